Context: an optimization exercise on an open-source flow, tuned for small area, a short achievable clock period and few clock cycles per item. The choices shown serve that exercise and are no tape-out recipe.
Where RTL was checked, it was by simulation tests only, not by an equivalence proof against the original.
Order is by start time. A run may have started before the one above it ended, and the first run may already hold edits.
Some runs may be left out. An edit can pass the tests and still lose a function that they never use.
No functional check of the RTL was part of runs 2 to 4.

==> flow/design.v <==
module network_4_8_12_16_20_16(clk, reset, s_valid, m_ready, data_in, m_valid, s_ready, data_out);
   input clk, reset,s_valid, m_ready;
   input signed [15:0] data_in;
   output logic signed [15:0] data_out;
   output logic m_valid, s_ready;
   logic  signed [15:0] data_in_1;
   logic  signed [15:0] data_out_1;
    logic m_valid_1, m_ready_1;
    logic m_valid_2, m_ready_2;
    logic s_ready_2,s_ready_3;
   logic  signed [15:0] data_out_2;
layer1_8_4_4_16 mod1(.clk(clk),.reset(reset),.data_in(data_in),.s_valid(s_valid),.s_ready(s_ready),
             .data_out(data_out_1),.m_valid(m_valid_1),.m_ready(m_ready_1));
layer2_12_8_6_16 mod2(.clk(clk),.reset(reset),.data_in(data_out_1),.s_valid(m_valid_1),.s_ready(m_ready_1),
             .data_out(data_out_2),.m_valid(m_valid_2),.m_ready(m_ready_2));
layer3_16_12_8_16 mod3(.clk(clk),.reset(reset),.data_in(data_out_2),.s_valid(m_valid_2),.s_ready(m_ready_2),
             .data_out(data_out),.m_valid(m_valid),.m_ready(m_ready));
endmodule
module ff(clk,clear_acc,in,out,enable);
   input clk,clear_acc;
   input signed [15:0] in;
   output logic signed [15:0] out;
   input enable;
   always_ff @(posedge clk) begin
      if(clear_acc)
        out <= 0;
      else if(enable)
        out <= in;
   end
endmodule
module adder(out,in1,in2);
   input signed [15:0] in1;
   input signed [15:0] in2;
   output logic signed [15:0] out;
   always_comb begin
        out = in1 + in2;
   end
endmodule
module memory(clk, data_in, data_out, addr, wr_en);
   parameter WIDTH=16, SIZE=4, LOGSIZE=2;
   input signed [WIDTH-1:0] data_in;
   output logic signed [WIDTH-1:0] data_out;
   input [LOGSIZE-1:0] addr;
   input clk, wr_en;
   logic [SIZE-1:0][WIDTH-1:0] mem;
   always_ff @(posedge clk) begin
        data_out <= mem[addr];
        if(wr_en)
          mem[addr] <= data_in;
   end
endmodule
module mult(out,in1,in2);
   input signed [15:0] in1, in2;
   output logic signed [15:0] out;
   always_comb begin
        out = in1 * in2;
   end
endmodule
module mux (out,in1,in2,sel);
   input signed [15:0] in1;
   input signed [15:0] in2;
   output logic signed [15:0] out;
   input sel;
   logic [15:0] fill_zero;
   assign fill_zero = 8'd0;
   always_comb begin
      if(sel)
        out = {fill_zero,in1};
      else
        out = in2;
   end
endmodule
module mac(clk,reset,out_rom_W,out_rom_B,x_data_out,en,data_out,accum_src);
     input signed [15:0] out_rom_W;
     input signed [15:0] out_rom_B;
     input signed [15:0] x_data_out;
     input en;
     input accum_src;
     input clk,reset; 
     output logic  signed [15:0] data_out;
     logic  signed [15:0] mult_out;
     logic  signed [15:0]adder_out;
     logic  signed [15:0]mux_out;
     logic  signed [15:0]pipe_out;
     logic  signed [15:0]data_out_r;
       logic clear_acc_pipe, enable_pipe;
   mult multiplier(.out(mult_out),
        .in1(out_rom_W),
        .in2(x_data_out));
   ff pipe(.clk(clk),
      .clear_acc(clear_acc_pipe),
      .in(mult_out),
      .out(pipe_out),
      .enable(enable_pipe));
   adder a1(.out(adder_out),
         .in1(data_out_r),
         .in2(pipe_out));
   mux mux1(.out(mux_out),
        .in2(adder_out),
        .in1(out_rom_B),
        .sel(accum_src));
   always @* begin
      if(data_out_r[15]==1)
        data_out <= 0;
      else
        data_out <= data_out_r;
   end
   ff f1(.clk(clk),
      .clear_acc(reset),
      .in(mux_out),
      .out(data_out_r),
      .enable(en));
   assign clear_acc_pipe = 0;
   assign enable_pipe = 1;
endmodule
module layer1_8_4_4_16(clk,reset,s_valid,m_ready,data_in,m_valid,s_ready,data_out);
   input clk, reset,s_valid, m_ready;
   input signed [15:0] data_in;
   output logic signed [15:0] data_out;
   output logic m_valid, s_ready;
   logic wr_en_a;
   logic wr_en_m;
   logic wr_en_x;
   logic accum_src;
   logic en;
     logic [1:0] sel_out;
   logic [3:0] addr_W;
   logic [0:0] addr_B;
   logic [2:0] addr_X;
   mvm_controlpath_layer1_8_4_4_16  cp(clk, s_valid, reset, m_ready, addr_W,addr_X, wr_en_x, m_valid,s_ready,accum_src,en,addr_B,sel_out);
   mvm_datapath_layer1_8_4_4_16 datapath(wr_en_x,addr_X,data_in,data_out,clk,reset,en,addr_W,addr_B,accum_src,sel_out);
endmodule
module layer1_8_4_4_16_W_rom0(clk, addr, z);
   input clk;
   input [2:0] addr;
   output logic signed [15:0] z;
   always_ff @(posedge clk) begin
      case(addr)
        0: z <= -16'd92;
        1: z <= -16'd38;
        2: z <= 16'd53;
        3: z <= 16'd3;
        4: z <= -16'd21;
        5: z <= 16'd40;
        6: z <= -16'd9;
        7: z <= 16'd22;
      endcase
   end
endmodule
module layer1_8_4_4_16_W_rom1(clk, addr, z);
   input clk;
   input [2:0] addr;
   output logic signed [15:0] z;
   always_ff @(posedge clk) begin
      case(addr)
        0: z <= 16'd109;
        1: z <= -16'd25;
        2: z <= 16'd0;
        3: z <= -16'd100;
        4: z <= 16'd59;
        5: z <= -16'd76;
        6: z <= -16'd80;
        7: z <= -16'd100;
      endcase
   end
endmodule
module layer1_8_4_4_16_W_rom2(clk, addr, z);
   input clk;
   input [2:0] addr;
   output logic signed [15:0] z;
   always_ff @(posedge clk) begin
      case(addr)
        0: z <= 16'd117;
        1: z <= 16'd56;
        2: z <= 16'd53;
        3: z <= -16'd77;
        4: z <= -16'd48;
        5: z <= -16'd89;
        6: z <= 16'd23;
        7: z <= -16'd6;
      endcase
   end
endmodule
module layer1_8_4_4_16_W_rom3(clk, addr, z);
   input clk;
   input [2:0] addr;
   output logic signed [15:0] z;
   always_ff @(posedge clk) begin
      case(addr)
        0: z <= 16'd67;
        1: z <= 16'd30;
        2: z <= 16'd116;
        3: z <= -16'd112;
        4: z <= 16'd111;
        5: z <= 16'd68;
        6: z <= -16'd10;
        7: z <= -16'd109;
      endcase
   end
endmodule
module layer1_8_4_4_16_B_rom0(clk, addr, z);
   input clk;
   input [0:0] addr;
   output logic signed [15:0] z;
   always_ff @(posedge clk) begin
      case(addr)
        0: z <= -16'd98;
        1: z <= 16'd19;
      endcase
   end
endmodule
module layer1_8_4_4_16_B_rom1(clk, addr, z);
   input clk;
   input [0:0] addr;
   output logic signed [15:0] z;
   always_ff @(posedge clk) begin
      case(addr)
        0: z <= -16'd85;
        1: z <= -16'd106;
      endcase
   end
endmodule
module layer1_8_4_4_16_B_rom2(clk, addr, z);
   input clk;
   input [0:0] addr;
   output logic signed [15:0] z;
   always_ff @(posedge clk) begin
      case(addr)
        0: z <= 16'd22;
        1: z <= -16'd88;
      endcase
   end
endmodule
module layer1_8_4_4_16_B_rom3(clk, addr, z);
   input clk;
   input [0:0] addr;
   output logic signed [15:0] z;
   always_ff @(posedge clk) begin
      case(addr)
        0: z <= -16'd116;
        1: z <= 16'd8;
      endcase
   end
endmodule
module mvm_datapath_layer1_8_4_4_16(wr_en_x,addr_X,data_in,data_out,clk,reset,en,addr_W,addr_B,accum_src,sel_out);
   input wr_en_x,clk,reset,en;
   input [3:0] addr_W;
   input [0:0] addr_B;
   input [2:0] addr_X;
   input accum_src;
   input signed [15:0] data_in;
   logic signed [15:0] x_data_out;
   output logic signed [15:0] data_out;
   input [1:0] sel_out;
   logic signed [15:0] out_rom_W_0;
   logic signed [15:0] data_out0;
   layer1_8_4_4_16_W_rom0 rom_W0(.clk(clk),.addr(addr_W[2:0]),.z(out_rom_W_0));
   logic signed [15:0] out_rom_B_0;
   layer1_8_4_4_16_B_rom0 rom_B0(.clk(clk),.addr(addr_B[0:0]),.z(out_rom_B_0));
      mac mac0(clk,reset,out_rom_W_0,out_rom_B_0,x_data_out,en,data_out0,accum_src);
   logic signed [15:0] out_rom_W_1;
   logic signed [15:0] data_out1;
   layer1_8_4_4_16_W_rom1 rom_W1(.clk(clk),.addr(addr_W[2:0]),.z(out_rom_W_1));
   logic signed [15:0] out_rom_B_1;
   layer1_8_4_4_16_B_rom1 rom_B1(.clk(clk),.addr(addr_B[0:0]),.z(out_rom_B_1));
      mac mac1(clk,reset,out_rom_W_1,out_rom_B_1,x_data_out,en,data_out1,accum_src);
   logic signed [15:0] out_rom_W_2;
   logic signed [15:0] data_out2;
   layer1_8_4_4_16_W_rom2 rom_W2(.clk(clk),.addr(addr_W[2:0]),.z(out_rom_W_2));
   logic signed [15:0] out_rom_B_2;
   layer1_8_4_4_16_B_rom2 rom_B2(.clk(clk),.addr(addr_B[0:0]),.z(out_rom_B_2));
      mac mac2(clk,reset,out_rom_W_2,out_rom_B_2,x_data_out,en,data_out2,accum_src);
   logic signed [15:0] out_rom_W_3;
   logic signed [15:0] data_out3;
   layer1_8_4_4_16_W_rom3 rom_W3(.clk(clk),.addr(addr_W[2:0]),.z(out_rom_W_3));
   logic signed [15:0] out_rom_B_3;
   layer1_8_4_4_16_B_rom3 rom_B3(.clk(clk),.addr(addr_B[0:0]),.z(out_rom_B_3));
      mac mac3(clk,reset,out_rom_W_3,out_rom_B_3,x_data_out,en,data_out3,accum_src);
  mux1layer1_8_4_4_16 Mux(.sel_line(sel_out),.data_out0(data_out0),.data_out1(data_out1),.data_out2(data_out2),.data_out3(data_out3),.data_out(data_out));
   memory #(16,4,2 )myMemInstX(.clk(clk),
            .data_in(data_in),
            .data_out(x_data_out),
            .addr(addr_X[1:0]),
            .wr_en(wr_en_x));
 endmodule
module mux1layer1_8_4_4_16(sel_line,data_out0,data_out1,data_out2,data_out3,data_out);
input[1:0] sel_line;
input signed [15:0]data_out0;
input signed [15:0]data_out1;
input signed [15:0]data_out2;
input signed [15:0]data_out3;
output logic signed [15:0]data_out;
always_comb
begin
	if(sel_line==0)
  		data_out = data_out0;
	else if (sel_line==1)
 			data_out = data_out1;
	else if (sel_line==2)
 			data_out = data_out2;
	else if (sel_line==3)
 			data_out = data_out3;
	else data_out=0;
end
endmodule
module mvm_controlpath_layer1_8_4_4_16(clk, s_valid, reset, m_ready, addr_W,addr_X, wr_en_x, m_valid,s_ready,accum_src,en,addr_B,sel_out);
   input clk, s_valid, reset, m_ready;
   output logic s_ready, m_valid;
   output logic wr_en_x;
   output logic[3:0] addr_W;
   output logic[0:0] addr_B;
   output logic [2:0] addr_X;
   output logic en;
   logic [3:0] next_state;
	output logic [1:0] sel_out;
   parameter [2:0] Initial=3'b000, Load_Vector=3'b001, Multiply=3'b010, Data_output=3'b101, Idle=3'b110, Idle_pipe2=3'b111;
 logic en_r;
   output logic accum_src;
   parameter M=8;
   parameter N=4;
   parameter P=4;
   logic [3:0] cntr_x;
   logic [3:0] cntr;
   always_ff @(posedge clk) begin
      if(reset == 1) begin
        s_ready <= 0;
        addr_W <= 0;
        addr_B <= 0;
        wr_en_x <= 0;
        en_r <= 1;
        addr_X <= 0;
        accum_src <= 0;  
        m_valid <= 0;
        cntr_x <= 0;
        cntr <= 0;
           sel_out<=0;
        next_state <= Initial;
      end
      else begin
        case(next_state)
        Initial: begin
                   addr_W <= 0;
                   addr_B <= 0;
                   s_ready <= 0;
                   wr_en_x <= 1;
                   addr_X <= 0;
                   accum_src <= 1;  
                   m_valid <= 0;
                   cntr_x <= 0;
                   addr_X <= 0;
                   next_state <= Load_Vector;
                   cntr <= 0;
                 end
        Load_Vector: begin
                       if(s_valid == 1) begin
                         s_ready <= 1;
                          wr_en_x <= 1;
                          accum_src <= 1;  
                         if(addr_X == N-1) begin
                           wr_en_x <= 0;
                           addr_X <= 0;
                           cntr_x <= 0;
                           next_state <= Multiply;
                         s_ready<=0;
                         end
                         else begin
                           cntr_x <= cntr_x + 1;
                            addr_X <= cntr_x;     
                         end
                       end
                       else begin
                          next_state <= Load_Vector;
                       end
                     end
        Multiply: begin
                    if(addr_X == 1) begin
                      accum_src <= 0;
                      addr_B <= addr_B + 1;
                    end
                    if(addr_X >= N) begin
                      next_state <= Idle_pipe2;
                      addr_X <= 0;
                      addr_W <= addr_W;
                    end
                    else begin
                      addr_X <= addr_X +1;
                       addr_W <= addr_W + 1;
                       m_valid<=0;
                    end
                  end
        Idle_pipe2: begin
                     m_valid<= 1;
                      next_state <= Data_output;
                    end
        Data_output: begin
            if(m_ready) begin
                     if(sel_out==P-1) begin 
		          accum_src <= 1;
                  	   m_valid<= 0;
			  sel_out<=0;
			end
			else begin
 				sel_out<=sel_out+1;
			end
                    if(addr_W >= (M*N)/P && sel_out==P-1) begin
                           accum_src <= 0;
                           addr_W <= 0;
                           addr_X <= 0;
                           s_ready <= 0;
                           next_state <= Initial;
                         end
                         else begin
				if(m_ready && sel_out==P-1)   
                            next_state <= Multiply;
                         end
                       end
                       else begin
                         next_state <= Data_output;
                       end
                     end
        endcase
      end 
   end 
always_comb begin 
en=en_r; 
     case(next_state) 
           Data_output:begin 
             if(m_ready) 
			if(sel_out==P-1)begin
                		en=1; 
			end else
				en=0;
               else
           en=0;
    end
       endcase 
      end
endmodule
module layer2_12_8_6_16(clk,reset,s_valid,m_ready,data_in,m_valid,s_ready,data_out);
   input clk, reset,s_valid, m_ready;
   input signed [15:0] data_in;
   output logic signed [15:0] data_out;
   output logic m_valid, s_ready;
   logic wr_en_a;
   logic wr_en_m;
   logic wr_en_x;
   logic accum_src;
   logic en;
     logic [2:0] sel_out;
   logic [4:0] addr_W;
   logic [0:0] addr_B;
   logic [3:0] addr_X;
   mvm_controlpath_layer2_12_8_6_16  cp(clk, s_valid, reset, m_ready, addr_W,addr_X, wr_en_x, m_valid,s_ready,accum_src,en,addr_B,sel_out);
   mvm_datapath_layer2_12_8_6_16 datapath(wr_en_x,addr_X,data_in,data_out,clk,reset,en,addr_W,addr_B,accum_src,sel_out);
endmodule
module layer2_12_8_6_16_W_rom0(clk, addr, z);
   input clk;
   input [3:0] addr;
   output logic signed [15:0] z;
   always_ff @(posedge clk) begin
      case(addr)
        0: z <= 16'd78;
        1: z <= 16'd94;
        2: z <= 16'd60;
        3: z <= 16'd18;
        4: z <= -16'd4;
        5: z <= 16'd48;
        6: z <= 16'd34;
        7: z <= 16'd103;
        8: z <= 16'd35;
        9: z <= 16'd36;
        10: z <= 16'd100;
        11: z <= -16'd82;
        12: z <= -16'd78;
        13: z <= 16'd59;
        14: z <= 16'd88;
        15: z <= 16'd108;
      endcase
   end
endmodule
module layer2_12_8_6_16_W_rom1(clk, addr, z);
   input clk;
   input [3:0] addr;
   output logic signed [15:0] z;
   always_ff @(posedge clk) begin
      case(addr)
        0: z <= -16'd40;
        1: z <= -16'd103;
        2: z <= -16'd3;
        3: z <= -16'd109;
        4: z <= -16'd51;
        5: z <= 16'd46;
        6: z <= -16'd81;
        7: z <= 16'd30;
        8: z <= -16'd88;
        9: z <= 16'd13;
        10: z <= -16'd71;
        11: z <= 16'd44;
        12: z <= -16'd21;
        13: z <= -16'd113;
        14: z <= 16'd126;
        15: z <= -16'd89;
      endcase
   end
endmodule
module layer2_12_8_6_16_W_rom2(clk, addr, z);
   input clk;
   input [3:0] addr;
   output logic signed [15:0] z;
   always_ff @(posedge clk) begin
      case(addr)
        0: z <= 16'd85;
        1: z <= 16'd70;
        2: z <= -16'd104;
        3: z <= 16'd68;
        4: z <= 16'd11;
        5: z <= 16'd14;
        6: z <= 16'd87;
        7: z <= 16'd41;
        8: z <= 16'd32;
        9: z <= 16'd98;
        10: z <= -16'd32;
        11: z <= 16'd98;
        12: z <= -16'd24;
        13: z <= 16'd0;
        14: z <= -16'd4;
        15: z <= -16'd120;
      endcase
   end
endmodule
module layer2_12_8_6_16_W_rom3(clk, addr, z);
   input clk;
   input [3:0] addr;
   output logic signed [15:0] z;
   always_ff @(posedge clk) begin
      case(addr)
        0: z <= 16'd58;
        1: z <= -16'd19;
        2: z <= 16'd53;
        3: z <= -16'd51;
        4: z <= 16'd3;
        5: z <= 16'd94;
        6: z <= 16'd85;
        7: z <= -16'd46;
        8: z <= -16'd99;
        9: z <= -16'd87;
        10: z <= 16'd118;
        11: z <= -16'd23;
        12: z <= -16'd122;
        13: z <= 16'd1;
        14: z <= 16'd9;
        15: z <= 16'd42;
      endcase
   end
endmodule
module layer2_12_8_6_16_W_rom4(clk, addr, z);
   input clk;
   input [3:0] addr;
   output logic signed [15:0] z;
   always_ff @(posedge clk) begin
      case(addr)
        0: z <= 16'd60;
        1: z <= 16'd17;
        2: z <= 16'd100;
        3: z <= -16'd72;
        4: z <= -16'd63;
        5: z <= 16'd6;
        6: z <= -16'd96;
        7: z <= 16'd26;
        8: z <= -16'd91;
        9: z <= -16'd18;
        10: z <= 16'd88;
        11: z <= -16'd40;
        12: z <= -16'd87;
        13: z <= 16'd48;
        14: z <= -16'd60;
        15: z <= -16'd46;
      endcase
   end
endmodule
module layer2_12_8_6_16_W_rom5(clk, addr, z);
   input clk;
   input [3:0] addr;
   output logic signed [15:0] z;
   always_ff @(posedge clk) begin
      case(addr)
        0: z <= 16'd32;
        1: z <= 16'd29;
        2: z <= 16'd45;
        3: z <= 16'd109;
        4: z <= -16'd53;
        5: z <= 16'd93;
        6: z <= 16'd11;
        7: z <= -16'd96;
        8: z <= -16'd66;
        9: z <= -16'd2;
        10: z <= 16'd126;
        11: z <= 16'd41;
        12: z <= 16'd13;
        13: z <= 16'd124;
        14: z <= 16'd81;
        15: z <= -16'd83;
      endcase
   end
endmodule
module layer2_12_8_6_16_B_rom0(clk, addr, z);
   input clk;
   input [0:0] addr;
   output logic signed [15:0] z;
   always_ff @(posedge clk) begin
      case(addr)
        0: z <= 16'd94;
        1: z <= -16'd49;
      endcase
   end
endmodule
module layer2_12_8_6_16_B_rom1(clk, addr, z);
   input clk;
   input [0:0] addr;
   output logic signed [15:0] z;
   always_ff @(posedge clk) begin
      case(addr)
        0: z <= -16'd79;
        1: z <= 16'd78;
      endcase
   end
endmodule
module layer2_12_8_6_16_B_rom2(clk, addr, z);
   input clk;
   input [0:0] addr;
   output logic signed [15:0] z;
   always_ff @(posedge clk) begin
      case(addr)
        0: z <= -16'd113;
        1: z <= 16'd53;
      endcase
   end
endmodule
module layer2_12_8_6_16_B_rom3(clk, addr, z);
   input clk;
   input [0:0] addr;
   output logic signed [15:0] z;
   always_ff @(posedge clk) begin
      case(addr)
        0: z <= -16'd58;
        1: z <= -16'd59;
      endcase
   end
endmodule
module layer2_12_8_6_16_B_rom4(clk, addr, z);
   input clk;
   input [0:0] addr;
   output logic signed [15:0] z;
   always_ff @(posedge clk) begin
      case(addr)
        0: z <= 16'd49;
        1: z <= -16'd73;
      endcase
   end
endmodule
module layer2_12_8_6_16_B_rom5(clk, addr, z);
   input clk;
   input [0:0] addr;
   output logic signed [15:0] z;
   always_ff @(posedge clk) begin
      case(addr)
        0: z <= 16'd11;
        1: z <= 16'd59;
      endcase
   end
endmodule
module mvm_datapath_layer2_12_8_6_16(wr_en_x,addr_X,data_in,data_out,clk,reset,en,addr_W,addr_B,accum_src,sel_out);
   input wr_en_x,clk,reset,en;
   input [4:0] addr_W;
   input [0:0] addr_B;
   input [3:0] addr_X;
   input accum_src;
   input signed [15:0] data_in;
   logic signed [15:0] x_data_out;
   output logic signed [15:0] data_out;
   input [2:0] sel_out;
   logic signed [15:0] out_rom_W_0;
   logic signed [15:0] data_out0;
   layer2_12_8_6_16_W_rom0 rom_W0(.clk(clk),.addr(addr_W[3:0]),.z(out_rom_W_0));
   logic signed [15:0] out_rom_B_0;
   layer2_12_8_6_16_B_rom0 rom_B0(.clk(clk),.addr(addr_B[0:0]),.z(out_rom_B_0));
      mac mac0(clk,reset,out_rom_W_0,out_rom_B_0,x_data_out,en,data_out0,accum_src);
   logic signed [15:0] out_rom_W_1;
   logic signed [15:0] data_out1;
   layer2_12_8_6_16_W_rom1 rom_W1(.clk(clk),.addr(addr_W[3:0]),.z(out_rom_W_1));
   logic signed [15:0] out_rom_B_1;
   layer2_12_8_6_16_B_rom1 rom_B1(.clk(clk),.addr(addr_B[0:0]),.z(out_rom_B_1));
      mac mac1(clk,reset,out_rom_W_1,out_rom_B_1,x_data_out,en,data_out1,accum_src);
   logic signed [15:0] out_rom_W_2;
   logic signed [15:0] data_out2;
   layer2_12_8_6_16_W_rom2 rom_W2(.clk(clk),.addr(addr_W[3:0]),.z(out_rom_W_2));
   logic signed [15:0] out_rom_B_2;
   layer2_12_8_6_16_B_rom2 rom_B2(.clk(clk),.addr(addr_B[0:0]),.z(out_rom_B_2));
      mac mac2(clk,reset,out_rom_W_2,out_rom_B_2,x_data_out,en,data_out2,accum_src);
   logic signed [15:0] out_rom_W_3;
   logic signed [15:0] data_out3;
   layer2_12_8_6_16_W_rom3 rom_W3(.clk(clk),.addr(addr_W[3:0]),.z(out_rom_W_3));
   logic signed [15:0] out_rom_B_3;
   layer2_12_8_6_16_B_rom3 rom_B3(.clk(clk),.addr(addr_B[0:0]),.z(out_rom_B_3));
      mac mac3(clk,reset,out_rom_W_3,out_rom_B_3,x_data_out,en,data_out3,accum_src);
   logic signed [15:0] out_rom_W_4;
   logic signed [15:0] data_out4;
   layer2_12_8_6_16_W_rom4 rom_W4(.clk(clk),.addr(addr_W[3:0]),.z(out_rom_W_4));
   logic signed [15:0] out_rom_B_4;
   layer2_12_8_6_16_B_rom4 rom_B4(.clk(clk),.addr(addr_B[0:0]),.z(out_rom_B_4));
      mac mac4(clk,reset,out_rom_W_4,out_rom_B_4,x_data_out,en,data_out4,accum_src);
   logic signed [15:0] out_rom_W_5;
   logic signed [15:0] data_out5;
   layer2_12_8_6_16_W_rom5 rom_W5(.clk(clk),.addr(addr_W[3:0]),.z(out_rom_W_5));
   logic signed [15:0] out_rom_B_5;
   layer2_12_8_6_16_B_rom5 rom_B5(.clk(clk),.addr(addr_B[0:0]),.z(out_rom_B_5));
      mac mac5(clk,reset,out_rom_W_5,out_rom_B_5,x_data_out,en,data_out5,accum_src);
  mux1layer2_12_8_6_16 Mux(.sel_line(sel_out),.data_out0(data_out0),.data_out1(data_out1),.data_out2(data_out2),.data_out3(data_out3),.data_out4(data_out4),.data_out5(data_out5),.data_out(data_out));
   memory #(16,8,3 )myMemInstX(.clk(clk),
            .data_in(data_in),
            .data_out(x_data_out),
            .addr(addr_X[2:0]),
            .wr_en(wr_en_x));
 endmodule
module mux1layer2_12_8_6_16(sel_line,data_out0,data_out1,data_out2,data_out3,data_out4,data_out5,data_out);
input[2:0] sel_line;
input signed [15:0]data_out0;
input signed [15:0]data_out1;
input signed [15:0]data_out2;
input signed [15:0]data_out3;
input signed [15:0]data_out4;
input signed [15:0]data_out5;
output logic signed [15:0]data_out;
always_comb
begin
	if(sel_line==0)
  		data_out = data_out0;
	else if (sel_line==1)
 			data_out = data_out1;
	else if (sel_line==2)
 			data_out = data_out2;
	else if (sel_line==3)
 			data_out = data_out3;
	else if (sel_line==4)
 			data_out = data_out4;
	else if (sel_line==5)
 			data_out = data_out5;
	else data_out=0;
end
endmodule
module mvm_controlpath_layer2_12_8_6_16(clk, s_valid, reset, m_ready, addr_W,addr_X, wr_en_x, m_valid,s_ready,accum_src,en,addr_B,sel_out);
   input clk, s_valid, reset, m_ready;
   output logic s_ready, m_valid;
   output logic wr_en_x;
   output logic[4:0] addr_W;
   output logic[0:0] addr_B;
   output logic [3:0] addr_X;
   output logic en;
   logic [3:0] next_state;
	output logic [2:0] sel_out;
   parameter [2:0] Initial=3'b000, Load_Vector=3'b001, Multiply=3'b010, Data_output=3'b101, Idle=3'b110, Idle_pipe2=3'b111;
 logic en_r;
   output logic accum_src;
   parameter M=12;
   parameter N=8;
   parameter P=6;
   logic [4:0] cntr_x;
   logic [3:0] cntr;
   always_ff @(posedge clk) begin
      if(reset == 1) begin
        s_ready <= 0;
        addr_W <= 0;
        addr_B <= 0;
        wr_en_x <= 0;
        en_r <= 1;
        addr_X <= 0;
        accum_src <= 0;  
        m_valid <= 0;
        cntr_x <= 0;
        cntr <= 0;
           sel_out<=0;
        next_state <= Initial;
      end
      else begin
        case(next_state)
        Initial: begin
                   addr_W <= 0;
                   addr_B <= 0;
                   s_ready <= 0;
                   wr_en_x <= 1;
                   addr_X <= 0;
                   accum_src <= 1;  
                   m_valid <= 0;
                   cntr_x <= 0;
                   addr_X <= 0;
                   next_state <= Load_Vector;
                   cntr <= 0;
                 end
        Load_Vector: begin
                       if(s_valid == 1) begin
                         s_ready <= 1;
                          wr_en_x <= 1;
                          accum_src <= 1;  
                         if(addr_X == N-1) begin
                           wr_en_x <= 0;
                           addr_X <= 0;
                           cntr_x <= 0;
                           next_state <= Multiply;
                         s_ready<=0;
                         end
                         else begin
                           cntr_x <= cntr_x + 1;
                            addr_X <= cntr_x;     
                         end
                       end
                       else begin
                          next_state <= Load_Vector;
                       end
                     end
        Multiply: begin
                    if(addr_X == 1) begin
                      accum_src <= 0;
                      addr_B <= addr_B + 1;
                    end
                    if(addr_X >= N) begin
                      next_state <= Idle_pipe2;
                      addr_X <= 0;
                      addr_W <= addr_W;
                    end
                    else begin
                      addr_X <= addr_X +1;
                       addr_W <= addr_W + 1;
                       m_valid<=0;
                    end
                  end
        Idle_pipe2: begin
                     m_valid<= 1;
                      next_state <= Data_output;
                    end
        Data_output: begin
            if(m_ready) begin
                     if(sel_out==P-1) begin 
		          accum_src <= 1;
                  	   m_valid<= 0;
			  sel_out<=0;
			end
			else begin
 				sel_out<=sel_out+1;
			end
                    if(addr_W >= (M*N)/P && sel_out==P-1) begin
                           accum_src <= 0;
                           addr_W <= 0;
                           addr_X <= 0;
                           s_ready <= 0;
                           next_state <= Initial;
                         end
                         else begin
				if(m_ready && sel_out==P-1)   
                            next_state <= Multiply;
                         end
                       end
                       else begin
                         next_state <= Data_output;
                       end
                     end
        endcase
      end 
   end 
always_comb begin 
en=en_r; 
     case(next_state) 
           Data_output:begin 
             if(m_ready) 
			if(sel_out==P-1)begin
                		en=1; 
			end else
				en=0;
               else
           en=0;
    end
       endcase 
      end
endmodule
module layer3_16_12_8_16(clk,reset,s_valid,m_ready,data_in,m_valid,s_ready,data_out);
   input clk, reset,s_valid, m_ready;
   input signed [15:0] data_in;
   output logic signed [15:0] data_out;
   output logic m_valid, s_ready;
   logic wr_en_a;
   logic wr_en_m;
   logic wr_en_x;
   logic accum_src;
   logic en;
     logic [2:0] sel_out;
   logic [5:0] addr_W;
   logic [0:0] addr_B;
   logic [4:0] addr_X;
   mvm_controlpath_layer3_16_12_8_16  cp(clk, s_valid, reset, m_ready, addr_W,addr_X, wr_en_x, m_valid,s_ready,accum_src,en,addr_B,sel_out);
   mvm_datapath_layer3_16_12_8_16 datapath(wr_en_x,addr_X,data_in,data_out,clk,reset,en,addr_W,addr_B,accum_src,sel_out);
endmodule
module layer3_16_12_8_16_W_rom0(clk, addr, z);
   input clk;
   input [4:0] addr;
   output logic signed [15:0] z;
   always_ff @(posedge clk) begin
      case(addr)
        0: z <= 16'd70;
        1: z <= 16'd65;
        2: z <= -16'd27;
        3: z <= 16'd108;
        4: z <= -16'd81;
        5: z <= -16'd66;
        6: z <= -16'd60;
        7: z <= -16'd40;
        8: z <= 16'd110;
        9: z <= 16'd8;
        10: z <= 16'd42;
        11: z <= -16'd84;
        12: z <= -16'd107;
        13: z <= -16'd52;
        14: z <= 16'd120;
        15: z <= -16'd85;
        16: z <= -16'd62;
        17: z <= -16'd71;
        18: z <= -16'd99;
        19: z <= 16'd58;
        20: z <= -16'd122;
        21: z <= 16'd113;
        22: z <= -16'd35;
        23: z <= -16'd77;
      endcase
   end
endmodule
module layer3_16_12_8_16_W_rom1(clk, addr, z);
   input clk;
   input [4:0] addr;
   output logic signed [15:0] z;
   always_ff @(posedge clk) begin
      case(addr)
        0: z <= -16'd122;
        1: z <= 16'd40;
        2: z <= 16'd86;
        3: z <= 16'd19;
        4: z <= 16'd36;
        5: z <= 16'd39;
        6: z <= 16'd65;
        7: z <= 16'd2;
        8: z <= 16'd88;
        9: z <= 16'd80;
        10: z <= 16'd73;
        11: z <= 16'd9;
        12: z <= -16'd68;
        13: z <= 16'd78;
        14: z <= -16'd23;
        15: z <= 16'd61;
        16: z <= 16'd17;
        17: z <= -16'd2;
        18: z <= -16'd58;
        19: z <= -16'd17;
        20: z <= 16'd125;
        21: z <= -16'd77;
        22: z <= -16'd1;
        23: z <= -16'd68;
      endcase
   end
endmodule
module layer3_16_12_8_16_W_rom2(clk, addr, z);
   input clk;
   input [4:0] addr;
   output logic signed [15:0] z;
   always_ff @(posedge clk) begin
      case(addr)
        0: z <= -16'd36;
        1: z <= -16'd104;
        2: z <= -16'd41;
        3: z <= -16'd111;
        4: z <= -16'd35;
        5: z <= 16'd15;
        6: z <= 16'd76;
        7: z <= -16'd93;
        8: z <= -16'd48;
        9: z <= -16'd78;
        10: z <= -16'd113;
        11: z <= -16'd1;
        12: z <= 16'd20;
        13: z <= -16'd98;
        14: z <= 16'd74;
        15: z <= -16'd74;
        16: z <= -16'd15;
        17: z <= 16'd120;
        18: z <= -16'd53;
        19: z <= 16'd6;
        20: z <= -16'd59;
        21: z <= -16'd61;
        22: z <= 16'd49;
        23: z <= 16'd7;
      endcase
   end
endmodule
module layer3_16_12_8_16_W_rom3(clk, addr, z);
   input clk;
   input [4:0] addr;
   output logic signed [15:0] z;
   always_ff @(posedge clk) begin
      case(addr)
        0: z <= -16'd16;
        1: z <= -16'd45;
        2: z <= 16'd87;
        3: z <= -16'd34;
        4: z <= 16'd92;
        5: z <= 16'd2;
        6: z <= 16'd11;
        7: z <= 16'd98;
        8: z <= -16'd86;
        9: z <= -16'd31;
        10: z <= -16'd10;
        11: z <= 16'd79;
        12: z <= -16'd4;
        13: z <= 16'd78;
        14: z <= -16'd62;
        15: z <= 16'd2;
        16: z <= 16'd63;
        17: z <= 16'd31;
        18: z <= 16'd54;
        19: z <= 16'd123;
        20: z <= -16'd19;
        21: z <= -16'd97;
        22: z <= 16'd57;
        23: z <= 16'd127;
      endcase
   end
endmodule
module layer3_16_12_8_16_W_rom4(clk, addr, z);
   input clk;
   input [4:0] addr;
   output logic signed [15:0] z;
   always_ff @(posedge clk) begin
      case(addr)
        0: z <= -16'd120;
        1: z <= -16'd73;
        2: z <= -16'd47;
        3: z <= 16'd96;
        4: z <= -16'd121;
        5: z <= -16'd102;
        6: z <= -16'd23;
        7: z <= -16'd29;
        8: z <= -16'd78;
        9: z <= 16'd64;
        10: z <= -16'd12;
        11: z <= 16'd15;
        12: z <= 16'd29;
        13: z <= 16'd127;
        14: z <= -16'd18;
        15: z <= 16'd26;
        16: z <= -16'd78;
        17: z <= 16'd109;
        18: z <= 16'd86;
        19: z <= 16'd70;
        20: z <= -16'd117;
        21: z <= 16'd33;
        22: z <= 16'd124;
        23: z <= -16'd4;
      endcase
   end
endmodule
module layer3_16_12_8_16_W_rom5(clk, addr, z);
   input clk;
   input [4:0] addr;
   output logic signed [15:0] z;
   always_ff @(posedge clk) begin
      case(addr)
        0: z <= -16'd49;
        1: z <= -16'd63;
        2: z <= 16'd51;
        3: z <= 16'd31;
        4: z <= -16'd13;
        5: z <= 16'd66;
        6: z <= -16'd98;
        7: z <= 16'd99;
        8: z <= -16'd106;
        9: z <= 16'd118;
        10: z <= -16'd63;
        11: z <= 16'd114;
        12: z <= 16'd25;
        13: z <= -16'd57;
        14: z <= -16'd126;
        15: z <= 16'd94;
        16: z <= 16'd10;
        17: z <= 16'd51;
        18: z <= -16'd26;
        19: z <= -16'd121;
        20: z <= 16'd1;
        21: z <= 16'd40;
        22: z <= 16'd9;
        23: z <= -16'd63;
      endcase
   end
endmodule
module layer3_16_12_8_16_W_rom6(clk, addr, z);
   input clk;
   input [4:0] addr;
   output logic signed [15:0] z;
   always_ff @(posedge clk) begin
      case(addr)
        0: z <= -16'd8;
        1: z <= 16'd76;
        2: z <= 16'd84;
        3: z <= 16'd34;
        4: z <= -16'd83;
        5: z <= -16'd54;
        6: z <= -16'd15;
        7: z <= -16'd75;
        8: z <= 16'd1;
        9: z <= 16'd67;
        10: z <= -16'd107;
        11: z <= 16'd9;
        12: z <= -16'd57;
        13: z <= -16'd65;
        14: z <= -16'd68;
        15: z <= 16'd52;
        16: z <= -16'd34;
        17: z <= 16'd117;
        18: z <= 16'd51;
        19: z <= 16'd124;
        20: z <= 16'd117;
        21: z <= -16'd95;
        22: z <= 16'd22;
        23: z <= -16'd89;
      endcase
   end
endmodule
module layer3_16_12_8_16_W_rom7(clk, addr, z);
   input clk;
   input [4:0] addr;
   output logic signed [15:0] z;
   always_ff @(posedge clk) begin
      case(addr)
        0: z <= 16'd93;
        1: z <= -16'd2;
        2: z <= 16'd108;
        3: z <= -16'd112;
        4: z <= -16'd65;
        5: z <= -16'd31;
        6: z <= 16'd31;
        7: z <= 16'd14;
        8: z <= 16'd34;
        9: z <= -16'd46;
        10: z <= -16'd82;
        11: z <= -16'd107;
        12: z <= -16'd114;
        13: z <= -16'd19;
        14: z <= 16'd110;
        15: z <= -16'd102;
        16: z <= -16'd114;
        17: z <= 16'd106;
        18: z <= 16'd22;
        19: z <= 16'd39;
        20: z <= -16'd78;
        21: z <= 16'd25;
        22: z <= 16'd6;
        23: z <= 16'd60;
      endcase
   end
endmodule
module layer3_16_12_8_16_B_rom0(clk, addr, z);
   input clk;
   input [0:0] addr;
   output logic signed [15:0] z;
   always_ff @(posedge clk) begin
      case(addr)
        0: z <= -16'd52;
        1: z <= 16'd12;
      endcase
   end
endmodule
module layer3_16_12_8_16_B_rom1(clk, addr, z);
   input clk;
   input [0:0] addr;
   output logic signed [15:0] z;
   always_ff @(posedge clk) begin
      case(addr)
        0: z <= 16'd108;
        1: z <= -16'd53;
      endcase
   end
endmodule
module layer3_16_12_8_16_B_rom2(clk, addr, z);
   input clk;
   input [0:0] addr;
   output logic signed [15:0] z;
   always_ff @(posedge clk) begin
      case(addr)
        0: z <= 16'd67;
        1: z <= 16'd15;
      endcase
   end
endmodule
module layer3_16_12_8_16_B_rom3(clk, addr, z);
   input clk;
   input [0:0] addr;
   output logic signed [15:0] z;
   always_ff @(posedge clk) begin
      case(addr)
        0: z <= 16'd78;
        1: z <= 16'd107;
      endcase
   end
endmodule
module layer3_16_12_8_16_B_rom4(clk, addr, z);
   input clk;
   input [0:0] addr;
   output logic signed [15:0] z;
   always_ff @(posedge clk) begin
      case(addr)
        0: z <= 16'd20;
        1: z <= -16'd63;
      endcase
   end
endmodule
module layer3_16_12_8_16_B_rom5(clk, addr, z);
   input clk;
   input [0:0] addr;
   output logic signed [15:0] z;
   always_ff @(posedge clk) begin
      case(addr)
        0: z <= -16'd51;
        1: z <= -16'd61;
      endcase
   end
endmodule
module layer3_16_12_8_16_B_rom6(clk, addr, z);
   input clk;
   input [0:0] addr;
   output logic signed [15:0] z;
   always_ff @(posedge clk) begin
      case(addr)
        0: z <= -16'd113;
        1: z <= 16'd103;
      endcase
   end
endmodule
module layer3_16_12_8_16_B_rom7(clk, addr, z);
   input clk;
   input [0:0] addr;
   output logic signed [15:0] z;
   always_ff @(posedge clk) begin
      case(addr)
        0: z <= 16'd91;
        1: z <= -16'd74;
      endcase
   end
endmodule
module mvm_datapath_layer3_16_12_8_16(wr_en_x,addr_X,data_in,data_out,clk,reset,en,addr_W,addr_B,accum_src,sel_out);
   input wr_en_x,clk,reset,en;
   input [5:0] addr_W;
   input [0:0] addr_B;
   input [4:0] addr_X;
   input accum_src;
   input signed [15:0] data_in;
   logic signed [15:0] x_data_out;
   output logic signed [15:0] data_out;
   input [2:0] sel_out;
   logic signed [15:0] out_rom_W_0;
   logic signed [15:0] data_out0;
   layer3_16_12_8_16_W_rom0 rom_W0(.clk(clk),.addr(addr_W[4:0]),.z(out_rom_W_0));
   logic signed [15:0] out_rom_B_0;
   layer3_16_12_8_16_B_rom0 rom_B0(.clk(clk),.addr(addr_B[0:0]),.z(out_rom_B_0));
      mac mac0(clk,reset,out_rom_W_0,out_rom_B_0,x_data_out,en,data_out0,accum_src);
   logic signed [15:0] out_rom_W_1;
   logic signed [15:0] data_out1;
   layer3_16_12_8_16_W_rom1 rom_W1(.clk(clk),.addr(addr_W[4:0]),.z(out_rom_W_1));
   logic signed [15:0] out_rom_B_1;
   layer3_16_12_8_16_B_rom1 rom_B1(.clk(clk),.addr(addr_B[0:0]),.z(out_rom_B_1));
      mac mac1(clk,reset,out_rom_W_1,out_rom_B_1,x_data_out,en,data_out1,accum_src);
   logic signed [15:0] out_rom_W_2;
   logic signed [15:0] data_out2;
   layer3_16_12_8_16_W_rom2 rom_W2(.clk(clk),.addr(addr_W[4:0]),.z(out_rom_W_2));
   logic signed [15:0] out_rom_B_2;
   layer3_16_12_8_16_B_rom2 rom_B2(.clk(clk),.addr(addr_B[0:0]),.z(out_rom_B_2));
      mac mac2(clk,reset,out_rom_W_2,out_rom_B_2,x_data_out,en,data_out2,accum_src);
   logic signed [15:0] out_rom_W_3;
   logic signed [15:0] data_out3;
   layer3_16_12_8_16_W_rom3 rom_W3(.clk(clk),.addr(addr_W[4:0]),.z(out_rom_W_3));
   logic signed [15:0] out_rom_B_3;
   layer3_16_12_8_16_B_rom3 rom_B3(.clk(clk),.addr(addr_B[0:0]),.z(out_rom_B_3));
      mac mac3(clk,reset,out_rom_W_3,out_rom_B_3,x_data_out,en,data_out3,accum_src);
   logic signed [15:0] out_rom_W_4;
   logic signed [15:0] data_out4;
   layer3_16_12_8_16_W_rom4 rom_W4(.clk(clk),.addr(addr_W[4:0]),.z(out_rom_W_4));
   logic signed [15:0] out_rom_B_4;
   layer3_16_12_8_16_B_rom4 rom_B4(.clk(clk),.addr(addr_B[0:0]),.z(out_rom_B_4));
      mac mac4(clk,reset,out_rom_W_4,out_rom_B_4,x_data_out,en,data_out4,accum_src);
   logic signed [15:0] out_rom_W_5;
   logic signed [15:0] data_out5;
   layer3_16_12_8_16_W_rom5 rom_W5(.clk(clk),.addr(addr_W[4:0]),.z(out_rom_W_5));
   logic signed [15:0] out_rom_B_5;
   layer3_16_12_8_16_B_rom5 rom_B5(.clk(clk),.addr(addr_B[0:0]),.z(out_rom_B_5));
      mac mac5(clk,reset,out_rom_W_5,out_rom_B_5,x_data_out,en,data_out5,accum_src);
   logic signed [15:0] out_rom_W_6;
   logic signed [15:0] data_out6;
   layer3_16_12_8_16_W_rom6 rom_W6(.clk(clk),.addr(addr_W[4:0]),.z(out_rom_W_6));
   logic signed [15:0] out_rom_B_6;
   layer3_16_12_8_16_B_rom6 rom_B6(.clk(clk),.addr(addr_B[0:0]),.z(out_rom_B_6));
      mac mac6(clk,reset,out_rom_W_6,out_rom_B_6,x_data_out,en,data_out6,accum_src);
   logic signed [15:0] out_rom_W_7;
   logic signed [15:0] data_out7;
   layer3_16_12_8_16_W_rom7 rom_W7(.clk(clk),.addr(addr_W[4:0]),.z(out_rom_W_7));
   logic signed [15:0] out_rom_B_7;
   layer3_16_12_8_16_B_rom7 rom_B7(.clk(clk),.addr(addr_B[0:0]),.z(out_rom_B_7));
      mac mac7(clk,reset,out_rom_W_7,out_rom_B_7,x_data_out,en,data_out7,accum_src);
  mux1layer3_16_12_8_16 Mux(.sel_line(sel_out),.data_out0(data_out0),.data_out1(data_out1),.data_out2(data_out2),.data_out3(data_out3),.data_out4(data_out4),.data_out5(data_out5),.data_out6(data_out6),.data_out7(data_out7),.data_out(data_out));
   memory #(16,12,4 )myMemInstX(.clk(clk),
            .data_in(data_in),
            .data_out(x_data_out),
            .addr(addr_X[3:0]),
            .wr_en(wr_en_x));
 endmodule
module mux1layer3_16_12_8_16(sel_line,data_out0,data_out1,data_out2,data_out3,data_out4,data_out5,data_out6,data_out7,data_out);
input[2:0] sel_line;
input signed [15:0]data_out0;
input signed [15:0]data_out1;
input signed [15:0]data_out2;
input signed [15:0]data_out3;
input signed [15:0]data_out4;
input signed [15:0]data_out5;
input signed [15:0]data_out6;
input signed [15:0]data_out7;
output logic signed [15:0]data_out;
always_comb
begin
	if(sel_line==0)
  		data_out = data_out0;
	else if (sel_line==1)
 			data_out = data_out1;
	else if (sel_line==2)
 			data_out = data_out2;
	else if (sel_line==3)
 			data_out = data_out3;
	else if (sel_line==4)
 			data_out = data_out4;
	else if (sel_line==5)
 			data_out = data_out5;
	else if (sel_line==6)
 			data_out = data_out6;
	else if (sel_line==7)
 			data_out = data_out7;
	else data_out=0;
end
endmodule
module mvm_controlpath_layer3_16_12_8_16(clk, s_valid, reset, m_ready, addr_W,addr_X, wr_en_x, m_valid,s_ready,accum_src,en,addr_B,sel_out);
   input clk, s_valid, reset, m_ready;
   output logic s_ready, m_valid;
   output logic wr_en_x;
   output logic[5:0] addr_W;
   output logic[0:0] addr_B;
   output logic [4:0] addr_X;
   output logic en;
   logic [3:0] next_state;
	output logic [2:0] sel_out;
   parameter [2:0] Initial=3'b000, Load_Vector=3'b001, Multiply=3'b010, Data_output=3'b101, Idle=3'b110, Idle_pipe2=3'b111;
 logic en_r;
   output logic accum_src;
   parameter M=16;
   parameter N=12;
   parameter P=8;
   logic [5:0] cntr_x;
   logic [3:0] cntr;
   always_ff @(posedge clk) begin
      if(reset == 1) begin
        s_ready <= 0;
        addr_W <= 0;
        addr_B <= 0;
        wr_en_x <= 0;
        en_r <= 1;
        addr_X <= 0;
        accum_src <= 0;  
        m_valid <= 0;
        cntr_x <= 0;
        cntr <= 0;
           sel_out<=0;
        next_state <= Initial;
      end
      else begin
        case(next_state)
        Initial: begin
                   addr_W <= 0;
                   addr_B <= 0;
                   s_ready <= 0;
                   wr_en_x <= 1;
                   addr_X <= 0;
                   accum_src <= 1;  
                   m_valid <= 0;
                   cntr_x <= 0;
                   addr_X <= 0;
                   next_state <= Load_Vector;
                   cntr <= 0;
                 end
        Load_Vector: begin
                       if(s_valid == 1) begin
                         s_ready <= 1;
                          wr_en_x <= 1;
                          accum_src <= 1;  
                         if(addr_X == N-1) begin
                           wr_en_x <= 0;
                           addr_X <= 0;
                           cntr_x <= 0;
                           next_state <= Multiply;
                         s_ready<=0;
                         end
                         else begin
                           cntr_x <= cntr_x + 1;
                            addr_X <= cntr_x;     
                         end
                       end
                       else begin
                          next_state <= Load_Vector;
                       end
                     end
        Multiply: begin
                    if(addr_X == 1) begin
                      accum_src <= 0;
                      addr_B <= addr_B + 1;
                    end
                    if(addr_X >= N) begin
                      next_state <= Idle_pipe2;
                      addr_X <= 0;
                      addr_W <= addr_W;
                    end
                    else begin
                      addr_X <= addr_X +1;
                       addr_W <= addr_W + 1;
                       m_valid<=0;
                    end
                  end
        Idle_pipe2: begin
                     m_valid<= 1;
                      next_state <= Data_output;
                    end
        Data_output: begin
            if(m_ready) begin
                     if(sel_out==P-1) begin 
		          accum_src <= 1;
                  	   m_valid<= 0;
			  sel_out<=0;
			end
			else begin
 				sel_out<=sel_out+1;
			end
                    if(addr_W >= (M*N)/P && sel_out==P-1) begin
                           accum_src <= 0;
                           addr_W <= 0;
                           addr_X <= 0;
                           s_ready <= 0;
                           next_state <= Initial;
                         end
                         else begin
				if(m_ready && sel_out==P-1)   
                            next_state <= Multiply;
                         end
                       end
                       else begin
                         next_state <= Data_output;
                       end
                     end
        endcase
      end 
   end 
always_comb begin 
en=en_r; 
     case(next_state) 
           Data_output:begin 
             if(m_ready) 
			if(sel_out==P-1)begin
                		en=1; 
			end else
				en=0;
               else
           en=0;
    end
       endcase 
      end
endmodule
==> flow/run.sh <==
#!/bin/bash
# synth_recipe.tcl (not shown) runs the flow's synth.tcl, then flattens the netlist and writes it again
# the make line also repeats each setting of config.mk as NAME=value (left out here)
make -C /OpenROAD-flow-scripts/flow DESIGN_CONFIG=/design/flow/config.mk WORK_HOME=/design/flow/orfs CLKGATE_MAP_FILE= SYNTH_SCRIPT=/design/flow/synth_recipe.tcl finish
==> flow/config.mk <==
export PLATFORM = sky130hd
export DESIGN_NAME = network_4_8_12_16_20_16
export DESIGN_NICKNAME = network_4_8_12_16_20_16
export VERILOG_FILES = /design/flow/design.v
export SDC_FILE = /design/flow/constraint.sdc
export NUM_CORES = 4
export LEC_CHECK = 0
export CAP_MARGIN = 20
export CORE_MARGIN = 2
export CORE_UTILIZATION = 40
export SLEW_MARGIN = 20
==> flow/constraint.sdc <==
create_clock -name core_clock -period 10.0 [get_ports {clk}]
set_input_delay 2.0000 -clock core_clock [delete_from_list [all_inputs] [get_ports {clk}]]
set_output_delay 2.0000 -clock core_clock [all_outputs]
set_load 0.01 [all_outputs]
==> results.txt, run 1 <==
number of buffers added for setup after CTS 0; fill cell instance count of the final layout 31,100; cell type with the highest aggregate area in the netlist fa_1; post-layout instance area approximately 140,000 µm²; hold depth 0; top-count cell post-synth inv_1; Post-Synthesis Cells ~14,000; pin count of the biggest net entering global routing between 90 and 100; CTS Buf Count 156; Synth warnings 50; Worst Reg-to-Reg Cells 18; Total Die Area between 300,000 and 400,000 µm²; via count of the first global-routing pass 95,600; Setup Crit Path Kind flip-flop to primary output; final hold violations 0; Clock Root Buffer clkbuf_16; clock-pin slew reported for the worst setup and hold paths after clock tree synthesis roughly 60 ps; CP Max Fanout 16; CP Capture Type primary output; cells taking the most area after synthesis fa_1 (21%), ha_1 (13%), dfxtp_1 (12%); most flop-heavy register mod3.datapath.myMemInstX.mem; Top Registers mod3.datapath.myMemInstX.mem: 192 flops, mod2.datapath.myMemInstX.mem: 128 flops, mod1.datapath.myMemInstX.mem: 64 flops; initial antenna violation count 9; row count roughly 210; Detail Route Antenna Nets 0; final period demand of the worst path roughly 7000 ps; global-route total usage across every layer a little over a fifth; overflow left after global routing 0; # setup viols final 0; top-area cell type share of the netlist area between 20% and 30%; CP Data Arrival Time between 4000 and 5000 ps; I/O pin count 38; total detailed-routing wirelength about 340,000 µm; global routing usage on met3 2.60%; prevailing post-synth register cell dfxtp_1; post-detailed-route DRC marker count 0; startpoint kind of the worst setup timing path flip-flop; weighted congestion at the end of routability-driven global placement about 0.93; share of the clock period used by the worst path 69.9%; syn_nets between 15,000 and 20,000; via density per instance about 5.3; max cap viols 0; number of register bits inferred by synthesis between 1,000 and 1,500; sum of net half-perimeters after detailed placement roughly 250,000 µm; RSZ-0062 raised after global routing no; maximum number of buffers from clock root to sink 4; number of instances resized during post-cts repair 0; Mapped Area between 100,000 and 150,000 µm²; transition time of the tightest slew-check pin between 1000 and 1500 ps; status timing/DRC/antenna clean; final layout net count about 16,000; H-Tree Depth 4; final worst slack between 3000 and 4000 ps; fraction of synthesis flops using an asynchronous set or reset pin 0%; final core utilization 43.1%; Slew headroom 24.7%; post-place setup slack around 4000 ps; first-pass GRT wire length around 550,000 µm; worst clock skew around 82 ps; Final Slew Violations 0; die extent in x roughly 570 µm; Syn-to-layout area delta 7.32%; type of the tightest min-delay check flip-flop to flip-flop; synthesized area per cell ~9.1 µm²; met1 Track Usage GR roughly 30%; CTS Hold Bufs 0; number of distinct library cells after synthesis 95; vias around 94,000; max reg flops between 150 and 200; first-pass detailed-route iteration total 6; Iter 0 DRT Violations 6,841; share of cells above drive strength 1 under 10%; count of port buffers added during placement 36; post-detailed-route wirelength per cell ~19 µm; number of enable flip-flop cells after synthesis 448; met2 track demand over resource 34.6%; placeable core area about 320,000 µm²; highest-utilization routing layer at the global route stage met2; highest clock rate between 0.1 and 0.15 GHz; required time at the endpoint of the critical path around 8000 ps; vertical die dimension around 570 µm; standard cell area after detailed placement 132,000 µm²; total negative slack 0 ps; clock latency on the worst-skew pair between 800 and 900 ps; synth cell count leaders inv_1 (2,393), nand2_1 (1,423), ha_1 (1,374); CTS tree yes; initial cell density of the core approximately 40%; Clock Sink Count 1,226; post-synthesis sequential area ratio a little under a quarter
-- metrics by stage --
stage | std cells | hold WS (ps)
3_5_place_dp | 17600 | 454
6_report | 17900 | 441
4_1_cts | 17900 | 447
3_3_place_gp | 17600 | 455
2_1_floorplan | 14000 | 364
5_1_grt | 17900 | 435
-- metal layers --
metal / up-vias / part of all wire, %
li1: 44600 / -
met1: 46700 / 46
met2: 2412 / 46
met3: 478 / 5.7
met4: 0 / 2.6
met5: - / 0
-- kinds of logic (layout without fill, tap and decap cells) --
logic type	Yosys count	after routing	synth area share, %
compound gates	2159	2159	11.3
mux	164	164	2.27
xor+xnor	822	822	5.63
buf+inv	3082	2847	9.09
fa+ha+maj	2724	2724	34.6
simple gates	3798	3798	14.4
flops	1226	1226	22.7
other cells	1	10	0.00293
-- worst paths after layout --
check | startpoint | end | slack, ps
max | mod3.cp.sel_out[0] | data_out[13] | 3010
min | mod1.cp.addr_B | mod1.datapath.rom_B0.z[0] | 440
max reg2reg | mod3.datapath.myMemInstX.data_out[1] | mod3.datapath.mac3.pipe.out[15] | 3840
min reg2reg | mod1.cp.addr_B | mod1.datapath.rom_B0.z[0] | 440
-- cell type report --
class | instances | area [µm²] | area share, %
multi-input combinational | 9668 | 87300 | 63.7
tap | 4180 | 5230 | 3.81
clock inverter | 82 | 930 | 0.678
timing repair buffer | 165 | 1360 | 0.990
clock buffer | 199 | 4230 | 3.08
inverter | 2401 | 9010 | 6.57
antenna | 9 | 22.5 | 0.0164
sequential | 1226 | 29100 | 21.2
-- placed cells by master, fill, tap and decap left out, drive strengths merged, types with 49 or more instances in the layout --
cell,n
inv,2406
edfxtp,448
nor2,673
nand2,1423
nor3,172
o21a,87
a211oi,77
a31oi,69
a22oi,80
a22o,215
o21bai,65
nand3,131
buf,130
mux4,97
dfxtp,778
clkinv,53
o22ai,57
fa,1350
a21o,100
xor2,189
nor3b,49
clkbuf,199
nand3b,87
o21ai,527
or3,51
nand2b,64
xnor2,633
nor2b,99
and2,943
a21oi,485
ha,1374
-- worst max-delay path, cell delays in order (launching register included) --
cell and delay (ps):
dfxtp_1 400, ha_1 220, and2_0 520, nor2b_1 760, nand2_1 130, o21ai_0 110, a21oi_1 110, o21a_1 220
o21ai_0 150, a21oi_1 90, o21ai_2 770, clkdlybuf4s50_1 690
Testbench counts, summed over its fixed seeds: cycles 13,344, vectors 192.
Power of run 1 is not shown: the default activity estimate is doubtful for this run.
==> run 2: too many edits to list; what changed since run 1 <==
flow/design.v: 1482 -> 4024 lines; modules unchanged: 0
  network_4_8_12_16_20_16: edited, 18 -> 4024 lines, shown in part
  removed: ff, adder, memory, mult, mux, mac, layer1_8_4_4_16, layer1_8_4_4_16_W_rom0, layer1_8_4_4_16_W_rom1, layer1_8_4_4_16_W_rom2, layer1_8_4_4_16_W_rom3, layer1_8_4_4_16_B_rom0, layer1_8_4_4_16_B_rom1, layer1_8_4_4_16_B_rom2, layer1_8_4_4_16_B_rom3, mvm_datapath_layer1_8_4_4_16, mux1layer1_8_4_4_16, mvm_controlpath_layer1_8_4_4_16, layer2_12_8_6_16, layer2_12_8_6_16_W_rom0, layer2_12_8_6_16_W_rom1, layer2_12_8_6_16_W_rom2, layer2_12_8_6_16_W_rom3, layer2_12_8_6_16_W_rom4, layer2_12_8_6_16_W_rom5, layer2_12_8_6_16_B_rom0, layer2_12_8_6_16_B_rom1, layer2_12_8_6_16_B_rom2, layer2_12_8_6_16_B_rom3, layer2_12_8_6_16_B_rom4 and 24 more
==> module network_4_8_12_16_20_16, changes in run 2, first 36 of 4041 lines <==
@@ -1,18 +1,4024 @@
 module network_4_8_12_16_20_16(clk, reset, s_valid, m_ready, data_in, m_valid, s_ready, data_out);
-   input clk, reset,s_valid, m_ready;
-   input signed [15:0] data_in;
-   output logic signed [15:0] data_out;
-   output logic m_valid, s_ready;
-   logic  signed [15:0] data_in_1;
-   logic  signed [15:0] data_out_1;
-    logic m_valid_1, m_ready_1;
-    logic m_valid_2, m_ready_2;
-    logic s_ready_2,s_ready_3;
-   logic  signed [15:0] data_out_2;
-layer1_8_4_4_16 mod1(.clk(clk),.reset(reset),.data_in(data_in),.s_valid(s_valid),.s_ready(s_ready),
-             .data_out(data_out_1),.m_valid(m_valid_1),.m_ready(m_ready_1));
-layer2_12_8_6_16 mod2(.clk(clk),.reset(reset),.data_in(data_out_1),.s_valid(m_valid_1),.s_ready(m_ready_1),
-             .data_out(data_out_2),.m_valid(m_valid_2),.m_ready(m_ready_2));
-layer3_16_12_8_16 mod3(.clk(clk),.reset(reset),.data_in(data_out_2),.s_valid(m_valid_2),.s_ready(m_ready_2),
-             .data_out(data_out),.m_valid(m_valid),.m_ready(m_ready));
+  input clk, reset, s_valid, m_ready;
+  input signed [15:0] data_in;
+  output logic signed [15:0] data_out;
+  output logic m_valid, s_ready;
+  localparam [15:0] MASK_l1a_o0 = 16'h6776;
+  localparam [15:0] MASK_l1a_t0 = 16'h8000;
+  localparam [15:0] MASK_l1a_n0 = 16'he740;
+  localparam [15:0] MASK_l1a_o1 = 16'h5f7;
+  localparam [15:0] MASK_l1a_t1 = 16'ha200;
+  localparam [15:0] MASK_l1a_n1 = 16'h504;
+  localparam [15:0] MASK_l1a_o2 = 16'hfbb6;
+  localparam [15:0] MASK_l1a_t2 = 16'h1;
+  localparam [15:0] MASK_l1a_n2 = 16'hcbb7;
+  localparam [15:0] MASK_l1a_o3 = 16'h1c63;
+  localparam [15:0] MASK_l1a_t3 = 16'h4094;
+  localparam [15:0] MASK_l1a_n3 = 16'h1801;
+  localparam [15:0] MASK_l1b_o0 = 16'h9026;
+  localparam [15:0] MASK_l1b_t0 = 16'h2241;
==> run 2 against run 1 <==
Still clean on timing, DRC and antenna. Die area shrank 40%. Register-to-register slack lost 1100 ps. Synthesized area shrank 40%. Final cell count shrank 45%. First-iteration DRC count shrank 14%. Hold slack lost 130 ps. Synthesized cell count shrank 47%. Non-clock buffer count grew 97. Sequential cell count shrank 431. Global-route usage grew 7.1 points. Sequential share of layout area grew 4.7 points. Via count shrank 41%. Largest cell class unchanged. Highest routed layer unchanged.
==> results.txt, run 2 <==
status timing/DRC/antenna clean; overflow left after global routing 0 (unchanged); max reg flops 192 (unchanged); post-detailed-route DRC marker count 0 (unchanged); max cap viols 0 (unchanged); number of enable flip-flop cells after synthesis 547 (+22%); final period demand of the worst path 7250 ps (+262 ps); row count 160 (-23%); clock latency on the worst-skew pair 770 ps (-100 ps); Clock Sink Count 795 (-35%); Final Slew Violations 0 (unchanged); delay of the slowest cell on the worst path 740 ps (-30 ps); Slowest-stage cell, CP a21oi_2; number of register bits inferred by synthesis 795 (-35%); initial cell density of the core 40.2% (about the same); final core utilization 43.5% (+0.40 points); Syn-to-layout area delta 8.36%; vertical die dimension 441 µm (-23%); top library cells by usage in the layout, fill and taps aside a22oi_1 (875), inv_1 (844), fa_1 (841), xnor2_1 (760), edfxtp_1 (547); synthesized area per cell 10.3 µm² (+13%); top-count cell post-synth a22oi_1; Mapped Area 76,300 µm² (-40%); standard cell area after detailed placement 79,300 µm² (-40%); top-area cell type share of the netlist area 22.1% (+0.94 points); CTS Buf Count 91 (-42%); first-pass detailed-route iteration total 6 (unchanged); I/O pin count 38 (unchanged); post-layout instance area 82,600 µm² (-40%); dominant delay contributor by cell family on the critical path adder cells; synth cell count leaders a22oi_1 (875), inv_1 (845), fa_1 (841); total detailed-routing wirelength 276,000 µm (-19%); weighted congestion at the end of routability-driven global placement 1.04 (+12%); placeable core area 190,000 µm² (-40%); via density per instance 5.69 (+8.4%); cells taking the most area after synthesis fa_1 (22%), edfxtp_1 (22%), xnor2_1 (8.7%); required time at the endpoint of the critical path 10,460 ps (+2460 ps); number of instances resized during post-cts repair 0 (unchanged); most common cell after layout, fill and taps aside a22oi_1; first-pass GRT wire length 399,000 µm (-27%); sum of net half-perimeters after detailed placement 218,000 µm (-14%); CTS Hold Bufs 0 (unchanged); Post-Synthesis Cells 7,396 (-47%); final layout net count 8,323 (-49%); Critical path buffers and inverters 2 (+1); maximum number of buffers from clock root to sink 3 (-1); Iter 0 DRT Violations 5,898 (-14%); global-route total usage across every layer 28.3% (+7.1 points); RSZ-0062 raised after global routing no; type of the tightest min-delay check flip-flop to flip-flop; fraction of synthesis flops using an asynchronous set or reset pin 0% (unchanged); worst clock skew 64.3 ps (-17.6 ps); die extent in x 441 µm (-23%); CP Max Fanout 24 (+8); vias 55,700 (-41%); syn_nets 8,528 (-49%); transition time of the tightest slew-check pin 1190 ps (+63.2 ps); Slew headroom 20.6% (-4.1 points); Top Registers acc: 192 flops, h2: 180 flops; prevailing post-synth register cell edfxtp_1; CTS tree yes; Synth warnings 3 (-94%); sequence of cells on the critical path inv_1 -> ha_1 -> nand2b_1 -> o21ai_0 -> a21oi_2 -> xnor2_1 -> fa_1 -> inv_1 -> fa_1 -> fa_1 -> fa_1 -> fa_1 -> ha_1 -> o21a_1 -> o211ai_1 -> o21ai_0 -> o21ai_0 -> o21ai_0 -> xor2_2 -> nor2b_1; final hold violations 0 (unchanged); share of the clock period used by the worst path 72.5% (+2.6 points); Setup Crit Path Kind flip-flop to flip-flop; cell type with the highest aggregate area in the netlist fa_1; CP Capture Type flip-flop; highest-utilization routing layer at the global route stage met2; highest clock rate 0.138 GHz (-3.6%); count of port buffers added during placement 37 (+2.8%); via count of the first global-routing pass 56,500 (-41%); # setup viols final 0 (unchanged); Total Die Area 194,000 µm² (-40%); Clock Root Buffer clkbuf_16; startpoint kind of the worst setup timing path flip-flop; post-detailed-route wirelength per cell 28.2 µm (+48%); fill cell instance count of the final layout 18,000 (-42%); met1 Track Usage GR 35.7% (+5.8 points); H-Tree Depth 3 (-1); clock-pin slew reported for the worst setup and hold paths after clock tree synthesis 70 ps (about the same); Detail Route Antenna Nets 0 (unchanged); most flop-heavy register acc; initial antenna violation count 1 (-8); CP Data Arrival Time 7710 ps (+2720 ps); number of buffers added for setup after CTS 0 (unchanged); Worst path most repeated cell fa_1; global routing usage on met3 3.95% (+1.4 points); post-synthesis sequential area ratio 28.1% (+5.3 points); met2 track demand over resource 45.8% (+11 points); total negative slack 0 ps (unchanged); number of distinct library cells after synthesis 88 (-7.4%); pin count of the biggest net entering global routing 83 (-14%); share of cells above drive strength 1 7.70% (+3.1 points)
-- run 2: per-stage QoR --
step / hold slack, ps / worst slack, ps / instances
floorplan: 310 / 2910 / 7396
global placement: 316 / 2430 / 9608
detailed placement: 315 / 2470 / 9609
CTS: 314 / 2380 / 9780
global route: 317 / 2230 / 9780
finish: 310 / 2750 / 9781
-- run 2: area by class of cell --
type | instances | area, µm² | area share [%]
Sequential cell | 795 | 21400 | 25.9
Clock buffer | 111 | 2480 | 3.00
Timing Repair Buffer | 262 | 2050 | 2.49
Tap cell | 2511 | 3140 | 3.80
Multi-Input combinational cell | 5190 | 49500 | 60.0
Antenna cell | 1 | 2.50 | 0.00303
Inverter | 851 | 3190 | 3.87
Clock inverter | 60 | 817 | 0.989
-- run 2: path summary, 6_finish.rpt --
path / startpoint / end / slack [ps] / cells after the start
setup / recovery: t[0] / h1[12] / 2750 / 20
hold / removal: l3_k[0] / l3_r0_6 / 310 / 0
setup reg to reg: t[0] / h1[12] / 2750 / 20
hold reg to reg: l3_k[0] / l3_r0_6 / 310 / 0
-- run 2: logic make-up after synthesis --
| kind of cell | count (synthesis) | share of synthesized area [%] |
|---|---|---|
| AO/OA/AOI/OAI | 1618 | 14.8 |
| buffers and inverters | 1411 | 7.33 |
| XOR/XNOR | 1273 | 14.7 |
| adder cells (fa/ha/maj) | 1112 | 26.5 |
| AND/OR/NAND/NOR | 1029 | 6.41 |
| flip-flops | 795 | 28.1 |
| multiplexers | 158 | 2.19 |
-- run 2: routing by layer --
| layer | vias to the layer above | wire (µm) |
|---|---|---|
| li1 | 24400 | - |
| met1 | 28000 | 108000 |
| met2 | 2678 | 128000 |
| met3 | 647 | 18500 |
| met4 | 0 | 21300 |
| met5 | - | 0 |
Power of run 2 is not shown: default switching activity piles up to over one toggle a cycle in this logic, so the estimate is an artifact.
## Run 3: large edit since run 2, in outline
flow/design.v: 4024 -> 4079 lines; modules unchanged: 0
  network_4_8_12_16_20_16: edited, 4024 -> 4079 lines, shown in part
==> module network_4_8_12_16_20_16, changes in run 3, first 41 of 4631 lines <==
@@ -27,6 +27,22 @@
   localparam [15:0] MASK_l1b_o3 = 16'h5531;
   localparam [15:0] MASK_l1b_t3 = 16'h8888;
   localparam [15:0] MASK_l1b_n3 = 16'h9ca9;
+  localparam [15:0] MASK_l1_k0 = 16'h5423;
+  localparam [15:0] MASK_l1_k1 = 16'ha651;
+  localparam [15:0] MASK_l1_k2 = 16'h2948;
+  localparam [15:0] MASK_l1_k3 = 16'h5550;
+  localparam [15:0] MASK_l1_k4 = 16'hdb87;
+  localparam [15:0] MASK_l1_k5 = 16'h1531;
+  localparam [15:0] MASK_l1_k6 = 16'h84ac;
+  localparam [15:0] MASK_l1_k7 = 16'hc44;
+  localparam [15:0] MASK_l1_k8 = 16'h444;
+  localparam [15:0] MASK_l1_k9 = 16'h444;
+  localparam [15:0] MASK_l1_k10 = 16'h444;
+  localparam [15:0] MASK_l1_k11 = 16'h444;
+  localparam [15:0] MASK_l1_k12 = 16'h444;
+  localparam [15:0] MASK_l1_k13 = 16'h444;
+  localparam [15:0] MASK_l1_k14 = 16'h444;
+  localparam [15:0] MASK_l1_k15 = 16'h444;
   localparam [15:0] MASK_l2u0_o0 = 16'h62a8;
   localparam [15:0] MASK_l2u0_t0 = 16'h9845;
   localparam [15:0] MASK_l2u0_n0 = 16'hf8c5;
@@ -39,6 +55,22 @@
   localparam [15:0] MASK_l2u0_o3 = 16'h3e17;
   localparam [15:0] MASK_l2u0_t3 = 16'h4088;
   localparam [15:0] MASK_l2u0_n3 = 16'h228a;
+  localparam [15:0] MASK_l2u0_k0 = 16'hf8c7;
+  localparam [15:0] MASK_l2u0_k1 = 16'h1;
+  localparam [15:0] MASK_l2u0_k2 = 16'h33b;
+  localparam [15:0] MASK_l2u0_k3 = 16'h1;
+  localparam [15:0] MASK_l2u0_k4 = 16'h7c03;
+  localparam [15:0] MASK_l2u0_k5 = 16'h2;
+  localparam [15:0] MASK_l2u0_k6 = 16'h228b;
+  localparam [15:0] MASK_l2u0_k7 = 16'h2;
+  localparam [15:0] MASK_l2u0_k8 = 16'h2;
+  localparam [15:0] MASK_l2u0_k9 = 16'h2;
+  localparam [15:0] MASK_l2u0_k10 = 16'h2;
+  localparam [15:0] MASK_l2u0_k11 = 16'h2;
+  localparam [15:0] MASK_l2u0_k12 = 16'h2;
+  localparam [15:0] MASK_l2u0_k13 = 16'h2;
--- a/flow/config.mk
+++ b/flow/config.mk
@@ -8,4 +8,5 @@
 export CAP_MARGIN = 20
 export CORE_MARGIN = 2
 export CORE_UTILIZATION = 40
+export SETUP_SLACK_MARGIN = 5
 export SLEW_MARGIN = 20
==> run 3 against run 2 <==
Design area rose by 9.7%. Critical path depth rose by 5. Synthesized area fell by 1.1%. Utilization rose by 4.8 points. Routed wire length rose by 9.6%. Non-clock buffer count rose by 414. Via count rose by 7.3%.
==> results.txt, run 3 <==
status timing/DRC/antenna clean; initial cell density of the core 40.2% (about the same); transition time of the tightest slew-check pin 1260 ps (+69.0 ps); number of distinct library cells after synthesis 102 (+16%); Final Slew Violations 0 (unchanged); fill cell instance count of the final layout 16,700 (-7.2%); row count 159 (-0.63%); synth cell count leaders fa_1 (853), a22oi_1 (836), inv_1 (748); top library cells by usage in the layout, fill and taps aside fa_1 (798), a22oi_1 (743), xnor2_1 (688), inv_1 (674), edfxtp_1 (563); via density per instance 5.94 (+4.3%); I/O pin count 38 (unchanged); global-route total usage across every layer 30.7% (+2.4 points); RSZ-0062 raised after global routing yes; worst clock skew 60.1 ps (-4.23 ps); pin count of the biggest net entering global routing 181 (+120%); prevailing post-synth register cell edfxtp_1; fraction of synthesis flops using an asynchronous set or reset pin 0% (unchanged); CTS tree yes; Clock Sink Count 763 (-4.0%); number of enable flip-flop cells after synthesis 563 (+2.9%); Setup Crit Path Kind flip-flop to flip-flop; vertical die dimension 438 µm (-0.53%); highest clock rate 0.186 GHz (+35%); cell type with the highest aggregate area in the netlist fa_1; maximum number of buffers from clock root to sink 3 (unchanged); most flop-heavy register acc; type of the tightest min-delay check flip-flop to flip-flop; Clock Root Buffer clkbuf_16; Synth warnings 3 (unchanged); syn_nets 8,399 (-1.5%); Worst R2R Setup Slack 4630 ps (+1880 ps); post-synthesis sequential area ratio 27.7% (-0.33 points); CP Capture Type flip-flop; clock latency on the worst-skew pair 740 ps (-30 ps); # setup viols final 0 (unchanged); die extent in x 438 µm (-0.53%); required time at the endpoint of the critical path 10,470 ps (about the same); post-place setup slack 3030 ps (+565 ps); via count of the first global-routing pass 59,600 (+5.5%); CP Data Arrival Time 5840 ps (-1870 ps); final period demand of the worst path 5370 ps (-1880 ps); max cap viols 0 (unchanged); synthesized area per cell 10.4 µm² (+0.47%); Worst path most repeated cell buf_4; share of the clock period used by the worst path 53.7% (-19 points); post-detailed-route wirelength per cell 30.1 µm (+6.5%); Iter 0 DRT Violations 7,128 (+21%); CTS Buf Count 87 (-4.4%); total detailed-routing wirelength 303,000 µm (+9.6%); first-pass GRT wire length 427,000 µm (+6.8%); highest-utilization routing layer at the global route stage met2; top-count cell post-synth fa_1; CTS Hold Bufs 0 (unchanged); Top Registers acc: 192 flops, h2: 180 flops; Syn-to-layout area delta 20.2%; sum of net half-perimeters after detailed placement 219,000 µm (+0.53%); global routing usage on met3 6.13% (+2.2 points); Slew headroom 15.7% (-4.9 points); post-detailed-route DRC marker count 0 (unchanged); startpoint kind of the worst setup timing path flip-flop; final layout net count 8,612 (+3.5%); weighted congestion at the end of routability-driven global placement 1.10 (+5.2%); CP Max Fanout 6 (-75%); Post-Synthesis Cells 7,283 (-1.5%); total negative slack 0 ps (unchanged); clock-pin slew reported for the worst setup and hold paths after clock tree synthesis 60 ps (about the same); placeable core area 188,000 µm² (-1.1%); met1 Track Usage GR 39.8% (+4.1 points); first-pass detailed-route iteration total 8 (+2); count of port buffers added during placement 37 (unchanged); final worst slack 4630 ps (+1880 ps); top-area cell type share of the netlist area 22.6% (+0.56 points); initial antenna violation count 1 (unchanged); max reg flops 192 (unchanged); Slowest-stage cell, CP fa_1; overflow left after global routing 0 (unchanged); cells taking the most area after synthesis fa_1 (23%), edfxtp_1 (22%), xnor2_1 (8.6%); share of cells above drive strength 1 21.7% (+14 points); H-Tree Depth 3 (unchanged); most common cell after layout, fill and taps aside fa_1; delay of the slowest cell on the worst path 530 ps (-210 ps); vias 59,700 (+7.3%); final hold violations 0 (unchanged); Detail Route Antenna Nets 0 (unchanged); number of register bits inferred by synthesis 763 (-4.0%); Mapped Area 75,400 µm² (-1.1%); met2 track demand over resource 46.0% (+0.18 points); Total Die Area 192,000 µm² (-1.1%)
run 3: cell count changes after synthesis, sizes merged, moves of 15 or more:
cell    delta
mux2      -15
ha        -28
o22ai     +36
xnor2     -15
inv       -98
a22oi     -38
edfxtp    +16
dfxtp     -48
run 3: cell families after synthesis:
group / count (synthesis) / synth area share, %
flip-flops: 763 / 27.7
buffers and inverters: 1315 / 6.92
adder cells (fa/ha/maj): 1096 / 26.7
multiplexers: 142 / 1.95
XOR/XNOR: 1261 / 14.7
AND/OR/NAND/NOR: 1053 / 6.72
AO/OA/AOI/OAI: 1653 / 15.3
run 3: area by class of cell:
class,count,area (µm²),share of cell area (%)
Multi-Input combinational cell,5210,54000,59.5
Sequential cell,763,20900,23.1
Timing Repair Buffer,676,6770,7.47
Tap cell,2495,3120,3.44
Inverter,758,2940,3.25
Clock buffer,114,2360,2.60
Clock inverter,45,538,0.593
Antenna cell,2,5.00,0.00552
run 3: metrics by stage:
step / cells / area [µm²] / util, % / hold slack [ps]
after CTS: 9928 / 87500 / 46.6 / 420
after global routing: 10100 / 90700 / 48.3 / 424
after floorplan: 7283 / 76500 / - / 400
after global placement: 9423 / 78700 / 42.0 / 400
final: 10100 / 90700 / 48.3 / 417
after detailed placement: 9423 / 78700 / 42.0 / 406
run 3: repair_timing:
item,in CTS,in global routing
buffers inserted,327,121
gates cloned,19,11
endpoints found under the setup margin,320,196
gates resized for setup,626,429
pin swaps,213,299
run 3: path summary, 6_finish.rpt:
| path | cells past startpoint | to | start |
|---|---|---|---|
| hold reg to reg | 0 | x0[14] | xs0[14] |
| setup reg to reg | 25 | acc[6][15] | u[1] |
| hold / removal | 0 | x0[14] | xs0[14] |
| setup / recovery | 25 | acc[6][15] | u[1] |
run 3: layer usage:
layer / wire length [µm] / vias to the layer above / share of wire (%)
met5: 14 / - / 0.0046
met4: 26500 / 2 / 8.8
met2: 131000 / 3579 / 43
li1: - / 25100 / -
met3: 27600 / 891 / 9.1
met1: 117000 / 30100 / 39
run 3: critical path, delay by kind of cell (launching register included):
| kind | cells | cell delay [ps] |
|---|---|---|
| adders and majority gates | 5 | 1940 |
| xor gates and xnor gates | 2 | 220 |
| buffers and inverters | 9 | 1170 |
| DFF | 1 | 400 |
| and+or+nand+nor | 2 | 220 |
| AOI/OAI and AO/OA | 7 | 1130 |
Power of run 3 is left out for the same reason.
==> run 4: changes to the inputs <==
--- a/flow/design.v
+++ b/flow/design.v
@@ -3549,451 +3549,355 @@
   wire l3_fs1791 = l3_fs1667 ^ l3_fs1669 ^ l3_fs1671;
   wire l3_fs1793 = l3_fs1673 ^ l3_fc1652 ^ l3_fc1654;
   wire l3_fs1795 = l3_fc1656 ^ l3_fc1658 ^ l3_fc1660;
+  wire l3_fs1797 = l3c6_p0_0 ^ l3c7_p0_0 ^ l3c8_p0_0;
+  wire l3_fc1798 = (l3c6_p0_0 & l3c7_p0_0) | (l3c6_p0_0 & l3c8_p0_0) | (l3c7_p0_0 & l3c8_p0_0);
+  wire l3_hs1799 = l3c9_p0_0 ^ l3c10_p0_0;
+  wire l3_hc1800 = l3c9_p0_0 & l3c10_p0_0;
+  wire l3_fs1801 = l3c9_p0_1 ^ l3c10_p0_1 ^ l3c11_p0_1;
+  wire l3_fc1802 = (l3c9_p0_1 & l3c10_p0_1) | (l3c9_p0_1 & l3c11_p0_1) | (l3c10_p0_1 & l3c11_p0_1);
+  wire l3_fs1803 = l3_k1 ^ l3_fs1679 ^ l3_fs1681;
+  wire l3_fc1804 = (l3_k1 & l3_fs1679) | (l3_k1 & l3_fs1681) | (l3_fs1679 & l3_fs1681);
+  wire l3_hs1805 = l3_fs1683 ^ l3_fc1676;
+  wire l3_hc1806 = l3_fs1683 & l3_fc1676;
+  wire l3_fs1807 = l3_fs1517 ^ l3_fs1519 ^ l3_fs1685;
+  wire l3_fc1808 = (l3_fs1517 & l3_fs1519) | (l3_fs1517 & l3_fs1685) | (l3_fs1519 & l3_fs1685);
+  wire l3_fs1809 = l3_fs1687 ^ l3_fs1689 ^ l3_hs1691;
+  wire l3_fc1810 = (l3_fs1687 & l3_fs1689) | (l3_fs1687 & l3_hs1691) | (l3_fs1689 & l3_hs1691);
+  wire l3_fs1811 = l3_fc1680 ^ l3_fc1682 ^ l3_fc1684;
+  wire l3_fc1812 = (l3_fc1680 & l3_fc1682) | (l3_fc1680 & l3_fc1684) | (l3_fc1682 & l3_fc1684);
+  wire l3_fs1813 = l3_fc1520 ^ l3_fs1693 ^ l3_fs1695;
+  wire l3_fc1814 = (l3_fc1520 & l3_fs1693) | (l3_fc1520 & l3_fs1695) | (l3_fs1693 & l3_fs1695);
+  wire l3_fs1815 = l3_fs1697 ^ l3_fs1699 ^ l3_fc1686;
+  wire l3_fc1816 = (l3_fs1697 & l3_fs1699) | (l3_fs1697 & l3_fc1686) | (l3_fs1699 & l3_fc1686);
+  wire l3_fs1817 = l3_fc1688 ^ l3_fc1690 ^ l3_hc1692;
+  wire l3_fc1818 = (l3_fc1688 & l3_fc1690) | (l3_fc1688 & l3_hc1692) | (l3_fc1690 & l3_hc1692);
+  wire l3_fs1819 = l3_hc1530 ^ l3_fs1701 ^ l3_fs1703;
+  wire l3_fc1820 = (l3_hc1530 & l3_fs1701) | (l3_hc1530 & l3_fs1703) | (l3_fs1701 & l3_fs1703);
+  wire l3_fs1821 = l3_fs1705 ^ l3_fs1707 ^ l3_fc1694;
+  wire l3_fc1822 = (l3_fs1705 & l3_fs1707) | (l3_fs1705 & l3_fc1694) | (l3_fs1707 & l3_fc1694);
+  wire l3_fs1823 = l3_fc1696 ^ l3_fc1698 ^ l3_fc1700;
+  wire l3_fc1824 = (l3_fc1696 & l3_fc1698) | (l3_fc1696 & l3_fc1700) | (l3_fc1698 & l3_fc1700);
+  wire l3_fs1825 = l3_hc1542 ^ l3_fs1709 ^ l3_fs1711;
+  wire l3_fc1826 = (l3_hc1542 & l3_fs1709) | (l3_hc1542 & l3_fs1711) | (l3_fs1709 & l3_fs1711);
+  wire l3_fs1827 = l3_fs1713 ^ l3_fs1715 ^ l3_fc1702;
+  wire l3_fc1828 = (l3_fs1713 & l3_fs1715) | (l3_fs1713 & l3_fc1702) | (l3_fs1715 & l3_fc1702);
+  wire l3_fs1829 = l3_fc1704 ^ l3_fc1706 ^ l3_fc1708;
+  wire l3_fc1830 = (l3_fc1704 & l3_fc1706) | (l3_fc1704 & l3_fc1708) | (l3_fc1706 & l3_fc1708);
+  wire l3_fs1831 = l3_fc1554 ^ l3_fs1717 ^ l3_fs1719;
+  wire l3_fc1832 = (l3_fc1554 & l3_fs1717) | (l3_fc1554 & l3_fs1719) | (l3_fs1717 & l3_fs1719);
+  wire l3_fs1833 = l3_fs1721 ^ l3_fs1723 ^ l3_fc1710;
+  wire l3_fc1834 = (l3_fs1721 & l3_fs1723) | (l3_fs1721 & l3_fc1710) | (l3_fs1723 & l3_fc1710);
+  wire l3_fs1835 = l3_fc1712 ^ l3_fc1714 ^ l3_fc1716;
+  wire l3_fc1836 = (l3_fc1712 & l3_fc1714) | (l3_fc1712 & l3_fc1716) | (l3_fc1714 & l3_fc1716);
+  wire l3_fs1837 = l3_fc1566 ^ l3_fs1725 ^ l3_fs1727;
+  wire l3_fc1838 = (l3_fc1566 & l3_fs1725) | (l3_fc1566 & l3_fs1727) | (l3_fs1725 & l3_fs1727);
+  wire l3_fs1839 = l3_fs1729 ^ l3_fs1731 ^ l3_fc1718;
+  wire l3_fc1840 = (l3_fs1729 & l3_fs1731) | (l3_fs1729 & l3_fc1718) | (l3_fs1731 & l3_fc1718);
+  wire l3_fs1841 = l3_fc1720 ^ l3_fc1722 ^ l3_fc1724;
+  wire l3_fc1842 = (l3_fc1720 & l3_fc1722) | (l3_fc1720 & l3_fc1724) | (l3_fc1722 & l3_fc1724);
+  wire l3_fs1843 = l3_fc1578 ^ l3_fs1733 ^ l3_fs1735;
+  wire l3_fc1844 = (l3_fc1578 & l3_fs1733) | (l3_fc1578 & l3_fs1735) | (l3_fs1733 & l3_fs1735);
+  wire l3_fs1845 = l3_fs1737 ^ l3_fs1739 ^ l3_fc1726;
+  wire l3_fc1846 = (l3_fs1737 & l3_fs1739) | (l3_fs1737 & l3_fc1726) | (l3_fs1739 & l3_fc1726);
+  wire l3_fs1847 = l3_fc1728 ^ l3_fc1730 ^ l3_fc1732;
+  wire l3_fc1848 = (l3_fc1728 & l3_fc1730) | (l3_fc1728 & l3_fc1732) | (l3_fc1730 & l3_fc1732);
+  wire l3_fs1849 = l3_fc1590 ^ l3_fs1741 ^ l3_fs1743;
+  wire l3_fc1850 = (l3_fc1590 & l3_fs1741) | (l3_fc1590 & l3_fs1743) | (l3_fs1741 & l3_fs1743);
+  wire l3_fs1851 = l3_fs1745 ^ l3_fs1747 ^ l3_fc1734;
+  wire l3_fc1852 = (l3_fs1745 & l3_fs1747) | (l3_fs1745 & l3_fc1734) | (l3_fs1747 & l3_fc1734);
+  wire l3_fs1853 = l3_fc1736 ^ l3_fc1738 ^ l3_fc1740;
+  wire l3_fc1854 = (l3_fc1736 & l3_fc1738) | (l3_fc1736 & l3_fc1740) | (l3_fc1738 & l3_fc1740);
+  wire l3_fs1855 = l3_fc1602 ^ l3_fs1749 ^ l3_fs1751;
+  wire l3_fc1856 = (l3_fc1602 & l3_fs1749) | (l3_fc1602 & l3_fs1751) | (l3_fs1749 & l3_fs1751);
+  wire l3_fs1857 = l3_fs1753 ^ l3_fs1755 ^ l3_fc1742;
+  wire l3_fc1858 = (l3_fs1753 & l3_fs1755) | (l3_fs1753 & l3_fc1742) | (l3_fs1755 & l3_fc1742);
+  wire l3_fs1859 = l3_fc1744 ^ l3_fc1746 ^ l3_fc1748;
+  wire l3_fc1860 = (l3_fc1744 & l3_fc1746) | (l3_fc1744 & l3_fc1748) | (l3_fc1746 & l3_fc1748);
+  wire l3_fs1861 = l3_fc1614 ^ l3_fs1757 ^ l3_fs1759;
+  wire l3_fc1862 = (l3_fc1614 & l3_fs1757) | (l3_fc1614 & l3_fs1759) | (l3_fs1757 & l3_fs1759);
+  wire l3_fs1863 = l3_fs1761 ^ l3_fs1763 ^ l3_fc1750;
+  wire l3_fc1864 = (l3_fs1761 & l3_fs1763) | (l3_fs1761 & l3_fc1750) | (l3_fs1763 & l3_fc1750);
+  wire l3_fs1865 = l3_fc1752 ^ l3_fc1754 ^ l3_fc1756;
+  wire l3_fc1866 = (l3_fc1752 & l3_fc1754) | (l3_fc1752 & l3_fc1756) | (l3_fc1754 & l3_fc1756);
+  wire l3_fs1867 = l3_fc1626 ^ l3_fs1765 ^ l3_fs1767;
+  wire l3_fc1868 = (l3_fc1626 & l3_fs1765) | (l3_fc1626 & l3_fs1767) | (l3_fs1765 & l3_fs1767);
+  wire l3_fs1869 = l3_fs1769 ^ l3_fs1771 ^ l3_fc1758;
+  wire l3_fc1870 = (l3_fs1769 & l3_fs1771) | (l3_fs1769 & l3_fc1758) | (l3_fs1771 & l3_fc1758);
+  wire l3_fs1871 = l3_fc1760 ^ l3_fc1762 ^ l3_fc1764;
+  wire l3_fc1872 = (l3_fc1760 & l3_fc1762) | (l3_fc1760 & l3_fc1764) | (l3_fc1762 & l3_fc1764);
+  wire l3_fs1873 = l3_fc1638 ^ l3_fs1773 ^ l3_fs1775;
+  wire l3_fc1874 = (l3_fc1638 & l3_fs1773) | (l3_fc1638 & l3_fs1775) | (l3_fs1773 & l3_fs1775);
+  wire l3_fs1875 = l3_fs1777 ^ l3_fs1779 ^ l3_fc1766;
+  wire l3_fc1876 = (l3_fs1777 & l3_fs1779) | (l3_fs1777 & l3_fc1766) | (l3_fs1779 & l3_fc1766);
+  wire l3_fs1877 = l3_fc1768 ^ l3_fc1770 ^ l3_fc1772;
+  wire l3_fc1878 = (l3_fc1768 & l3_fc1770) | (l3_fc1768 & l3_fc1772) | (l3_fc1770 & l3_fc1772);
+  wire l3_fs1879 = l3_fc1650 ^ l3_fs1781 ^ l3_fs1783;
+  wire l3_fc1880 = (l3_fc1650 & l3_fs1781) | (l3_fc1650 & l3_fs1783) | (l3_fs1781 & l3_fs1783);
+  wire l3_fs1881 = l3_fs1785 ^ l3_fs1787 ^ l3_fc1774;
+  wire l3_fc1882 = (l3_fs1785 & l3_fs1787) | (l3_fs1785 & l3_fc1774) | (l3_fs1787 & l3_fc1774);
+  wire l3_fs1883 = l3_fc1776 ^ l3_fc1778 ^ l3_fc1780;
+  wire l3_fc1884 = (l3_fc1776 & l3_fc1778) | (l3_fc1776 & l3_fc1780) | (l3_fc1778 & l3_fc1780);
+  wire l3_fs1885 = l3_fc1662 ^ l3_fs1789 ^ l3_fs1791;
+  wire l3_fs1887 = l3_fs1793 ^ l3_fs1795 ^ l3_fc1782;
+  wire l3_fs1889 = l3_fc1784 ^ l3_fc1786 ^ l3_fc1788;
   logic l3_r0_0;
   logic l3_r0_1;
   logic l3_r0_2;
   logic l3_r0_3;
   logic l3_r0_4;
   logic l3_r0_5;
-  logic l3_r0_6;
-  logic l3_r0_7;
-  logic l3_r0_8;
   logic l3_r1_0;
   logic l3_r1_1;
   logic l3_r1_2;
   logic l3_r1_3;
   logic l3_r1_4;
   logic l3_r1_5;
-  logic l3_r1_6;
-  logic l3_r1_7;
-  logic l3_r1_8;
   logic l3_r2_0;
   logic l3_r2_1;
   logic l3_r2_2;
   logic l3_r2_3;
   logic l3_r2_4;
   logic l3_r2_5;
-  logic l3_r2_6;
-  logic l3_r2_7;
-  logic l3_r2_8;
   logic l3_r3_0;
   logic l3_r3_1;
   logic l3_r3_2;
   logic l3_r3_3;
   logic l3_r3_4;
   logic l3_r3_5;
-  logic l3_r3_6;
-  logic l3_r3_7;
-  logic l3_r3_8;
   logic l3_r4_0;
   logic l3_r4_1;
   logic l3_r4_2;
   logic l3_r4_3;
   logic l3_r4_4;
   logic l3_r4_5;
-  logic l3_r4_6;
-  logic l3_r4_7;
-  logic l3_r4_8;
   logic l3_r5_0;
   logic l3_r5_1;
   logic l3_r5_2;
   logic l3_r5_3;
   logic l3_r5_4;
   logic l3_r5_5;
-  logic l3_r5_6;
-  logic l3_r5_7;
-  logic l3_r5_8;
   logic l3_r6_0;
   logic l3_r6_1;
   logic l3_r6_2;
   logic l3_r6_3;
   logic l3_r6_4;
   logic l3_r6_5;
-  logic l3_r6_6;
-  logic l3_r6_7;
-  logic l3_r6_8;
   logic l3_r7_0;
   logic l3_r7_1;
   logic l3_r7_2;
   logic l3_r7_3;
   logic l3_r7_4;
   logic l3_r7_5;
-  logic l3_r7_6;
-  logic l3_r7_7;
-  logic l3_r7_8;
   logic l3_r8_0;
   logic l3_r8_1;
   logic l3_r8_2;
   logic l3_r8_3;
   logic l3_r8_4;
   logic l3_r8_5;
-  logic l3_r8_6;
-  logic l3_r8_7;
-  logic l3_r8_8;
   logic l3_r9_0;
   logic l3_r9_1;
   logic l3_r9_2;
   logic l3_r9_3;
   logic l3_r9_4;
   logic l3_r9_5;
-  logic l3_r9_6;
-  logic l3_r9_7;
-  logic l3_r9_8;
   logic l3_r10_0;
   logic l3_r10_1;
   logic l3_r10_2;
   logic l3_r10_3;
   logic l3_r10_4;
   logic l3_r10_5;
-  logic l3_r10_6;
-  logic l3_r10_7;
-  logic l3_r10_8;
   logic l3_r11_0;
   logic l3_r11_1;
   logic l3_r11_2;
   logic l3_r11_3;
   logic l3_r11_4;
   logic l3_r11_5;
-  logic l3_r11_6;
-  logic l3_r11_7;
-  logic l3_r11_8;
   logic l3_r12_0;
   logic l3_r12_1;
   logic l3_r12_2;
   logic l3_r12_3;
   logic l3_r12_4;
   logic l3_r12_5;
-  logic l3_r12_6;
-  logic l3_r12_7;
-  logic l3_r12_8;
   logic l3_r13_0;
   logic l3_r13_1;
   logic l3_r13_2;
   logic l3_r13_3;
   logic l3_r13_4;
   logic l3_r13_5;
-  logic l3_r13_6;
-  logic l3_r13_7;
-  logic l3_r13_8;
   logic l3_r14_0;
   logic l3_r14_1;
   logic l3_r14_2;
   logic l3_r14_3;
   logic l3_r14_4;
   logic l3_r14_5;
-  logic l3_r14_6;
-  logic l3_r14_7;
-  logic l3_r14_8;
   logic l3_r15_0;
   logic l3_r15_1;
   logic l3_r15_2;
   logic l3_r15_3;
   logic l3_r15_4;
   logic l3_r15_5;
-  logic l3_r15_6;
-  logic l3_r15_7;
-  logic l3_r15_8;
   always_ff @(posedge clk) begin
-    l3_r0_0 <= l3c6_p0_0;
-    l3_r0_1 <= l3c7_p0_0;
-    l3_r0_2 <= l3c8_p0_0;
-    l3_r0_3 <= l3c9_p0_0;
-    l3_r0_4 <= l3c10_p0_0;
-    l3_r0_5 <= l3c11_p0_0;
-    l3_r0_6 <= l3_k0;
-    l3_r0_7 <= l3_fs1675;
-    l3_r0_8 <= l3_fs1677;
-    l3_r1_0 <= l3c9_p0_1;
-    l3_r1_1 <= l3c10_p0_1;
-    l3_r1_2 <= l3c11_p0_1;
-    l3_r1_3 <= l3_k1;
-    l3_r1_4 <= l3_fs1679;
-    l3_r1_5 <= l3_fs1681;
-    l3_r1_6 <= l3_fs1683;
-    l3_r1_7 <= l3_fc1676;
-    l3_r1_8 <= l3_fc1678;
-    l3_r2_0 <= l3_fs1517;
-    l3_r2_1 <= l3_fs1519;
-    l3_r2_2 <= l3_fs1685;
-    l3_r2_3 <= l3_fs1687;
-    l3_r2_4 <= l3_fs1689;
-    l3_r2_5 <= l3_hs1691;
-    l3_r2_6 <= l3_fc1680;
-    l3_r2_7 <= l3_fc1682;
-    l3_r2_8 <= l3_fc1684;
-    l3_r3_0 <= l3_fc1520;
-    l3_r3_1 <= l3_fs1693;
-    l3_r3_2 <= l3_fs1695;
-    l3_r3_3 <= l3_fs1697;
-    l3_r3_4 <= l3_fs1699;
-    l3_r3_5 <= l3_fc1686;
-    l3_r3_6 <= l3_fc1688;
-    l3_r3_7 <= l3_fc1690;
-    l3_r3_8 <= l3_hc1692;
-    l3_r4_0 <= l3_hc1530;
-    l3_r4_1 <= l3_fs1701;
-    l3_r4_2 <= l3_fs1703;
-    l3_r4_3 <= l3_fs1705;
-    l3_r4_4 <= l3_fs1707;
-    l3_r4_5 <= l3_fc1694;
-    l3_r4_6 <= l3_fc1696;
-    l3_r4_7 <= l3_fc1698;
-    l3_r4_8 <= l3_fc1700;
-    l3_r5_0 <= l3_hc1542;
-    l3_r5_1 <= l3_fs1709;
-    l3_r5_2 <= l3_fs1711;
-    l3_r5_3 <= l3_fs1713;
-    l3_r5_4 <= l3_fs1715;
-    l3_r5_5 <= l3_fc1702;
-    l3_r5_6 <= l3_fc1704;
-    l3_r5_7 <= l3_fc1706;
-    l3_r5_8 <= l3_fc1708;
-    l3_r6_0 <= l3_fc1554;
-    l3_r6_1 <= l3_fs1717;
-    l3_r6_2 <= l3_fs1719;
-    l3_r6_3 <= l3_fs1721;
-    l3_r6_4 <= l3_fs1723;
-    l3_r6_5 <= l3_fc1710;
-    l3_r6_6 <= l3_fc1712;
-    l3_r6_7 <= l3_fc1714;
-    l3_r6_8 <= l3_fc1716;
-    l3_r7_0 <= l3_fc1566;
-    l3_r7_1 <= l3_fs1725;
-    l3_r7_2 <= l3_fs1727;
-    l3_r7_3 <= l3_fs1729;
-    l3_r7_4 <= l3_fs1731;
-    l3_r7_5 <= l3_fc1718;
-    l3_r7_6 <= l3_fc1720;
-    l3_r7_7 <= l3_fc1722;
-    l3_r7_8 <= l3_fc1724;
-    l3_r8_0 <= l3_fc1578;
-    l3_r8_1 <= l3_fs1733;
-    l3_r8_2 <= l3_fs1735;
-    l3_r8_3 <= l3_fs1737;
-    l3_r8_4 <= l3_fs1739;
-    l3_r8_5 <= l3_fc1726;
-    l3_r8_6 <= l3_fc1728;
-    l3_r8_7 <= l3_fc1730;
-    l3_r8_8 <= l3_fc1732;
-    l3_r9_0 <= l3_fc1590;
-    l3_r9_1 <= l3_fs1741;
-    l3_r9_2 <= l3_fs1743;
-    l3_r9_3 <= l3_fs1745;
-    l3_r9_4 <= l3_fs1747;
-    l3_r9_5 <= l3_fc1734;
-    l3_r9_6 <= l3_fc1736;
-    l3_r9_7 <= l3_fc1738;
-    l3_r9_8 <= l3_fc1740;
-    l3_r10_0 <= l3_fc1602;
-    l3_r10_1 <= l3_fs1749;
-    l3_r10_2 <= l3_fs1751;
-    l3_r10_3 <= l3_fs1753;
-    l3_r10_4 <= l3_fs1755;
-    l3_r10_5 <= l3_fc1742;
-    l3_r10_6 <= l3_fc1744;
-    l3_r10_7 <= l3_fc1746;
-    l3_r10_8 <= l3_fc1748;
-    l3_r11_0 <= l3_fc1614;
-    l3_r11_1 <= l3_fs1757;
-    l3_r11_2 <= l3_fs1759;
-    l3_r11_3 <= l3_fs1761;
-    l3_r11_4 <= l3_fs1763;
-    l3_r11_5 <= l3_fc1750;
-    l3_r11_6 <= l3_fc1752;
-    l3_r11_7 <= l3_fc1754;
-    l3_r11_8 <= l3_fc1756;
-    l3_r12_0 <= l3_fc1626;
-    l3_r12_1 <= l3_fs1765;
-    l3_r12_2 <= l3_fs1767;
-    l3_r12_3 <= l3_fs1769;
-    l3_r12_4 <= l3_fs1771;
-    l3_r12_5 <= l3_fc1758;
-    l3_r12_6 <= l3_fc1760;
-    l3_r12_7 <= l3_fc1762;
-    l3_r12_8 <= l3_fc1764;
-    l3_r13_0 <= l3_fc1638;
-    l3_r13_1 <= l3_fs1773;
-    l3_r13_2 <= l3_fs1775;
-    l3_r13_3 <= l3_fs1777;
-    l3_r13_4 <= l3_fs1779;
-    l3_r13_5 <= l3_fc1766;
-    l3_r13_6 <= l3_fc1768;
-    l3_r13_7 <= l3_fc1770;
-    l3_r13_8 <= l3_fc1772;
-    l3_r14_0 <= l3_fc1650;
-    l3_r14_1 <= l3_fs1781;
-    l3_r14_2 <= l3_fs1783;
-    l3_r14_3 <= l3_fs1785;
-    l3_r14_4 <= l3_fs1787;
-    l3_r14_5 <= l3_fc1774;
-    l3_r14_6 <= l3_fc1776;
-    l3_r14_7 <= l3_fc1778;
-    l3_r14_8 <= l3_fc1780;
-    l3_r15_0 <= l3_fc1662;
-    l3_r15_1 <= l3_fs1789;
-    l3_r15_2 <= l3_fs1791;
-    l3_r15_3 <= l3_fs1793;
-    l3_r15_4 <= l3_fs1795;
-    l3_r15_5 <= l3_fc1782;
-    l3_r15_6 <= l3_fc1784;
-    l3_r15_7 <= l3_fc1786;
-    l3_r15_8 <= l3_fc1788;
+    l3_r0_0 <= l3c11_p0_0;
+    l3_r0_1 <= l3_k0;
+    l3_r0_2 <= l3_fs1675;
+    l3_r0_3 <= l3_fs1677;
+    l3_r0_4 <= l3_fs1797;
+    l3_r0_5 <= l3_hs1799;
+    l3_r1_0 <= l3_fc1678;
+    l3_r1_1 <= l3_fs1801;
+    l3_r1_2 <= l3_fs1803;
+    l3_r1_3 <= l3_hs1805;
+    l3_r1_4 <= l3_fc1798;
+    l3_r1_5 <= l3_hc1800;
+    l3_r2_0 <= l3_fs1807;
+    l3_r2_1 <= l3_fs1809;
+    l3_r2_2 <= l3_fs1811;
+    l3_r2_3 <= l3_fc1802;
+    l3_r2_4 <= l3_fc1804;
+    l3_r2_5 <= l3_hc1806;
+    l3_r3_0 <= l3_fs1813;
+    l3_r3_1 <= l3_fs1815;
+    l3_r3_2 <= l3_fs1817;
+    l3_r3_3 <= l3_fc1808;
+    l3_r3_4 <= l3_fc1810;
+    l3_r3_5 <= l3_fc1812;
+    l3_r4_0 <= l3_fs1819;
+    l3_r4_1 <= l3_fs1821;
+    l3_r4_2 <= l3_fs1823;
+    l3_r4_3 <= l3_fc1814;
+    l3_r4_4 <= l3_fc1816;
+    l3_r4_5 <= l3_fc1818;
+    l3_r5_0 <= l3_fs1825;
+    l3_r5_1 <= l3_fs1827;
+    l3_r5_2 <= l3_fs1829;
+    l3_r5_3 <= l3_fc1820;
+    l3_r5_4 <= l3_fc1822;
+    l3_r5_5 <= l3_fc1824;
+    l3_r6_0 <= l3_fs1831;
+    l3_r6_1 <= l3_fs1833;
+    l3_r6_2 <= l3_fs1835;
+    l3_r6_3 <= l3_fc1826;
+    l3_r6_4 <= l3_fc1828;
+    l3_r6_5 <= l3_fc1830;
+    l3_r7_0 <= l3_fs1837;
+    l3_r7_1 <= l3_fs1839;
+    l3_r7_2 <= l3_fs1841;
+    l3_r7_3 <= l3_fc1832;
+    l3_r7_4 <= l3_fc1834;
+    l3_r7_5 <= l3_fc1836;
+    l3_r8_0 <= l3_fs1843;
+    l3_r8_1 <= l3_fs1845;
+    l3_r8_2 <= l3_fs1847;
+    l3_r8_3 <= l3_fc1838;
+    l3_r8_4 <= l3_fc1840;
+    l3_r8_5 <= l3_fc1842;
+    l3_r9_0 <= l3_fs1849;
+    l3_r9_1 <= l3_fs1851;
+    l3_r9_2 <= l3_fs1853;
+    l3_r9_3 <= l3_fc1844;
+    l3_r9_4 <= l3_fc1846;
+    l3_r9_5 <= l3_fc1848;
+    l3_r10_0 <= l3_fs1855;
+    l3_r10_1 <= l3_fs1857;
+    l3_r10_2 <= l3_fs1859;
+    l3_r10_3 <= l3_fc1850;
+    l3_r10_4 <= l3_fc1852;
+    l3_r10_5 <= l3_fc1854;
+    l3_r11_0 <= l3_fs1861;
+    l3_r11_1 <= l3_fs1863;
+    l3_r11_2 <= l3_fs1865;
+    l3_r11_3 <= l3_fc1856;
+    l3_r11_4 <= l3_fc1858;
+    l3_r11_5 <= l3_fc1860;
+    l3_r12_0 <= l3_fs1867;
+    l3_r12_1 <= l3_fs1869;
+    l3_r12_2 <= l3_fs1871;
+    l3_r12_3 <= l3_fc1862;
+    l3_r12_4 <= l3_fc1864;
+    l3_r12_5 <= l3_fc1866;
+    l3_r13_0 <= l3_fs1873;
+    l3_r13_1 <= l3_fs1875;
+    l3_r13_2 <= l3_fs1877;
+    l3_r13_3 <= l3_fc1868;
+    l3_r13_4 <= l3_fc1870;
+    l3_r13_5 <= l3_fc1872;
+    l3_r14_0 <= l3_fs1879;
+    l3_r14_1 <= l3_fs1881;
+    l3_r14_2 <= l3_fs1883;
+    l3_r14_3 <= l3_fc1874;
+    l3_r14_4 <= l3_fc1876;
+    l3_r14_5 <= l3_fc1878;
+    l3_r15_0 <= l3_fs1885;
+    l3_r15_1 <= l3_fs1887;
+    l3_r15_2 <= l3_fs1889;
+    l3_r15_3 <= l3_fc1880;
+    l3_r15_4 <= l3_fc1882;
+    l3_r15_5 <= l3_fc1884;
   end
-  wire l3_fs1797 = l3_r0_0 ^ l3_r0_1 ^ l3_r0_2;
-  wire l3_fc1798 = (l3_r0_0 & l3_r0_1) | (l3_r0_0 & l3_r0_2) | (l3_r0_1 & l3_r0_2);
-  wire l3_hs1799 = l3_r0_3 ^ l3_r0_4;
-  wire l3_hc1800 = l3_r0_3 & l3_r0_4;
-  wire l3_fs1801 = l3_r1_0 ^ l3_r1_1 ^ l3_r1_2;
-  wire l3_fc1802 = (l3_r1_0 & l3_r1_1) | (l3_r1_0 & l3_r1_2) | (l3_r1_1 & l3_r1_2);
-  wire l3_fs1803 = l3_r1_3 ^ l3_r1_4 ^ l3_r1_5;
-  wire l3_fc1804 = (l3_r1_3 & l3_r1_4) | (l3_r1_3 & l3_r1_5) | (l3_r1_4 & l3_r1_5);
-  wire l3_hs1805 = l3_r1_6 ^ l3_r1_7;
-  wire l3_hc1806 = l3_r1_6 & l3_r1_7;
-  wire l3_fs1807 = l3_r2_0 ^ l3_r2_1 ^ l3_r2_2;
-  wire l3_fc1808 = (l3_r2_0 & l3_r2_1) | (l3_r2_0 & l3_r2_2) | (l3_r2_1 & l3_r2_2);
-  wire l3_fs1809 = l3_r2_3 ^ l3_r2_4 ^ l3_r2_5;
-  wire l3_fc1810 = (l3_r2_3 & l3_r2_4) | (l3_r2_3 & l3_r2_5) | (l3_r2_4 & l3_r2_5);
-  wire l3_fs1811 = l3_r2_6 ^ l3_r2_7 ^ l3_r2_8;
-  wire l3_fc1812 = (l3_r2_6 & l3_r2_7) | (l3_r2_6 & l3_r2_8) | (l3_r2_7 & l3_r2_8);
-  wire l3_fs1813 = l3_r3_0 ^ l3_r3_1 ^ l3_r3_2;
-  wire l3_fc1814 = (l3_r3_0 & l3_r3_1) | (l3_r3_0 & l3_r3_2) | (l3_r3_1 & l3_r3_2);
-  wire l3_fs1815 = l3_r3_3 ^ l3_r3_4 ^ l3_r3_5;
-  wire l3_fc1816 = (l3_r3_3 & l3_r3_4) | (l3_r3_3 & l3_r3_5) | (l3_r3_4 & l3_r3_5);
-  wire l3_fs1817 = l3_r3_6 ^ l3_r3_7 ^ l3_r3_8;
-  wire l3_fc1818 = (l3_r3_6 & l3_r3_7) | (l3_r3_6 & l3_r3_8) | (l3_r3_7 & l3_r3_8);
-  wire l3_fs1819 = l3_r4_0 ^ l3_r4_1 ^ l3_r4_2;
-  wire l3_fc1820 = (l3_r4_0 & l3_r4_1) | (l3_r4_0 & l3_r4_2) | (l3_r4_1 & l3_r4_2);
-  wire l3_fs1821 = l3_r4_3 ^ l3_r4_4 ^ l3_r4_5;
-  wire l3_fc1822 = (l3_r4_3 & l3_r4_4) | (l3_r4_3 & l3_r4_5) | (l3_r4_4 & l3_r4_5);
-  wire l3_fs1823 = l3_r4_6 ^ l3_r4_7 ^ l3_r4_8;
-  wire l3_fc1824 = (l3_r4_6 & l3_r4_7) | (l3_r4_6 & l3_r4_8) | (l3_r4_7 & l3_r4_8);
-  wire l3_fs1825 = l3_r5_0 ^ l3_r5_1 ^ l3_r5_2;
-  wire l3_fc1826 = (l3_r5_0 & l3_r5_1) | (l3_r5_0 & l3_r5_2) | (l3_r5_1 & l3_r5_2);
-  wire l3_fs1827 = l3_r5_3 ^ l3_r5_4 ^ l3_r5_5;
-  wire l3_fc1828 = (l3_r5_3 & l3_r5_4) | (l3_r5_3 & l3_r5_5) | (l3_r5_4 & l3_r5_5);
-  wire l3_fs1829 = l3_r5_6 ^ l3_r5_7 ^ l3_r5_8;
-  wire l3_fc1830 = (l3_r5_6 & l3_r5_7) | (l3_r5_6 & l3_r5_8) | (l3_r5_7 & l3_r5_8);
-  wire l3_fs1831 = l3_r6_0 ^ l3_r6_1 ^ l3_r6_2;
-  wire l3_fc1832 = (l3_r6_0 & l3_r6_1) | (l3_r6_0 & l3_r6_2) | (l3_r6_1 & l3_r6_2);
-  wire l3_fs1833 = l3_r6_3 ^ l3_r6_4 ^ l3_r6_5;
-  wire l3_fc1834 = (l3_r6_3 & l3_r6_4) | (l3_r6_3 & l3_r6_5) | (l3_r6_4 & l3_r6_5);
-  wire l3_fs1835 = l3_r6_6 ^ l3_r6_7 ^ l3_r6_8;
-  wire l3_fc1836 = (l3_r6_6 & l3_r6_7) | (l3_r6_6 & l3_r6_8) | (l3_r6_7 & l3_r6_8);
-  wire l3_fs1837 = l3_r7_0 ^ l3_r7_1 ^ l3_r7_2;
-  wire l3_fc1838 = (l3_r7_0 & l3_r7_1) | (l3_r7_0 & l3_r7_2) | (l3_r7_1 & l3_r7_2);
-  wire l3_fs1839 = l3_r7_3 ^ l3_r7_4 ^ l3_r7_5;
-  wire l3_fc1840 = (l3_r7_3 & l3_r7_4) | (l3_r7_3 & l3_r7_5) | (l3_r7_4 & l3_r7_5);
-  wire l3_fs1841 = l3_r7_6 ^ l3_r7_7 ^ l3_r7_8;
-  wire l3_fc1842 = (l3_r7_6 & l3_r7_7) | (l3_r7_6 & l3_r7_8) | (l3_r7_7 & l3_r7_8);
-  wire l3_fs1843 = l3_r8_0 ^ l3_r8_1 ^ l3_r8_2;
-  wire l3_fc1844 = (l3_r8_0 & l3_r8_1) | (l3_r8_0 & l3_r8_2) | (l3_r8_1 & l3_r8_2);
-  wire l3_fs1845 = l3_r8_3 ^ l3_r8_4 ^ l3_r8_5;
-  wire l3_fc1846 = (l3_r8_3 & l3_r8_4) | (l3_r8_3 & l3_r8_5) | (l3_r8_4 & l3_r8_5);
-  wire l3_fs1847 = l3_r8_6 ^ l3_r8_7 ^ l3_r8_8;
-  wire l3_fc1848 = (l3_r8_6 & l3_r8_7) | (l3_r8_6 & l3_r8_8) | (l3_r8_7 & l3_r8_8);
-  wire l3_fs1849 = l3_r9_0 ^ l3_r9_1 ^ l3_r9_2;
-  wire l3_fc1850 = (l3_r9_0 & l3_r9_1) | (l3_r9_0 & l3_r9_2) | (l3_r9_1 & l3_r9_2);
-  wire l3_fs1851 = l3_r9_3 ^ l3_r9_4 ^ l3_r9_5;
-  wire l3_fc1852 = (l3_r9_3 & l3_r9_4) | (l3_r9_3 & l3_r9_5) | (l3_r9_4 & l3_r9_5);
-  wire l3_fs1853 = l3_r9_6 ^ l3_r9_7 ^ l3_r9_8;
-  wire l3_fc1854 = (l3_r9_6 & l3_r9_7) | (l3_r9_6 & l3_r9_8) | (l3_r9_7 & l3_r9_8);
-  wire l3_fs1855 = l3_r10_0 ^ l3_r10_1 ^ l3_r10_2;
-  wire l3_fc1856 = (l3_r10_0 & l3_r10_1) | (l3_r10_0 & l3_r10_2) | (l3_r10_1 & l3_r10_2);
-  wire l3_fs1857 = l3_r10_3 ^ l3_r10_4 ^ l3_r10_5;
-  wire l3_fc1858 = (l3_r10_3 & l3_r10_4) | (l3_r10_3 & l3_r10_5) | (l3_r10_4 & l3_r10_5);
-  wire l3_fs1859 = l3_r10_6 ^ l3_r10_7 ^ l3_r10_8;
-  wire l3_fc1860 = (l3_r10_6 & l3_r10_7) | (l3_r10_6 & l3_r10_8) | (l3_r10_7 & l3_r10_8);
-  wire l3_fs1861 = l3_r11_0 ^ l3_r11_1 ^ l3_r11_2;
-  wire l3_fc1862 = (l3_r11_0 & l3_r11_1) | (l3_r11_0 & l3_r11_2) | (l3_r11_1 & l3_r11_2);
-  wire l3_fs1863 = l3_r11_3 ^ l3_r11_4 ^ l3_r11_5;
-  wire l3_fc1864 = (l3_r11_3 & l3_r11_4) | (l3_r11_3 & l3_r11_5) | (l3_r11_4 & l3_r11_5);
-  wire l3_fs1865 = l3_r11_6 ^ l3_r11_7 ^ l3_r11_8;
-  wire l3_fc1866 = (l3_r11_6 & l3_r11_7) | (l3_r11_6 & l3_r11_8) | (l3_r11_7 & l3_r11_8);
-  wire l3_fs1867 = l3_r12_0 ^ l3_r12_1 ^ l3_r12_2;
-  wire l3_fc1868 = (l3_r12_0 & l3_r12_1) | (l3_r12_0 & l3_r12_2) | (l3_r12_1 & l3_r12_2);
-  wire l3_fs1869 = l3_r12_3 ^ l3_r12_4 ^ l3_r12_5;
-  wire l3_fc1870 = (l3_r12_3 & l3_r12_4) | (l3_r12_3 & l3_r12_5) | (l3_r12_4 & l3_r12_5);
-  wire l3_fs1871 = l3_r12_6 ^ l3_r12_7 ^ l3_r12_8;
-  wire l3_fc1872 = (l3_r12_6 & l3_r12_7) | (l3_r12_6 & l3_r12_8) | (l3_r12_7 & l3_r12_8);
-  wire l3_fs1873 = l3_r13_0 ^ l3_r13_1 ^ l3_r13_2;
-  wire l3_fc1874 = (l3_r13_0 & l3_r13_1) | (l3_r13_0 & l3_r13_2) | (l3_r13_1 & l3_r13_2);
-  wire l3_fs1875 = l3_r13_3 ^ l3_r13_4 ^ l3_r13_5;
-  wire l3_fc1876 = (l3_r13_3 & l3_r13_4) | (l3_r13_3 & l3_r13_5) | (l3_r13_4 & l3_r13_5);
-  wire l3_fs1877 = l3_r13_6 ^ l3_r13_7 ^ l3_r13_8;
-  wire l3_fc1878 = (l3_r13_6 & l3_r13_7) | (l3_r13_6 & l3_r13_8) | (l3_r13_7 & l3_r13_8);
-  wire l3_fs1879 = l3_r14_0 ^ l3_r14_1 ^ l3_r14_2;
-  wire l3_fc1880 = (l3_r14_0 & l3_r14_1) | (l3_r14_0 & l3_r14_2) | (l3_r14_1 & l3_r14_2);
-  wire l3_fs1881 = l3_r14_3 ^ l3_r14_4 ^ l3_r14_5;
-  wire l3_fc1882 = (l3_r14_3 & l3_r14_4) | (l3_r14_3 & l3_r14_5) | (l3_r14_4 & l3_r14_5);
-  wire l3_fs1883 = l3_r14_6 ^ l3_r14_7 ^ l3_r14_8;
-  wire l3_fc1884 = (l3_r14_6 & l3_r14_7) | (l3_r14_6 & l3_r14_8) | (l3_r14_7 & l3_r14_8);
-  wire l3_fs1885 = l3_r15_0 ^ l3_r15_1 ^ l3_r15_2;
-  wire l3_fs1887 = l3_r15_3 ^ l3_r15_4 ^ l3_r15_5;
-  wire l3_fs1889 = l3_r15_6 ^ l3_r15_7 ^ l3_r15_8;
-  wire l3_fs1891 = l3_r0_5 ^ l3_r0_6 ^ l3_r0_7;
-  wire l3_fc1892 = (l3_r0_5 & l3_r0_6) | (l3_r0_5 & l3_r0_7) | (l3_r0_6 & l3_r0_7);
-  wire l3_fs1893 = l3_r1_8 ^ l3_fs1801 ^ l3_fs1803;
-  wire l3_fc1894 = (l3_r1_8 & l3_fs1801) | (l3_r1_8 & l3_fs1803) | (l3_fs1801 & l3_fs1803);
-  wire l3_hs1895 = l3_hs1805 ^ l3_fc1798;
-  wire l3_hc1896 = l3_hs1805 & l3_fc1798;
-  wire l3_fs1897 = l3_fs1807 ^ l3_fs1809 ^ l3_fs1811;
-  wire l3_fc1898 = (l3_fs1807 & l3_fs1809) | (l3_fs1807 & l3_fs1811) | (l3_fs1809 & l3_fs1811);
-  wire l3_fs1899 = l3_fc1802 ^ l3_fc1804 ^ l3_hc1806;
-  wire l3_fc1900 = (l3_fc1802 & l3_fc1804) | (l3_fc1802 & l3_hc1806) | (l3_fc1804 & l3_hc1806);
-  wire l3_fs1901 = l3_fs1813 ^ l3_fs1815 ^ l3_fs1817;
-  wire l3_fc1902 = (l3_fs1813 & l3_fs1815) | (l3_fs1813 & l3_fs1817) | (l3_fs1815 & l3_fs1817);
-  wire l3_fs1903 = l3_fc1808 ^ l3_fc1810 ^ l3_fc1812;
-  wire l3_fc1904 = (l3_fc1808 & l3_fc1810) | (l3_fc1808 & l3_fc1812) | (l3_fc1810 & l3_fc1812);
-  wire l3_fs1905 = l3_fs1819 ^ l3_fs1821 ^ l3_fs1823;
-  wire l3_fc1906 = (l3_fs1819 & l3_fs1821) | (l3_fs1819 & l3_fs1823) | (l3_fs1821 & l3_fs1823);
-  wire l3_fs1907 = l3_fc1814 ^ l3_fc1816 ^ l3_fc1818;
-  wire l3_fc1908 = (l3_fc1814 & l3_fc1816) | (l3_fc1814 & l3_fc1818) | (l3_fc1816 & l3_fc1818);
-  wire l3_fs1909 = l3_fs1825 ^ l3_fs1827 ^ l3_fs1829;
-  wire l3_fc1910 = (l3_fs1825 & l3_fs1827) | (l3_fs1825 & l3_fs1829) | (l3_fs1827 & l3_fs1829);
-  wire l3_fs1911 = l3_fc1820 ^ l3_fc1822 ^ l3_fc1824;
-  wire l3_fc1912 = (l3_fc1820 & l3_fc1822) | (l3_fc1820 & l3_fc1824) | (l3_fc1822 & l3_fc1824);
-  wire l3_fs1913 = l3_fs1831 ^ l3_fs1833 ^ l3_fs1835;
-  wire l3_fc1914 = (l3_fs1831 & l3_fs1833) | (l3_fs1831 & l3_fs1835) | (l3_fs1833 & l3_fs1835);
-  wire l3_fs1915 = l3_fc1826 ^ l3_fc1828 ^ l3_fc1830;
-  wire l3_fc1916 = (l3_fc1826 & l3_fc1828) | (l3_fc1826 & l3_fc1830) | (l3_fc1828 & l3_fc1830);
-  wire l3_fs1917 = l3_fs1837 ^ l3_fs1839 ^ l3_fs1841;
-  wire l3_fc1918 = (l3_fs1837 & l3_fs1839) | (l3_fs1837 & l3_fs1841) | (l3_fs1839 & l3_fs1841);
-  wire l3_fs1919 = l3_fc1832 ^ l3_fc1834 ^ l3_fc1836;
-  wire l3_fc1920 = (l3_fc1832 & l3_fc1834) | (l3_fc1832 & l3_fc1836) | (l3_fc1834 & l3_fc1836);
-  wire l3_fs1921 = l3_fs1843 ^ l3_fs1845 ^ l3_fs1847;
-  wire l3_fc1922 = (l3_fs1843 & l3_fs1845) | (l3_fs1843 & l3_fs1847) | (l3_fs1845 & l3_fs1847);
-  wire l3_fs1923 = l3_fc1838 ^ l3_fc1840 ^ l3_fc1842;
-  wire l3_fc1924 = (l3_fc1838 & l3_fc1840) | (l3_fc1838 & l3_fc1842) | (l3_fc1840 & l3_fc1842);
-  wire l3_fs1925 = l3_fs1849 ^ l3_fs1851 ^ l3_fs1853;
-  wire l3_fc1926 = (l3_fs1849 & l3_fs1851) | (l3_fs1849 & l3_fs1853) | (l3_fs1851 & l3_fs1853);
-  wire l3_fs1927 = l3_fc1844 ^ l3_fc1846 ^ l3_fc1848;
-  wire l3_fc1928 = (l3_fc1844 & l3_fc1846) | (l3_fc1844 & l3_fc1848) | (l3_fc1846 & l3_fc1848);
-  wire l3_fs1929 = l3_fs1855 ^ l3_fs1857 ^ l3_fs1859;
-  wire l3_fc1930 = (l3_fs1855 & l3_fs1857) | (l3_fs1855 & l3_fs1859) | (l3_fs1857 & l3_fs1859);
-  wire l3_fs1931 = l3_fc1850 ^ l3_fc1852 ^ l3_fc1854;
-  wire l3_fc1932 = (l3_fc1850 & l3_fc1852) | (l3_fc1850 & l3_fc1854) | (l3_fc1852 & l3_fc1854);
-  wire l3_fs1933 = l3_fs1861 ^ l3_fs1863 ^ l3_fs1865;
-  wire l3_fc1934 = (l3_fs1861 & l3_fs1863) | (l3_fs1861 & l3_fs1865) | (l3_fs1863 & l3_fs1865);
-  wire l3_fs1935 = l3_fc1856 ^ l3_fc1858 ^ l3_fc1860;
-  wire l3_fc1936 = (l3_fc1856 & l3_fc1858) | (l3_fc1856 & l3_fc1860) | (l3_fc1858 & l3_fc1860);
-  wire l3_fs1937 = l3_fs1867 ^ l3_fs1869 ^ l3_fs1871;
-  wire l3_fc1938 = (l3_fs1867 & l3_fs1869) | (l3_fs1867 & l3_fs1871) | (l3_fs1869 & l3_fs1871);
-  wire l3_fs1939 = l3_fc1862 ^ l3_fc1864 ^ l3_fc1866;
-  wire l3_fc1940 = (l3_fc1862 & l3_fc1864) | (l3_fc1862 & l3_fc1866) | (l3_fc1864 & l3_fc1866);
-  wire l3_fs1941 = l3_fs1873 ^ l3_fs1875 ^ l3_fs1877;
-  wire l3_fc1942 = (l3_fs1873 & l3_fs1875) | (l3_fs1873 & l3_fs1877) | (l3_fs1875 & l3_fs1877);
-  wire l3_fs1943 = l3_fc1868 ^ l3_fc1870 ^ l3_fc1872;
-  wire l3_fc1944 = (l3_fc1868 & l3_fc1870) | (l3_fc1868 & l3_fc1872) | (l3_fc1870 & l3_fc1872);
-  wire l3_fs1945 = l3_fs1879 ^ l3_fs1881 ^ l3_fs1883;
-  wire l3_fc1946 = (l3_fs1879 & l3_fs1881) | (l3_fs1879 & l3_fs1883) | (l3_fs1881 & l3_fs1883);
-  wire l3_fs1947 = l3_fc1874 ^ l3_fc1876 ^ l3_fc1878;
-  wire l3_fc1948 = (l3_fc1874 & l3_fc1876) | (l3_fc1874 & l3_fc1878) | (l3_fc1876 & l3_fc1878);
-  wire l3_fs1949 = l3_fs1885 ^ l3_fs1887 ^ l3_fs1889;
-  wire l3_fs1951 = l3_fc1880 ^ l3_fc1882 ^ l3_fc1884;
-  wire l3_hs1953 = l3_r0_8 ^ l3_fs1797;
-  wire l3_hc1954 = l3_r0_8 & l3_fs1797;
-  wire l3_fs1955 = l3_hc1800 ^ l3_fs1893 ^ l3_hs1895;
-  wire l3_fc1956 = (l3_hc1800 & l3_fs1893) | (l3_hc1800 & l3_hs1895) | (l3_fs1893 & l3_hs1895);
+  wire l3_fs1891 = l3_r0_0 ^ l3_r0_1 ^ l3_r0_2;
+  wire l3_fc1892 = (l3_r0_0 & l3_r0_1) | (l3_r0_0 & l3_r0_2) | (l3_r0_1 & l3_r0_2);
+  wire l3_fs1893 = l3_r1_0 ^ l3_r1_1 ^ l3_r1_2;
+  wire l3_fc1894 = (l3_r1_0 & l3_r1_1) | (l3_r1_0 & l3_r1_2) | (l3_r1_1 & l3_r1_2);
+  wire l3_hs1895 = l3_r1_3 ^ l3_r1_4;
+  wire l3_hc1896 = l3_r1_3 & l3_r1_4;
+  wire l3_fs1897 = l3_r2_0 ^ l3_r2_1 ^ l3_r2_2;
+  wire l3_fc1898 = (l3_r2_0 & l3_r2_1) | (l3_r2_0 & l3_r2_2) | (l3_r2_1 & l3_r2_2);
+  wire l3_fs1899 = l3_r2_3 ^ l3_r2_4 ^ l3_r2_5;
+  wire l3_fc1900 = (l3_r2_3 & l3_r2_4) | (l3_r2_3 & l3_r2_5) | (l3_r2_4 & l3_r2_5);
+  wire l3_fs1901 = l3_r3_0 ^ l3_r3_1 ^ l3_r3_2;
+  wire l3_fc1902 = (l3_r3_0 & l3_r3_1) | (l3_r3_0 & l3_r3_2) | (l3_r3_1 & l3_r3_2);
+  wire l3_fs1903 = l3_r3_3 ^ l3_r3_4 ^ l3_r3_5;
+  wire l3_fc1904 = (l3_r3_3 & l3_r3_4) | (l3_r3_3 & l3_r3_5) | (l3_r3_4 & l3_r3_5);
+  wire l3_fs1905 = l3_r4_0 ^ l3_r4_1 ^ l3_r4_2;
+  wire l3_fc1906 = (l3_r4_0 & l3_r4_1) | (l3_r4_0 & l3_r4_2) | (l3_r4_1 & l3_r4_2);
+  wire l3_fs1907 = l3_r4_3 ^ l3_r4_4 ^ l3_r4_5;
+  wire l3_fc1908 = (l3_r4_3 & l3_r4_4) | (l3_r4_3 & l3_r4_5) | (l3_r4_4 & l3_r4_5);
+  wire l3_fs1909 = l3_r5_0 ^ l3_r5_1 ^ l3_r5_2;
+  wire l3_fc1910 = (l3_r5_0 & l3_r5_1) | (l3_r5_0 & l3_r5_2) | (l3_r5_1 & l3_r5_2);
+  wire l3_fs1911 = l3_r5_3 ^ l3_r5_4 ^ l3_r5_5;
+  wire l3_fc1912 = (l3_r5_3 & l3_r5_4) | (l3_r5_3 & l3_r5_5) | (l3_r5_4 & l3_r5_5);
+  wire l3_fs1913 = l3_r6_0 ^ l3_r6_1 ^ l3_r6_2;
+  wire l3_fc1914 = (l3_r6_0 & l3_r6_1) | (l3_r6_0 & l3_r6_2) | (l3_r6_1 & l3_r6_2);
+  wire l3_fs1915 = l3_r6_3 ^ l3_r6_4 ^ l3_r6_5;
+  wire l3_fc1916 = (l3_r6_3 & l3_r6_4) | (l3_r6_3 & l3_r6_5) | (l3_r6_4 & l3_r6_5);
+  wire l3_fs1917 = l3_r7_0 ^ l3_r7_1 ^ l3_r7_2;
+  wire l3_fc1918 = (l3_r7_0 & l3_r7_1) | (l3_r7_0 & l3_r7_2) | (l3_r7_1 & l3_r7_2);
+  wire l3_fs1919 = l3_r7_3 ^ l3_r7_4 ^ l3_r7_5;
+  wire l3_fc1920 = (l3_r7_3 & l3_r7_4) | (l3_r7_3 & l3_r7_5) | (l3_r7_4 & l3_r7_5);
+  wire l3_fs1921 = l3_r8_0 ^ l3_r8_1 ^ l3_r8_2;
+  wire l3_fc1922 = (l3_r8_0 & l3_r8_1) | (l3_r8_0 & l3_r8_2) | (l3_r8_1 & l3_r8_2);
+  wire l3_fs1923 = l3_r8_3 ^ l3_r8_4 ^ l3_r8_5;
+  wire l3_fc1924 = (l3_r8_3 & l3_r8_4) | (l3_r8_3 & l3_r8_5) | (l3_r8_4 & l3_r8_5);
+  wire l3_fs1925 = l3_r9_0 ^ l3_r9_1 ^ l3_r9_2;
+  wire l3_fc1926 = (l3_r9_0 & l3_r9_1) | (l3_r9_0 & l3_r9_2) | (l3_r9_1 & l3_r9_2);
+  wire l3_fs1927 = l3_r9_3 ^ l3_r9_4 ^ l3_r9_5;
+  wire l3_fc1928 = (l3_r9_3 & l3_r9_4) | (l3_r9_3 & l3_r9_5) | (l3_r9_4 & l3_r9_5);
+  wire l3_fs1929 = l3_r10_0 ^ l3_r10_1 ^ l3_r10_2;
+  wire l3_fc1930 = (l3_r10_0 & l3_r10_1) | (l3_r10_0 & l3_r10_2) | (l3_r10_1 & l3_r10_2);
+  wire l3_fs1931 = l3_r10_3 ^ l3_r10_4 ^ l3_r10_5;
+  wire l3_fc1932 = (l3_r10_3 & l3_r10_4) | (l3_r10_3 & l3_r10_5) | (l3_r10_4 & l3_r10_5);
+  wire l3_fs1933 = l3_r11_0 ^ l3_r11_1 ^ l3_r11_2;
+  wire l3_fc1934 = (l3_r11_0 & l3_r11_1) | (l3_r11_0 & l3_r11_2) | (l3_r11_1 & l3_r11_2);
+  wire l3_fs1935 = l3_r11_3 ^ l3_r11_4 ^ l3_r11_5;
+  wire l3_fc1936 = (l3_r11_3 & l3_r11_4) | (l3_r11_3 & l3_r11_5) | (l3_r11_4 & l3_r11_5);
+  wire l3_fs1937 = l3_r12_0 ^ l3_r12_1 ^ l3_r12_2;
+  wire l3_fc1938 = (l3_r12_0 & l3_r12_1) | (l3_r12_0 & l3_r12_2) | (l3_r12_1 & l3_r12_2);
+  wire l3_fs1939 = l3_r12_3 ^ l3_r12_4 ^ l3_r12_5;
+  wire l3_fc1940 = (l3_r12_3 & l3_r12_4) | (l3_r12_3 & l3_r12_5) | (l3_r12_4 & l3_r12_5);
+  wire l3_fs1941 = l3_r13_0 ^ l3_r13_1 ^ l3_r13_2;
+  wire l3_fc1942 = (l3_r13_0 & l3_r13_1) | (l3_r13_0 & l3_r13_2) | (l3_r13_1 & l3_r13_2);
+  wire l3_fs1943 = l3_r13_3 ^ l3_r13_4 ^ l3_r13_5;
+  wire l3_fc1944 = (l3_r13_3 & l3_r13_4) | (l3_r13_3 & l3_r13_5) | (l3_r13_4 & l3_r13_5);
+  wire l3_fs1945 = l3_r14_0 ^ l3_r14_1 ^ l3_r14_2;
+  wire l3_fc1946 = (l3_r14_0 & l3_r14_1) | (l3_r14_0 & l3_r14_2) | (l3_r14_1 & l3_r14_2);
+  wire l3_fs1947 = l3_r14_3 ^ l3_r14_4 ^ l3_r14_5;
+  wire l3_fc1948 = (l3_r14_3 & l3_r14_4) | (l3_r14_3 & l3_r14_5) | (l3_r14_4 & l3_r14_5);
+  wire l3_fs1949 = l3_r15_0 ^ l3_r15_1 ^ l3_r15_2;
+  wire l3_fs1951 = l3_r15_3 ^ l3_r15_4 ^ l3_r15_5;
+  wire l3_hs1953 = l3_r0_3 ^ l3_r0_4;
+  wire l3_hc1954 = l3_r0_3 & l3_r0_4;
+  wire l3_fs1955 = l3_r1_5 ^ l3_fs1893 ^ l3_hs1895;
+  wire l3_fc1956 = (l3_r1_5 & l3_fs1893) | (l3_r1_5 & l3_hs1895) | (l3_fs1893 & l3_hs1895);
   wire l3_fs1957 = l3_fs1897 ^ l3_fs1899 ^ l3_fc1894;
   wire l3_fc1958 = (l3_fs1897 & l3_fs1899) | (l3_fs1897 & l3_fc1894) | (l3_fs1899 & l3_fc1894);
   wire l3_fs1959 = l3_fs1901 ^ l3_fs1903 ^ l3_fc1898;
@@ -4021,8 +3925,8 @@
   wire l3_fs1981 = l3_fs1945 ^ l3_fs1947 ^ l3_fc1942;
   wire l3_fc1982 = (l3_fs1945 & l3_fs1947) | (l3_fs1945 & l3_fc1942) | (l3_fs1947 & l3_fc1942);
   wire l3_fs1983 = l3_fs1949 ^ l3_fs1951 ^ l3_fc1946;
-  wire l3_hs1985 = l3_hs1799 ^ l3_fs1891;
-  wire l3_hc1986 = l3_hs1799 & l3_fs1891;
+  wire l3_hs1985 = l3_r0_5 ^ l3_fs1891;
+  wire l3_hc1986 = l3_r0_5 & l3_fs1891;
   wire l3_fs1987 = l3_fc1892 ^ l3_fs1955 ^ l3_hc1954;
   wire l3_fc1988 = (l3_fc1892 & l3_fs1955) | (l3_fc1892 & l3_hc1954) | (l3_fs1955 & l3_hc1954);
   wire l3_fs1989 = l3_hc1896 ^ l3_fs1957 ^ l3_fc1956;
==> run 4 against run 3 <==
Via count is 0.28% lower. Largest cell class unchanged. Final cell count about the same. Still clean on timing, DRC and antenna. Sequential cell count decreased by 48. Critical path type unchanged. Synthesized cell count fell by 1.5%. Die area fell by 1.3%.
==> results.txt, run 4 <==
top-area cell type share of the netlist area 22.9% (+0.31 points); fraction of synthesis flops using an asynchronous set or reset pin 0% (unchanged); CP Max Fanout 7 (+1); most flop-heavy register acc; I/O pin count 38 (unchanged); standard cell area after detailed placement 78,200 µm² (-0.63%); synthesized area per cell 10.4 µm² (+0.14%); Worst R2R Setup Slack 4390 ps (-240 ps); cell type with the highest aggregate area in the netlist fa_1; number of enable flip-flop cells after synthesis 563 (unchanged); Slew headroom 14.7% (-1.0 points); highest clock rate 0.178 GHz (-4.2%); post-layout instance area 91,100 µm² (+0.46%); Worst Reg-to-Reg Cells 18 (-28%); CTS Hold Bufs 0 (unchanged); final layout net count 8,623 (+0.13%); Total Die Area 190,000 µm² (-1.3%); post-synthesis sequential area ratio 26.8% (-0.91 points); initial cell density of the core 40.2% (about the same); sum of net half-perimeters after detailed placement 223,000 µm (+2.0%); global-route total usage across every layer 31.0% (+0.29 points); CP Capture Type flip-flop; dominant delay contributor by cell family on the critical path adder cells; initial antenna violation count 9 (+8); uppermost metal layer occupied by signal nets met5; hold depth 0 (unchanged); type of the tightest min-delay check flip-flop to flip-flop; cells taking the most area after synthesis fa_1 (23%), edfxtp_1 (23%), xnor2_1 (9.0%); pin count of the biggest net entering global routing 181 (unchanged); Clock Sink Count 715 (-6.3%); CP Data Arrival Time 6260 ps (+420 ps); number of register bits inferred by synthesis 715 (-6.3%); top library cells by usage in the layout, fill and taps aside a22oi_1 (764), fa_1 (722), inv_1 (682), xnor2_1 (681), edfxtp_1 (563); share of cells above drive strength 1 25.2% (+3.5 points); Setup Crit Path Kind flip-flop to flip-flop; status timing/DRC/antenna clean; cell count along the critical path 18 (-28%); Top Registers acc: 192 flops, h2: 180 flops; transition time of the tightest slew-check pin 1280 ps (+19.6 ps); sequence of cells on the critical path clkinvlp_4 -> ha_4 -> buf_6 -> and2_4 -> nor3_2 -> a31oi_1 -> buf_6 -> buf_6 -> buf_6 -> a22oi_2 -> xor2_1 -> fa_1 -> fa_2 -> fa_2 -> fa_2 -> fa_1 -> inv_2 -> fa_2; syn_nets 8,292 (-1.3%); via density per instance 5.92 (-0.22%); delay of the slowest cell on the worst path 620 ps (+90 ps); total detailed-routing wirelength 302,000 µm (-0.27%); Mapped Area 74,400 µm² (-1.3%); via count of the first global-routing pass 59,200 (-0.60%); WHS 417 ps (-0.132 ps); Final Slew Violations 0 (unchanged); number of distinct library cells after synthesis 97 (-4.9%); final hold violations 0 (unchanged); share of the clock period used by the worst path 56.1% (+2.4 points); H-Tree Depth 3 (unchanged); RSZ-0062 raised after global routing yes; overflow left after global routing 0 (unchanged); clock latency on the worst-skew pair 760 ps (+20 ps); prevailing post-synth register cell edfxtp_1; Clock Root Buffer clkbuf_16; required time at the endpoint of the critical path 10,660 ps (+190 ps); placeable core area 185,000 µm² (-1.3%); vias 59,600 (-0.28%); top-count cell post-synth a22oi_1; wl on met1 120,000 µm (+2.6%); CTS Buf Count 83 (-4.6%); vertical die dimension 435 µm (-0.67%); final core utilization 49.2% (+0.84 points); Detail Route Antenna Nets 0 (unchanged); footprint of the flip-flops and latches 20,000 µm² (-4.6%); WL met2 133,000 µm (+1.2%); Critical path buffers and inverters 6 (-3); first-pass detailed-route iteration total 8 (unchanged); worst clock skew 74.4 ps (+14.3 ps); weighted congestion at the end of routability-driven global placement 1.08 (-1.7%); total negative slack 0 ps (unchanged); row count 158 (-0.63%); max cap viols 0 (unchanged); maximum number of buffers from clock root to sink 3 (unchanged); max reg flops 192 (unchanged); first-pass GRT wire length 429,000 µm (+0.49%); die extent in x 435 µm (-0.67%); post-detailed-route DRC marker count 0 (unchanged); clock-pin slew reported for the worst setup and hold paths after clock tree synthesis 60 ps (about the same); # setup viols final 0 (unchanged); fill cell instance count of the final layout 16,600 (-0.59%); synth cell count leaders a22oi_1 (873), fa_1 (853), inv_1 (770); Post-Synthesis Cells 7,175 (-1.5%); startpoint kind of the worst setup timing path flip-flop; Iter 0 DRT Violations 7,016 (-1.6%); most common cell after layout, fill and taps aside a22oi_1; Synth warnings 3 (unchanged); count of port buffers added during placement 37 (unchanged); final period demand of the worst path 5610 ps (+237 ps); Slowest-stage cell, CP fa_2; post-detailed-route wirelength per cell 30.0 µm (-0.20%); met3 layer wire length in the routed design 28,400 µm (+2.7%); footprint of the multi-input gates 54,400 µm² (+0.74%); CTS tree yes; Syn-to-layout area delta 22.4%
-- run 4: cell types whose count changed in the layout (fill, tap and decap cells not counted), sizes merged, moves of 15 or more --
cell / before / now
dfxtp: 200 / 152
mux2: 25 / 53
a31oi: 38 / 69
o31ai: 15 / 30
inv: 752 / 772
a22oi: 838 / 874
o22ai: 96 / 40
xnor2: 745 / 763
nand3: 62 / 37
buf: 623 / 735
a21oi: 216 / 170
o21ai: 190 / 160
-- run 4: routing by layer --
metal | up-vias | track usage, %
met5 | - | 0
met4 | 8 | 17.3
met3 | 916 | 6.43
met2 | 3477 | 47.4
met1 | 30200 | 41.0
li1 | 24900 | -
-- run 4: cell families after synthesis --
kind of cell	Yosys count	share of synthesized area, %
fa+ha+maj	1097	27.0
flops	715	26.8
simple gates	1041	6.76
xor+xnor	1268	15.0
compound gates	1569	15.0
mux	163	2.30
buf+inv	1322	7.10
-- run 4: cell type report --
class	instances	area share, %
clock inverter	52	0.787
timing repair buffer	786	8.41
multi-input combinational	5144	59.7
inverter	776	3.26
sequential	715	21.9
clock buffer	102	2.48
tap	2480	3.41
antenna	1	0.00275
-- run 4: worst paths after layout --
kind,end,startpoint
max,l3_r12_0,v[0]
min,x0[10],xs0[10]
max reg2reg,l3_r12_0,v[0]
min reg2reg,x0[10],xs0[10]
-- run 4: what timing repair did --
item                                    in CTS  in global routing
endpoints found under the setup margin     245                182
buffers inserted                           405                136
resized for setup                          763                316
gates cloned                                16                  7
pin swaps                                  305                305
-- run 4: stage by stage --
step	cells	setup WS, ps
after global placement	9337	3150
final	10100	4390
after CTS	9912	4470
after detailed placement	9337	3350
after floorplan	7175	4480
after global routing	10100	4310
Power of run 4 is left out for the same reason.
==> run 5: too many edits to list; what changed since run 4 <==
flow/design.v: 3983 -> 4161 lines; modules unchanged: 0
  network_4_8_12_16_20_16: edited, 3983 -> 4161 lines, shown in part
==> module network_4_8_12_16_20_16, changes in run 5, first 48 of 4777 lines <==
@@ -3,6 +3,7 @@
   input signed [15:0] data_in;
   output logic signed [15:0] data_out;
   output logic m_valid, s_ready;
+  localparam [15:0] MASK_l1_sel = 16'haaaa;
   localparam [15:0] MASK_l1a_o0 = 16'h6776;
   localparam [15:0] MASK_l1a_t0 = 16'h8000;
   localparam [15:0] MASK_l1a_n0 = 16'he740;
@@ -43,6 +44,8 @@
   localparam [15:0] MASK_l1_k13 = 16'h444;
   localparam [15:0] MASK_l1_k14 = 16'h444;
   localparam [15:0] MASK_l1_k15 = 16'h444;
+  localparam [15:0] MASK_l2_odd = 16'haaaa;
+  localparam [15:0] MASK_l2_first = 16'h3;
   localparam [15:0] MASK_l2u0_o0 = 16'h62a8;
   localparam [15:0] MASK_l2u0_t0 = 16'h9845;
   localparam [15:0] MASK_l2u0_n0 = 16'hf8c5;
@@ -341,7 +344,7 @@
   logic V1, V2, V2d, V3;      
   logic [1:0] cnt;            
   logic [15:0] e1, e2;        
-  logic tokA;               
+  logic tokA;                 
   wire adv = ({1'b0, cnt} + {2'b0, tokA}) < 3'd3;
   wire full = ic[2];
   wire empty = ~V1 & ~V2 & ~V2d & ~V3;
@@ -350,14 +353,18 @@
   wire acc_in = s_valid & s_ready;
   wire issue = go & V3;       
   wire pop = m_valid & m_ready;
+  wire [3:0] t_n = go ? t + 4'd1 : t;
+  wire [3:0] u_n = go ? u + 4'd1 : u;
+  wire [3:0] v_n = go ? v + 4'd1 : v;
   always_ff @(posedge clk) begin
+    t <= reset ? 4'd15 : t_n;
+    u <= reset ? 4'd12 : u_n;
+    v <= reset ? 4'd11 : v_n;
     if (reset) begin
-      t <= 4'd15; u <= 4'd12; v <= 4'd11;
       ic <= 3'd0; s_ready <= 1'b0;
       V1 <= 1'b0; V2 <= 1'b0; V2d <= 1'b0; V3 <= 1'b0;
     end else begin
       if (go) begin
-        t <= t + 4'd1; u <= u + 4'd1; v <= v + 4'd1;
         if (t == 4'd15) V1 <= full;
         if (t == 4'd2) begin V2 <= V1; V2d <= V2; end
         if (t == 4'd3) begin V3 <= V2d; V2d <= 1'b0; end
@@ -377,8 +384,9 @@
==> run 5 against run 4 <==
Still clean. Synthesized area up 5.4%. Clock-buffer cell count up 16. Die area up 5.4%.
==> results.txt, run 5 <==
Worst path most repeated cell xnor2_1; row count 162 (+2.5%); footprint of the multi-input gates 51,200 µm² (-5.8%); first-pass GRT wire length 401,000 µm (-6.5%); total negative slack 0 ps (unchanged); most common cell after layout, fill and taps aside inv_1; weighted congestion at the end of routability-driven global placement 1.04 (-3.8%); CP Data Arrival Time 5950 ps (-310 ps); status timing/DRC/antenna clean; highest-utilization routing layer at the global route stage met2; standard cell area after detailed placement 81,200 µm² (+3.9%); CTS Hold Bufs 0 (unchanged); total detailed-routing wirelength 277,000 µm (-8.2%); overflow left after global routing 0 (unchanged); via count of the first global-routing pass 58,100 (-1.9%); max reg flops 192 (unchanged); required time at the endpoint of the critical path 10,680 ps (+20 ps); synth cell count leaders inv_1 (1,052), fa_1 (855), a22oi_1 (843); post-detailed-route DRC marker count 0 (unchanged); count of port buffers added during placement 37 (unchanged); final period demand of the worst path 5270 ps (-333 ps); CTS Buf Count 95 (+14%); Slew headroom 23.3% (+8.6 points); Post-Synthesis Cells 7,732 (+7.8%); Iter 0 DRT Violations 6,907 (-1.6%); fill cell instance count of the final layout 18,300 (+10%); share of cells above drive strength 1 11.3% (-14 points); vertical die dimension 447 µm (+2.7%); initial cell density of the core 40.2% (+0.062 points); sequence of cells on the critical path inv_8 -> ha_4 -> buf_6 -> nand2b_4 -> buf_4 -> a32oi_4 -> buf_6 -> a22oi_2 -> xor2_1 -> fa_1 -> fa_2 -> inv_2 -> fa_2 -> fa_2 -> xor2_2 -> xnor2_2 -> xnor2_1 -> xnor2_1 -> xnor2_1 -> xnor2_1 -> xnor2_1; type of the tightest min-delay check flip-flop to flip-flop; Top Registers acc: 192 flops, h2: 180 flops; transition time of the tightest slew-check pin 1140 ps (-141 ps); maximum number of buffers from clock root to sink 3 (unchanged); global-route total usage across every layer 27.4% (-3.6 points); final hold violations 0 (unchanged); cell type with the highest aggregate area in the netlist fa_1; worst clock skew 114 ps (+39.5 ps); clock latency on the worst-skew pair 810 ps (+50 ps); syn_nets 8,862 (+6.9%); top-area cell type share of the netlist area 21.8% (-1.1 points); initial antenna violation count 11 (+2); number of register bits inferred by synthesis 835 (+17%); top library cells by usage in the layout, fill and taps aside inv_1 (1,031), a22oi_1 (826), fa_1 (818), xnor2_1 (780), edfxtp_1 (563); pin count of the biggest net entering global routing 161 (-11%); CP Max Fanout 8 (+1); final layout net count 8,746 (+1.4%); vias 58,500 (-1.8%); Mapped Area 78,500 µm² (+5.4%); most flop-heavy register acc; Setup Crit Path Kind flip-flop to flip-flop; prevailing post-synth register cell edfxtp_1; dominant delay contributor by cell family on the critical path adder cells; top-count cell post-synth inv_1; met1 Track Usage GR 35.2% (-5.8 points); cells taking the most area after synthesis fa_1 (22%), edfxtp_1 (22%), xnor2_1 (8.8%); Final Slew Violations 0 (unchanged); share of the clock period used by the worst path 52.7% (-3.3 points); startpoint kind of the worst setup timing path flip-flop; sum of net half-perimeters after detailed placement 213,000 µm (-4.6%); CP Capture Type flip-flop; Clock Root Buffer clkbuf_16; Total Die Area 200,000 µm² (+5.4%); met2 track demand over resource 42.8% (-4.5 points); CTS tree yes; Synth warnings 3 (unchanged); post-detailed-route wirelength per cell 26.8 µm (-11%); RSZ-0062 raised after global routing yes; number of enable flip-flop cells after synthesis 563 (unchanged); placeable core area 195,000 µm² (+5.3%); first-pass detailed-route iteration total 7 (-1); die extent in x 447 µm (+2.7%); H-Tree Depth 3 (unchanged); clock-pin slew reported for the worst setup and hold paths after clock tree synthesis 90 ps (+30 ps); footprint of the flip-flops and latches 22,400 µm² (+12%); global routing usage on met3 5.12% (-1.3 points); via density per instance 5.66 (-4.4%); Slowest-stage cell, CP fa_2; Worst Reg-to-Reg Cells 21 (+3); highest clock rate 0.190 GHz (+6.3%); Critical path buffers and inverters 5 (-1); synthesized area per cell 10.1 µm² (-2.2%); max cap viols 0 (unchanged); post-layout instance area 87,700 µm² (-3.7%); delay of the slowest cell on the worst path 560 ps (-60 ps); fraction of synthesis flops using an asynchronous set or reset pin 0% (unchanged); hold depth 0 (unchanged); # setup viols final 0 (unchanged); I/O pin count 38 (unchanged); number of distinct library cells after synthesis 88 (-9.3%); Detail Route Antenna Nets 0 (unchanged); post-synthesis sequential area ratio 28.5% (+1.7 points); Clock Sink Count 835 (+17%); cell count along the critical path 21 (+3); Syn-to-layout area delta 11.8%
[run 5: through the flow]
stage	setup WS [ps]	util (%)	std cells	hold WS, ps
after floorplan	4990	-	7732	400
after global placement	3370	41.7	9986	401
after detailed placement	3490	41.7	9986	405
after CTS	4870	44.6	10300	416
after global routing	4520	45.0	10300	424
final	4730	45.0	10300	417
[run 5: kinds of logic (layout without fill, tap and decap cells)]
| logic type | count (synthesis) | in the layout | synth area share [%] |
|---|---|---|---|
| XOR/XNOR | 1262 | 1262 | 14.1 |
| multiplexers | 159 | 159 | 2.12 |
| adder cells (fa/ha/maj) | 1110 | 1110 | 25.9 |
| AND/OR/NAND/NOR | 1117 | 1117 | 6.88 |
| other | 0 | 4 | 0 |
| AO/OA/AOI/OAI | 1622 | 1622 | 14.4 |
| buffers and inverters | 1627 | 1591 | 8.10 |
| flip-flops | 835 | 835 | 28.5 |
[run 5: final timing paths]
path | to | slack [ps] | startpoint
setup / recovery | l3_r15_4 | 4730 | v[1]
hold / removal | x0[10] | 420 | xs0[10]
setup reg to reg | l3_r15_4 | 4730 | v[1]
hold reg to reg | x0[10] | 420 | xs0[10]
[run 5: final cells by class]
type / count / share of cell area [%]
clock buffer: 118 / 2.94
inverter: 1060 / 4.60
timing repair buffer: 352 / 3.94
clock inverter: 59 / 0.809
tap: 2624 / 3.74
antenna: 4 / 0.0114
sequential: 835 / 25.5
multi-input combinational: 5270 / 58.4
timing repair inverter: 2 / 0.0114
[run 5: per-layer routing]
layer	share of wire [%]	vias to the layer above	wire length [µm]
li1	-	25500	-
met1	39	29400	108000
met2	45	2974	125000
met3	8.3	650	23100
met4	7.2	0	20100
met5	0	-	0
[run 5: what timing repair did]
action | 4_1_cts | 5_1_grt
resized for setup | 298 | 147
buffers inserted | 119 | 28
endpoints found under the hold margin | 0 | 0
cloned | 5 | 5
endpoints found under the setup margin | 252 | 97
pin swaps | 65 | 53
Testbench counts for the RTL of run 5, summed over its fixed seeds: cycles 3,296, vectors 192.
Power of run 5 is left out for the same reason.
==> run 6: changes to the inputs <==
--- a/flow/config.mk
+++ b/flow/config.mk
@@ -7,6 +7,6 @@
 export LEC_CHECK = 0
 export CAP_MARGIN = 20
 export CORE_MARGIN = 2
-export CORE_UTILIZATION = 40
+export CORE_UTILIZATION = 60
 export SETUP_SLACK_MARGIN = 5
 export SLEW_MARGIN = 20
==> run 6 against run 5 <==
Still clean on timing, DRC and antenna. Clock-buffer cell count is 4 lower. Critical path depth is 1 lower. Routed wire length is 0.55% lower. Die area shrank 33%. Synthesized cell count unchanged. Synthesized area stayed put. First-iteration DRC count grew 18%. Register-to-register slack worse by 90 ps. Critical path type unchanged. Critical endpoint is now l3_r15_3. Largest cell class unchanged.
==> results.txt, run 6 <==
area fraction in compound gates after synthesis 14.4% (unchanged); total negative slack 0 ps (unchanged); CP Max Fanout 11 (+3); prevailing post-synth register cell edfxtp_1; max reg flops 192 (unchanged); share of synthesized cell area in and, or, nand and nor gates 6.88% (unchanged); synthesized area per cell 10.1 µm² (unchanged); Mapped Area 78,500 µm² (unchanged); Adder-Cell Fraction of Synth Area 25.9% (unchanged); Slowest-stage cell, CP fa_1; share of the clock period used by the worst path 53.6% (+0.87 points); area share of xor/xnor cells in the synthesized design 14.1% (unchanged); transition time of the tightest slew-check pin 1040 ps (-101 ps); highest clock rate 0.187 GHz (-1.6%); most common cell after layout, fill and taps aside inv_1; Total Die Area 134,000 µm² (-33%); Clock Sink Count 835 (unchanged); row count 132 (-19%); final hold violations 0 (unchanged); number of register bits inferred by synthesis 835 (unchanged); overflow left after global routing 0 (unchanged); Setup Crit Path Kind flip-flop to flip-flop; weighted congestion at the end of routability-driven global placement 1.09 (+4.6%); number of distinct library cells after synthesis 88 (unchanged); # setup viols final 0 (unchanged); cells taking the most area after synthesis fa_1 (22%), edfxtp_1 (22%), xnor2_1 (8.8%); initial cell density of the core 60.5% (+20 points); RSZ-0062 raised after global routing yes; vertical die dimension 366 µm (-18%); vias 59,800 (+2.2%); max cap viols 0 (unchanged); sequence of cells on the critical path inv_8 -> ha_2 -> and2_1 -> o21ai_0 -> o31a_2 -> a22oi_1 -> xor2_1 -> fa_1 -> fa_1 -> inv_2 -> fa_2 -> xor2_1 -> xnor2_1 -> xnor2_1 -> xnor2_1 -> xnor2_1 -> xnor2_1 -> xnor2_1 -> xnor2_1 -> xnor3_1; first-pass detailed-route iteration total 10 (+3); initial antenna violation count 14 (+3); Slew headroom 28.8% (+5.5 points); top-area cell type share of the netlist area 21.8% (unchanged); clock latency on the worst-skew pair 750 ps (-60 ps); syn_nets 8,862 (unchanged); fraction of synthesis flops using an asynchronous set or reset pin 0% (unchanged); Synth warnings 3 (unchanged); die extent in x 366 µm (-18%); count of port buffers added during placement 37 (unchanged); Final Slew Violations 0 (unchanged); top library cells by usage in the layout, fill and taps aside inv_1 (1,035), a22oi_1 (833), fa_1 (813), xnor2_1 (781), edfxtp_1 (563); first-pass GRT wire length 398,000 µm (-0.78%); final period demand of the worst path 5360 ps (+86.8 ps); CP Capture Type flip-flop; final layout net count 8,759 (+0.15%); post-synthesis sequential area ratio 28.5% (unchanged); placeable core area 130,000 µm² (-34%); pin count of the biggest net entering global routing 81 (-50%); Post-Synthesis Cells 7,732 (unchanged); top-count cell post-synth inv_1; post-detailed-route wirelength per cell 29.1 µm (+8.6%); delay of the slowest cell on the worst path 560 ps (about the same); I/O pin count 38 (unchanged); sum of net half-perimeters after detailed placement 209,000 µm (-1.8%); total detailed-routing wirelength 275,000 µm (-0.55%); number of enable flip-flop cells after synthesis 563 (unchanged); status timing/DRC/antenna clean; cell type with the highest aggregate area in the netlist fa_1; H-Tree Depth 3 (unchanged); most flop-heavy register acc; CP Data Arrival Time 5940 ps (about the same); main combinational cell family by area after synthesis adder cells; startpoint kind of the worst setup timing path flip-flop; Detail Route Antenna Nets 0 (unchanged); via count of the first global-routing pass 57,800 (-0.52%); share of cell area taken by muxes after synthesis 2.12% (unchanged); Clock Root Buffer clkbuf_16; CTS Buf Count 89 (-6.3%); post-detailed-route DRC marker count 0 (unchanged); maximum number of buffers from clock root to sink 3 (unchanged); clock-pin slew reported for the worst setup and hold paths after clock tree synthesis 70 ps (-20 ps); worst clock skew 62.2 ps (-51.7 ps); type of the tightest min-delay check flip-flop to flip-flop; via density per instance 6.32 (+12%); Iter 0 DRT Violations 8,153 (+18%); share of cells above drive strength 1 11.2% (-0.10 points); Syn-to-layout area delta 10.1%; Top Registers acc: 192 flops, h2: 180 flops; Worst path most repeated cell xnor2_1; global-route total usage across every layer 41.2% (+14 points); synth cell count leaders inv_1 (1,052), fa_1 (855), a22oi_1 (843); CTS tree yes; required time at the endpoint of the critical path 10,580 ps (-100 ps)
[run 6: cell families after synthesis]
logic type | count (synthesis)
mux | 159
flops | 835
buf+inv | 1627
fa+ha+maj | 1110
xor+xnor | 1262
simple gates | 1117
compound gates | 1622
[run 6: timing repair]
action                     4_1_cts  5_1_grt
resized for setup              250      163
setup buffers                  131       53
cloned                           7        0
pin swaps                       55       55
setup endpoints to repair      264      111
hold buffers                     0        0
[run 6: worst paths after layout]
kind,slack [ps],endpoint,depth (start not counted),start
max,4640,l3_r15_3,20,v[1]
max reg2reg,4640,l3_r15_3,20,v[1]
min reg2reg,420,x0[3],0,xs0[3]
min,420,x0[3],0,xs0[3]
[run 6: routing by layer]
metal  vias up  track usage [%]  share of wire (%)
met3       761             11.6                 12
li1      25500                -                  -
met2      3804             58.5                 42
met5         -                0              0.022
met4         8             22.7                6.8
met1     29700             56.9                 39
[run 6: worst max-delay path: cells and delay by family, from the launching register on]
family / cells / cell delay (ps)
buffers and inverters: 2 / 150
AO/OA/AOI/OAI: 3 / 900
adder cells (fa/ha/maj): 4 / 1680
flip-flops: 1 / 470
XOR/XNOR: 10 / 1720
AND/OR/NAND/NOR: 1 / 250
[run 6: through the flow]
stage | hold WS (ps) | utilization (%) | area, µm² | cells | setup slack [ps]
floorplan | 400 | - | 78700 | 7732 | 4990
global placement | 402 | 61.7 | 80000 | 9089 | 3580
detailed placement | 406 | 61.7 | 80000 | 9089 | 3580
CTS | 417 | 65.9 | 85400 | 9391 | 4760
global route | 422 | 66.6 | 86400 | 9446 | 4540
finish | 416 | 66.6 | 86400 | 9453 | 4640
[run 6: final cells by class]
cell class,instances,area (µm²)
Timing Repair Buffer,372,3540
Multi-Input combinational cell,5271,51300
Fill cell,10100,43200
Clock inverter,50,480
Inverter,1060,4040
Antenna cell,9,22.5
Tap cell,1742,2180
Clock buffer,114,2490
Sequential cell,835,22400
Power of run 6 is left out for the same reason.
--- run 7: outline of the changes from run 6 ---
flow/design.v: 4161 -> 4312 lines; modules unchanged: 0
  network_4_8_12_16_20_16: edited, 4161 -> 4312 lines, shown in part
==> module network_4_8_12_16_20_16, changes in run 7, first 43 of 5248 lines <==
@@ -384,14 +384,18 @@
       x0 <= xs0; x1 <= xs1; x2 <= xs2; x3 <= xs3;
     end
   end
-  wire l1_sel = MASK_l1_sel[t];
+  logic l1_sel;
+  always_ff @(posedge clk) l1_sel <= MASK_l1_sel[t_n];
   wire [15:0] xa = l1_sel ? x2 : x0;
   wire [15:0] xb = l1_sel ? x3 : x1;
   logic [15:0] csa, csb;    
   logic [14:0] h1;
-  wire l1a_o0 = MASK_l1a_o0[t];
-  wire l1a_t0 = MASK_l1a_t0[t];
-  wire l1a_n0 = MASK_l1a_n0[t];
+  logic l1a_o0;
+  always_ff @(posedge clk) l1a_o0 <= MASK_l1a_o0[t_n];
+  logic l1a_t0;
+  always_ff @(posedge clk) l1a_t0 <= MASK_l1a_t0[t_n];
+  logic l1a_n0;
+  always_ff @(posedge clk) l1a_n0 <= MASK_l1a_n0[t_n];
   wire l1a_p0_0 = ((l1a_o0 & xa[0])) ^ l1a_n0;
   wire l1a_p0_1 = ((l1a_o0 & xa[1]) | (l1a_t0 & xa[0])) ^ l1a_n0;
   wire l1a_p0_2 = ((l1a_o0 & xa[2]) | (l1a_t0 & xa[1])) ^ l1a_n0;
@@ -408,9 +412,12 @@
   wire l1a_p0_13 = ((l1a_o0 & xa[13]) | (l1a_t0 & xa[12])) ^ l1a_n0;
   wire l1a_p0_14 = ((l1a_o0 & xa[14]) | (l1a_t0 & xa[13])) ^ l1a_n0;
   wire l1a_p0_15 = ((l1a_o0 & xa[15]) | (l1a_t0 & xa[14])) ^ l1a_n0;
-  wire l1a_o1 = MASK_l1a_o1[t];
-  wire l1a_t1 = MASK_l1a_t1[t];
-  wire l1a_n1 = MASK_l1a_n1[t];
+  logic l1a_o1;
+  always_ff @(posedge clk) l1a_o1 <= MASK_l1a_o1[t_n];
+  logic l1a_t1;
+  always_ff @(posedge clk) l1a_t1 <= MASK_l1a_t1[t_n];
+  logic l1a_n1;
+  always_ff @(posedge clk) l1a_n1 <= MASK_l1a_n1[t_n];
   wire l1a_p1_2 = ((l1a_o1 & xa[0])) ^ l1a_n1;
   wire l1a_p1_3 = ((l1a_o1 & xa[1]) | (l1a_t1 & xa[0])) ^ l1a_n1;
   wire l1a_p1_4 = ((l1a_o1 & xa[2]) | (l1a_t1 & xa[1])) ^ l1a_n1;
@@ -425,9 +432,12 @@
   wire l1a_p1_13 = ((l1a_o1 & xa[11]) | (l1a_t1 & xa[10])) ^ l1a_n1;
   wire l1a_p1_14 = ((l1a_o1 & xa[12]) | (l1a_t1 & xa[11])) ^ l1a_n1;
   wire l1a_p1_15 = ((l1a_o1 & xa[13]) | (l1a_t1 & xa[12])) ^ l1a_n1;
--- a/flow/config.mk
+++ b/flow/config.mk
@@ -7,6 +7,6 @@
 export LEC_CHECK = 0
 export CAP_MARGIN = 20
 export CORE_MARGIN = 2
-export CORE_UTILIZATION = 60
+export CORE_UTILIZATION = 40
 export SETUP_SLACK_MARGIN = 5
 export SLEW_MARGIN = 20
==> run 7 against run 6 <==
Die area up 53%. Utilization fell by 23 points. Synthesized cell count up 0.61%. Hold slack gained 0.51 ps. Register-to-register slack better by 450 ps. Highest routed layer is now met4.
==> results.txt, run 7 <==
share of cells above drive strength 1 8.25% (-2.9 points); type of the tightest min-delay check flip-flop to flip-flop; global routing usage on met3 3.15% (-8.4 points); total negative slack 0 ps (unchanged); post-synthesis sequential area ratio 30.7% (+2.2 points); footprint of the multi-input gates 50,200 µm² (-2.0%); total detailed-routing wirelength 278,000 µm (+1.1%); RSZ-0062 raised after global routing yes; highest-utilization routing layer at the global route stage met2; max reg flops 192 (unchanged); Iter 0 DRT Violations 7,255 (-11%); H-Tree Depth 3 (unchanged); clock-pin slew reported for the worst setup and hold paths after clock tree synthesis 70 ps (about the same); endpoint with the worst hold slack x0[2]; synth cell count leaders a22oi_1 (922), inv_1 (897), fa_1 (855); transition time of the tightest slew-check pin 1220 ps (+180 ps); count of port buffers added during placement 37 (unchanged); number of distinct library cells after synthesis 86 (-2.3%); initial antenna violation count 5 (-9); global-route total usage across every layer 26.8% (-14 points); row count 164 (+24%); Clock Sink Count 952 (+14%); # setup viols final 0 (unchanged); final period demand of the worst path 4910 ps (-448 ps); CTS tree yes; worst flop-to-flop path startpoint V3; Crit Reg-Reg Endpoint l3c1_o3; placeable core area 200,000 µm² (+54%); syn_nets 8,915 (+0.60%); met2 track demand over resource 42.9% (-16 points); final hold violations 0 (unchanged); max cap viols 0 (unchanged); overflow left after global routing 0 (unchanged); Detail Route Antenna Nets 0 (unchanged); Worst Reg-to-Reg Cells 11 (-45%); cell type with the highest aggregate area in the netlist fa_1; vias 58,200 (-2.7%); Worst R2R Setup Slack 5090 ps (+450 ps); via density per instance 5.69 (-10%); synthesized area per cell 10.3 µm² (+1.9%); post-detailed-route wirelength per cell 27.2 µm (-6.6%); launch point of the worst hold path xs0[2]; fill cell instance count of the final layout 18,900 (+87%); number of enable flip-flop cells after synthesis 562 (-0.18%); met1 Track Usage GR 33.8% (-23 points); maximum number of buffers from clock root to sink 3 (unchanged); number of register bits inferred by synthesis 952 (+14%); vertical die dimension 452 µm (+24%); CP Data Arrival Time 5530 ps (-410 ps); Synth warnings 3 (unchanged); top-area cell type share of the netlist area 21.3% (-0.54 points); Top Registers acc: 192 flops, h2: 180 flops; worst clock skew 107 ps (+45.0 ps); via count of the first global-routing pass 58,100 (+0.46%); Clock Root Buffer clkbuf_16; top-count cell post-synth a22oi_1; Post-Synthesis Cells 7,779 (+0.61%); cells taking the most area after synthesis fa_1 (21%), edfxtp_1 (21%), dfxtp_1 (9.7%); top library cells by usage in the layout, fill and taps aside a22oi_1 (905), inv_1 (891), fa_1 (843), xnor2_1 (686), xor2_1 (586); weighted congestion at the end of routability-driven global placement 1.04 (-4.2%); first-pass GRT wire length 404,000 µm (+1.5%); required time at the endpoint of the critical path 10,620 ps (+40 ps); most flop-heavy register acc; footprint of the flip-flops and latches 24,800 µm² (+11%); prevailing post-synth register cell edfxtp_1; Mapped Area 80,400 µm² (+2.5%); CTS Buf Count 108 (+21%); die extent in x 452 µm (+24%); CP Max Fanout 19 (+8); Setup Crit Path Kind flip-flop to flip-flop; Slew headroom 17.9% (-11 points); hold depth 0 (unchanged); pin count of the biggest net entering global routing 128 (+58%); initial cell density of the core 40.2% (-20 points); CP Capture Type flip-flop; I/O pin count 38 (unchanged); status timing/DRC/antenna clean; post-detailed-route DRC marker count 0 (unchanged); Total Die Area 205,000 µm² (+53%); final layout net count 8,602 (-1.8%); first-pass detailed-route iteration total 8 (-2); CTS Hold Bufs 0 (unchanged); Final Slew Violations 0 (unchanged); clock latency on the worst-skew pair 800 ps (+50 ps); Syn-to-layout area delta 8.49%; share of the clock period used by the worst path 49.1% (-4.5 points); highest clock rate 0.204 GHz (+9.1%); sum of net half-perimeters after detailed placement 215,000 µm (+2.9%); fraction of synthesis flops using an asynchronous set or reset pin 0% (unchanged); most common cell after layout, fill and taps aside a22oi_1; startpoint kind of the worst setup timing path flip-flop
-- run 7: changes by cell type in the layout (fill, tap and decap cells not counted), sizes merged, moves of 27 or more --
cell	delta
o22ai	-77
clkbuf	+27
o21ai	+48
dfxtp	+118
inv	-146
nand2	+34
a22oi	+78
xnor2	-100
xor2	+124
buf	-171
nor2	-60
mux2i	-38
-- run 7: worst max-delay path by stage --
stage	from	endpoint	cells after the start
2_1_floorplan	l1_sel	csa[15]	17
3_3_place_gp	u[2]	acc[8][14]	12
3_5_place_dp	u[2]	acc[7][14]	14
4_1_cts	h2[5][5]	l3_r15_1	15
5_1_grt	u[1]	acc[2][15]	15
6_report	V3	l3c1_o3	11
-- run 7: final cells by class --
class / count / share of cell area, %
antenna: 9 / 0.0258
clock buffer: 141 / 3.37
clock inverter: 65 / 0.867
inverter: 905 / 3.91
multi-input combinational: 5303 / 57.5
sequential: 952 / 28.5
tap: 2656 / 3.81
timing repair buffer: 196 / 2.02
-- run 7: cells by family after synthesis --
group	count (synthesis)	share of synthesized area [%]
AOI/OAI and AO/OA	1636	13.9
buffers and inverters	1524	7.27
adders and majority gates	1116	25.3
DFF	952	30.7
muxes	142	1.84
and+or+nand+nor	1124	6.92
xor gates and xnor gates	1285	14.0
-- run 7: what timing repair did --
action	in CTS	in global routing
gates resized for setup	82	126
setup endpoints to repair	80	47
pin swaps	0	10
gates cloned	0	1
buffers inserted	24	51
-- run 7: through the flow --
step	hold WS (ps)	worst slack [ps]	instances	utilization, %	instance area, µm²
floorplan	400	5030	7779	-	80500
global placement	401	4500	9935	41.2	82400
detailed placement	406	4340	9935	41.2	82400
CTS	416	5000	10200	43.2	86400
global route	427	4960	10200	43.7	87300
finish	416	5090	10200	43.7	87300
-- run 7: worst max-delay path, cell delays in order (launching register included) --
cell and delay [ps]:
dfxtp_1 490, or4_4 630, o31ai_4 430, inv_2 300, xnor2_1 230, buf_4 320, inv_2 200, ha_1 900
nor2_1 450, a21oi_1 230, nor2_1 60, a21oi_1 450
-- run 7: layer usage --
layer	part of all wire, %	up-vias
li1	-	25400
met1	39	29100
met4	8.8	0
met5	0	-
met3	6.6	683
met2	46	2991
Testbench counts for the RTL of run 7, summed over its fixed seeds: cycles 3,296, vectors 192.
Power of run 7 is left out for the same reason.
## Run 8: large edit since run 7, in outline
flow/design.v: 4312 -> 4184 lines; modules unchanged: 0
  network_4_8_12_16_20_16: edited, 4312 -> 4184 lines, shown in part
==> module network_4_8_12_16_20_16 as of run 8, first 40 of 4184 lines <==
module network_4_8_12_16_20_16(clk, reset, s_valid, m_ready, data_in, m_valid, s_ready, data_out);
  input clk, reset, s_valid, m_ready;
  input signed [15:0] data_in;
  output logic signed [15:0] data_out;
  output logic m_valid, s_ready;
  localparam [15:0] MASK_l1_sel = 16'haaaa;
  localparam [15:0] MASK_l1a_o0 = 16'h6776;
  localparam [15:0] MASK_l1a_t0 = 16'h8000;
  localparam [15:0] MASK_l1a_n0 = 16'he740;
  localparam [15:0] MASK_l1a_o1 = 16'h5f7;
  localparam [15:0] MASK_l1a_t1 = 16'ha200;
  localparam [15:0] MASK_l1a_n1 = 16'h504;
  localparam [15:0] MASK_l1a_o2 = 16'hfbb6;
  localparam [15:0] MASK_l1a_t2 = 16'h1;
  localparam [15:0] MASK_l1a_n2 = 16'hcbb7;
  localparam [15:0] MASK_l1a_o3 = 16'h1c63;
  localparam [15:0] MASK_l1a_t3 = 16'h4094;
  localparam [15:0] MASK_l1a_n3 = 16'h1801;
  localparam [15:0] MASK_l1b_o0 = 16'h9026;
  localparam [15:0] MASK_l1b_t0 = 16'h2241;
  localparam [15:0] MASK_l1b_n0 = 16'hb267;
  localparam [15:0] MASK_l1b_o1 = 16'hec2b;
  localparam [15:0] MASK_l1b_t1 = 16'h1314;
  localparam [15:0] MASK_l1b_n1 = 16'h2919;
  localparam [15:0] MASK_l1b_o2 = 16'h87a0;
  localparam [15:0] MASK_l1b_t2 = 16'h184d;
  localparam [15:0] MASK_l1b_n2 = 16'h1524;
  localparam [15:0] MASK_l1b_o3 = 16'h5531;
  localparam [15:0] MASK_l1b_t3 = 16'h8888;
  localparam [15:0] MASK_l1b_n3 = 16'h9ca9;
  localparam [15:0] MASK_l1_k0 = 16'h5423;
  localparam [15:0] MASK_l1_k1 = 16'ha651;
  localparam [15:0] MASK_l1_k2 = 16'h2948;
  localparam [15:0] MASK_l1_k3 = 16'h5550;
  localparam [15:0] MASK_l1_k4 = 16'hdb87;
  localparam [15:0] MASK_l1_k5 = 16'h1531;
  localparam [15:0] MASK_l1_k6 = 16'h84ac;
  localparam [15:0] MASK_l1_k7 = 16'hc44;
  localparam [15:0] MASK_l1_k8 = 16'h444;
  localparam [15:0] MASK_l1_k9 = 16'h444;
==> run 8 against run 7 <==
Setup slack gained 110 ps. Routed wire length fell by 3.2%. Maximum frequency up 2.3%. Clock-buffer cell count fell by 8. Final cell count fell by 3.0%. Utilization decreased by 0.55 points. Synthesized cell count decreased by 2.6%. Largest cell class unchanged.
==> results.txt, run 8 <==
Worst Reg-to-Reg Cells 16 (+5); final period demand of the worst path 4800 ps (-110 ps); H-Tree Depth 3 (unchanged); most flop-heavy register h2; endpoint with the worst hold slack x0[1]; max reg flops 180 (-6.3%); I/O pin count 38 (unchanged); initial antenna violation count 5 (unchanged); vias 55,500 (-4.5%); fraction of synthesis flops using an asynchronous set or reset pin 0% (unchanged); first-pass detailed-route iteration total 9 (+1); # setup viols final 0 (unchanged); Mapped Area 78,500 µm² (-2.4%); Total Die Area 200,000 µm² (-2.4%); final layout net count 8,320 (-3.3%); Clock Sink Count 954 (+0.21%); post-place setup slack 4730 ps (+394 ps); initial cell density of the core 40.3% (about the same); top-area cell type share of the netlist area 21.5% (+0.22 points); top-count cell post-synth inv_1; clock latency on the worst-skew pair 800 ps (about the same); worst clock skew 70.6 ps (-36.6 ps); top library cells by usage in the layout, fill and taps aside inv_1 (919), a22oi_1 (918), fa_1 (817), xnor2_1 (699), xor2_1 (565); uppermost metal layer occupied by signal nets met4; clock-pin slew reported for the worst setup and hold paths after clock tree synthesis 60 ps (about the same); CTS Buf Count 105 (-2.8%); CTS Hold Bufs 0 (unchanged); maximum number of buffers from clock root to sink 3 (unchanged); overflow left after global routing 0 (unchanged); share of the clock period used by the worst path 48.0% (-1.1 points); number of register bits inferred by synthesis 954 (+0.21%); share of cells above drive strength 1 5.25% (-3.0 points); sum of net half-perimeters after detailed placement 217,000 µm (+0.74%); RSZ-0062 raised after global routing no; final worst slack 5200 ps (+110 ps); transition time of the tightest slew-check pin 1280 ps (+61.8 ps); startpoint kind of the worst setup timing path flip-flop; synthesized area per cell 10.4 µm² (+0.17%); die extent in x 447 µm (-1.2%); global-route total usage across every layer 26.9% (+0.046 points); post-detailed-route wirelength per cell 27.2 µm (-0.22%); weighted congestion at the end of routability-driven global placement 1.01 (-2.5%); met3 layer wire length in the routed design 16,700 µm (-8.8%); fill cell instance count of the final layout 18,600 (-2.0%); first-pass GRT wire length 392,000 µm (-3.0%); Syn-to-layout area delta 7.09%; required time at the endpoint of the critical path 10,500 ps (-120 ps); Crit Reg-Reg Endpoint l2u4_rb[15]; Clock Root Buffer clkbuf_16; placeable core area 195,000 µm² (-2.4%); most common cell after layout, fill and taps aside inv_1; CTS tree yes; count of port buffers added during placement 36 (-2.7%); number of distinct library cells after synthesis 88 (+2.3%); total negative slack 0 ps (unchanged); Setup Crit Path Kind flip-flop to flip-flop; max cap viols 0 (unchanged); via count of the first global-routing pass 55,600 (-4.3%); Iter 0 DRT Violations 6,828 (-5.9%); worst flop-to-flop path startpoint h1[4]; final hold violations 0 (unchanged); vertical die dimension 447 µm (-1.2%); Final Slew Violations 0 (unchanged); CP Capture Type flip-flop; cells taking the most area after synthesis edfxtp_1 (21%), fa_1 (21%), dfxtp_1 (10%); highest clock rate 0.208 GHz (+2.3%); CP Data Arrival Time 5300 ps (-230 ps); total detailed-routing wirelength 269,000 µm (-3.2%); Post-Synthesis Cells 7,579 (-2.6%); via density per instance 5.60 (-1.6%); Slew headroom 14.6% (-3.3 points); CP Max Fanout 50 (+31); WL met2 123,000 µm (-4.2%); type of the tightest min-delay check flip-flop to flip-flop; Worst R2R Setup Slack 5200 ps (+110 ps); number of enable flip-flop cells after synthesis 562 (unchanged); final core utilization 43.1% (-0.55 points); synth cell count leaders inv_1 (920), a22oi_1 (918), fa_1 (817); wl on met1 110,000 µm (+2.6%); hold depth 0 (unchanged); Detail Route Antenna Nets 0 (unchanged); row count 162 (-1.2%); launch point of the worst hold path xs0[1]; prevailing post-synth register cell edfxtp_1; pin count of the biggest net entering global routing 181 (+41%); cell type with the highest aggregate area in the netlist edfxtp_1; Synth warnings 2 (-1); status timing/DRC/antenna clean; post-detailed-route DRC marker count 0 (unchanged); syn_nets 8,699 (-2.4%); post-synthesis sequential area ratio 31.5% (+0.81 points)
-- run 8: worst max path at each step --
stage              from          end
2_1_floorplan    cnt[0]     h2[0][0]
3_3_place_gp   l2_first  l2u0_rb[15]
3_5_place_dp   l2_first  l2u0_rb[15]
4_1_cts           h1[7]  l2u0_rb[15]
5_1_grt           h1[2]  l2u4_rb[15]
6_report          h1[4]  l2u4_rb[15]
-- run 8: layout make-up --
type | instances | area, µm² | share of cell area, %
multi-input combinational | 5112 | 48100 | 57.2
sequential | 954 | 24800 | 29.5
inverter | 928 | 3500 | 4.16
tap | 2624 | 3280 | 3.90
clock buffer | 133 | 2810 | 3.35
timing repair buffer | 99 | 905 | 1.08
clock inverter | 64 | 663 | 0.789
antenna | 5 | 12.5 | 0.0149
-- run 8: layer usage --
metal / track usage, % / up-vias
li1: - / 24500
met1: 35.4 / 28000
met2: 42.1 / 2507
met3: 3.59 / 528
met4: 16.3 / 0
met5: 0 / -
-- run 8: critical path: stages, from the launching register on --
cell	delay, ps
edfxtp_1	340
buf_6	370
a22oi_1	190
xor2_1	200
fa_1	550
inv_1	60
fa_1	520
inv_1	50
fa_1	530
inv_1	40
ha_1	360
and3_1	200
a31o_2	260
o41ai_2	370
o2111ai_1	180
a21oi_1	190
xnor2_1	80
-- run 8: cells by family after synthesis --
group / after synthesis / synth area share, %
AOI/OAI and AO/OA: 1588 / 13.9
xor gates and xnor gates: 1275 / 14.4
adders and majority gates: 1100 / 25.3
buffers and inverters: 1513 / 7.41
DFF: 954 / 31.5
muxes: 47 / 0.716
other: 1 / 0.00478
and+or+nand+nor: 1101 / 6.79
-- run 8: metrics by stage --
| stage | hold slack (ps) | instances | instance area (µm²) |
|---|---|---|---|
| 6_report | 418 | 9919 | 84100 |
| 5_1_grt | 423 | 9917 | 84100 |
| 4_1_cts | 418 | 9911 | 83900 |
| 3_5_place_dp | 405 | 9714 | 80400 |
| 3_3_place_gp | 400 | 9713 | 80400 |
| 2_1_floorplan | 400 | 7579 | 78600 |
-- run 8: repair_timing --
item                                    CTS  global route
buffers inserted                          0             3
endpoints found under the setup margin   13            23
endpoints found under the hold margin     0             0
resized for setup                        14            42
Testbench counts for the RTL of run 8, summed over its fixed seeds: cycles 3,296, vectors 192.
Power of run 8 is left out for the same reason.
==> run 9: changes to the inputs <==
==> flow/flow/run.sh (new file) <==
#!/bin/bash
set -euo pipefail
export SETUP_SLACK_MARGIN=5.5
bash standard.sh finish > standard.log 2>&1
==> flow/standard.sh (new file) <==
#!/bin/bash
# synth_recipe.tcl (not shown) runs the flow's synth.tcl, then flattens the netlist and writes it again
# the make line also repeats each setting of config.mk as NAME=value (left out here)
make -C /OpenROAD-flow-scripts/flow DESIGN_CONFIG=/design/flow/config.mk WORK_HOME=/design/flow/orfs CLKGATE_MAP_FILE= SYNTH_SCRIPT=/design/flow/synth_recipe.tcl "${@:-finish}"
--- a/flow/config.mk
+++ b/flow/config.mk
@@ -8,5 +8,4 @@
 export CAP_MARGIN = 20
 export CORE_MARGIN = 2
 export CORE_UTILIZATION = 40
-export SETUP_SLACK_MARGIN = 5
 export SLEW_MARGIN = 20
removed: flow/run.sh
==> run 9 against run 8 <==
Still clean. Final cell count rose by 1.1%. Sequential share of layout area fell by 0.71 points. Setup slack gained 230 ps. Die area stayed put. Critical path depth unchanged. Maximum frequency increased by 5.1%. Largest cell class unchanged.
==> results.txt, run 9 <==
final hold violations 0 (unchanged); worst clock skew 92.1 ps (+21.5 ps); number of enable flip-flop cells after synthesis 562 (unchanged); max reg flops 180 (unchanged); overflow left after global routing 0 (unchanged); prevailing post-synth register cell edfxtp_1; delay of the slowest cell on the worst path 840 ps (+290 ps); weighted congestion at the end of routability-driven global placement 1.06 (+4.9%); via density per instance 5.63 (+0.64%); status timing/DRC/antenna clean; die extent in x 447 µm (unchanged); CP Data Arrival Time 5110 ps (-190 ps); post-detailed-route wirelength per cell 27.6 µm (+1.5%); synthesized area per cell 10.4 µm² (unchanged); Post-Synthesis Cells 7,579 (unchanged); Detail Route Antenna Nets 0 (unchanged); Slew headroom 28.1% (+13 points); final layout net count 8,421 (+1.2%); Synth warnings 2 (unchanged); top library cells by usage in the layout, fill and taps aside inv_1 (909), a22oi_1 (882), fa_1 (798), xnor2_1 (694), edfxtp_1 (562); Worst Reg-to-Reg Cells 16 (unchanged); max cap viols 0 (unchanged); first-pass GRT wire length 399,000 µm (+1.7%); maximum number of buffers from clock root to sink 3 (unchanged); share of cells above drive strength 1 9.32% (+4.1 points); endpoint with the worst hold slack l2u2_ra[4]; I/O pin count 38 (unchanged); Clock Root Buffer clkbuf_16; vias 56,500 (+1.7%); final core utilization 44.4% (+1.2 points); # setup viols final 0 (unchanged); launch point of the worst hold path l2u2_rb[4]; transition time of the tightest slew-check pin 1080 ps (-202 ps); H-Tree Depth 3 (unchanged); via count of the first global-routing pass 56,600 (+1.9%); top-area cell type share of the netlist area 21.5% (unchanged); crit path from l1a_t0; vertical die dimension 447 µm (unchanged); CTS Hold Bufs 0 (unchanged); total negative slack 0 ps (unchanged); most common cell after layout, fill and taps aside inv_1; syn_nets 8,699 (unchanged); Setup Crit Path Kind flip-flop to flip-flop; CP Capture Type flip-flop; required time at the endpoint of the critical path 10,540 ps (+40 ps); row count 162 (unchanged); worst flop-to-flop path startpoint l1a_t0; hold depth 0 (unchanged); total detailed-routing wirelength 276,000 µm (+2.6%); highest clock rate 0.219 GHz (+5.1%); initial cell density of the core 40.3% (unchanged); share of the clock period used by the worst path 45.7% (-2.3 points); pin count of the biggest net entering global routing 153 (-15%); first-pass detailed-route iteration total 7 (-2); CP Max Fanout 15 (-70%); cells taking the most area after synthesis edfxtp_1 (21%), fa_1 (21%), dfxtp_1 (10%); sum of net half-perimeters after detailed placement 214,000 µm (-1.1%); Syn-to-layout area delta 10.2%; final period demand of the worst path 4570 ps (-234 ps); fill cell instance count of the final layout 18,500 (-0.26%); Clock Sink Count 954 (unchanged); post-detailed-route DRC marker count 0 (unchanged); dominant delay contributor by cell family on the critical path adder cells; synth cell count leaders inv_1 (920), a22oi_1 (918), fa_1 (817); clock-pin slew reported for the worst setup and hold paths after clock tree synthesis 60 ps (about the same); Total Die Area 200,000 µm² (unchanged); Worst R2R Setup Slack 5430 ps (+230 ps); cell type with the highest aggregate area in the netlist edfxtp_1; top-count cell post-synth inv_1; Slowest-stage cell, CP dfxtp_1; most flop-heavy register h2; number of register bits inferred by synthesis 954 (unchanged); clock latency on the worst-skew pair 810 ps (about the same); type of the tightest min-delay check flip-flop to flip-flop; sequence of cells on the critical path a22oi_2 -> xor2_2 -> fa_1 -> fa_1 -> inv_1 -> fa_1 -> inv_1 -> fa_1 -> inv_1 -> fa_2 -> xnor2_2 -> xnor2_1 -> xnor2_1 -> xnor2_1 -> xnor2_1 -> xnor2_1; count of port buffers added during placement 36 (unchanged); Final Slew Violations 0 (unchanged); post-synthesis sequential area ratio 31.5% (unchanged); placeable core area 195,000 µm² (unchanged); RSZ-0062 raised after global routing yes; initial antenna violation count 11 (+6); global-route total usage across every layer 27.4% (+0.50 points); Critical path buffers and inverters 3 (-1); Worst path most repeated cell xnor2_1; fraction of synthesis flops using an asynchronous set or reset pin 0% (unchanged); number of distinct library cells after synthesis 88 (unchanged); Mapped Area 78,500 µm² (unchanged); Crit Reg-Reg Endpoint csa[15]; CTS tree yes; Iter 0 DRT Violations 6,522 (-4.5%); startpoint kind of the worst setup timing path flip-flop; CTS Buf Count 108 (+2.9%)
## run 9: cell count changes in the layout (fill, tap and decap cells not counted), sizes merged
cell	delta
buf	+92
inv	+9
clkbuf	+6
bufbuf	+4
bufinv	-3
diode	+3
clkinv	-2
clkinvlp	-1
## run 9: layout make-up
| class | instances | area, µm² | share of cell area (%) |
|---|---|---|---|
| multi-input combinational | 5112 | 49100 | 56.7 |
| sequential | 954 | 24900 | 28.8 |
| inverter | 928 | 3530 | 4.08 |
| tap | 2624 | 3280 | 3.80 |
| clock buffer | 138 | 3050 | 3.52 |
| timing repair buffer | 196 | 1980 | 2.29 |
| clock inverter | 66 | 672 | 0.777 |
| antenna | 8 | 20.0 | 0.0231 |
| timing repair inverter | 1 | 11.3 | 0.0130 |
## run 9: worst max path at each step
stage,to,slack (ps),cells past startpoint
finish,csa[15],5430,16
CTS,l3c8_t0,5350,10
floorplan,h2[0][0],2610,4
detailed placement,l3c8_t0,3980,10
global route,csa[15],5220,18
global placement,l3c8_t0,3860,10
## run 9: metal layers
layer  vias to the layer above  routed length, µm  GRT usage [%]
met2                      2770             128000           43.8
met4                         6              20000           16.2
li1                      24700                  -              -
met5                         -                 47              0
met1                     28400             109000           35.1
met3                       636              19400           4.27
## run 9: stage by stage
step / hold slack [ps] / setup WS [ps] / cell area [µm²] / cells
after detailed placement: 405 / 3980 / 80500 / 9723
after global routing: 420 / 5220 / 86500 / 10000
after global placement: 401 / 3860 / 80500 / 9723
final: 411 / 5430 / 86500 / 10000
after CTS: 404 / 5350 / 85200 / 9968
after floorplan: 400 / 2610 / 78600 / 7579
## run 9: cell families after synthesis
| family | Yosys count | synth area share, % |
|---|---|---|
| fa+ha+maj | 1100 | 25.3 |
| simple gates | 1101 | 6.79 |
| xor+xnor | 1275 | 14.4 |
| other cells | 1 | 0.00478 |
| buf+inv | 1513 | 7.41 |
| compound gates | 1588 | 13.9 |
| mux | 47 | 0.716 |
| flops | 954 | 31.5 |
## run 9: what timing repair did
item	in CTS	in global routing
gates cloned	7	2
gates resized for setup	136	199
endpoints found under the setup margin	224	105
setup buffers	34	49
pin swaps	29	89
Power of run 9 is left out for the same reason.
==> run 10: changes to the inputs <==
--- a/flow/config.mk
+++ b/flow/config.mk
@@ -7,5 +7,5 @@
 export LEC_CHECK = 0
 export CAP_MARGIN = 20
 export CORE_MARGIN = 2
-export CORE_UTILIZATION = 40
+export CORE_UTILIZATION = 55
 export SLEW_MARGIN = 20
==> run 10 against run 9 <==
Still clean on timing, DRC and antenna. Setup slack got worse by 35 ps. Routed wire length rose by 0.12%. Synthesized cell count unchanged. Final cell count is 6.9% lower. Synthesized area unchanged. Critical path depth up 3. Largest cell class unchanged. Highest routed layer unchanged.
==> results.txt, run 10 <==
initial cell density of the core 55.4% (+15 points); CTS tree yes; required time at the endpoint of the critical path 10,490 ps (-50 ps); maximum number of buffers from clock root to sink 3 (unchanged); share of the clock period used by the worst path 46.0% (+0.35 points); Detail Route Antenna Nets 0 (unchanged); top-count cell post-synth inv_1; final period demand of the worst path 4600 ps (+34.9 ps); prevailing post-synth register cell edfxtp_1; pin count of the biggest net entering global routing 117 (-24%); first-pass GRT wire length 395,000 µm (-1.0%); number of register bits inferred by synthesis 954 (unchanged); share of cells above drive strength 1 11.5% (+2.1 points); worst clock skew 69.3 ps (-22.8 ps); Slowest-stage cell, CP fa_1; vias 57,600 (+1.9%); footprint of the flip-flops and latches 25,000 µm² (+0.48%); post-detailed-route wirelength per cell 29.6 µm (+7.5%); CTS Hold Bufs 0 (unchanged); count of port buffers added during placement 36 (unchanged); post-detailed-route DRC marker count 0 (unchanged); synth cell count leaders inv_1 (920), a22oi_1 (918), fa_1 (817); synthesized area per cell 10.4 µm² (unchanged); final layout net count 8,467 (+0.55%); startpoint kind of the worst setup timing path flip-flop; RSZ-0062 raised after global routing yes; total negative slack 0 ps (unchanged); CP Capture Type flip-flop; Critical path buffers and inverters 5 (+2); placeable core area 142,000 µm² (-27%); Post-Synthesis Cells 7,579 (unchanged); sequence of cells on the critical path buf_12 -> buf_16 -> mux2_4 -> a22oi_2 -> xor2_1 -> fa_1 -> fa_1 -> inv_1 -> fa_1 -> inv_1 -> fa_1 -> inv_2 -> fa_2 -> xnor2_2 -> xnor2_1 -> xnor2_1 -> xnor2_1 -> xnor2_1 -> xnor2_1; type of the tightest min-delay check flip-flop to flip-flop; dominant delay contributor by cell family on the critical path adder cells; Worst path most repeated cell xnor2_1; die extent in x 382 µm (-15%); total detailed-routing wirelength 277,000 µm (+0.12%); # setup viols final 0 (unchanged); final hold violations 0 (unchanged); overflow left after global routing 0 (unchanged); Final Slew Violations 0 (unchanged); Iter 0 DRT Violations 7,999 (+23%); Mapped Area 78,500 µm² (unchanged); sum of net half-perimeters after detailed placement 212,000 µm (-1.3%); fraction of synthesis flops using an asynchronous set or reset pin 0% (unchanged); fill cell instance count of the final layout 12,000 (-35%); CP Max Fanout 6 (-9); H-Tree Depth 3 (unchanged); top-area cell type share of the netlist area 21.5% (unchanged); Syn-to-layout area delta 9.87%; I/O pin count 38 (unchanged); delay of the slowest cell on the worst path 490 ps (-350 ps); cell type with the highest aggregate area in the netlist edfxtp_1; most flop-heavy register h2; row count 138 (-15%); Clock Sink Count 954 (unchanged); clock-pin slew reported for the worst setup and hold paths after clock tree synthesis 70 ps (about the same); global-route total usage across every layer 37.3% (+9.9 points); CTS Buf Count 104 (-3.7%); cells taking the most area after synthesis edfxtp_1 (21%), fa_1 (21%), dfxtp_1 (10%); post-synthesis sequential area ratio 31.5% (unchanged); vertical die dimension 382 µm (-15%); weighted congestion at the end of routability-driven global placement 1.06 (about the same); transition time of the tightest slew-check pin 1100 ps (+19.7 ps); status timing/DRC/antenna clean; via density per instance 6.17 (+9.5%); max reg flops 180 (unchanged); number of enable flip-flop cells after synthesis 562 (unchanged); Total Die Area 146,000 µm² (-27%); footprint of the multi-input gates 49,300 µm² (+0.52%); clock latency on the worst-skew pair 770 ps (-40 ps); Clock Root Buffer clkbuf_16; max cap viols 0 (unchanged); Setup Crit Path Kind flip-flop to flip-flop; initial antenna violation count 13 (+2); highest clock rate 0.217 GHz (-0.76%); Synth warnings 2 (unchanged); syn_nets 8,699 (unchanged); first-pass detailed-route iteration total 6 (-1); Slew headroom 26.8% (-1.3 points); via count of the first global-routing pass 55,800 (-1.4%); top library cells by usage in the layout, fill and taps aside inv_1 (906), a22oi_1 (854), fa_1 (795), xnor2_1 (685), edfxtp_1 (562); number of distinct library cells after synthesis 88 (unchanged); most common cell after layout, fill and taps aside inv_1; CP Data Arrival Time 5100 ps (about the same)
==> run 10: cell counts after synthesis <==
No cell type changed its count.
==> run 10: repair_timing <==
item,CTS,global route
setup endpoints to repair,145,127
pin swaps,19,111
cloned,9,5
resized for setup,211,275
setup buffers,41,94
==> run 10: layout make-up <==
class	count	share of cell area (%)
repair inverters	1	0.00580
repair buffers	246	2.85
clock buffers	138	3.37
multi-input cells	5112	57.2
well taps	1890	2.74
flip-flops and latches	954	29.0
inverters	928	4.07
clock inverters	56	0.772
diodes	11	0.0319
==> run 10: logic make-up (layout without fill, tap and decap cells) <==
kind of cell,count (synthesis),count (layout),share of synthesized area (%)
other cells,1,12,0.00478
flops,954,954,31.5
mux,47,47,0.716
simple gates,1101,1101,6.79
compound gates,1588,1588,13.9
buf+inv,1513,1369,7.41
fa+ha+maj,1100,1100,25.3
xor+xnor,1275,1275,14.4
==> run 10: worst register-to-register path: cells and delay by family (launching register included) <==
kind	cells	cell delay, ps
DFF	1	400
buffers and inverters	5	460
adders and majority gates	5	1940
AOI/OAI and AO/OA	1	140
xor gates and xnor gates	7	1060
muxes	1	340
==> run 10: path summary, 6_finish.rpt <==
kind         startpoint  endpoint  slack (ps)  cells after the start
min reg2reg      xs0[9]     x0[9]         410                      0
max reg2reg      l1_sel   csa[15]        5400                     19
max              l1_sel   csa[15]        5400                     19
min              xs0[9]     x0[9]         410                      0
==> run 10: metal layers <==
| metal | part of all wire (%) | global-route usage, % | vias to the layer above |
|---|---|---|---|
| li1 | - | - | 24800 |
| met5 | 0.034 | 0 | - |
| met1 | 41 | 53.1 | 29000 |
| met3 | 9.7 | 7.62 | 601 |
| met4 | 6.1 | 19.4 | 4 |
| met2 | 43 | 53.6 | 3163 |
==> run 10: per-stage QoR <==
step                std cells  setup WS [ps]  instance area (µm²)  util (%)  hold WS (ps)
finish                   9336           5400                86300      60.9           415
global route             9328           5220                86200      60.9           424
CTS                      9225           5360                84200      59.5           417
detailed placement       8981           4860                79500      56.2           405
global placement         8981           4840                79500      56.2           401
floorplan                7579           2610                78600         -           400
Power of run 10 is left out for the same reason.
==> run 11: changes to the inputs <==
--- a/flow/config.mk
+++ b/flow/config.mk
@@ -7,5 +7,5 @@
 export LEC_CHECK = 0
 export CAP_MARGIN = 20
 export CORE_MARGIN = 2
-export CORE_UTILIZATION = 55
+export CORE_UTILIZATION = 65
 export SLEW_MARGIN = 20
==> run 11 against run 10 <==
Routed wire length increased by 0.12%. First-iteration DRC count increased by 19%. Non-clock buffer count decreased by 21. Design area decreased by 0.77%. Via count increased by 3.2%. Final cell count decreased by 3.3%. Hold slack about the same. Critical path depth decreased by 4. Sequential share of layout area increased by 0.22 points. Clock skew decreased by 27 ps. Utilization increased by 11 points. Largest cell class unchanged. Highest routed layer unchanged.
==> results.txt, run 11 <==
number of distinct library cells after synthesis 88 (unchanged); count of port buffers added during placement 36 (unchanged); status timing/DRC/antenna clean; maximum number of buffers from clock root to sink 3 (unchanged); Worst R2R Setup Slack 5330 ps (-60 ps); post-detailed-route wirelength per cell 30.7 µm (+3.5%); CTS tree yes; number of register bits inferred by synthesis 954 (unchanged); total detailed-routing wirelength 277,000 µm (+0.12%); startpoint kind of the worst setup timing path flip-flop; Crit Reg-Reg Endpoint l3_r15_3; endpoint with the worst hold slack l2u0_ra[13]; overflow left after global routing 0 (unchanged); delay of the slowest cell on the worst path 630 ps (+140 ps); post-detailed-route DRC marker count 0 (unchanged); number of enable flip-flop cells after synthesis 562 (unchanged); syn_nets 8,699 (unchanged); WHS 415 ps (+0.357 ps); most common cell after layout, fill and taps aside inv_1; worst flop-to-flop path startpoint l3c7_o0; via count of the first global-routing pass 57,900 (+3.7%); sum of net half-perimeters after detailed placement 203,000 µm (-4.0%); total placed cells including tap cells 8,694 (-3.2%); row count 127 (-8.0%); fill cell instance count of the final layout 8,649 (-28%); transition time of the tightest slew-check pin 1070 ps (-23.5 ps); fraction of synthesis flops using an asynchronous set or reset pin 0% (unchanged); Mapped Area 78,500 µm² (unchanged); # setup viols final 0 (unchanged); placeable core area 120,000 µm² (-15%); weighted congestion at the end of routability-driven global placement 1.08 (+1.2%); die extent in x 352 µm (-7.9%); Detail Route Antenna Nets 0 (unchanged); max reg flops 180 (unchanged); CTS Hold Bufs 0 (unchanged); Syn-to-layout area delta 9.03%; highest clock rate 0.214 GHz (-1.4%); Clock Sink Count 954 (unchanged); CTS Buf Count 99 (-4.8%); final period demand of the worst path 4670 ps (+64.8 ps); vertical die dimension 352 µm (-7.9%); type of the tightest min-delay check flip-flop to flip-flop; clock-pin slew reported for the worst setup and hold paths after clock tree synthesis 70 ps (about the same); share of cells above drive strength 1 10.9% (-0.57 points); Total Die Area 124,000 µm² (-15%); prevailing post-synth register cell edfxtp_1; Final Slew Violations 0 (unchanged); sequence of cells on the critical path a22oi_1 -> xor2_1 -> fa_1 -> inv_1 -> fa_2 -> fa_1 -> fa_2 -> xnor2_1 -> xnor2_1 -> xnor2_1 -> xnor2_1 -> xnor2_1 -> xnor2_1 -> xnor2_1 -> xnor2_1; Synth warnings 2 (unchanged); synthesized area per cell 10.4 µm² (unchanged); Slowest-stage cell, CP dfxtp_2; max cap viols 0 (unchanged); CP Data Arrival Time 5320 ps (+220 ps); CP Capture Type flip-flop; Slew headroom 28.3% (+1.5 points); first-pass detailed-route iteration total 9 (+3); global-route total usage across every layer 44.6% (+7.3 points); initial antenna violation count 16 (+3); first-pass GRT wire length 397,000 µm (+0.56%); via density per instance 6.59 (+6.8%); Clock Root Buffer clkbuf_16; most flop-heavy register h2; cells taking the most area after synthesis edfxtp_1 (21%), fa_1 (21%), dfxtp_1 (10%); Post-Synthesis Cells 7,579 (unchanged); clock latency on the worst-skew pair 750 ps (-20 ps); final layout net count 8,442 (-0.30%); share of the clock period used by the worst path 46.7% (+0.65 points); final hold violations 0 (unchanged); I/O pin count 38 (unchanged); launch point of the worst hold path l2u0_rb[13]; worst clock skew 42.7 ps (-26.6 ps); RSZ-0062 raised after global routing yes; footprint of the multi-input gates 49,200 µm² (-0.28%); post-synthesis sequential area ratio 31.5% (unchanged); footprint of the flip-flops and latches 25,000 µm² (about the same); Setup Crit Path Kind flip-flop to flip-flop; hold depth 0 (unchanged); required time at the endpoint of the critical path 10,650 ps (+160 ps); Finished Layout Cells 9,027 (-3.3%); top-area cell type share of the netlist area 21.5% (unchanged); vias 59,500 (+3.2%); H-Tree Depth 3 (unchanged); total negative slack 0 ps (unchanged); initial cell density of the core 65.5% (+10 points); pin count of the biggest net entering global routing 125 (+6.8%); Worst Reg-to-Reg Cells 15 (-4); synth cell count leaders inv_1 (920), a22oi_1 (918), fa_1 (817); Iter 0 DRT Violations 9,558 (+19%); top-count cell post-synth inv_1; Worst path most repeated cell xnor2_1; cell type with the highest aggregate area in the netlist edfxtp_1; CP Max Fanout 15 (+9); top library cells by usage in the layout, fill and taps aside inv_1 (906), a22oi_1 (856), fa_1 (803), xnor2_1 (693), edfxtp_1 (562)
## run 11: cell counts after synthesis
Identical to the previous run, type by type.
## run 11: layout make-up
type / instances / area share (%)
antenna: 7 / 0.0205
clock buffer: 129 / 3.30
clock inverter: 58 / 0.804
inverter: 928 / 4.13
multi-input combinational: 5112 / 57.5
sequential: 954 / 29.2
tap: 1612 / 2.36
timing repair buffer: 225 / 2.70
timing repair inverter: 2 / 0.0219
## run 11: repair_timing
item                       in CTS  in global routing
setup buffers                  80                 44
setup endpoints to repair     242                141
cloned                          9                  5
pin swaps                      23                116
gates resized for setup       225                233
## run 11: worst max path at each step
stage	slack (ps)	start	depth (start not counted)	endpoint
2_1_floorplan	2610	cnt[0]	4	h2[0][0]
3_3_place_gp	4370	t[3]	10	l3c3_n3
3_5_place_dp	4290	t[3]	10	l3c3_n3
4_1_cts	5410	h2[3][13]	16	l3_r15_3
5_1_grt	5180	h2[3][11]	17	l3_r15_3
6_report	5330	l3c7_o0	15	l3_r15_3
## run 11: logic make-up after synthesis
family	count (synthesis)	synth area share (%)
compound gates	1588	13.9
buf+inv	1513	7.41
xor+xnor	1275	14.4
simple gates	1101	6.79
fa+ha+maj	1100	25.3
flops	954	31.5
mux	47	0.716
other cells	1	0.00478
## run 11: metrics by stage
stage | worst slack, ps | area [µm²] | utilization [%]
CTS | 5410 | 84100 | 70.2
global route | 5180 | 85600 | 71.4
floorplan | 2610 | 78600 | -
detailed placement | 4290 | 79100 | 66.0
global placement | 4370 | 79100 | 66.0
finish | 5330 | 85600 | 71.4
## run 11: metal layers
| metal | vias to the layer above | global-route usage, % | part of all wire [%] |
|---|---|---|---|
| li1 | 24700 | - | - |
| met1 | 29300 | 59.7 | 37 |
| met2 | 4385 | 62.0 | 41 |
| met3 | 995 | 15.8 | 14 |
| met4 | 16 | 26.8 | 7.9 |
| met5 | - | 1.18 | 0.036 |
## run 11: worst max-delay path: cells and delay by family, from the launching register on
family	cells	cell delay, ps
fa+ha+maj	4	2040
flops	1	630
buf+inv	1	60
compound gates	1	150
xor+xnor	9	1680
Power of run 11 is left out for the same reason.
==> run 12: changes to the inputs <==
==> flow/flow/run.sh (replaced) <==
#!/bin/bash
set -euo pipefail
export SETUP_SLACK_MARGIN=5.5
bash standard.sh synth > synth.log 2>&1
python3 flow/flip_fa.py orfs/results/sky130hd/network_4_8_12_16_20_16/base/1_2_yosys.v > flip_fa.log 2>&1
bash standard.sh finish > standard.log 2>&1
==> flow/flow/flip_fa.py (new file) <==
#!/usr/bin/env python3
"""Inverter clean-up between full-adder cells in a Yosys netlist (sky130hd).

Yosys's extract_fa often leaves an inverter between one full adder and the next. A full adder
with all three inputs complemented gives both outputs complemented, so each full adder may be
used in either polarity. This script picks a polarity for each full adder (greedy local search)
that needs as few inverters as possible, removes the inverters between cells and re-inserts one
inverter per signal where some load still needs the complement. Registers, ports and all other
cells are left as they are.

usage: flip_fa.py NETLIST   (rewrites NETLIST in place, keeps NETLIST.orig)
"""
import collections
import re
import shutil
import sys

OUT_PINS = {"Y", "X", "Q", "Q_N", "SUM", "COUT"}
INV = re.compile(r"sky130_fd_sc_hd__inv_\d+$")
FA = re.compile(r"sky130_fd_sc_hd__fa_\d+$")
FA_IN = {"A", "B", "CIN"}


def esc(n):
    """A net as written in a pin connection: escaped names need a space before the bracket."""
    return n + " " if n.startswith("\\") else n


def main(path):
    text = open(path).read()
    # module body: cell instances "TYPE NAME ( .P(net), ... );"
    cell_re = re.compile(r"^(\s*)(sky130_fd_sc_hd__\w+)\s+(\S+)\s*\((.*?)\);\n", re.S | re.M)
    cells = []
    for m in cell_re.finditer(text):
        pins = [(p, n.strip()) for p, n in re.findall(r"\.(\w+)\(([^()]*)\)", m.group(4))]
        cells.append({"m": m, "type": m.group(2), "name": m.group(3), "pins": pins})
    fixed_nets = set()
    for m in re.finditer(r"^\s*assign\s+(.*?);", text, re.M | re.S):
        for tok in re.findall(r"\\\S+|[A-Za-z_][A-Za-z0-9_$]*(?:\[\d+\])?", m.group(1)):
            fixed_nets.add(tok)
    for m in re.finditer(r"^\s*(input|output|inout)\s+(?:\[(\d+):(\d+)\]\s+)?(\\\S+|\w+)\s*;", text, re.M):
        name = m.group(4)
        fixed_nets.add(name)
        if m.group(2) is not None:
            hi, lo = int(m.group(2)), int(m.group(3))
            for i in range(min(hi, lo), max(hi, lo) + 1):
                fixed_nets.add(f"{name}[{i}]")

    drv = {}
    loads = collections.defaultdict(list)
    for ci, c in enumerate(cells):
        for pi, (p, n) in enumerate(c["pins"]):
            if p in OUT_PINS:
                drv[n] = (ci, pi)
            else:
                loads[n].append((ci, pi))

    def is_inv(ci):
        return bool(INV.match(cells[ci]["type"]))

    def is_fa(ci):
        return bool(FA.match(cells[ci]["type"]))

    # an inverter may be removed if its output net is not fixed and only feeds cell pins
    def removable(ci):
        c = cells[ci]
        y = dict(c["pins"]).get("Y")
        a = dict(c["pins"]).get("A")
        return y is not None and a is not None and y not in fixed_nets and a in drv

    # every load pin of the design, by the non-inverter output ("root") it reaches through
    # removable inverters, with the number of inversions on the way
    rl = collections.defaultdict(list)   # root (ci, pi) -> [(load ci, load pi, parity)]
    removed = set(ci for ci in range(len(cells)) if is_inv(ci) and removable(ci))
    for ci, c in enumerate(cells):
        if ci in removed:
            continue
        for pi, (p, n) in enumerate(c["pins"]):
            if p in OUT_PINS or n not in drv:
                continue
            par, net = 0, n
            while net in drv and drv[net][0] in removed:
                par ^= 1
                net = dict(cells[drv[net][0]]["pins"])["A"]
            if net not in drv:
                raise SystemExit(f"inverter chain without a cell driver at {n}")
            rl[drv[net]].append((ci, pi, par))

    fas = [ci for ci in range(len(cells)) if is_fa(ci)]
    flip = {ci: 0 for ci in fas}

    def fl(ci, pin=None):
        if ci in flip and (pin is None or pin in FA_IN or pin in ("SUM", "COUT")):
            return flip[ci]
        return 0

    def rcost(root):
        fr = fl(root[0])
        return 1 if any(par ^ fr ^ fl(ci, cells[ci]["pins"][pi][0]) for ci, pi, par in rl[root]) else 0

    inc = collections.defaultdict(set)
    for root, ls in rl.items():
        if root[0] in flip:
            inc[root[0]].add(root)
        for ci, pi, par in ls:
            if ci in flip:
                inc[ci].add(root)
    # an FA on a net we keep as it is (a port, an assign, a constant) stays unflipped
    frozen = set()
    for ci in fas:
        for p, n in cells[ci]["pins"]:
            if n in fixed_nets or n not in drv:
                frozen.add(ci)
    base = sum(rcost(r) for r in rl)
    for _ in range(30):
        changed = False
        for ci in fas:
            if ci in frozen:
                continue
            before = sum(rcost(r) for r in inc[ci])
            flip[ci] ^= 1
            after = sum(rcost(r) for r in inc[ci])
            if after < before:
                changed = True
            else:
                flip[ci] ^= 1
        if not changed:
            break
    after = sum(rcost(r) for r in rl)

    # rewrite: every accounted load connects to its root net or to the root's single inverter
    newpin = {}
    new_cells = []
    new_wires = []
    k = 0
    for root, ls in rl.items():
        rnet = cells[root[0]]["pins"][root[1]][1]
        fr = fl(root[0])
        invnet = None
        for ci, pi, par in ls:
            need = par ^ fr ^ fl(ci, cells[ci]["pins"][pi][0])
            if need:
                if invnet is None:
                    k += 1
                    invnet = f"_fa_flip_n{k}_"
                    new_wires.append(invnet)
                    new_cells.append(f"  sky130_fd_sc_hd__inv_1 _fa_flip_i{k}_ (\n    .A({esc(rnet)}),\n    .Y({invnet})\n  );\n")
                newpin[(ci, pi)] = invnet
            else:
                newpin[(ci, pi)] = rnet
    # consistency: every load of a removed inverter must have been re-pointed
    for ci in removed:
        y = dict(cells[ci]["pins"])["Y"]
        for (lc, lp) in loads[y]:
            if lc not in removed and (lc, lp) not in newpin:
                raise SystemExit(f"unaccounted load {cells[lc]['name']}.{cells[lc]['pins'][lp][0]}")

    out = []
    pos = 0
    for ci, c in enumerate(cells):
        m = c["m"]
        out.append(text[pos:m.start()])
        pos = m.end()
        if ci in removed:
            continue
        pins = [(p, newpin.get((ci, pi), n)) for pi, (p, n) in enumerate(c["pins"])]
        body = ",\n".join(f"    .{p}({esc(n)})" for p, n in pins)
        out.append(f"{m.group(1)}{c['type']} {c['name']} (\n{body}\n  );\n")
    out.append(text[pos:])
    res = "".join(out)
    decl = "".join(f"  wire {w};\n" for w in new_wires) + "".join(new_cells)
    idx = res.rindex("endmodule")
    res = res[:idx] + decl + res[idx:]
    shutil.copyfile(path, path + ".orig")
    open(path, "w").write(res)
    ninv_before = sum(1 for c in cells if INV.match(c["type"]))
    print(f"full adders {len(fas)}, flipped {sum(flip.values())}, frozen {len(frozen)}")
    print(f"inverting signals {base} -> {after}; inverters {ninv_before} -> "
          f"{ninv_before - len(removed) + len(new_cells)}")


if __name__ == "__main__":
    main(sys.argv[1])
--- a/flow/config.mk
+++ b/flow/config.mk
@@ -7,5 +7,5 @@
 export LEC_CHECK = 0
 export CAP_MARGIN = 20
 export CORE_MARGIN = 2
-export CORE_UTILIZATION = 65
+export CORE_UTILIZATION = 40
 export SLEW_MARGIN = 20
==> run 12 against run 11 <==
Routed wire length grew 1.2%. Die area grew 58%. Critical path type unchanged. Hold slack lost 0.63 ps. Via count shrank 7.2%. Synthesized cell count shrank 6.4%.
==> results.txt, run 12 <==
post-detailed-route DRC marker count 0 (unchanged); CP Data Arrival Time 5180 ps (-140 ps); required time at the endpoint of the critical path 10,500 ps (-150 ps); post-detailed-route wirelength per cell 29.6 µm (-3.5%); clock latency on the worst-skew pair 760 ps (about the same); Total Die Area 195,000 µm² (+58%); Setup Crit Path Kind flip-flop to flip-flop; Slew headroom 18.6% (-9.6 points); Crit Reg-Reg Endpoint csa[15]; final layout net count 7,984 (-5.4%); maximum number of buffers from clock root to sink 3 (unchanged); vertical die dimension 442 µm (+26%); CTS tree yes; CTS Buf Count 105 (+6.1%); CP Max Fanout 10 (-5); Iter 0 DRT Violations 6,536 (-32%); Clock Root Buffer clkbuf_16; clock-pin slew reported for the worst setup and hold paths after clock tree synthesis 60 ps (about the same); overflow left after global routing 0 (unchanged); Worst Reg-to-Reg Cells 17 (+2); share of the clock period used by the worst path 46.8% (+0.090 points); first-pass GRT wire length 398,000 µm (+0.33%); launch point of the worst hold path xs0[9]; worst flop-to-flop path startpoint l1_sel; total negative slack 0 ps (unchanged); top library cells by usage in the layout, fill and taps aside a22oi_1 (855), fa_1 (800), xnor2_1 (689), edfxtp_1 (562), xor2_1 (550); syn_nets 8,212 (-5.6%); Synth warnings 2 (unchanged); initial cell density of the core 40.3% (-25 points); first-pass detailed-route iteration total 8 (-1); vias 55,200 (-7.2%); initial antenna violation count 3 (-13); endpoint with the worst hold slack x0[9]; H-Tree Depth 3 (unchanged); CP Capture Type flip-flop; type of the tightest min-delay check flip-flop to flip-flop; sum of net half-perimeters after detailed placement 215,000 µm (+6.0%); row count 160 (+26%); worst clock skew 45.6 ps (+2.86 ps); share of cells above drive strength 1 11.7% (+0.82 points); total detailed-routing wirelength 280,000 µm (+1.2%); global-route total usage across every layer 27.9% (-17 points); I/O pin count 38 (unchanged); standard cell area after detailed placement 78,600 µm² (-0.68%); final period demand of the worst path 4680 ps (+8.95 ps); placeable core area 190,000 µm² (+59%); highest clock rate 0.214 GHz (-0.19%); status timing/DRC/antenna clean; synthesized area per cell 10.8 µm² (+4.4%); Syn-to-layout area delta 10.8%; RSZ-0062 raised after global routing yes; hold depth 0 (unchanged); Post-Synthesis Cells 7,092 (-6.4%); max cap viols 0 (unchanged); # setup viols final 0 (unchanged); WHS 415 ps (-0.634 ps); die extent in x 442 µm (+26%); via count of the first global-routing pass 55,100 (-4.8%); weighted congestion at the end of routability-driven global placement 1.01 (-6.0%); most common cell after layout, fill and taps aside a22oi_1; transition time of the tightest slew-check pin 1220 ps (+146 ps); final core utilization 44.6% (-27 points); pin count of the biggest net entering global routing 106 (-15%); Final Slew Violations 0 (unchanged); startpoint kind of the worst setup timing path flip-flop; count of port buffers added during placement 36 (unchanged); final hold violations 0 (unchanged); Mapped Area 76,700 µm² (-2.3%); CTS Hold Bufs 0 (unchanged); Detail Route Antenna Nets 0 (unchanged); Clock Sink Count 954 (unchanged); Worst R2R Setup Slack 5320 ps (about the same); via density per instance 5.83 (-11%); post-layout instance area 85,000 µm² (-0.75%); most flop-heavy register h2; max reg flops 180 (unchanged)
-- run 12: how the worst max path moves through the flow --
stage / slack [ps] / end / start
after floorplan: 2620 / h2[0][0] / cnt[0]
after global placement: 4520 / l2u3_rb[14] / l2_first
after detailed placement: 4490 / l2u3_rb[14] / l2_first
after CTS: 5320 / csa[15] / l1_sel
after global routing: 5140 / csa[15] / l1_sel
final: 5320 / csa[15] / l1_sel
-- run 12: metal layers --
| layer | part of all wire (%) | GRT usage, % | vias up |
|---|---|---|---|
| met5 | 0.0096 | 0 | - |
| met4 | 7.6 | 16.4 | 4 |
| met1 | 40 | 36.6 | 28100 |
| met3 | 6.8 | 3.77 | 614 |
| met2 | 46 | 44.4 | 2628 |
| li1 | - | - | 23800 |
-- run 12: worst max-delay path: stages (launching register included) --
cell and delay, ps:
dfxtp_4 350, buf_12 140, buf_6 120, mux2_4 300, a22oi_2 230, xor2_2 190, fa_2 480, fa_2 550
inv_2 40, fa_2 350, fa_2 360, fa_2 390, xnor2_2 220, xnor2_2 100, xnor2_1 200, xnor2_1 170
xnor2_1 160, xnor2_1 80
-- run 12: cell type report --
cell class / count / area (µm²)
Antenna cell: 1 / 2.50
Clock buffer: 155 / 2990
Clock inverter: 38 / 390
Fill cell: 17700 / 105000
Inverter: 441 / 1690
Multi-Input combinational cell: 5112 / 49300
Sequential cell: 954 / 25000
Tap cell: 2511 / 3140
Timing Repair Buffer: 249 / 2490
Timing Repair inverter: 1 / 11.3
-- run 12: timing repair --
action                                  4_1_cts  5_1_grt
pin swaps                                    18      121
resized for setup                           196      248
gates cloned                                  9        7
setup buffers                                45       81
endpoints found under the setup margin      121       46
-- run 12: metrics by stage --
| step | setup slack [ps] | cells |
|---|---|---|
| 2_1_floorplan | 2620 | 7092 |
| 3_3_place_gp | 4520 | 9126 |
| 3_5_place_dp | 4490 | 9126 |
| 4_1_cts | 5320 | 9373 |
| 5_1_grt | 5140 | 9461 |
| 6_report | 5320 | 9462 |
Power of run 12 is left out for the same reason.
==> run 13: changes to the inputs <==
==> flow/flow/run.sh (replaced) <==
#!/bin/bash
set -euo pipefail
export SETUP_SLACK_MARGIN=5.75
bash standard.sh synth > synth.log 2>&1
python3 flow/flip_fa.py orfs/results/sky130hd/network_4_8_12_16_20_16/base/1_2_yosys.v > flip_fa.log 2>&1
bash standard.sh finish > standard.log 2>&1
==> run 13 against run 12 <==
Maximum frequency grew 0.95%. Synthesized cell count is the same. First-iteration DRC count shrank 7.8%. Sequential share of layout area shrank 0.76 points. Design area grew 2.7%. Routed wire length grew 0.90%. Hold slack gained 7.2 ps. Highest routed layer unchanged. Critical endpoint unchanged. Sequential cell count is the same. Clock skew grew 4.7 ps. Register-to-register slack gained 40 ps. Setup slack gained 44 ps. Global-route usage grew 0.52 points.
==> results.txt, run 13 <==
Clock Root Buffer clkbuf_16; syn_nets 8,212 (unchanged); RSZ-0062 raised after global routing yes; initial antenna violation count 7 (+4); Detail Route Antenna Nets 0 (unchanged); max reg flops 180 (unchanged); highest clock rate 0.216 GHz (+0.95%); Worst Reg-to-Reg Cells 17 (unchanged); worst flop-to-flop path startpoint l1_sel; final core utilization 45.8% (+1.2 points); total detailed-routing wirelength 283,000 µm (+0.90%); initial cell density of the core 40.3% (unchanged); synthesized area per cell 10.8 µm² (unchanged); most common cell after layout, fill and taps aside a22oi_1; post-detailed-route DRC marker count 0 (unchanged); weighted congestion at the end of routability-driven global placement 1.04 (+2.5%); Total Die Area 195,000 µm² (unchanged); Synth warnings 2 (unchanged); final hold violations 0 (unchanged); Mapped Area 76,700 µm² (unchanged); final layout net count 8,067 (+1.0%); Slowest-stage cell, CP fa_2; total negative slack 0 ps (unchanged); Final Slew Violations 0 (unchanged); # setup viols final 0 (unchanged); CTS tree yes; worst clock skew 50.3 ps (+4.69 ps); Iter 0 DRT Violations 6,023 (-7.8%); placeable core area 190,000 µm² (unchanged); Setup Crit Path Kind flip-flop to flip-flop; Critical path buffers and inverters 3 (unchanged); final period demand of the worst path 4630 ps (-43.8 ps); maximum number of buffers from clock root to sink 3 (unchanged); type of the tightest min-delay check flip-flop to flip-flop; dominant delay contributor by cell family on the critical path adder cells; transition time of the tightest slew-check pin 1030 ps (-193 ps); clock-pin slew reported for the worst setup and hold paths after clock tree synthesis 70 ps (about the same); I/O pin count 38 (unchanged); post-detailed-route wirelength per cell 29.6 µm (-0.11%); cell count along the critical path 17 (unchanged); clock latency on the worst-skew pair 790 ps (+30 ps); most flop-heavy register h2; Clock Sink Count 954 (unchanged); startpoint kind of the worst setup timing path flip-flop; share of the clock period used by the worst path 46.3% (-0.44 points); CTS Buf Count 107 (+1.9%); CP Capture Type flip-flop; top library cells by usage in the layout, fill and taps aside a22oi_1 (818), fa_1 (739), xnor2_1 (685), edfxtp_1 (562), xor2_1 (541); pin count of the biggest net entering global routing 79 (-25%); status timing/DRC/antenna clean; H-Tree Depth 3 (unchanged); first-pass GRT wire length 405,000 µm (+1.6%); overflow left after global routing 0 (unchanged); max cap viols 0 (unchanged); global-route total usage across every layer 28.5% (+0.52 points); Worst R2R Setup Slack 5370 ps (+40 ps); CTS Hold Bufs 0 (unchanged); Syn-to-layout area delta 13.8%; CP Max Fanout 10 (unchanged); Crit Reg-Reg Endpoint csa[15]; Slew headroom 31.4% (+13 points); sequence of cells on the critical path buf_12 -> buf_4 -> mux2_4 -> a22oi_2 -> xor2_2 -> fa_2 -> fa_2 -> inv_1 -> fa_2 -> fa_2 -> fa_2 -> xnor2_2 -> xnor2_1 -> xnor2_1 -> xnor2_1 -> xnor2_1 -> xnor2_1; fill cell instance count of the final layout 17,300 (-2.2%); delay of the slowest cell on the worst path 540 ps (about the same); via count of the first global-routing pass 56,000 (+1.7%); vertical die dimension 442 µm (unchanged); first-pass detailed-route iteration total 6 (-2); count of port buffers added during placement 36 (unchanged); crit path from l1_sel; die extent in x 442 µm (unchanged); share of cells above drive strength 1 15.8% (+4.1 points); crit path to csa[15]; Post-Synthesis Cells 7,092 (unchanged); sum of net half-perimeters after detailed placement 212,000 µm (-1.4%); CP Data Arrival Time 5180 ps (about the same); vias 55,700 (+0.99%); required time at the endpoint of the critical path 10,550 ps (+50 ps); via density per instance 5.83 (about the same); row count 160 (unchanged)
==> run 13: layout make-up <==
| cell class | instances | area [µm²] | area share (%) |
|---|---|---|---|
| inverters | 441 | 1690 | 1.93 |
| diodes | 8 | 20.0 | 0.0229 |
| flip-flops and latches | 954 | 25000 | 28.6 |
| clock buffers | 145 | 3070 | 3.52 |
| multi-input cells | 5113 | 50400 | 57.7 |
| repair buffers | 330 | 3320 | 3.81 |
| well taps | 2511 | 3140 | 3.60 |
| clock inverters | 56 | 662 | 0.759 |
==> run 13: routing by layer <==
| layer | track usage [%] | routed length [µm] | vias to the layer above |
|---|---|---|---|
| li1 | - | - | 24000 |
| met1 | 36.3 | 111000 | 28300 |
| met2 | 45.1 | 128000 | 2761 |
| met3 | 3.99 | 18600 | 731 |
| met4 | 19.1 | 24300 | 4 |
| met5 | 0 | 44 | - |
==> run 13: worst min path at each step <==
stage	cells after the start	end	slack, ps	from
6_report	0	x0[14]	420	xs0[14]
2_1_floorplan	0	x0[0]	400	xs0[0]
5_1_grt	0	x0[4]	420	xs0[4]
4_1_cts	0	x0[14]	420	xs0[14]
3_5_place_dp	0	x0[10]	410	xs0[10]
3_3_place_gp	0	x0[4]	400	xs0[4]
==> run 13: worst register-to-register path, stage by stage, from the launching register on <==
cell and delay [ps]:
dfxtp_4 350, buf_12 140, buf_4 140, mux2_4 310, a22oi_2 200, xor2_2 190, fa_2 480, fa_2 540
inv_1 50, fa_2 330, fa_2 360, fa_2 380, xnor2_2 150, xnor2_1 210, xnor2_1 160, xnor2_1 160
xnor2_1 150, xnor2_1 90
==> run 13: repair_timing <==
item | CTS | global route
gates resized for setup | 451 | 244
setup endpoints to repair | 204 | 79
buffers inserted | 157 | 49
pin swaps | 178 | 183
cloned | 18 | 0
==> run 13: metrics by stage <==
step                      cells  hold slack [ps]  cell area (µm²)  setup slack, ps
after global routing       9554              424            87200             5200
after CTS                  9501              420            85700             5330
after global placement     9125              403            78600             4640
after floorplan            7092              400            76900             2620
final                      9558              422            87200             5370
after detailed placement   9125              406            78600             4690
Power of run 13 is left out for the same reason.
==> run 14: changes to the inputs <==
==> flow/flow/run.sh (replaced) <==
#!/bin/bash
set -euo pipefail
export SETUP_SLACK_MARGIN=5.25
bash standard.sh synth > synth.log 2>&1
python3 flow/flip_fa.py orfs/results/sky130hd/network_4_8_12_16_20_16/base/1_2_yosys.v > flip_fa.log 2>&1
bash standard.sh finish > standard.log 2>&1
==> run 14 against run 13 <==
Critical path type unchanged. Via count shrank 2.4%. Synthesized cell count is the same. Sequential cell count is the same. Synthesized area is the same. Critical path depth shrank 2. Final cell count shrank 1.9%. Sequential share of layout area grew 1.3 points. Design area shrank 4.6%. Clock-buffer cell count shrank 4. Largest cell class unchanged. Still clean on timing, DRC and antenna.
==> results.txt, run 14 <==
first-pass GRT wire length 390,000 µm (-3.7%); placeable core area 190,000 µm² (unchanged); worst clock skew 42.3 ps (-8.00 ps); hold depth 0 (unchanged); pin count of the biggest net entering global routing 177 (+120%); most common cell after layout, fill and taps aside a22oi_1; launch point of the worst hold path xs0[0]; crit path from l3c2_t3; Setup Crit Path Kind flip-flop to flip-flop; Syn-to-layout area delta 8.57%; type of the tightest min-delay check flip-flop to flip-flop; CP Max Fanout 9 (-1); transition time of the tightest slew-check pin 1180 ps (+154 ps); share of cells above drive strength 1 7.91% (-7.9 points); post-detailed-route DRC marker count 0 (unchanged); CP Capture Type flip-flop; total placed cells including tap cells 9,134 (+0.099%); maximum number of buffers from clock root to sink 3 (unchanged); vias 54,400 (-2.4%); sum of net half-perimeters after detailed placement 212,000 µm (-0.45%); status timing/DRC/antenna clean; clock-pin slew reported for the worst setup and hold paths after clock tree synthesis 60 ps (about the same); Slew headroom 21.2% (-10 points); overflow left after global routing 0 (unchanged); weighted congestion at the end of routability-driven global placement 1.05 (+0.89%); most flop-heavy register h2; fill cell instance count of the final layout 17,800 (+2.7%); startpoint kind of the worst setup timing path flip-flop; Detail Route Antenna Nets 0 (unchanged); row count 160 (unchanged); CTS tree yes; vertical die dimension 442 µm (unchanged); Clock Sink Count 954 (unchanged); first-pass detailed-route iteration total 7 (+1); cell count along the critical path 15 (-2); WHS 419 ps (-3.18 ps); Slowest-stage cell, CP dfxtp_1; I/O pin count 38 (unchanged); final layout net count 7,883 (-2.3%); total negative slack 0 ps (unchanged); max cap viols 0 (unchanged); via count of the first global-routing pass 54,700 (-2.3%); Clock Root Buffer clkbuf_16; sequence of cells on the critical path a22oi_1 -> xor2_1 -> fa_1 -> fa_1 -> fa_1 -> inv_1 -> fa_1 -> xnor2_1 -> xnor2_1 -> xnor2_1 -> xnor2_1 -> xnor2_1 -> xnor2_1 -> xnor2_1 -> xnor2_1; final hold violations 0 (unchanged); delay of the slowest cell on the worst path 720 ps (+180 ps); initial antenna violation count 5 (-2); initial cell density of the core 40.3% (unchanged); final core utilization 43.7% (-2.1 points); CP Data Arrival Time 5370 ps (+190 ps); count of port buffers added during placement 36 (unchanged); worst flop-to-flop path startpoint l3c2_t3; H-Tree Depth 3 (unchanged); clock latency on the worst-skew pair 770 ps (-20 ps); # setup viols final 0 (unchanged); Iter 0 DRT Violations 6,525 (+8.3%); required time at the endpoint of the critical path 10,680 ps (+130 ps); Mapped Area 76,700 µm² (unchanged); CTS Hold Bufs 0 (unchanged); Critical path buffers and inverters 1 (-2); post-detailed-route wirelength per cell 28.8 µm (-2.7%); RSZ-0062 raised after global routing yes; global-route total usage across every layer 27.2% (-1.3 points); max reg flops 180 (unchanged); share of the clock period used by the worst path 47.0% (+0.63 points); synthesized area per cell 10.8 µm² (unchanged); Final Slew Violations 0 (unchanged); Synth warnings 2 (unchanged); Total Die Area 195,000 µm² (unchanged); dominant delay contributor by cell family on the critical path adder cells; Worst path most repeated cell xnor2_1; Post-Synthesis Cells 7,092 (unchanged); highest clock rate 0.213 GHz (-1.3%); via density per instance 5.81 (-0.42%); top library cells by usage in the layout, fill and taps aside a22oi_1 (908), fa_1 (813), xnor2_1 (697), xor2_1 (562), edfxtp_1 (562); die extent in x 442 µm (unchanged); Finished Layout Cells 9,372 (-1.9%); final period demand of the worst path 4700 ps (+62.7 ps); total detailed-routing wirelength 270,000 µm (-4.6%); Worst Reg-to-Reg Cells 15 (-2); syn_nets 8,212 (unchanged); Worst R2R Setup Slack 5300 ps (-60 ps); CTS Buf Count 107 (unchanged)
## run 14: cell type report
class | count | area [µm²] | share of cell area [%]
multi-input cells | 5112 | 48300 | 58.0
well taps | 2511 | 3140 | 3.77
inverters | 441 | 1670 | 2.01
flip-flops and latches | 954 | 24900 | 29.9
repair buffers | 147 | 1390 | 1.67
clock buffers | 141 | 3020 | 3.63
clock inverters | 60 | 806 | 0.968
diodes | 6 | 15.0 | 0.0180
## run 14: per-layer routing
layer	vias to the layer above	track usage, %	wire length, µm
met4	0	16.2	19300
li1	23600	-	-
met2	2549	44.0	127000
met1	27700	34.8	107000
met5	-	0	0
met3	591	3.62	16700
## run 14: metrics by stage
stage / area [µm²] / setup slack (ps)
3_3_place_gp: 78600 / 4510
4_1_cts: 82700 / 5200
5_1_grt: 83200 / 5190
3_5_place_dp: 78600 / 4510
6_report: 83200 / 5300
2_1_floorplan: 76800 / 2620
## run 14: what timing repair did
action	4_1_cts	5_1_grt
setup endpoints to repair	60	52
buffers inserted	5	23
gates cloned	2	1
gates resized for setup	73	120
pin swaps	4	11
## run 14: path summary, 6_finish.rpt
kind,end
setup / recovery,l3_r15_3
hold / removal,x0[0]
setup reg to reg,l3_r15_3
hold reg to reg,x0[0]
## run 14: worst reg2reg max path, stage by stage (launching register included)
cell,delay [ps]
dfxtp_1,720
a22oi_1,200
xor2_1,200
fa_1,570
fa_1,510
fa_1,590
inv_1,80
fa_1,470
xnor2_1,210
xnor2_1,150
xnor2_1,110
xnor2_1,150
xnor2_1,230
xnor2_1,160
xnor2_1,150
xnor2_1,130
Power of run 14 is left out for the same reason.
==> run 15: changes to the inputs <==
==> flow/flow/run.sh (replaced) <==
#!/bin/bash
set -euo pipefail
export SETUP_SLACK_MARGIN=5.5
bash standard.sh synth > synth.log 2>&1
python3 flow/flip_fa.py orfs/results/sky130hd/network_4_8_12_16_20_16/base/1_2_yosys.v > flip_fa.log 2>&1
bash standard.sh finish > standard.log 2>&1
--- a/flow/config.mk
+++ b/flow/config.mk
@@ -7,5 +7,5 @@
 export LEC_CHECK = 0
 export CAP_MARGIN = 20
 export CORE_MARGIN = 2
-export CORE_UTILIZATION = 40
+export CORE_UTILIZATION = 32
 export SLEW_MARGIN = 20
==> run 15 against run 14 <==
Still clean on timing, DRC and antenna. Die area increased by 25%. Design area increased by 2.8%. Clock-buffer cell count decreased by 7. Global-route usage decreased by 6.1 points. Non-clock buffer count increased by 63. Synthesized cell count unchanged. Critical path depth increased by 2. Maximum frequency increased by 1.0%. Hold slack got worse by 1.9 ps. Utilization decreased by 7.8 points. Setup slack improved by 48 ps. First-iteration DRC count decreased by 11%.
==> results.txt, run 15 <==
startpoint kind of the worst setup timing path flip-flop; total detailed-routing wirelength 268,000 µm (-0.74%); Mapped Area 76,700 µm² (unchanged); footprint of the multi-input gates 49,100 µm² (+1.5%); post-detailed-route DRC marker count 0 (unchanged); H-Tree Depth 3 (unchanged); Detail Route Antenna Nets 0 (unchanged); count of port buffers added during placement 36 (unchanged); clock latency on the worst-skew pair 780 ps (about the same); CP Data Arrival Time 5180 ps (-190 ps); sum of net half-perimeters after detailed placement 205,000 µm (-3.1%); type of the tightest min-delay check flip-flop to flip-flop; max reg flops 180 (unchanged); most common cell after layout, fill and taps aside a22oi_1; global-route total usage across every layer 21.1% (-6.1 points); Post-Synthesis Cells 7,092 (unchanged); Synth warnings 2 (unchanged); pin count of the biggest net entering global routing 83 (-53%); synthesized area per cell 10.8 µm² (unchanged); highest clock rate 0.215 GHz (+1.0%); status timing/DRC/antenna clean; first-pass GRT wire length 381,000 µm (-2.3%); Clock Sink Count 954 (unchanged); placeable core area 238,000 µm² (+25%); share of the clock period used by the worst path 46.5% (-0.48 points); Syn-to-layout area delta 11.6%; row count 179 (+12%); worst clock skew 41.7 ps (-0.532 ps); required time at the endpoint of the critical path 10,530 ps (-150 ps); final period demand of the worst path 4650 ps (-48.3 ps); final hold violations 0 (unchanged); transition time of the tightest slew-check pin 1090 ps (-90.7 ps); Iter 0 DRT Violations 5,804 (-11%); syn_nets 8,212 (unchanged); maximum number of buffers from clock root to sink 3 (unchanged); Final Slew Violations 0 (unchanged); overflow left after global routing 0 (unchanged); footprint of the flip-flops and latches 25,000 µm² (+0.28%); Slew headroom 26.8% (+5.6 points); initial cell density of the core 32.2% (-8.1 points); first-pass detailed-route iteration total 7 (unchanged); final core utilization 35.9% (-7.8 points); die extent in x 494 µm (+12%); top library cells by usage in the layout, fill and taps aside a22oi_1 (873), fa_1 (780), xnor2_1 (695), edfxtp_1 (562), xor2_1 (555); share of cells above drive strength 1 11.1% (+3.2 points); RSZ-0062 raised after global routing yes; via count of the first global-routing pass 55,100 (+0.80%); vias 54,400 (+0.026%); CP Max Fanout 10 (+1); CTS tree yes; weighted congestion at the end of routability-driven global placement 0.999 (-4.5%); clock-pin slew reported for the worst setup and hold paths after clock tree synthesis 60 ps (about the same); Total Die Area 244,000 µm² (+25%); via density per instance 5.40 (-7.1%); post-detailed-route wirelength per cell 26.6 µm (-7.8%); fill cell instance count of the final layout 23,400 (+32%); CTS Buf Count 106 (-0.93%); I/O pin count 38 (unchanged); CP Capture Type flip-flop; max cap viols 0 (unchanged); Setup Crit Path Kind flip-flop to flip-flop; initial antenna violation count 12 (+7); total negative slack 0 ps (unchanged); Clock Root Buffer clkbuf_16; most flop-heavy register h2; vertical die dimension 494 µm (+12%); # setup viols final 0 (unchanged); final layout net count 7,946 (+0.80%)
==> run 15: per-stage QoR <==
step                      std cells  setup slack (ps)  cell area (µm²)  hold WS (ps)
after floorplan                7092              2620            76800           400
after global placement         9775              4420            79300           402
after detailed placement       9775              4590            79300           406
after CTS                     10000              5300            83900           415
after global routing          10100              5190            85500           418
final                         10100              5350            85500           417
==> run 15: what timing repair did <==
action / CTS / global route
resized for setup: 177 / 213
gates cloned: 3 / 13
hold buffers: 0 / 0
setup endpoints to repair: 121 / 60
setup buffers: 38 / 55
pin swaps: 5 / 103
==> run 15: final cells by class <==
cell class | instances | share of cell area [%]
repair buffers | 210 | 2.52
repair inverters | 1 | 0.0102
inverters | 441 | 1.97
flip-flops and latches | 954 | 29.2
clock inverters | 64 | 0.894
clock buffers | 134 | 3.44
diodes | 4 | 0.0117
multi-input cells | 5112 | 57.3
well taps | 3167 | 4.63
==> run 15: worst max-delay path, stage by stage (launching register included) <==
cell	delay [ps]
dfxtp_4	360
buf_12	140
mux2_4	340
buf_4	140
a22oi_2	120
xor2_1	210
fa_1	490
fa_2	550
inv_1	50
fa_2	330
fa_2	360
fa_2	380
xnor2_2	140
xnor2_1	200
xnor2_1	160
xnor2_1	150
xnor2_1	150
xnor2_1	100
==> run 15: layer usage <==
metal,track usage [%],routed length [µm],share of wire [%],vias to the layer above
li1,-,-,-,23700
met1,26.6,104000,39,27300
met2,33.5,123000,46,2607
met3,3.23,18800,7.0,732
met4,14.1,22900,8.6,4
met5,0,32,0.012,-
==> run 15: final timing paths <==
path,slack [ps],start,cells after the start,end
setup / recovery,5350,l1_sel,17,csa[15]
hold / removal,420,xs0[11],0,x0[11]
setup reg to reg,5350,l1_sel,17,csa[15]
hold reg to reg,420,xs0[11],0,x0[11]
Power of run 15 is left out for the same reason.
==> run 16: changes to the inputs <==
==> flow/flow/run.sh (replaced) <==
#!/bin/bash
set -euo pipefail
export SETUP_SLACK_MARGIN=5
bash standard.sh synth > synth.log 2>&1
python3 flow/flip_fa.py orfs/results/sky130hd/network_4_8_12_16_20_16/base/1_2_yosys.v > flip_fa.log 2>&1
bash standard.sh finish > standard.log 2>&1
--- a/flow/config.mk
+++ b/flow/config.mk
@@ -7,5 +7,5 @@
 export LEC_CHECK = 0
 export CAP_MARGIN = 20
 export CORE_MARGIN = 2
-export CORE_UTILIZATION = 32
+export CORE_UTILIZATION = 40
 export SLEW_MARGIN = 20
==> run 16 against run 15 <==
Still clean. Clock-buffer cell count shrank 4. Via count shrank 0.84%. Register-to-register slack lost 230 ps. Die area shrank 20%. Design area shrank 3.4%. Routed wire length grew 0.16%. Maximum frequency shrank 4.7%. Setup slack lost 230 ps. Hold slack gained 0.93 ps. Final cell count shrank 7.2%. Global-route usage grew 6.0 points. Critical endpoint is now l3_r15_3.
==> results.txt, run 16 <==
status timing/DRC/antenna clean; total detailed-routing wirelength 268,000 µm (+0.16%); final core utilization 43.4% (+7.5 points); Post-Synthesis Cells 7,092 (unchanged); worst clock skew 82.0 ps (+40.2 ps); die extent in x 442 µm (-10%); Syn-to-layout area delta 7.81%; first-pass detailed-route iteration total 7 (unchanged); worst flop-to-flop path startpoint l3c0_n3; share of cells above drive strength 1 6.43% (-4.7 points); CTS Buf Count 108 (+1.9%); pin count of the biggest net entering global routing 74 (-11%); fill cell instance count of the final layout 17,700 (-24%); vias 54,000 (-0.84%); Worst R2R Setup Slack 5120 ps (-230 ps); Iter 0 DRT Violations 6,372 (+9.8%); count of port buffers added during placement 36 (unchanged); max reg flops 180 (unchanged); Synth warnings 2 (unchanged); Slew headroom 28.7% (+1.9 points); Final Slew Violations 0 (unchanged); weighted congestion at the end of routability-driven global placement 1.05 (+4.7%); Total Die Area 195,000 µm² (-20%); RSZ-0062 raised after global routing yes; vertical die dimension 442 µm (-10%); Clock Sink Count 954 (unchanged); global-route total usage across every layer 27.1% (+6.0 points); placeable core area 190,000 µm² (-20%); syn_nets 8,212 (unchanged); Mapped Area 76,700 µm² (unchanged); clock latency on the worst-skew pair 820 ps (+40 ps); Clock Root Buffer clkbuf_16; endpoint with the worst hold slack x0[10]; synthesized area per cell 10.8 µm² (unchanged); WHS 418 ps (+0.927 ps); top library cells by usage in the layout, fill and taps aside a22oi_1 (915), fa_1 (816), xnor2_1 (698), xor2_1 (564), edfxtp_1 (562); final hold violations 0 (unchanged); first-pass GRT wire length 389,000 µm (+2.1%); startpoint kind of the worst setup timing path flip-flop; highest clock rate 0.205 GHz (-4.7%); CP Capture Type flip-flop; overflow left after global routing 0 (unchanged); # setup viols final 0 (unchanged); most common cell after layout, fill and taps aside a22oi_1; sum of net half-perimeters after detailed placement 212,000 µm (+3.3%); post-detailed-route wirelength per cell 28.7 µm (+7.9%); via count of the first global-routing pass 54,200 (-1.8%); CP Max Fanout 10 (unchanged); Crit Reg-Reg Endpoint l3_r15_3; H-Tree Depth 3 (unchanged); CTS tree yes; maximum number of buffers from clock root to sink 3 (unchanged); total negative slack 0 ps (unchanged); Worst Reg-to-Reg Cells 14 (-3); max cap viols 0 (unchanged); final period demand of the worst path 4880 ps (+228 ps); standard cell area after detailed placement 78,600 µm² (-0.94%); launch point of the worst hold path xs0[10]; share of the clock period used by the worst path 48.8% (+2.3 points); via density per instance 5.76 (+6.8%); post-layout instance area 82,700 µm² (-3.4%); initial cell density of the core 40.3% (+8.1 points); final layout net count 7,871 (-0.94%); I/O pin count 38 (unchanged); Detail Route Antenna Nets 0 (unchanged); row count 160 (-11%); clock-pin slew reported for the worst setup and hold paths after clock tree synthesis 60 ps (about the same); most flop-heavy register h2; required time at the endpoint of the critical path 10,620 ps (+90 ps); hold depth 0 (unchanged); post-detailed-route DRC marker count 0 (unchanged); CP Data Arrival Time 5490 ps (+310 ps); initial antenna violation count 5 (-7); transition time of the tightest slew-check pin 1070 ps (-23.5 ps); type of the tightest min-delay check flip-flop to flip-flop; Setup Crit Path Kind flip-flop to flip-flop
==> run 16: worst max-delay path by stage <==
stage,startpoint,endpoint,slack (ps),cells past startpoint
2_1_floorplan,cnt[0],h2[0][0],2620,4
3_3_place_gp,l1_sel,csa[15],4570,16
3_5_place_dp,h1[2],l2u4_rb[15],4610,14
4_1_cts,h1[3],l2u4_rb[15],5000,14
5_1_grt,l1_sel,csa[15],4930,16
6_report,l3c0_n3,l3_r15_3,5120,14
==> run 16: repair_timing <==
action | 4_1_cts | 5_1_grt
hold buffers | 0 | 0
setup buffers | 1 | 14
endpoints found under the setup margin | 11 | 34
cloned | 2 | 0
gates resized for setup | 18 | 55
pin swaps | 0 | 3
==> run 16: area by class of cell <==
cell class	instances	area, µm²	area share (%)
well taps	2511	3140	3.80
clock buffers	130	2930	3.54
diodes	8	20.0	0.0242
repair buffers	134	1190	1.44
multi-input cells	5112	48200	58.3
flip-flops and latches	954	24800	30.0
clock inverters	74	771	0.932
inverters	441	1660	2.01
==> run 16: worst max-delay path: stages (launching register included) <==
cell	delay [ps]
dfxtp_1	790
xor2_1	210
fa_1	570
fa_1	630
fa_1	520
inv_1	120
fa_1	430
xnor2_1	210
xnor2_1	160
xnor2_1	150
xnor2_1	110
xnor2_1	350
xnor2_1	190
xnor2_1	170
xnor2_1	130
==> run 16: per-layer routing <==
metal	up-vias	GRT usage [%]	wire (µm)
met2	2566	43.5	124000
met1	27300	35.4	108000
met4	2	14.9	17800
met5	-	0	52
met3	532	3.85	18000
li1	23600	-	-
==> run 16: per-stage QoR <==
stage,setup slack [ps],std cells
2_1_floorplan,2620,7092
3_3_place_gp,4570,9134
3_5_place_dp,4610,9134
4_1_cts,5000,9341
5_1_grt,4930,9361
6_report,5120,9364
Power of run 16 is left out for the same reason.
==> run 17: changes to the inputs <==
==> flow/flow/run.sh (replaced) <==
#!/bin/bash
set -euo pipefail
export SETUP_SLACK_MARGIN=4.75
bash standard.sh synth > synth.log 2>&1
python3 flow/flip_fa.py orfs/results/sky130hd/network_4_8_12_16_20_16/base/1_2_yosys.v > flip_fa.log 2>&1
bash standard.sh finish > standard.log 2>&1
==> run 17 against run 16 <==
Via count is 0.19% lower. Maximum frequency down 4.2%. Critical path depth decreased by 1.
==> results.txt, run 17 <==
Slowest-stage cell, CP dfxtp_1; count of port buffers added during placement 36 (unchanged); sequence of cells on the critical path xnor2_1 -> fa_1 -> inv_1 -> fa_1 -> fa_1 -> fa_1 -> xnor2_1 -> xnor2_1 -> xnor2_1 -> xnor2_1 -> xnor2_1 -> xnor2_1 -> xnor2_1; total negative slack 0 ps (unchanged); H-Tree Depth 3 (unchanged); CP Capture Type flip-flop; dominant delay contributor by cell family on the critical path adder cells; most flop-heavy register h2; synthesized area per cell 10.8 µm² (unchanged); CTS tree yes; transition time of the tightest slew-check pin 1140 ps (+75.8 ps); CTS Buf Count 105 (-2.8%); global-route total usage across every layer 27.3% (+0.15 points); max reg flops 180 (unchanged); Syn-to-layout area delta 7.41%; top library cells by usage in the layout, fill and taps aside a22oi_1 (918), fa_1 (817), xnor2_1 (699), xor2_1 (565), edfxtp_1 (562); total detailed-routing wirelength 269,000 µm (+0.28%); Mapped Area 76,700 µm² (unchanged); sum of net half-perimeters after detailed placement 213,000 µm (+0.48%); pin count of the biggest net entering global routing 178 (+140%); max cap viols 0 (unchanged); CP Max Fanout 14 (+4); startpoint kind of the worst setup timing path flip-flop; WHS 412 ps (-5.18 ps); initial cell density of the core 40.3% (unchanged); Iter 0 DRT Violations 6,503 (+2.1%); first-pass detailed-route iteration total 8 (+1); clock-pin slew reported for the worst setup and hold paths after clock tree synthesis 60 ps (about the same); weighted congestion at the end of routability-driven global placement 1.05 (about the same); Worst path most repeated cell xnor2_1; status timing/DRC/antenna clean; fill cell instance count of the final layout 17,800 (+0.24%); Clock Sink Count 954 (unchanged); post-detailed-route wirelength per cell 28.8 µm (+0.61%); initial antenna violation count 7 (+2); # setup viols final 0 (unchanged); Total Die Area 195,000 µm² (unchanged); post-place setup slack 4530 ps (-83.3 ps); Critical path buffers and inverters 1 (unchanged); final hold violations 0 (unchanged); Detail Route Antenna Nets 0 (unchanged); syn_nets 8,212 (unchanged); final layout net count 7,839 (-0.41%); final period demand of the worst path 5090 ps (+212 ps); type of the tightest min-delay check flip-flop to flip-flop; via count of the first global-routing pass 54,800 (+1.3%); share of cells above drive strength 1 5.29% (-1.1 points); Final Slew Violations 0 (unchanged); final worst slack 4910 ps (-212 ps); delay of the slowest cell on the worst path 1010 ps (+220 ps); row count 160 (unchanged); vertical die dimension 442 µm (unchanged); worst clock skew 127 ps (+45.0 ps); share of the clock period used by the worst path 50.9% (+2.1 points); highest clock rate 0.197 GHz (-4.2%); overflow left after global routing 0 (unchanged); I/O pin count 38 (unchanged); placeable core area 190,000 µm² (unchanged); Setup Crit Path Kind flip-flop to flip-flop; clock latency on the worst-skew pair 820 ps (about the same); Synth warnings 2 (unchanged); Worst R2R Setup Slack 4910 ps (-210 ps); via density per instance 5.77 (+0.13%); post-detailed-route DRC marker count 0 (unchanged); most common cell after layout, fill and taps aside a22oi_1; CP Data Arrival Time 5660 ps (+170 ps); first-pass GRT wire length 390,000 µm (+0.44%); Slew headroom 23.8% (-5.0 points); die extent in x 442 µm (unchanged); maximum number of buffers from clock root to sink 3 (unchanged); Clock Root Buffer clkbuf_16; vias 53,900 (-0.19%); Post-Synthesis Cells 7,092 (unchanged); RSZ-0062 raised after global routing no; required time at the endpoint of the critical path 10,570 ps (-50 ps)
[run 17: worst paths after layout]
kind,startpoint,to,depth (start not counted)
max,l3c2_n1,l3_r15_3,13
min,xs0[3],x0[3],0
max reg2reg,l3c2_n1,l3_r15_3,13
min reg2reg,xs0[3],x0[3],0
[run 17: layout make-up]
class	instances	area (µm²)	share of cell area, %
Antenna cell	13	32.5	0.0395
Inverter	441	1660	2.02
Sequential cell	954	24700	30.0
Timing Repair Buffer	105	953	1.16
Multi-Input combinational cell	5112	48100	58.4
Clock inverter	71	920	1.12
Tap cell	2511	3140	3.81
Clock buffer	127	2800	3.40
[run 17: worst reg2reg max path: stages (launching register included)]
cell	delay, ps
dfxtp_1	1010
xnor2_1	220
fa_1	520
inv_1	70
fa_1	530
fa_1	540
fa_1	560
xnor2_1	180
xnor2_1	150
xnor2_1	280
xnor2_1	180
xnor2_1	150
xnor2_1	380
xnor2_1	130
[run 17: stage by stage]
stage          instance area, µm²  cells  utilization, %
2_1_floorplan               76700   7092               -
5_1_grt                     82400   9330            43.3
4_1_cts                     82200   9316            43.2
6_report                    82400   9334            43.3
3_3_place_gp                78500   9118            41.2
3_5_place_dp                78500   9118            41.2
[run 17: per-layer routing]
metal / share of wire [%] / track usage (%) / up-vias
li1: - / - / 23600
met1: 40 / 35.4 / 27300
met2: 46 / 43.6 / 2481
met3: 6.3 / 3.50 / 515
met4: 7.0 / 16.3 / 2
met5: 0.0048 / 0 / -
[run 17: repair_timing]
item | 4_1_cts | 5_1_grt
hold buffers | 0 | 0
resized for setup | 5 | 11
hold endpoints to repair | 0 | 0
endpoints found under the setup margin | 25 | 12
cloned | 0 | 2
buffers inserted | 0 | 3
Power of run 17 is left out for the same reason.

## static timing again, ports no longer ideal
Ports are ideal in the flow. The routed layouts listed here were re-timed in OpenROAD. Step 1: set_driving_cell puts a clkbuf_16 on clk and a buf_2 on each other input, an assumption about the parent block. Step 2 also shifts input and output timing later by t, the mid clock arrival at the registers, as if the neighbouring blocks saw the same clock. Three values: ideal, step 1, step 2; two values: the first two.
| run | shift t [ns] | setup WS [ns] | worst hold slack (ns) | latest minus earliest clock arrival (ns) | pins driven straight from the clock port |
|---|---|---|---|---|---|
| run 1 | 0.918 | 3.009 / 2.917 / 3.835 | 0.441 / 0.441 / 0.441 | 0.092 / 0.093 | 1 |
| run 2 | 0.811 | 2.747 / 2.747 / 2.747 | 0.310 / 0.310 / 0.310 | 0.071 / 0.071 | 1 |
| run 3 | 0.812 | 4.631 / 4.631 / 4.631 | 0.417 / 0.417 / 0.417 | 0.084 / 0.085 | 1 |
| run 4 | 0.818 | 4.394 / 4.394 / 4.394 | 0.417 / 0.417 / 0.417 | 0.076 / 0.076 | 1 |
| run 5 | 0.853 | 4.727 / 4.727 / 4.727 | 0.417 / 0.417 / 0.417 | 0.115 / 0.115 | 1 |
| run 6 | 0.797 | 4.640 / 4.640 / 4.640 | 0.416 / 0.416 / 0.416 | 0.063 / 0.063 | 1 |
| run 7 | 0.837 | 5.088 / 5.088 / 5.088 | 0.416 / 0.416 / 0.416 | 0.111 / 0.111 | 1 |
| run 8 | 0.846 | 5.198 / 5.198 / 5.198 | 0.418 / 0.418 / 0.418 | 0.071 / 0.071 | 1 |
| run 9 | 0.846 | 5.432 / 5.432 / 5.432 | 0.411 / 0.411 / 0.411 | 0.094 / 0.094 | 1 |
| run 10 | 0.812 | 5.397 / 5.397 / 5.335 | 0.415 / 0.415 / 0.415 | 0.070 / 0.070 | 1 |
| run 11 | 0.811 | 5.332 / 5.332 / 5.332 | 0.415 / 0.415 / 0.415 | 0.043 / 0.042 | 1 |
| run 12 | 0.818 | 5.323 / 5.323 / 5.267 | 0.415 / 0.415 / 0.415 | 0.051 / 0.052 | 1 |
| run 13 | 0.853 | 5.367 / 5.367 / 5.359 | 0.422 / 0.422 / 0.422 | 0.054 / 0.054 | 1 |
| run 14 | 0.839 | 5.304 / 5.304 / 5.304 | 0.419 / 0.419 / 0.419 | 0.043 / 0.043 | 1 |
| run 15 | 0.839 | 5.352 / 5.352 / 5.352 | 0.417 / 0.417 / 0.417 | 0.049 / 0.050 | 1 |
| run 16 | 0.857 | 5.125 / 5.125 / 5.125 | 0.418 / 0.418 / 0.418 | 0.084 / 0.083 | 1 |
| run 17 | 0.841 | 4.913 / 4.913 / 4.913 | 0.412 / 0.412 / 0.412 | 0.128 / 0.127 | 1 |
After both steps every run listed still meets setup and hold. For run 10, which loses most, drivers alone change the setup slack by 0.000 ns; drivers and shift together by -0.062 ns.
